Source: an optimization exercise on an open RTL-to-GDS flow (aim: small area, a short achievable clock period and few clock cycles). Production flows keep margins and buffers that such runs may drop. RTL that was checked went through simulation tests only; none was proved equivalent to the original. Order is by start time. A run may have started before the one above it ended, and the first run may already hold edits. Not every run is shown, and edits may drop behaviour that the tests do not exercise. For runs 2 to 4, 13 and 15 to 17, only the layout was checked, not whether the RTL still works. Power and IR drop assume default switching activity.

==> design/flow/design.v <==
module fixed_point_add (
    a,
    b,
    result
);
parameter INTEGER_PART_WIDTH    = 8;
parameter FRACTIONAL_PART_WIDTH = 8;
localparam NUMBER_WIDTH = INTEGER_PART_WIDTH + FRACTIONAL_PART_WIDTH;
localparam MAX_POSITIVE_NUMBER = 2 ** (NUMBER_WIDTH - 1) - 1;
localparam MIN_NEGATIVE_NUMBER = -MAX_POSITIVE_NUMBER - 1;
input signed [NUMBER_WIDTH - 1:0] a;
input signed [NUMBER_WIDTH - 1:0] b;
output reg signed [NUMBER_WIDTH - 1:0] result;
wire signed [NUMBER_WIDTH - 1:0] result_with_overflow;
assign result_with_overflow = a + b;
always @(*) begin
    if (a >= 0 && b >= 0 && result_with_overflow < 0) begin
        result = MAX_POSITIVE_NUMBER;
    end else if (a < 0 && b < 0 && result_with_overflow >= 0) begin
        result = MIN_NEGATIVE_NUMBER;
    end else begin
        result = result_with_overflow;
    end
end
endmodule
module fixed_point_sub (
    a,
    b,
    result
);
parameter INTEGER_PART_WIDTH    = 8;
parameter FRACTIONAL_PART_WIDTH = 8;
localparam NUMBER_WIDTH = INTEGER_PART_WIDTH + FRACTIONAL_PART_WIDTH;
localparam MAX_POSITIVE_NUMBER = 2 ** (NUMBER_WIDTH - 1) - 1;
localparam MIN_NEGATIVE_NUMBER = -MAX_POSITIVE_NUMBER - 1;
input signed [NUMBER_WIDTH - 1:0] a;
input signed [NUMBER_WIDTH - 1:0] b;
output reg signed [NUMBER_WIDTH - 1:0] result;
wire signed [NUMBER_WIDTH:0] result_with_overflow;
assign result_with_overflow = a - b;
always @(*) begin
    if      (result_with_overflow < MIN_NEGATIVE_NUMBER) result = MIN_NEGATIVE_NUMBER;
    else if (result_with_overflow > MAX_POSITIVE_NUMBER) result = MAX_POSITIVE_NUMBER;
    else                                                 result = result_with_overflow;
end
endmodule
module fixed_point_mul (
    clk,
    rst,
    start,
    done,
    a,
    b,
    result
);
parameter INTEGER_PART_WIDTH    = 8;
parameter FRACTIONAL_PART_WIDTH = 8;
localparam NUMBER_WIDTH = INTEGER_PART_WIDTH + FRACTIONAL_PART_WIDTH;
localparam MAX_POSITIVE_NUMBER = 2 ** (NUMBER_WIDTH - 1) - 1;
localparam MIN_NEGATIVE_NUMBER = -MAX_POSITIVE_NUMBER - 1;
localparam COUNTER_WIDTH = $clog2(NUMBER_WIDTH);
input clk;
input rst;
input      start;
output reg done;
input signed [NUMBER_WIDTH - 1:0] a;
input signed [NUMBER_WIDTH - 1:0] b;
output reg signed [NUMBER_WIDTH - 1:0] result;
reg [NUMBER_WIDTH:0] a_abs_reg;
reg [NUMBER_WIDTH:0] b_abs_reg;
reg                  result_sign;  
reg [2 * NUMBER_WIDTH:0] full_precision_result_abs;
reg [COUNTER_WIDTH - 1:0] counter;
wire [2 * NUMBER_WIDTH - FRACTIONAL_PART_WIDTH:0] full_precision_result_abs_rounded = full_precision_result_abs[2 * NUMBER_WIDTH:FRACTIONAL_PART_WIDTH] + full_precision_result_abs[FRACTIONAL_PART_WIDTH - 1];
always @(*) begin
    if (result_sign) begin
        if (full_precision_result_abs_rounded > -MIN_NEGATIVE_NUMBER) begin
            result = MIN_NEGATIVE_NUMBER;
        end else begin
            result = -full_precision_result_abs_rounded;
        end
    end else begin
        if (full_precision_result_abs_rounded > MAX_POSITIVE_NUMBER) begin
            result = MAX_POSITIVE_NUMBER;
        end else begin
            result = full_precision_result_abs_rounded;
        end
    end
end
always @(posedge clk) begin
    if (rst)                              done <= 1;
    else if (done)                        done <= !start;
    else if (counter == NUMBER_WIDTH - 1) done <= 1;
end
always @(posedge clk) begin
    if (done && start) begin
        a_abs_reg <= (a < 0) ? -a : a;
    end
end
always @(posedge clk) begin
    if (done && start) begin
        b_abs_reg <= (b < 0) ? -b : b;
    end
end
always @(posedge clk) begin
    if (done && start) result_sign <= (a < 0) ^ (b < 0);
end
always @(posedge clk) begin
    if (done) begin
        if (start) begin
            full_precision_result_abs <= {(2 * NUMBER_WIDTH + 1){1'b0}};
        end
    end else if (b_abs_reg[counter]) begin
        full_precision_result_abs <= full_precision_result_abs + (a_abs_reg << counter);
    end
end
always @(posedge clk) begin
    if (rst) counter <= 0;
    else if (!done) begin
        if (counter == NUMBER_WIDTH - 1) counter <= 0;
        else                             counter <= counter + 1;
    end
end
endmodule
module fixed_point_div (
    clk,
    rst,
    start,
    done,
    a,
    b,
    result
);
parameter INTEGER_PART_WIDTH    = 8;
parameter FRACTIONAL_PART_WIDTH = 8;
localparam NUMBER_WIDTH = INTEGER_PART_WIDTH + FRACTIONAL_PART_WIDTH;
localparam MAX_POSITIVE_NUMBER = 2 ** (NUMBER_WIDTH - 1) - 1;
localparam MIN_NEGATIVE_NUMBER = -MAX_POSITIVE_NUMBER - 1;
localparam COUNTER_WIDTH = $clog2(NUMBER_WIDTH + FRACTIONAL_PART_WIDTH + 1);
input clk;
input rst;
input      start;
output reg done;
input signed [NUMBER_WIDTH - 1:0] a;
input signed [NUMBER_WIDTH - 1:0] b;
output reg signed [NUMBER_WIDTH - 1:0] result;
reg [NUMBER_WIDTH + FRACTIONAL_PART_WIDTH:0] a_abs_reg;
reg [NUMBER_WIDTH:0]                         b_abs_reg;
reg                                          result_sign;  
reg [NUMBER_WIDTH + FRACTIONAL_PART_WIDTH:0] quotient, next_quotient;
reg [NUMBER_WIDTH + FRACTIONAL_PART_WIDTH:0] remainder, next_remainder;
reg [COUNTER_WIDTH - 1:0] counter;
always @(*) begin
    if (result_sign) begin
        if (quotient > -MIN_NEGATIVE_NUMBER) result = MIN_NEGATIVE_NUMBER;
        else                                 result = -quotient;
    end else begin
        if (quotient > MAX_POSITIVE_NUMBER) result = MAX_POSITIVE_NUMBER;
        else                                result = quotient;
    end
end
always @(*) begin
    next_quotient  = quotient;
    next_remainder = remainder;
    if (done) begin
        if (start) begin
            next_quotient  = {(NUMBER_WIDTH + FRACTIONAL_PART_WIDTH){1'b0}};
            next_remainder = {(NUMBER_WIDTH + FRACTIONAL_PART_WIDTH){1'b0}};
        end
    end else begin
        next_remainder = {next_remainder, a_abs_reg[counter]};
        if (next_remainder >= b_abs_reg) begin
            next_quotient[counter] = 1;
            next_remainder         = next_remainder - b_abs_reg;
        end
    end
end
always @(posedge clk) begin
    if (rst)               done <= 1;
    else if (done)         done <= !start;
    else if (counter == 0) done <= 1;
end
always @(posedge clk) begin
    if (done && start) begin
        a_abs_reg <= ((a < 0) ? -a : a) << FRACTIONAL_PART_WIDTH;
    end
end
always @(posedge clk) begin
    if (done && start) begin
        b_abs_reg <= (b < 0) ? -b : b;
    end
end
always @(posedge clk) begin
    if (done && start) result_sign <= (a < 0) ^ (b < 0);
end
always @(posedge clk) begin
    quotient <= next_quotient;
end
always @(posedge clk) begin
    remainder <= next_remainder;
end
always @(posedge clk) begin
    if (rst) counter <= NUMBER_WIDTH + FRACTIONAL_PART_WIDTH;
    else if (!done) begin
        if (counter == 0) counter <= NUMBER_WIDTH + FRACTIONAL_PART_WIDTH;
        else              counter <= counter - 1;
    end
end
endmodule
module fixed_point_pow (
    clk,
    rst,
    start,
    done,
    a,
    b,
    result
);
parameter INTEGER_PART_WIDTH    = 8;
parameter FRACTIONAL_PART_WIDTH = 8;
localparam NUMBER_WIDTH = INTEGER_PART_WIDTH + FRACTIONAL_PART_WIDTH;
localparam STATE_READY            = 0;
localparam STATE_CHECK_POWER_ZERO = 1;
localparam STATE_START_MUL        = 2;
localparam STATE_WAIT_MUL         = 3;
input clk;
input rst;
input  start;
output done;
input signed [NUMBER_WIDTH - 1:0] a;
input signed [NUMBER_WIDTH - 1:0] b;
output reg signed [NUMBER_WIDTH - 1:0] result;
reg signed [NUMBER_WIDTH - 1:0]       value;
reg        [INTEGER_PART_WIDTH - 1:0] power;
reg [1:0] state;
wire                             result_mul_start = (state == STATE_START_MUL);
wire                             result_mul_done;
wire signed [NUMBER_WIDTH - 1:0] result_mul_a     = result;
wire signed [NUMBER_WIDTH - 1:0] result_mul_b     = value;
wire signed [NUMBER_WIDTH - 1:0] result_mul_result;
assign done = (state == STATE_READY);
fixed_point_mul #(
    .INTEGER_PART_WIDTH    (INTEGER_PART_WIDTH),
    .FRACTIONAL_PART_WIDTH (FRACTIONAL_PART_WIDTH)
) result_mul (
    .clk    (clk),
    .rst    (rst),
    .start  (result_mul_start),
    .done   (result_mul_done),
    .a      (result_mul_a),
    .b      (result_mul_b),
    .result (result_mul_result)
);
always @(posedge clk) begin
    if (rst) state <= STATE_READY;
    else case (state)
        STATE_READY:            state <= start ? STATE_CHECK_POWER_ZERO : STATE_READY;
        STATE_CHECK_POWER_ZERO: state <= (power == 0) ? STATE_READY : STATE_START_MUL;
        STATE_START_MUL:        state <= STATE_WAIT_MUL;
        STATE_WAIT_MUL:         state <= result_mul_done ? STATE_CHECK_POWER_ZERO : STATE_WAIT_MUL;
    endcase
end
always @(posedge clk) begin
    case (state)
        STATE_READY: begin
            if (start) begin
                value <= a;
            end
        end
    endcase
end
always @(posedge clk) begin
    case (state)
        STATE_READY: begin
            if (start) begin
                power <= b[NUMBER_WIDTH - 1-:INTEGER_PART_WIDTH];
            end
        end
        STATE_START_MUL: begin
            power <= power - 1;
        end
    endcase
end
always @(posedge clk) begin
    case (state)
        STATE_READY: begin
            if (start) begin
                result <= 1 << FRACTIONAL_PART_WIDTH;
            end
        end
        STATE_WAIT_MUL: begin
            if (result_mul_done) begin
                result <= result_mul_result;
            end
        end
    endcase
end
endmodule
module fixed_point_alu (
    clk,
    rst,
    start,
    done,
    op,
    a,
    b,
    result
);
parameter INTEGER_PART_WIDTH    = 11;
parameter FRACTIONAL_PART_WIDTH = 8;
localparam NUMBER_WIDTH = INTEGER_PART_WIDTH + FRACTIONAL_PART_WIDTH;
localparam OP_ADD = 3'b000;
localparam OP_SUB = 3'b001;
localparam OP_MUL = 3'b010;
localparam OP_DIV = 3'b011;
localparam OP_POW = 3'b100;
localparam STATE_READY     = 0;
localparam STATE_ADD       = 1;
localparam STATE_SUB       = 2;
localparam STATE_MUL_START = 3;
localparam STATE_MUL_WAIT  = 4;
localparam STATE_DIV_START = 5;
localparam STATE_DIV_WAIT  = 6;
localparam STATE_POW_START = 7;
localparam STATE_POW_WAIT  = 8;
input clk;
input rst;
input  start;
output done;
input [2:0] op;
input signed [NUMBER_WIDTH - 1:0] a;
input signed [NUMBER_WIDTH - 1:0] b;
output reg signed [NUMBER_WIDTH - 1:0] result;
wire signed [NUMBER_WIDTH - 1:0] fixed_point_add_result;
wire signed [NUMBER_WIDTH - 1:0] fixed_point_sub_result;
wire                             fixed_point_mul_start;
wire                             fixed_point_mul_done;
wire signed [NUMBER_WIDTH - 1:0] fixed_point_mul_result;
wire                             fixed_point_div_start;
wire                             fixed_point_div_done;
wire signed [NUMBER_WIDTH - 1:0] fixed_point_div_result;
wire                             fixed_point_pow_start;
wire                             fixed_point_pow_done;
wire signed [NUMBER_WIDTH - 1:0] fixed_point_pow_result;
reg [3:0] state;
assign done = (state == STATE_READY);
assign fixed_point_mul_start = (state == STATE_MUL_START);
assign fixed_point_div_start = (state == STATE_DIV_START);
assign fixed_point_pow_start = (state == STATE_POW_START);
fixed_point_add #(
    .INTEGER_PART_WIDTH    (INTEGER_PART_WIDTH),
    .FRACTIONAL_PART_WIDTH (FRACTIONAL_PART_WIDTH)
) fixed_point_add (
    .a      (a),
    .b      (b),
    .result (fixed_point_add_result)
);
fixed_point_sub #(
    .INTEGER_PART_WIDTH    (INTEGER_PART_WIDTH),
    .FRACTIONAL_PART_WIDTH (FRACTIONAL_PART_WIDTH)
) fixed_point_sub (
    .a      (a),
    .b      (b),
    .result (fixed_point_sub_result)
);
fixed_point_mul #(
    .INTEGER_PART_WIDTH    (INTEGER_PART_WIDTH),
    .FRACTIONAL_PART_WIDTH (FRACTIONAL_PART_WIDTH)
) fixed_point_mul (
    .clk    (clk),
    .rst    (rst),
    .start  (fixed_point_mul_start),
    .done   (fixed_point_mul_done),
    .a      (a),
    .b      (b),
    .result (fixed_point_mul_result)
);
fixed_point_div #(
    .INTEGER_PART_WIDTH    (INTEGER_PART_WIDTH),
    .FRACTIONAL_PART_WIDTH (FRACTIONAL_PART_WIDTH)
) fixed_point_div (
    .clk    (clk),
    .rst    (rst),
    .start  (fixed_point_div_start),
    .done   (fixed_point_div_done),
    .a      (a),
    .b      (b),
    .result (fixed_point_div_result)
);
fixed_point_pow #(
    .INTEGER_PART_WIDTH    (INTEGER_PART_WIDTH),
    .FRACTIONAL_PART_WIDTH (FRACTIONAL_PART_WIDTH)
) fixed_point_pow (
    .clk    (clk),
    .rst    (rst),
    .start  (fixed_point_pow_start),
    .done   (fixed_point_pow_done),
    .a      (a),
    .b      (b),
    .result (fixed_point_pow_result)
);
always @(posedge clk) begin
    if (rst) state <= STATE_READY;
    else case (state)
        STATE_READY: begin
            if (start) begin
                case (op)
                    OP_ADD: state <= STATE_ADD;
                    OP_SUB: state <= STATE_SUB;
                    OP_MUL: state <= STATE_MUL_START;
                    OP_DIV: state <= STATE_DIV_START;
                    OP_POW: state <= STATE_POW_START;
                endcase
            end
        end
        STATE_ADD, STATE_SUB: state <= STATE_READY;
        STATE_MUL_START: state <= STATE_MUL_WAIT;
        STATE_MUL_WAIT: if (fixed_point_mul_done) state <= STATE_READY;
        STATE_DIV_START: state <= STATE_DIV_WAIT;
        STATE_DIV_WAIT: if (fixed_point_div_done) state <= STATE_READY;
        STATE_POW_START: state <= STATE_POW_WAIT;
        STATE_POW_WAIT: if (fixed_point_pow_done) state <= STATE_READY;
    endcase
end
always @(posedge clk) begin
    if (rst) result <= 0;
    else case (state)
        STATE_ADD:                                result <= fixed_point_add_result;
        STATE_SUB:                                result <= fixed_point_sub_result;
        STATE_MUL_WAIT: if (fixed_point_mul_done) result <= fixed_point_mul_result;
        STATE_DIV_WAIT: if (fixed_point_div_done) result <= fixed_point_div_result;
        STATE_POW_WAIT: if (fixed_point_pow_done) result <= fixed_point_pow_result;
    endcase
end
endmodule
==> design/flow/run.sh <==
#!/bin/bash
# synth_recipe.tcl (not shown) runs the flow's synth.tcl, then flattens the netlist and writes it again
# the make line also repeats each setting of config.mk as NAME=value (left out here)
make -C /OpenROAD-flow-scripts/flow DESIGN_CONFIG=/design/flow/config.mk WORK_HOME=/design/flow/orfs CLKGATE_MAP_FILE= SYNTH_SCRIPT=/design/flow/synth_recipe.tcl finish
==> design/flow/config.mk <==
export PLATFORM = sky130hd
export DESIGN_NAME = fixed_point_alu
export DESIGN_NICKNAME = fixed_point_alu
export VERILOG_FILES = /design/flow/design.v
export SDC_FILE = /design/flow/constraint.sdc
export NUM_CORES = 4
export LEC_CHECK = 0
export CAP_MARGIN = 20
export CORE_MARGIN = 2
export CORE_UTILIZATION = 40
export SLEW_MARGIN = 20
==> design/flow/constraint.sdc <==
create_clock -name core_clock -period 7.0 [get_ports {clk}]
set_input_delay 1.4000 -clock core_clock [delete_from_list [all_inputs] [get_ports {clk}]]
set_output_delay 1.4000 -clock core_clock [all_outputs]
set_load 0.01 [all_outputs]
==> metrics.cfg, run 1 <==
[run_status]
outcome=timing/DRC/antenna clean

[floorplanning]
rows=96
die_area_um2=71800
design.core.area_um2=68800
fp.dieW_um=268
dieHeight_um=268
ios=64
initial_utilization_pct=40.5

[global_route]
grt_start_max_net_pins=71
globalRoute.busiestLayer=met2
grtUsageMet1_pct=31.3
antenna_found_initial=3
grt_pass1_vias=22300
grt_usage_pct=23.5
grt_pass1_wl_um=131000
met2_usage_pct=39.3
grt_util_met3_pct=2.55
grt_overflow_total=0

[worst_setup_path]
crit_fanout=21
cp-start-kind=register
worst-endpoint-required_ps=7320
cp.arrival_ps=5700
critPathKind=reg -> reg
crit_path_end_kind=register

[clock_network]
cts_resized=0
clock_path_buffers=3
cts_setup_buffers=0
cts-hold-fix-buffers=0
root_buffer=clkbuf_16
cts.sinks=348
clk-insertion-delay-late_ps=590
htree_levels=2
numCtsBuffers=43
cts.reportedPaths.clkPinSlew_ps=60
cts_tree=yes

[synth]
synth_top_area_cell=edfxtp_1
synth.ff_latch_count=348
synth.avg_cell_area_um2=8.87
synth_top_area_share_pct=32.8
synth_cells=3143
ys_warn_count=6
synth_edf_count=305
synth.distinct_cells=91
ys.flop_type=edfxtp_1
synth.area.top_cells=edfxtp_1 33%, ha_1 7.0%, xnor2_1 5.2%
async_flop_share_pct=0
mappedNetlistArea_um2=27900
seq_area_frac_synth_pct=35.9

[routing]
drc_errors=0
drt_iter0_markers=1884
routed_wl_um=85400
wl_per_cell_um=20.9
num_vias=23900
drt-pass1-iter-count=5
ant_nets=0
vias_per_cell=5.83

[finish]
nets=3337
drive_gt1_share_pct=6.19
instances_no_fill=4098
area_growth_pct=10.5
antennaDiodeCount=0
reg_top3=fixed_point_mul.full_precision_result_abs (39), fixed_point_pow.result_mul.full_precision_result_abs (39), fixed_point_div.quotient (28)
fin_util_pct=44.8

[placed_design]
place_hpwl_um=65600
io_buffer_count=63
dp_cells=4017
gp_congestion=0.933

[timing]
fin_skew_ps=24.1
fin_tns_setup_ps=0
hold_slack_ps=528
timing.slew.headroom_pct=29.9
max_freq_mhz=186
maxSlewViolCount=0
min_period_ps=5380
final_hold_viol_count=0
worst_pin_slew_ps=1040
rsz0062_at_grt=false
timing.final.crit_share_pct=76.9
setup_violations=0

[power_and_ir_drop]
p_switching_mw=2.09
p_seq_share_pct=39.6
comb_power_share_pct=24.9
intPower_mw=4.47
switching_share_pct=31.8
finalPower_mw=6.56
ir_worst_vdd_mv=0.193
leakage_nw=11.2
clockPowerShare_pct=35.6
cellPowerDensity_nw_per_um2=213

[flow_run]
cap_violations=0

[worst_hold_path]
hold_path.class=reg -> reg

==> worst max-delay path, stage by stage, from the launching register on <==
cell and delay (ps):
dfxtp_1 900, inv_1 450, a21oi_1 320, mux2i_1 140, o22a_1 270, nor2_1 190, ha_1 330, a21oi_1 190
a21oi_1 80, a311o_1 340, o211a_1 290, a31o_2 280, a2111oi_0 600, o311ai_0 260, a31oi_1 240, xor2_1 170
nor2_1 50
==> cell families (layout without fill, tap and decap cells) <==
logic type / Yosys count / after routing / share of synthesized area (%)
AND/OR/NAND/NOR: 1111 / 1111 / 19.4
AO/OA/AOI/OAI: 877 / 877 / 20.3
flip-flops: 348 / 348 / 35.9
buffers and inverters: 287 / 306 / 4.11
XOR/XNOR: 255 / 255 / 8.01
adder cells (fa/ha/maj): 161 / 161 / 7.36
multiplexers: 103 / 103 / 4.94
other: 1 / 6 / 0.0134
==> per-layer routing <==
metal | up-vias | routed length (µm)
met5 | - | 12
met4 | 2 | 3100
met3 | 145 | 4640
met2 | 744 | 40200
met1 | 11300 | 37500
li1 | 11700 | -
==> Yosys cell counts (all sizes together) (8+ instances only) <==
library cell    n
edfxtp        305
o21bai         17
o311ai         10
a31oi          33
clkbuf        106
o211a           9
xor2           88
ha            156
o211ai         27
o31ai          28
o221ai          8
a211oi         48
nand2         277
nor3b          15
or4            13
or3            32
or2            16
dfxtp          43
o21ai         215
o21a           28
o31a            8
a311oi         19
inv           134
nor3          100
xnor2         167
o22ai          28
mux2           16
nor2          336
nor2b          40
a2111oi         8
a21oi         229
a21o           60
and2           29
nand3          65
mux2i          61
o41ai          11
mux4           26
and4           12
nand4          35
nand2b         52
nand3b         10
and3           29
a221oi         24
nor4           30
buf            46
==> worst paths after layout <==
| check | end | start | slack [ps] | cells after the start |
|---|---|---|---|---|
| setup / recovery | fixed_point_mul.full_precision_result_abs[35] | fixed_point_mul.counter[0] | 1620 | 16 |
| hold / removal | result[18] | result[18] | 530 | 2 |
| setup reg to reg | fixed_point_mul.full_precision_result_abs[35] | fixed_point_mul.counter[0] | 1620 | 16 |
| hold reg to reg | result[18] | result[18] | 530 | 2 |
==> per-stage QoR <==
| step | instance area, µm² | setup WS, ps |
|---|---|---|
| 2_1_floorplan | 27900 | 1780 |
| 3_3_place_gp | 29300 | 1510 |
| 3_5_place_dp | 29300 | 1500 |
| 4_1_cts | 30800 | 1640 |
| 5_1_grt | 30800 | 1100 |
| 6_report | 30800 | 1620 |
==> cells in the final DEF, fill, tap and decap left out, types with 48 or more instances in the layout <==
cell type        Yosys  layout
nor2_1             336     334
edfxtp_1           305     305
nand2_1            277     277
a21oi_1            229     228
o21ai_0            210     210
xnor2_1            167     167
ha_1               156     156
inv_1              132     132
nor3_1              98      97
xor2_1              88      88
nand3_1             65      65
clkdlybuf4s50_1      0      63
mux2i_1             61      61
a21o_1              60      60
nand2b_1            52      51
a211oi_1            48      48
==> power groups by stage <==
stage                     Clock, mW  Combinational [mW]  Sequential [mW]
after floorplan                   0                1.11             2.56
after global placement            0                1.61             2.64
after detailed placement          0                1.61             2.64
after CTS                      2.38                1.62             2.59
after global routing           2.46                1.79             2.61
final                          2.33                1.63             2.60
==> layout make-up <==
| cell class | count | area [µm²] |
|---|---|---|
| Fill cell | 6736 | 38000 |
| Timing Repair Buffer | 91 | 861 |
| Inverter | 135 | 507 |
| Sequential cell | 348 | 10000 |
| Multi-Input combinational cell | 2513 | 16800 |
| Clock buffer | 63 | 1240 |
| Clock inverter | 17 | 230 |
| Tap cell | 931 | 1160 |
Testbench counts, summed over its fixed seeds: cycles 258,645.
==> inputs of run 2 (changes only) <==
==> design/flow/design.v (replaced) <==
module fixed_point_add #(
    parameter N = 20
) (
    input  [N - 1:0] x,
    input  [N - 1:0] y,
    input            ci,
    output [N - 1:0] s,
    output           co
);
wire [N - 1:0] p0 = x ^ y;
wire [N - 1:0] g0 = x & y;
reg [N - 1:0] g, p;
integer i, k;
always @(*) begin
    g    = g0;
    p    = p0;
    g[0] = g0[0] | (p0[0] & ci);
    for (k = 1; k < N; k = k * 2)
        for (i = 0; i < N; i = i + 1)
            if ((i / k) % 2 == 1) begin
                g[i] = g[i] | (p[i] & g[(i / k) * k - 1]);
                p[i] = p[i] & p[(i / k) * k - 1];
            end
end
assign s  = p0 ^ {g[N - 2:0], ci};
assign co = g[N - 1];
endmodule
module fixed_point_sub;
endmodule
module fixed_point_mul;
endmodule
module fixed_point_div;
endmodule
module fixed_point_pow;
endmodule
module fixed_point_alu (
    clk,
    rst,
    start,
    done,
    op,
    a,
    b,
    result
);
parameter INTEGER_PART_WIDTH    = 11;
parameter FRACTIONAL_PART_WIDTH = 8;
localparam W = 19;
input clk;
input rst;
input  start;
output done;
input [2:0] op;
input signed [W - 1:0] a;
input signed [W - 1:0] b;
output reg signed [W - 1:0] result;
localparam [W - 1:0] MAXV = 19'h3ffff;
localparam [W - 1:0] MINV = 19'h40000;
localparam M_MUL  = 2'd0;
localparam M_DIV0 = 2'd1;
localparam M_DIV  = 2'd2;
reg        busy;
reg [1:0]  mode;
reg [3:0]  icnt;       
reg [10:0] pcnt;       
reg        neg;        
reg        short;      
reg        prev;       
reg [19:0] sh;         
reg [20:0] acc;        
assign done = !busy;
wire go = start && !busy;
wire [W:0] as_sum;
wire       as_co;
fixed_point_add #(.N(W + 1)) as_add (
    .x  ({a[W - 1], a}),
    .y  ({b[W - 1], b} ^ {(W + 1){op[0]}}),
    .ci (op[0]),
    .s  (as_sum),
    .co (as_co)
);
wire [W - 1:0] as_res = (as_sum[W] != as_sum[W - 1]) ? (as_sum[W] ? MINV : MAXV) : as_sum[W - 1:0];
wire a_small = (a[18:11] == {8{a[18]}});
wire b_small = (b[18:11] == {8{b[18]}});
wire m_swap  = b_small && !a_small;
function [21:0] brow;
    input [2:0]  bits;
    input [18:0] m;
    reg one, two, ng;
    reg [20:0] mm, x;
    begin
        one  = bits[0] ^ bits[1];
        two  = (bits == 3'b011) | (bits == 3'b100);
        ng   = bits[2] & ~(bits[1] & bits[0]);
        mm   = {{2{m[18]}}, m};
        x    = ({21{one}} & mm) | ({21{two}} & {mm[19:0], 1'b0});
        brow = {x[20] ^ ng, x ^ {21{ng}}};
    end
endfunction
wire [2:0]  bd0 = {sh[1:0], prev};
wire [2:0]  bd1 = sh[3:1];
wire        n0  = bd0[2] & ~(bd0[1] & bd0[0]);
wire        n1  = bd1[2] & ~(bd1[1] & bd1[0]);
wire [21:0] pr0 = brow(bd0, result);
wire [21:0] pr1 = brow(bd1, result);
wire [24:0] x0 = {{4{acc[20]}}, acc};
wire [24:0] x1 = {{3{pr0[21]}}, pr0};
wire [24:0] x2 = {pr1[21], pr1, n1, n1};
wire [24:0] cs_s = x0 ^ x1 ^ x2;
wire [24:0] cs_c = {(x0[23:0] & x1[23:0]) | (x0[23:0] & x2[23:0]) | (x1[23:0] & x2[23:0]), n0};
wire [24:0] msum;
wire        m_co;
fixed_point_add #(.N(25)) m_add (
    .x  (cs_s),
    .y  (cs_c),
    .ci (n1),
    .s  (msum),
    .co (m_co)
);
wire [20:0] acc_n = msum[24:4];
wire [19:0] sh_n  = {msum[3:0], sh[19:4]};
wire m_fit_l = (acc_n[20:6]  == {15{acc_n[20]}});
wire m_fit_s = (acc_n[20:14] == {7{acc_n[20]}});
wire [W - 1:0] m_raw = short ? {acc_n[14:0], sh_n[19:16]} : {acc_n[6:0], sh_n[19:8]};
wire           m_fit = short ? m_fit_s : m_fit_l;
wire [W - 1:0] m_res = m_fit ? m_raw : (acc_n[20] ? MINV : MAXV);
function [20:0] rinit;
    input n;
    rinit = {13'd0, ~n, {7{n}}};
endfunction
function [18:0] vabs;
    input [18:0] v;
    reg   [18:0] o;
    integer i;
    begin
        o[0] = 1'b0;
        for (i = 1; i < 19; i = i + 1) o[i] = o[i - 1] | v[i - 1];
        vabs = v[18] ? v ^ o : v;
    end
endfunction
wire [18:0] da = result;
wire [18:0] db = sh[18:0];
reg  [18:0] db_sm;     
integer k;
always @(*) begin
    db_sm[18] = db[18];
    for (k = 17; k >= 0; k = k - 1) db_sm[k] = db_sm[k + 1] | db[k];
end
function le;
    input integer c;
    le = ((c >= 0 ? (da >> c) : (da << -c)) & ~db_sm) == 0;
endfunction
wire d_ovf = (db == 0) || !le(10);   
wire d_z   = le(-9);                 
wire d_l6  = le(-3);                 
wire d_l12 = le(3);                  
wire [26:0] nd = {da, 8'd0};
wire [18:0] t0 = {acc[17:0], result[18]};
wire [18:0] s0;
wire        q1;
fixed_point_add #(.N(19)) d_sub0 (.x(t0), .y(~db), .ci(1'b1), .s(s0), .co(q1));
wire [17:0] r0 = q1 ? s0[17:0] : t0[17:0];
wire [18:0] t1 = {r0, result[17]};
wire [18:0] s1;
wire        q0;
fixed_point_add #(.N(19)) d_sub1 (.x(t1), .y(~db), .ci(1'b1), .s(s1), .co(q0));
wire [17:0] r1 = q0 ? s1[17:0] : t1[17:0];
wire [16:0] qh = result[16:0];
reg  [16:0] qh_or;
always @(*) begin
    qh_or[0] = 1'b0;
    for (k = 1; k < 17; k = k + 1) qh_or[k] = qh_or[k - 1] | qh[k - 1];
end
wire        q_lo_or = q1 | q0;
wire [16:0] qh_neg  = qh ^ (qh_or | {17{q_lo_or}});
wire [W - 1:0] d_res = qh[16] ? (neg ? MINV : MAXV) :
                       neg ? {q_lo_or | (|qh), qh_neg[15:0], q1 ^ q0, q0} : {1'b0, qh[15:0], q1, q0};
always @(posedge clk) begin
    if (rst) begin
        busy   <= 1'b0;
        result <= 0;
    end else if (go) begin
        case (op)
            3'd0, 3'd1: result <= as_res;
            3'd2: begin
                result <= m_swap ? a : b;
                sh     <= m_swap ? {b[W - 1], b} : {a[W - 1], a};
                short  <= a_small | b_small;
                prev   <= 1'b0;
                acc    <= rinit(a[W - 1] ^ b[W - 1]);
                icnt   <= (a_small | b_small) ? 4'd2 : 4'd4;
                pcnt   <= 11'd0;
                mode   <= M_MUL;
                busy   <= 1'b1;
            end
            3'd3: begin
                result <= vabs(a);
                sh     <= {1'b0, vabs(b)};
                neg    <= a[W - 1] ^ b[W - 1];
                mode   <= M_DIV0;
                busy   <= 1'b1;
            end
            default: begin
                result <= (b[18:8] == 0) ? 19'h00100 : a;
                sh     <= {a[W - 1], a};
                short  <= a_small;
                prev   <= 1'b0;
                acc    <= rinit(1'b0);
                icnt   <= a_small ? 4'd2 : 4'd4;
                pcnt   <= b[18:8] - 11'd2;
                mode   <= M_MUL;
                busy   <= (b[18:9] != 0);
            end
        endcase
    end else if (busy) begin
        case (mode)
            M_MUL: begin
                if (icnt == 0) begin
                    result <= m_res;
                    if (pcnt == 0) begin
                        busy <= 1'b0;
                    end else begin
                        pcnt <= pcnt - 1;
                        sh   <= {a[W - 1], a};
                        prev <= 1'b0;
                        acc  <= rinit(a[W - 1] ^ m_res[W - 1]);
                        icnt <= short ? 4'd2 : 4'd4;
                    end
                end else begin
                    acc  <= acc_n;
                    sh   <= sh_n;
                    prev <= sh[3];
                    icnt <= icnt - 1;
                end
            end
            M_DIV0: begin
                mode <= M_DIV;
                if (d_ovf) begin
                    result <= neg ? MINV : MAXV;
                    busy   <= 1'b0;
                end else if (d_z) begin
                    result <= 0;
                    busy   <= 1'b0;
                end else if (d_l6) begin
                    acc    <= nd >> 6;
                    result <= {nd[5:0], 13'd0};
                    icnt   <= 4'd2;
                end else if (d_l12) begin
                    acc    <= nd >> 12;
                    result <= {nd[11:0], 7'd0};
                    icnt   <= 4'd5;
                end else begin
                    acc    <= nd >> 20;
                    result <= nd[19:1];
                    icnt   <= 4'd9;
                end
            end
            default: begin
                acc[17:0] <= r1;
                if (icnt == 0) begin
                    result <= d_res;
                    busy   <= 1'b0;
                end else begin
                    result <= {result[16:0], q1, q0};
                    icnt   <= icnt - 1;
                end
            end
        endcase
    end
end
endmodule
--- a/design/flow/config.mk
+++ b/design/flow/config.mk
@@ -7,2 +7,3 @@
 export LEC_CHECK = 0
+export ABC_AREA = 1
 export CAP_MARGIN = 20
==> run 2 against run 1 <==
Non-clock buffer count rose by 25. Sequential power decreased by 73%. Global-route usage up 8.9 points. Combinational power increased by 110%. Clock skew decreased by 11 ps. Routed wire length fell by 32%. Fmax fell by 17%. Cell area shrank 51%. Sequential cell count down 267. Core utilization up 0.35 points. Worst hold slack better by 140 ps. Critical path type unchanged. Largest cell class unchanged.
==> metrics.cfg, run 2 <==
[worst_setup_path]
crit_fanout=23
rr_startpoint=sh[0]
worst-endpoint-required_ps=7280
cp_slowest_cell=edfxtp_1
reg2regPathDepth=44
cp-start-kind=register
cpPeakStageDelay_ps=460
critPathKind=reg -> reg
cp.arrival_ps=6760
cpMostUsedCell=nand2_1
rr_endpoint=result[14]
crit_path_end_kind=register
reg2reg_slack_ps=510

[floorplanning]
initial_utilization_pct=40.7
design.core.area_um2=33600
dieHeight_um=189
rows=67
ios=64
fp.dieW_um=189
die_area_um2=35700

[global_route]
grt_pass1_vias=14300
grt_usage_pct=32.4
grt_pass1_wl_um=87600
grt_overflow_total=0
grt_start_max_net_pins=46
antenna_found_initial=3

[finish]
drive_gt1_share_pct=7.41
nets=2281
stdcell_area_um2=15200
reg_top3=acc (21), sh (20), result (19)
regMostFlops=acc
mostFrequentLayoutCells=452 x nand2_1, 236 x inv_1, 158 x nand3_1
instances_no_fill=2528
largest_reg_flops=21
area_growth_pct=11.0
layout_commonest_cell=nand2_1

[worst_hold_path]
holdPathEnd=pcnt[0]
hold_path.class=reg -> reg
hold_depth=1
hold_start=pcnt[0]

[clock_network]
cts.sinks=81
clock_path_buffers=2
clk-insertion-delay-late_ps=370
htree_levels=3
numCtsBuffers=9
root_buffer=clkbuf_16
cts-hold-fix-buffers=0
cts_tree=yes
cts.reportedPaths.clkPinSlew_ps=80

[routing]
drc_errors=0
drt_iter0_markers=1605
ant_nets=0
num_vias=15100
drt-pass1-iter-count=6
routed_wl_um=58000
vias_per_cell=5.96
wl_per_cell_um=22.9

[timing]
layout_setup_ws_ps=514
fin_skew_ps=12.7
maxSlewViolCount=0
hold_slack_ps=670
worst_pin_slew_ps=1030
min_period_ps=6490
final_hold_viol_count=0
timing.final.crit_share_pct=92.7
timing.slew.headroom_pct=30.8
setup_violations=0
max_freq_mhz=154

[placed_design]
gp_congestion=0.990
post-place-ws_ps=219
place_hpwl_um=45400
place_area_um2=14900
dp_cells=2509
io_buffer_count=63

[run_status]
outcome=timing/DRC/antenna clean

[synth]
ys_warn_count=4
async_flop_share_pct=0
synth.area.top_cells=edfxtp_1 13%, nand2_1 12%, ha_1 11%
synth_commonest_cells=453 x nand2_1, 236 x inv_1, 158 x nand3_1, 145 x a21oi_1, 134 x o21ai_0
synth.avg_cell_area_um2=6.72
synth.ff_latch_count=81
synth_top_area_share_pct=13.4
ys.flop_type=edfxtp_1
seq_area_frac_synth_pct=16.3
synth_edf_count=61
mappedNetlistArea_um2=13700
synth.distinct_cells=59
synth_cells=2036
synth_top_area_cell=edfxtp_1
post-synth-top-count-cell=nand2_1

[power_and_ir_drop]
leakage_nw=7.12
cellPowerDensity_nw_per_um2=299
finalPower_mw=4.53
ir_worst_vdd_mv=0.205

[flow_run]
cap_violations=0

run 2: power breakdown:
group	switching [mW]	leakage, nW	total (mW)	internal [mW]
logic	2.23	6.24	3.35	1.12
clock network	0.234	0.131	0.479	0.246
registers	0.101	0.741	0.706	0.605
run 2: layout make-up:
type	instances	area, µm²
diodes	1	2.50
clock inverters	6	52.6
fillers	3559	18400
well taps	448	561
repair buffers	116	1030
inverters	267	1000
multi-input cells	1599	10100
flip-flops and latches	81	2230
clock buffers	10	229
run 2: layer usage:
layer  vias up  part of all wire (%)  GRT usage (%)
met2       699                    44           52.0
li1       7006                     -              -
met4         6                   5.7           17.2
met1      7169                    42           41.6
met5         -                 0.071              0
met3       198                   8.3           5.60
run 2: critical path: cells and delay by family (launching register included):
kind            cells  cell delay [ps]
fa+ha+maj           4             1190
simple gates       30             3370
flops               1              460
buf+inv             4              440
compound gates      6              950
run 2: kinds of logic (layout without fill, tap and decap cells):
| group | Yosys count | count (layout) | share of synthesized area [%] |
|---|---|---|---|
| flip-flops | 81 | 81 | 16.3 |
| multiplexers | 2 | 2 | 0.146 |
| XOR/XNOR | 114 | 114 | 7.30 |
| other | 0 | 1 | 0 |
| buffers and inverters | 356 | 399 | 10.3 |
| AND/OR/NAND/NOR | 846 | 846 | 27.8 |
| AO/OA/AOI/OAI | 474 | 474 | 20.9 |
| adder cells (fa/ha/maj) | 163 | 163 | 17.2 |
run 2: worst max-delay path by stage:
stage / startpoint / end / slack [ps] / depth (start not counted)
2_1_floorplan: result[18] / result[14] / 1100 / 47
3_3_place_gp: a[1] / result[17] / 220 / 27
3_5_place_dp: a[1] / result[17] / 220 / 27
4_1_cts: sh[0] / result[14] / 360 / 45
5_1_grt: sh[0] / result[14] / -4 / 44
6_report: sh[0] / result[14] / 510 / 44
run 2: through the flow:
stage                     TNS [ps]  util (%)
after floorplan                  0         -
after global placement           0      44.2
after detailed placement         0      44.2
after CTS                        0      45.0
after global routing         -3.51      45.1
final                            0      45.1
run 2: timing repair:
action / CTS / global route
resized for setup: 0 / 6
buffers inserted: 0 / 2
endpoints found under the setup margin: 0 / 9
==> inputs of run 3 (changes only) <==
--- a/design/flow/config.mk
+++ b/design/flow/config.mk
@@ -11,2 +11,3 @@
 export CORE_UTILIZATION = 40
+export SETUP_SLACK_MARGIN = 3
 export SLEW_MARGIN = 20
==> run 3 against run 2 <==
Clock power grew 2%. Sequential power grew 1%. Synthesized cell count is the same. Fmax grew 12%. Register-to-register slack gained 710 ps. Global-route usage grew 1.7 points. Routed wire length grew 8.0%. Worst setup slack gained 710 ps. Sequential share of layout area shrank 2.1 points. Core utilization grew 7.6 points. Clock-buffer cell count shrank 1.
==> metrics.cfg, run 3 <==
[run_status]
outcome=timing/DRC/antenna clean

[worst_setup_path]
worst-endpoint-required_ps=7210
cpPeakStageDelay_ps=620
critPathKind=reg -> reg
crit_fanout=7
reg2regPathDepth=33
cp_slowest_cell=a221oi_2
critical-path-top-delay-family=buffers and inverters
path_buf_inv=19
cpMostUsedCell=buf_4
reg2reg_slack_ps=1220
cp.arrival_ps=5990
crit_path_end_kind=register
rr_endpoint=acc[7]
rr_startpoint=sh[17]
cp-start-kind=register

[worst_hold_path]
hold_path.class=reg -> reg
hold_start=icnt[0]
holdPathEnd=icnt[0]
hold_depth=3

[power_and_ir_drop]
leakage_nw=7.87
ir_worst_vdd_mv=0.231
cellPowerDensity_nw_per_um2=324

[routing]
drc_errors=0
wl_per_cell_um=23.7
num_vias=15900
ant_nets=0
drt_iter0_markers=1889
routed_wl_um=62600
drt-pass1-iter-count=6
vias_per_cell=6.02

[synth]
synth.avg_cell_area_um2=6.72
synth.ff_latch_count=81
ys_warn_count=4
mappedNetlistArea_um2=13700
async_flop_share_pct=0
synth_cells=2036
seq_area_frac_synth_pct=16.3
synth_top_area_cell=edfxtp_1
synth.distinct_cells=59
synth_top_area_share_pct=13.4
synth.area.top_cells=edfxtp_1 13%, nand2_1 12%, ha_1 11%
post-synth-top-count-cell=nand2_1
ys.flop_type=edfxtp_1
synth_commonest_cells=453 x nand2_1, 236 x inv_1, 158 x nand3_1, 145 x a21oi_1, 134 x o21ai_0
synth_edf_count=61

[floorplanning]
die_area_um2=35700
fp.dieW_um=189
dieHeight_um=189
rows=67
ios=64
design.core.area_um2=33600
initial_utilization_pct=40.7

[timing]
fin_tns_setup_ps=0
worst_pin_slew_ps=994
max_freq_mhz=173
rsz0062_at_grt=true
setup_violations=0
timing.slew.headroom_pct=33.1
fin_skew_ps=11.0
timing.final.crit_share_pct=82.5
final_hold_viol_count=0
min_period_ps=5780
maxSlewViolCount=0
hold_slack_ps=670

[finish]
nets=2399
layout_commonest_cell=nand2_1
area_growth_pct=29.6
antennaDiodeCount=0
regMostFlops=acc
drive_gt1_share_pct=21.9
largest_reg_flops=21
reg_top3=acc (21), sh (20), result (19)
stdcell_area_um2=17700
mostFrequentLayoutCells=427 x nand2_1, 211 x inv_1, 144 x nand3_1

[global_route]
grt_start_max_net_pins=46
grt_overflow_total=0
grt_pass1_wl_um=92000
grt_pass1_vias=15200
antenna_found_initial=1
grt_usage_pct=34.0

[clock_network]
cts-hold-fix-buffers=0
clk-insertion-delay-late_ps=370
clock_path_buffers=2
cts.sinks=81
root_buffer=clkbuf_16
htree_levels=3
cts.reportedPaths.clkPinSlew_ps=70
numCtsBuffers=9
cts_tree=yes

[placed_design]
place_hpwl_um=45700
gp_congestion=1.00
place_area_um2=15400
io_buffer_count=63

[flow_run]
cap_violations=0

==> run 3: cell counts after synthesis <==
No cell type changed its count.
==> run 3: timing repair <==
action | CTS | global route
pin swaps | 68 | 44
gates resized for setup | 147 | 104
setup buffers | 84 | 47
endpoints found under the setup margin | 75 | 61
gates cloned | 3 | 2
==> run 3: kinds of logic after synthesis <==
family          count (synthesis)  share of synthesized area, %
simple gates                  846                          27.8
compound gates                474                          20.9
flops                          81                          16.3
mux                             2                         0.146
fa+ha+maj                     163                          17.2
buf+inv                       356                          10.3
xor+xnor                      114                          7.30
==> run 3: worst max path at each step <==
stage           start    endpoint  cells past startpoint
6_report       sh[17]      acc[7]                     33
2_1_floorplan   sh[0]  result[14]                     47
5_1_grt         sh[0]  result[12]                     45
3_3_place_gp    sh[0]  result[14]                     46
4_1_cts         sh[0]  result[17]                     44
3_5_place_dp    sh[0]  result[14]                     46
==> run 3: layout make-up <==
class                      count  area (µm²)
timing repair buffer         232        2160
sequential                    81        2240
inverter                     267        1090
timing repair inverter         1        7.51
clock inverter                 7        58.8
fill                        3265       15900
tap                          448         561
multi-input combinational   1600       11400
clock buffer                   9         225
==> run 3: metal layers <==
metal  global-route usage, %  vias up  wire, µm
li1                        -     7246         -
met1                    41.5     7515     24000
met2                    55.7      928     28700
met3                    6.12      247      5510
met4                    21.3        0      4500
met5                       0        -         0
==> run 3: worst min-delay path, stage by stage, from the launching register on <==
cell and delay [ps]:
edfxtp_1 320, inv_1 60, nand2_1 60, a21oi_1 60
==> run 3: report_power, final <==
part / switching (mW) / internal (mW)
logic: 2.67 / 1.86
clock network: 0.242 / 0.247
registers: 0.109 / 0.605
total: 3.02 / 2.71
==> run 3: metrics by stage <==
stage,instances,utilization [%],setup WS [ps],total power [mW]
finish,2645,52.7,1220,5.74
global route,2645,52.7,843,6.10
CTS,2596,50.1,1490,5.08
detailed placement,2493,45.8,720,4.09
global placement,2493,45.8,817,4.05
floorplan,2036,-,1530,3.10
==> inputs of run 4 (changes only) <==
--- a/design/flow/design.v
+++ b/design/flow/design.v
@@ -7,2 +7,3 @@
     output [N - 1:0] s,
+    output [N - 1:0] c,
     output           co
@@ -24,3 +25,4 @@
 end
-assign s  = p0 ^ {g[N - 2:0], ci};
+assign c  = {g[N - 2:0], ci};
+assign s  = p0 ^ c;
 assign co = g[N - 1];
@@ -66,2 +68,3 @@
 reg        neg;        
+reg        dsb;        
 reg        short;      
@@ -70,11 +73,15 @@
 reg [20:0] acc;        
+reg [15:1] orr;        
 assign done = !busy;
 wire go = start && !busy;
+wire       as_div = op[1] & op[0];
 wire [W:0] as_sum;
+wire [W:0] as_c;
 wire       as_co;
 fixed_point_add #(.N(W + 1)) as_add (
-    .x  ({a[W - 1], a}),
-    .y  ({b[W - 1], b} ^ {(W + 1){op[0]}}),
-    .ci (op[0]),
+    .x  (as_div ? {(W + 1){1'b0}} : {a[W - 1], a}),
+    .y  (as_div ? {1'b0, a ^ {W{a[W - 1]}}} : ({b[W - 1], b} ^ {(W + 1){op[0]}})),
+    .ci (as_div ? a[W - 1] : op[0]),
     .s  (as_sum),
+    .c  (as_c),
     .co (as_co)
@@ -111,2 +118,3 @@
 wire [24:0] msum;
+wire [24:0] m_c;
 wire        m_co;
@@ -117,2 +125,3 @@
     .s  (msum),
+    .c  (m_c),
     .co (m_co)
@@ -121,4 +130,7 @@
 wire [19:0] sh_n  = {msum[3:0], sh[19:4]};
-wire m_fit_l = (acc_n[20:6]  == {15{acc_n[20]}});
-wire m_fit_s = (acc_n[20:14] == {7{acc_n[20]}});
+wire [24:0] m_p  = cs_s ^ cs_c;
+wire [24:0] m_z  = ~(m_p[24:0] ^ {cs_s[23:0] | cs_c[23:0], 1'b0});
+wire [24:0] m_o  = ~(m_p[24:0] ^ ~{cs_s[23:0] & cs_c[23:0], 1'b1});
+wire m_fit_l = ((&m_z[24:11]) & ~(m_p[10] ^ m_c[10])) | ((&m_o[24:11]) & (m_p[10] ^ m_c[10]));
+wire m_fit_s = ((&m_z[24:19]) & ~(m_p[18] ^ m_c[18])) | ((&m_o[24:19]) & (m_p[18] ^ m_c[18]));
 wire [W - 1:0] m_raw = short ? {acc_n[14:0], sh_n[19:16]} : {acc_n[6:0], sh_n[19:8]};
@@ -130,49 +142,37 @@
 endfunction
-function [18:0] vabs;
-    input [18:0] v;
-    reg   [18:0] o;
-    integer i;
-    begin
-        o[0] = 1'b0;
-        for (i = 1; i < 19; i = i + 1) o[i] = o[i - 1] | v[i - 1];
-        vabs = v[18] ? v ^ o : v;
-    end
-endfunction
 wire [18:0] da = result;
-wire [18:0] db = sh[18:0];
-reg  [18:0] db_sm;     
+wire [18:0] bl = ~sh[18:0];
+reg  [18:0] bl_sm;     
 integer k;
 always @(*) begin
-    db_sm[18] = db[18];
-    for (k = 17; k >= 0; k = k - 1) db_sm[k] = db_sm[k + 1] | db[k];
+    bl_sm[18] = bl[18];
+    for (k = 17; k >= 0; k = k - 1) bl_sm[k] = bl_sm[k + 1] | bl[k];
 end
+wire [18:0] bh_sm = dsb ? {bl_sm[17:0], 1'b1} : bl_sm;
 function le;
     input integer c;
-    le = ((c >= 0 ? (da >> c) : (da << -c)) & ~db_sm) == 0;
+    input [18:0]  sm;
+    le = ((c >= 0 ? (da >> c) : (da << -c)) & ~sm) == 0;
 endfunction
-wire d_ovf = (db == 0) || !le(10);   
-wire d_z   = le(-9);                 
-wire d_l6  = le(-3);                 
-wire d_l12 = le(3);                  
+wire d_ovf = ((bl == 0) && !dsb) || !le(10, bh_sm);   
+wire d_z   = le(-9, bl_sm);                           
+wire d_l6  = le(-3, bl_sm);                           
+wire d_l12 = le(3, bl_sm);                            
 wire [26:0] nd = {da, 8'd0};
 wire [18:0] t0 = {acc[17:0], result[18]};
-wire [18:0] s0;
+wire [18:0] s0, c0;
 wire        q1;
-fixed_point_add #(.N(19)) d_sub0 (.x(t0), .y(~db), .ci(1'b1), .s(s0), .co(q1));
+fixed_point_add #(.N(19)) d_sub0 (.x(t0), .y(sh[18:0]), .ci(~dsb), .s(s0), .c(c0), .co(q1));
 wire [17:0] r0 = q1 ? s0[17:0] : t0[17:0];
 wire [18:0] t1 = {r0, result[17]};
-wire [18:0] s1;
+wire [18:0] s1, c1;
 wire        q0;
-fixed_point_add #(.N(19)) d_sub1 (.x(t1), .y(~db), .ci(1'b1), .s(s1), .co(q0));
+fixed_point_add #(.N(19)) d_sub1 (.x(t1), .y(sh[18:0]), .ci(~dsb), .s(s1), .c(c1), .co(q0));
 wire [17:0] r1 = q0 ? s1[17:0] : t1[17:0];
-wire [16:0] qh = result[16:0];
-reg  [16:0] qh_or;
-always @(*) begin
-    qh_or[0] = 1'b0;
-    for (k = 1; k < 17; k = k + 1) qh_or[k] = qh_or[k - 1] | qh[k - 1];
-end
+wire [15:0] qh      = result[15:0];
 wire        q_lo_or = q1 | q0;
-wire [16:0] qh_neg  = qh ^ (qh_or | {17{q_lo_or}});
-wire [W - 1:0] d_res = qh[16] ? (neg ? MINV : MAXV) :
-                       neg ? {q_lo_or | (|qh), qh_neg[15:0], q1 ^ q0, q0} : {1'b0, qh[15:0], q1, q0};
+wire [15:0] qh_neg  = qh ^ ({orr, 1'b0} | {16{q_lo_or}});
+wire        q_any   = orr[15] | qh[15] | q_lo_or;
+wire [W - 1:0] d_res = (result[17] | result[16]) ? (neg ? MINV : MAXV) :
+                       neg ? {q_any, qh_neg, q1 ^ q0, q0} : {1'b0, qh, q1, q0};
 always @(posedge clk) begin
@@ -196,4 +196,5 @@
             3'd3: begin
-                result <= vabs(a);
-                sh     <= {1'b0, vabs(b)};
+                result <= as_sum[W - 1:0];
+                sh     <= {1'b0, b ^ {W{~b[W - 1]}}};
+                dsb    <= b[W - 1];
                 neg    <= a[W - 1] ^ b[W - 1];
@@ -237,2 +238,3 @@
                 mode <= M_DIV;
+                orr  <= 0;
                 if (d_ovf) begin
@@ -264,2 +266,3 @@
                     result <= {result[16:0], q1, q0};
+                    orr    <= {orr[13:1] | {13{q_lo_or}}, q_lo_or, q0};
                     icnt   <= icnt - 1;
--- a/design/flow/config.mk
+++ b/design/flow/config.mk
@@ -11,3 +11,2 @@
 export CORE_UTILIZATION = 40
-export SETUP_SLACK_MARGIN = 3
 export SLEW_MARGIN = 20
==> run 4 against run 3 <==
Synthesized area rose by 5.3%. Worst setup slack worse by 640 ps. Power fell by 18%. Synthesized cell count grew 3.5%. Critical path type unchanged. Sequential cell count increased by 16. Still clean. Worst hold slack worse by 98 ps.
==> metrics.cfg, run 4 <==
[finish]
antennaDiodeCount=0
largest_reg_flops=21
drive_gt1_share_pct=6.37
regMostFlops=acc
area_growth_pct=10.7
instances_no_fill=2613
reg_top3=acc (21), sh (20), result (19)
nFillCells=3711
nets=2338
mostFrequentLayoutCells=400 x nand2_1, 291 x inv_1, 164 x nor2_1
multiInputGateArea_um2=10100
layout_commonest_cell=nand2_1
regArea_um2=2710

[timing]
setup_violations=0
fin_tns_setup_ps=0
final_hold_viol_count=0
worst_pin_slew_ps=1130
rsz0062_at_grt=false
maxSlewViolCount=0
max_freq_mhz=156
timing.final.crit_share_pct=91.7
fin_skew_ps=21.7
timing.slew.headroom_pct=24.8
min_period_ps=6420

[synth]
synth_top_area_cell=edfxtp_1
synth_cells=2107
synth.avg_cell_area_um2=6.83
async_flop_share_pct=0
synth.area.top_cells=edfxtp_1 16%, nand2_1 10%, ha_1 8.3%
seq_area_frac_synth_pct=18.8
ys.flop_type=edfxtp_1
synth_edf_count=77
ys_warn_count=4
synth.distinct_cells=61
post-synth-top-count-cell=nand2_1
mappedNetlistArea_um2=14400
synth_top_area_share_pct=16.1
synth.ff_latch_count=97
synth_commonest_cells=400 x nand2_1, 291 x inv_1, 168 x nor2_1, 155 x a21oi_1, 149 x o21ai_0

[routing]
routed_wl_um=64400
vias_per_cell=5.99
drt-pass1-iter-count=8
drc_errors=0
drt_iter0_markers=1715
wl_per_cell_um=24.7
num_vias=15700
ant_nets=0

[clock_network]
cts.reportedPaths.clkPinSlew_ps=90
numCtsBuffers=9
htree_levels=3
cts_setup_buffers=0
clock_path_buffers=2
cts.sinks=97
cts_tree=yes
root_buffer=clkbuf_16
clk-insertion-delay-late_ps=390

[global_route]
grt_start_max_net_pins=41
grt_usage_pct=33.6
grt_overflow_total=0
grt_pass1_wl_um=94800
antenna_found_initial=0
grt_pass1_vias=14900

[worst_setup_path]
path_buf_inv=5
cpMostUsedCell=nand2_1
worst-endpoint-required_ps=7250
critical-path-top-delay-family=simple AND/OR/NAND/NOR gates
cp.arrival_ps=6670
cpPeakStageDelay_ps=430
crit_path_end_kind=register
cp_slowest_cell=edfxtp_1
cp-start-kind=register
critPathKind=reg -> reg
crit_fanout=25

[placed_design]
place_hpwl_um=51300
gp_congestion=1.01
io_buffer_count=63
dp_cells=2597

[floorplanning]
dieHeight_um=194
fp.dieW_um=194
design.core.area_um2=35500
ios=64
rows=69
die_area_um2=37500
initial_utilization_pct=40.6

[power_and_ir_drop]
cellPowerDensity_nw_per_um2=296
leakage_nw=7.32
ir_worst_vdd_mv=0.281

[flow_run]
cap_violations=0

[run_status]
outcome=timing/DRC/antenna clean

[worst_hold_path]
hold_path.class=reg -> reg

==> run 4: cell count changes in the layout (fill, tap and decap cells not counted), sizes merged, moves of 16 or more <==
cell / change
a31oi: +18
buf: -117
edfxtp: +16
ha: -25
inv: +53
nand2: -58
nand3: -35
nand4: +21
nor2: +42
==> run 4: path summary, 6_finish.rpt <==
check | start | endpoint | slack [ps] | cells after the start
worst min register to register | orr[4] | orr[6] | 570 | 2
worst max register to register | sh[0] | result[16] | 580 | 42
worst min-delay path | orr[4] | orr[6] | 570 | 2
worst max-delay path | sh[0] | result[16] | 580 | 42
==> run 4: repair_timing <==
item,in CTS,in global routing
hold endpoints to repair,0,0
endpoints found under the setup margin,0,9
resized for setup,0,2
hold buffers,0,0
==> run 4: cell type report <==
type,instances,share of cell area (%)
multi-input cells,1610,63.6
flip-flops and latches,97,17.0
inverters,313,7.41
repair buffers,116,6.45
well taps,461,3.62
clock buffers,9,1.41
clock inverters,7,0.479
==> run 4: tightest hold or removal path, cell delays in order, from the launching register on <==
cell and delay (ps):
edfxtp_1 350, o21ai_0 70, inv_1 50
==> run 4: cells by family (layout without fill, tap and decap cells) <==
family          Yosys count  count (layout)  share of synthesized area, %
flops                    97              97                          18.8
fa+ha+maj               147             147                          15.4
compound gates          517             517                          21.3
buf+inv                 400             445                          10.8
mux                       3               3                         0.209
xor+xnor                134             134                          8.15
simple gates            809             809                          25.3
==> run 4: per-layer routing <==
| layer | track usage [%] | wire length, µm | up-vias |
|---|---|---|---|
| met4 | 20.5 | 4530 | 0 |
| met1 | 41.8 | 25000 | 7262 |
| met2 | 55.3 | 29300 | 963 |
| met5 | 0 | 0 | - |
| li1 | - | - | 7211 |
| met3 | 4.66 | 5590 | 226 |
==> run 4: through the flow <==
stage / cell area, µm² / power (mW) / util, % / setup WS (ps) / hold WS (ps)
detailed placement: 15600 / 4.11 / 44.1 / 635 / 551
finish: 15900 / 4.71 / 44.9 / 579 / 572
global placement: 15600 / 4.08 / 44.1 / 822 / 575
floorplan: 14400 / 3.06 / - / 1050 / 518
CTS: 15900 / 4.65 / 44.9 / 590 / 569
global route: 15900 / 5.09 / 44.9 / 24.4 / 622
==> run 4: where the power goes <==
part / internal, mW / switching (mW)
clock: 0.256 / 0.278
sequential: 0.717 / 0.0911
combinational: 1.15 / 2.22
==> inputs of run 5 (changes only) <==
--- a/design/flow/design.v
+++ b/design/flow/design.v
@@ -73,3 +73,2 @@
 reg [20:0] acc;        
-reg [15:1] orr;        
 assign done = !busy;
@@ -150,12 +149,11 @@
 end
-wire [18:0] bh_sm = dsb ? {bl_sm[17:0], 1'b1} : bl_sm;
+wire [18:0] b_sm = (dsb && (bl == bl_sm)) ? {bl_sm[17:0], 1'b1} : bl_sm;
 function le;
     input integer c;
-    input [18:0]  sm;
-    le = ((c >= 0 ? (da >> c) : (da << -c)) & ~sm) == 0;
+    le = ((c >= 0 ? (da >> c) : (da << -c)) & ~b_sm) == 0;
 endfunction
-wire d_ovf = ((bl == 0) && !dsb) || !le(10, bh_sm);   
-wire d_z   = le(-9, bl_sm);                           
-wire d_l6  = le(-3, bl_sm);                           
-wire d_l12 = le(3, bl_sm);                            
+wire d_ovf = ((bl == 0) && !dsb) || !le(10);   
+wire d_z   = le(-9);                           
+wire d_l7  = le(-2);                           
+wire d_l13 = le(4);                            
 wire [26:0] nd = {da, 8'd0};
@@ -171,8 +169,12 @@
 wire [17:0] r1 = q0 ? s1[17:0] : t1[17:0];
-wire [15:0] qh      = result[15:0];
-wire        q_lo_or = q1 | q0;
-wire [15:0] qh_neg  = qh ^ ({orr, 1'b0} | {16{q_lo_or}});
-wire        q_any   = orr[15] | qh[15] | q_lo_or;
-wire [W - 1:0] d_res = (result[17] | result[16]) ? (neg ? MINV : MAXV) :
-                       neg ? {q_any, qh_neg, q1 ^ q0, q0} : {1'b0, qh, q1, q0};
+wire [16:0] qh = result[16:0];
+reg  [16:0] qh_or;     
+always @(*) begin
+    qh_or[0] = 1'b0;
+    for (k = 1; k < 17; k = k + 1) qh_or[k] = qh_or[k - 1] | qh[k - 1];
+end
+wire [16:0] qh_neg = qh ^ (qh_or | {17{q1}});
+wire        q_any  = qh_or[16] | qh[16] | q1;
+wire [W - 1:0] d_res = result[17] ? (neg ? MINV : MAXV) :
+                       neg ? {q_any, qh_neg, q1} : {1'b0, qh, q1};
 always @(posedge clk) begin
@@ -238,3 +240,2 @@
                 mode <= M_DIV;
-                orr  <= 0;
                 if (d_ovf) begin
@@ -245,13 +246,13 @@
                     busy   <= 1'b0;
-                end else if (d_l6) begin
-                    acc    <= nd >> 6;
-                    result <= {nd[5:0], 13'd0};
-                    icnt   <= 4'd2;
-                end else if (d_l12) begin
-                    acc    <= nd >> 12;
-                    result <= {nd[11:0], 7'd0};
-                    icnt   <= 4'd5;
+                end else if (d_l7) begin
+                    acc    <= nd >> 7;
+                    result <= {nd[6:0], 12'd0};
+                    icnt   <= 4'd3;
+                end else if (d_l13) begin
+                    acc    <= nd >> 13;
+                    result <= {nd[12:0], 6'd0};
+                    icnt   <= 4'd6;
                 end else begin
-                    acc    <= nd >> 20;
-                    result <= nd[19:1];
+                    acc    <= nd >> 19;
+                    result <= nd[18:0];
                     icnt   <= 4'd9;
@@ -266,3 +267,2 @@
                     result <= {result[16:0], q1, q0};
-                    orr    <= {orr[13:1] | {13{q_lo_or}}, q_lo_or, q0};
                     icnt   <= icnt - 1;
==> run 5 against run 4 <==
Still clean on timing, DRC and antenna. Clock skew down 10 ps. Fmax up 2.6%. Sequential share of layout area down 2.2 points. Sequential cell count down 15. Worst hold slack better by 47 ps. Clock power down 8.2%. Critical path depth down 3. Die area down 3.9%. Cell area down 3.9%. Register-to-register slack better by 160 ps. Core utilization down 0.27 points. Clock-buffer cell count unchanged. Critical path type unchanged. Highest routed layer is now met5.
==> metrics.cfg, run 5 <==
[run_status]
outcome=timing/DRC/antenna clean

[power_and_ir_drop]
cellPowerDensity_nw_per_um2=312
leakage_nw=7.09
ir_worst_vdd_mv=0.243

[synth]
seq_area_frac_synth_pct=16.4
synth.avg_cell_area_um2=6.52
synth.ff_latch_count=82
synth_top_area_share_pct=13.7
synth.distinct_cells=55
mappedNetlistArea_um2=13800
synth_commonest_cells=503 x nand2_1, 255 x inv_1, 153 x o21ai_0, 152 x a21oi_1, 134 x nand3_1
ys_warn_count=4
synth.area.top_cells=nand2_1 14%, edfxtp_1 13%, ha_1 8.7%
synth_edf_count=62
post-synth-top-count-cell=nand2_1
synth_cells=2120
ys.flop_type=edfxtp_1
async_flop_share_pct=0
synth_top_area_cell=nand2_1

[finish]
stdcell_area_um2=15300
nFillCells=3624
nets=2331
largest_reg_flops=21
layout_commonest_cell=nand2_1
mostFrequentLayoutCells=503 x nand2_1, 254 x inv_1, 153 x o21ai_0
regMostFlops=acc
drive_gt1_share_pct=5.64
area_growth_pct=10.8
reg_top3=acc (21), sh (20), result (19)

[routing]
ant_nets=0
vias_per_cell=6.00
drt_iter0_markers=1698
drt-pass1-iter-count=6
drc_errors=0
num_vias=15600
wl_per_cell_um=22.8
routed_wl_um=59300

[placed_design]
gp_congestion=1.07
io_buffer_count=63
place_hpwl_um=46700
place_area_um2=15000

[worst_setup_path]
worst-endpoint-required_ps=7120
rr_startpoint=sh[0]
cp-start-kind=register
cp_slowest_cell=fa_1
crit_path_end_kind=register
critPathKind=reg -> reg
crit_fanout=30
cpPeakStageDelay_ps=470
rr_endpoint=acc[8]
cp.arrival_ps=6380
reg2reg_slack_ps=740
cpMostUsedCell=nand2_1
critPathLaunch=sh[0]
reg2regPathDepth=39

[floorplanning]
rows=68
dieHeight_um=190
initial_utilization_pct=40.3
fp.dieW_um=190
die_area_um2=36100
ios=64
design.core.area_um2=34300

[timing]
maxSlewViolCount=0
timing.slew.headroom_pct=28.6
min_period_ps=6260
hold_slack_ps=619
fin_skew_ps=11.3
fin_tns_setup_ps=0
timing.final.crit_share_pct=89.4
worst_pin_slew_ps=1070
rsz0062_at_grt=false
final_hold_viol_count=0
setup_violations=0
max_freq_mhz=160

[clock_network]
cts_tree=yes
cts-hold-fix-buffers=0
cts.reportedPaths.clkPinSlew_ps=70
clock_path_buffers=2
root_buffer=clkbuf_16
clk-insertion-delay-late_ps=360
numCtsBuffers=9
htree_levels=3
cts.sinks=82

[flow_run]
cap_violations=0

[global_route]
grt_overflow_total=0
grt_usage_pct=32.6
grt_pass1_vias=14800
grt_pass1_wl_um=88800
antenna_found_initial=1
grt_start_max_net_pins=38

[worst_hold_path]
hold_start=result[16]
holdPathEnd=result[16]
hold_depth=2
hold_path.class=reg -> reg

==> run 5: cell count changes after synthesis, moves of 13 or more <==
| cell | delta |
|---|---|
| inv_1 | -36 |
| o22ai_1 | -13 |
| clkbuf_1 | +31 |
| nand2_1 | +103 |
| nor2_1 | -37 |
| edfxtp_1 | -15 |
| buf_2 | -16 |
==> run 5: worst max-delay path by stage <==
stage | end | slack, ps | cells past startpoint
finish | acc[8] | 740 | 39
global route | acc[1] | 140 | 42
CTS | acc[0] | 690 | 42
detailed placement | acc[0] | 710 | 42
global placement | acc[13] | 840 | 42
floorplan | acc[0] | 1260 | 42
==> run 5: final cells by class <==
cell class	count	area, µm²	area share [%]
Tap cell	455	569	3.72
Inverter	272	1020	6.66
Clock inverter	7	67.6	0.441
Sequential cell	82	2260	14.8
Clock buffer	9	225	1.47
Timing Repair Buffer	121	1070	6.96
Multi-Input combinational cell	1654	10100	66.0
Antenna cell	1	2.50	0.0163
==> run 5: critical path: cells and delay by family, from the launching register on <==
kind / cells / cell delay, ps
simple gates: 24 / 2140
buf+inv: 6 / 970
flops: 1 / 430
compound gates: 6 / 1160
fa+ha+maj: 3 / 1300
==> run 5: kinds of logic (layout without fill, tap and decap cells) <==
kind of cell / after synthesis / count (layout) / share of synthesized area, %
AO/OA/AOI/OAI: 493 / 493 / 21.0
XOR/XNOR: 132 / 132 / 8.36
adder cells (fa/ha/maj): 147 / 147 / 16.1
buffers and inverters: 384 / 409 / 10.7
flip-flops: 82 / 82 / 16.4
multiplexers: 2 / 2 / 0.145
other: 0 / 1 / 0
AND/OR/NAND/NOR: 880 / 880 / 27.4
==> run 5: timing repair <==
| action | 4_1_cts | 5_1_grt |
|---|---|---|
| endpoints found under the hold margin | 0 | 0 |
| buffers inserted | 0 | 0 |
| endpoints found under the setup margin | 0 | 2 |
| gates resized for setup | 0 | 1 |
==> run 5: stage by stage <==
step	util, %	total power, mW	cells	setup WS, ps
after floorplan	-	3.08	2120	1260
after global placement	43.8	4.16	2584	843
after detailed placement	43.8	4.18	2584	706
after CTS	44.7	4.69	2600	688
after global routing	44.7	5.16	2600	136
final	44.7	4.78	2601	742
==> run 5: report_power, final <==
| group | internal, mW | leakage, nW | switching (mW) | total (mW) |
|---|---|---|---|---|
| logic | 1.25 | 6.20 | 2.32 | 3.57 |
| registers | 0.621 | 0.747 | 0.104 | 0.725 |
| clock network | 0.252 | 0.143 | 0.237 | 0.490 |
==> run 5: metal layers <==
metal	wire [µm]	track usage (%)	vias up
met5	13	0	-
met4	3550	17.7	2
met3	6130	5.59	206
met2	26100	51.9	945
met1	23500	42.1	7243
li1	-	-	7197
Testbench counts for the RTL of run 5, summed over its fixed seeds: cycles 48,035.
==> inputs of run 6 (changes only) <==
==> design/flow/flow/run.sh (new file) <==
#!/bin/bash
# Standard layout, but the port buffers are plain buffers instead of the
# delay cells buffer_ports picks by default.
cp standard.sh standard_sh_copy.txt
export BUFFER_PORTS_ARGS="-buffer_cell sky130_fd_sc_hd__buf_2"
bash standard.sh > standard.log 2>&1
==> design/flow/standard.sh (new file) <==
#!/bin/bash
# synth_recipe.tcl (not shown) runs the flow's synth.tcl, then flattens the netlist and writes it again
# the make line also repeats each setting of config.mk as NAME=value (left out here)
make -C /OpenROAD-flow-scripts/flow DESIGN_CONFIG=/design/flow/config.mk WORK_HOME=/design/flow/orfs CLKGATE_MAP_FILE= SYNTH_SCRIPT=/design/flow/synth_recipe.tcl "${@:-finish}"
removed: design/flow/run.sh
==> run 6 against run 5 <==
Core utilization fell by 0.89 points. Sequential power rose by 1%. Combinational power barely moved. Worst setup slack got worse by 120 ps. First-iteration DRC count rose by 1.8%. Clock power rose by 12%. Critical path depth rose by 1. Sequential cell count did not move. Global-route usage rose by 1.1 points. Power rose by 1.4%. Cell area fell by 2.0%. Largest power group unchanged. Highest routed layer unchanged.
==> metrics.cfg, run 6 <==
[synth]
synth.avg_cell_area_um2=6.52
seq_area_frac_synth_pct=16.4
synth_edf_count=62
async_flop_share_pct=0
ys.flop_type=edfxtp_1
synth.ff_latch_count=82
synth_commonest_cells=503 x nand2_1, 255 x inv_1, 153 x o21ai_0, 152 x a21oi_1, 134 x nand3_1
mappedNetlistArea_um2=13800
synth_cells=2120
post-synth-top-count-cell=nand2_1
synth_top_area_cell=nand2_1
synth.distinct_cells=55
ys_warn_count=4
synth_top_area_share_pct=13.7
synth.area.top_cells=nand2_1 14%, edfxtp_1 13%, ha_1 8.7%

[routing]
num_vias=15400
wl_per_cell_um=23.5
drc_errors=0
vias_per_cell=5.93
drt_iter0_markers=1728
routed_wl_um=61000
drt-pass1-iter-count=8
ant_nets=0

[timing]
hold_slack_ps=636
layout_setup_ws_ps=622
fin_tns_setup_ps=0
max_freq_mhz=157
final_hold_viol_count=0
worst_pin_slew_ps=1020
setup_violations=0
timing.final.crit_share_pct=91.1
maxSlewViolCount=0
timing.slew.headroom_pct=31.9
fin_skew_ps=15.3
min_period_ps=6380
rsz0062_at_grt=false

[clock_network]
cts.sinks=82
cts_setup_buffers=0
cts_resized=0
root_buffer=clkbuf_16
htree_levels=3
cts.reportedPaths.clkPinSlew_ps=70
clock_path_buffers=2
cts_tree=yes
cts-hold-fix-buffers=0
numCtsBuffers=9
clk-insertion-delay-late_ps=370

[power_and_ir_drop]
ir_worst_vdd_mv=0.258
cellPowerDensity_nw_per_um2=323
leakage_nw=7.12

[floorplanning]
ios=64
rows=68
die_area_um2=36100
design.core.area_um2=34300
dieHeight_um=190
initial_utilization_pct=40.3
fp.dieW_um=190

[finish]
drive_gt1_share_pct=8.50
antennaDiodeCount=0
largest_reg_flops=21
layout_commonest_cell=nand2_1
nets=2328
reg_top3=acc (21), sh (20), result (19)
mostFrequentLayoutCells=503 x nand2_1, 254 x inv_1, 152 x a21oi_1, 152 x o21ai_0, 134 x nand3_1
area_growth_pct=8.59
regMostFlops=acc

[worst_setup_path]
critical-path-top-delay-family=simple AND/OR/NAND/NOR gates
path_buf_inv=6
rr_startpoint=sh[0]
crit_fanout=30
reg2reg_slack_ps=620
critPathKind=reg -> reg
cpMostUsedCell=nand2_1
reg2regPathDepth=40
cp_slowest_cell=fa_1
cp.arrival_ps=6500
crit_path_end_kind=register
worst-endpoint-required_ps=7120
cpPeakStageDelay_ps=430
cp-start-kind=register
rr_endpoint=acc[11]

[global_route]
met2_usage_pct=55.7
antenna_found_initial=1
grt_util_met3_pct=4.63
grt_overflow_total=0
grt_start_max_net_pins=36
grtUsageMet1_pct=43.7
grt_usage_pct=33.7
globalRoute.busiestLayer=met2
grt_pass1_vias=14500
grt_pass1_wl_um=90800

[worst_hold_path]
hold_path.class=reg -> reg
hold_start=result[16]
hold_depth=2
holdPathEnd=result[16]

[placed_design]
place_hpwl_um=48400
io_buffer_count=63
gp_congestion=1.05
post-place-ws_ps=445

[run_status]
outcome=timing/DRC/antenna clean

[flow_run]
cap_violations=0

==> run 6: cell counts after synthesis <==
Identical to the previous run, type by type.
==> run 6: layout make-up <==
type,instances,area [µm²]
Sequential cell,82,2260
Tap cell,455,569
Fill cell,3673,19300
Inverter,272,1020
Multi-Input combinational cell,1654,10100
Clock inverter,7,98.8
Timing Repair Buffer,118,728
Clock buffer,9,225
==> run 6: how the worst max path moves through the flow <==
stage / end / from / slack, ps / depth (start not counted)
3_3_place_gp: acc[11] / sh[0] / 560 / 40
6_report: acc[11] / sh[0] / 620 / 40
4_1_cts: acc[11] / sh[0] / 410 / 40
2_1_floorplan: acc[0] / result[18] / 1260 / 42
5_1_grt: acc[11] / sh[0] / 30 / 39
3_5_place_dp: acc[11] / sh[0] / 450 / 40
==> run 6: kinds of logic (layout without fill, tap and decap cells) <==
family          Yosys count  count (layout)  synth area share, %
mux                       2               2                0.145
buf+inv                 384             406                 10.7
fa+ha+maj               147             147                 16.1
xor+xnor                132             132                 8.36
flops                    82              82                 16.4
simple gates            880             880                 27.4
compound gates          493             493                 21.0
==> run 6: worst min-delay path: stages, from the launching register on <==
cell,delay (ps)
dfxtp_1,420
nand2_1,110
a21oi_1,50
==> run 6: stage by stage <==
stage          util, %  std cells  instance area, µm²  total power [mW]
3_3_place_gp      42.8       2581               14700              4.17
6_report          43.8       2597               15000              4.85
4_1_cts           43.8       2597               15000              4.77
5_1_grt           43.8       2597               15000              5.21
2_1_floorplan        -       2120               13800              3.08
3_5_place_dp      42.8       2581               14700              4.20
==> run 6: metal layers <==
layer  wire length, µm  vias up
met2             28100      819
met4              2900        4
met5                40        -
met1             24500     7250
met3              5470      149
li1                  -     7186
==> run 6: power by group <==
group	internal (mW)	switching [mW]
Combinational	1.22	2.34
Clock	0.316	0.234
Sequential	0.621	0.113
==> inputs of run 7 (changes only) <==
==> design/flow/run.sh (new file) <==
#!/bin/bash
# synth_recipe.tcl (not shown) runs the flow's synth.tcl, then flattens the netlist and writes it again
# the make line also repeats each setting of config.mk as NAME=value (left out here)
make -C /OpenROAD-flow-scripts/flow DESIGN_CONFIG=/design/flow/config.mk WORK_HOME=/design/flow/orfs CLKGATE_MAP_FILE= SYNTH_SCRIPT=/design/flow/synth_recipe.tcl finish
--- a/design/flow/config.mk
+++ b/design/flow/config.mk
@@ -11,2 +11,3 @@
 export CORE_UTILIZATION = 40
+export SETUP_SLACK_MARGIN = 2.5
 export SLEW_MARGIN = 20
removed: design/flow/flow/run.sh
removed: design/flow/standard.sh
==> run 7 against run 6 <==
Core utilization is 7.3 points higher. Critical endpoint is now acc[3]. Critical path type unchanged. Fmax increased by 19%. Worst hold slack better by 3.7 ps. Combinational power is 33% higher. Largest power group unchanged. Cell count grew 5.0%. Non-clock buffer count grew 124. Highest routed layer is now met4. Global-route usage up 0.92 points. Worst setup slack better by 1000 ps. Sequential power shrank 2%. Sequential share of layout area down 2.1 points. First-iteration DRC count up 8.0%.
==> metrics.cfg, run 7 <==
[synth]
async_flop_share_pct=0
ys_warn_count=4
synth_top_area_share_pct=13.7
synth.avg_cell_area_um2=6.52
synth.distinct_cells=55
ys.flop_type=edfxtp_1
post-synth-top-count-cell=nand2_1
synth.area.top_cells=nand2_1 14%, edfxtp_1 13%, ha_1 8.7%
mappedNetlistArea_um2=13800
synth_cells=2120
synth_commonest_cells=503 x nand2_1, 255 x inv_1, 153 x o21ai_0, 152 x a21oi_1, 134 x nand3_1
synth_edf_count=62
synth_top_area_cell=nand2_1
seq_area_frac_synth_pct=16.4
synth.ff_latch_count=82

[timing]
maxSlewViolCount=0
worst_pin_slew_ps=1120
max_freq_mhz=186
fin_tns_setup_ps=0
rsz0062_at_grt=true
timing.slew.headroom_pct=25.1
min_period_ps=5370
timing.final.crit_share_pct=76.7
fin_skew_ps=12.2
final_hold_viol_count=0
setup_violations=0

[routing]
num_vias=16400
wl_per_cell_um=23.1
routed_wl_um=62900
ant_nets=0
drt-pass1-iter-count=7
drc_errors=0
drt_iter0_markers=1867
vias_per_cell=6.00

[finish]
antennaDiodeCount=0
nFillCells=3368
drive_gt1_share_pct=18.9
mostFrequentLayoutCells=445 x nand2_1, 240 x inv_1, 149 x buf_4
regArea_um2=2270
largest_reg_flops=21
stdcell_area_um2=17500
instances_no_fill=2726
reg_top3=acc (21), sh (20), result (19)
layout_commonest_cell=nand2_1
nets=2457
regMostFlops=acc
area_growth_pct=26.6
multiInputGateArea_um2=11000

[clock_network]
clock_path_buffers=2
root_buffer=clkbuf_16
numCtsBuffers=9
clk-insertion-delay-late_ps=370
cts_tree=yes
cts.reportedPaths.clkPinSlew_ps=80
htree_levels=3
cts.sinks=82

[placed_design]
io_buffer_count=63
dp_cells=2578
gp_congestion=1.06
place_hpwl_um=46500
place_area_um2=15100

[power_and_ir_drop]
intPower_mw=2.80
p_seq_share_pct=12.0
leakage_nw=7.94
clockPowerShare_pct=8.6
cellPowerDensity_nw_per_um2=342
switching_share_pct=53.3
comb_power_share_pct=79.4
p_switching_mw=3.19
ir_worst_vdd_mv=0.263

[floorplanning]
fp.dieW_um=190
die_area_um2=36100
ios=64
initial_utilization_pct=40.3
rows=68
design.core.area_um2=34300
dieHeight_um=190

[worst_setup_path]
path_buf_inv=17
cp.arrival_ps=5490
crit_path_end_kind=register
cp_slowest_cell=fa_2
reg2reg_slack_ps=1630
cpPeakStageDelay_ps=410
worst-endpoint-required_ps=7120
crit_fanout=11
cp-start-kind=register
cpMostUsedCell=buf_4
critPathKind=reg -> reg
critical-path-top-delay-family=buffers and inverters

[global_route]
grt_usage_pct=34.6
grt_overflow_total=0
grt_pass1_vias=15600
grt_start_max_net_pins=40
grt_pass1_wl_um=94000
antenna_found_initial=1

[flow_run]
cap_violations=0

[worst_hold_path]
hold_path.class=reg -> reg

[run_status]
outcome=timing/DRC/antenna clean

[run 7: area by class of cell]
cell class | count | share of cell area (%)
well taps | 455 | 3.25
flip-flops and latches | 82 | 12.9
multi-input cells | 1657 | 63.1
clock buffers | 10 | 1.31
repair buffers | 242 | 12.8
repair inverters | 2 | 0.107
clock inverters | 6 | 0.372
inverters | 272 | 6.15
[run 7: path summary, 6_finish.rpt]
kind,startpoint,to,depth (start not counted)
worst max-delay path,sh[0],acc[3],40
worst min-delay path,result[16],result[16],2
worst max register to register,sh[0],acc[3],40
worst min register to register,result[16],result[16],2
[run 7: metal layers]
metal  vias up  share of wire (%)  track usage [%]  wire length (µm)
li1       7473                  -                -                 -
met1      7619                 38             42.0             23800
met2       998                 45             54.8             28000
met3       270                 10             7.64              6290
met4         0                7.7             23.5              4820
met5         -                  0                0                 0
[run 7: per-stage QoR]
step | worst slack (ps) | utilization (%) | hold WS [ps] | total power [mW]
after global routing | 1400 | 51.1 | 641 | 6.36
after detailed placement | 778 | 44.0 | 538 | 4.22
after CTS | 1870 | 49.9 | 626 | 5.59
final | 1630 | 51.1 | 640 | 5.99
after floorplan | 1910 | - | 512 | 3.15
after global placement | 840 | 44.0 | 517 | 4.18
[run 7: worst min-delay path: stages, from the launching register on]
cell and delay [ps]:
dfxtp_1 420, nand2_1 110, a21oi_1 60
[run 7: repair_timing]
action | 4_1_cts | 5_1_grt
hold buffers | 0 | 0
buffers inserted | 104 | 21
endpoints found under the setup margin | 56 | 83
pin swaps | 80 | 76
resized for setup | 212 | 57
cloned | 6 | 1
[run 7: power groups by stage]
stage          sequential (mW)  combinational [mW]  clock, mW
2_1_floorplan            0.693                2.46          0
3_3_place_gp             0.733                3.45          0
3_5_place_dp             0.733                3.49          0
4_1_cts                  0.719                4.36      0.514
5_1_grt                  0.724                5.11      0.531
6_report                 0.722                4.76      0.512
[run 7: kinds of logic after synthesis]
logic type               synth area share [%]
flip-flops                               16.4
adder cells (fa/ha/maj)                  16.1
buffers and inverters                    10.7
AO/OA/AOI/OAI                            21.0
XOR/XNOR                                 8.36
AND/OR/NAND/NOR                          27.4
multiplexers                            0.145
==> inputs of run 8 (changes only) <==
--- a/design/flow/config.mk
+++ b/design/flow/config.mk
@@ -11,3 +11,3 @@
 export CORE_UTILIZATION = 40
-export SETUP_SLACK_MARGIN = 2.5
+export SETUP_SLACK_MARGIN = 1.5
 export SLEW_MARGIN = 20
==> run 8 against run 7 <==
Cell area fell by 8.5%. Synthesized cell count did not move. Power fell by 13%. Clock-buffer cell count fell by 1. Combinational power fell by 17%. Worst setup slack improved by 6.3 ps. Largest power group unchanged. Worst hold slack improved by 11 ps. Critical path type unchanged. Clock skew rose by 2.7 ps. Critical endpoint is now acc[6]. Routed wire length fell by 1.4%.
==> metrics.cfg, run 8 <==
[run_status]
outcome=timing/DRC/antenna clean

[worst_setup_path]
worst-endpoint-required_ps=7110
cp.arrival_ps=5470
cpPeakStageDelay_ps=450
crit_path_end_kind=register
path_buf_inv=3
crit_fanout=8
cp_slowest_cell=edfxtp_1
critPathKind=reg -> reg
cp-start-kind=register
critical-path-top-delay-family=simple AND/OR/NAND/NOR gates
cpMostUsedCell=nand2_2

[timing]
min_period_ps=5360
fin_skew_ps=14.9
worst_pin_slew_ps=1040
setup_violations=0
timing.final.crit_share_pct=76.6
max_freq_mhz=186
timing.slew.headroom_pct=30.2
final_hold_viol_count=0
fin_tns_setup_ps=0
rsz0062_at_grt=true
maxSlewViolCount=0

[synth]
synth.ff_latch_count=82
synth_compound_area_share_pct=21.0
synth_xor_area_share_pct=8.36
synth.area.mux_share_pct=0.145
async_flop_share_pct=0
ys_warn_count=4
synth_top_family_by_area=simple AND/OR/NAND/NOR gates
post-synth-top-count-cell=nand2_1
synth.area.top_cells=nand2_1 14%, edfxtp_1 13%, ha_1 8.7%
synth_commonest_cells=503 x nand2_1, 255 x inv_1, 153 x o21ai_0, 152 x a21oi_1, 134 x nand3_1
ys.flop_type=edfxtp_1
synth_top_area_cell=nand2_1
synthSimpleGateAreaFrac_pct=27.4
synth.distinct_cells=55
synth_edf_count=62
seq_area_frac_synth_pct=16.4
synth_cells=2120
synth_top_area_share_pct=13.7
synth.avg_cell_area_um2=6.52
mappedNetlistArea_um2=13800
synthAdderAreaFrac_pct=16.1

[clock_network]
clock_path_buffers=2
cts.sinks=82
cts.reportedPaths.clkPinSlew_ps=80
root_buffer=clkbuf_16
htree_levels=3
numCtsBuffers=9
cts_tree=yes
clk-insertion-delay-late_ps=370

[worst_hold_path]
hold_path.class=reg -> reg

[finish]
stdcell_area_um2=16000
multiInputGateArea_um2=10400
layout_commonest_cell=nand2_1
regArea_um2=2270
drive_gt1_share_pct=10.3
instances_no_fill=2637
nFillCells=3648
area_growth_pct=15.8
regMostFlops=acc
mostFrequentLayoutCells=482 x nand2_1, 246 x inv_1, 149 x a21oi_1
largest_reg_flops=21
antennaDiodeCount=0
reg_top3=acc (21), sh (20), result (19)
nets=2368

[global_route]
grt_pass1_wl_um=90900
grt_usage_pct=33.6
grt_pass1_vias=14800
grt_start_max_net_pins=40
grt_overflow_total=0
antenna_found_initial=1

[flow_run]
cap_violations=0

[power_and_ir_drop]
ir_worst_vdd_mv=0.238
switching_share_pct=55.1
comb_power_share_pct=76.2
clockPowerShare_pct=9.6
intPower_mw=2.34
cellPowerDensity_nw_per_um2=325
leakage_nw=7.36
p_switching_mw=2.86
p_seq_share_pct=14.1
finalPower_mw=5.20

[floorplanning]
rows=68
ios=64
design.core.area_um2=34300
fp.dieW_um=190
dieHeight_um=190
initial_utilization_pct=40.3
die_area_um2=36100

[routing]
wl_per_cell_um=23.5
wl_met2_um=28300
top_layer=met5
ant_nets=0
drt_iter0_markers=1580
num_vias=15800
met3WireLength_um=5950
drc_errors=0
vias_per_cell=6.00
met1Wirelength_um=24200
routed_wl_um=62000
drt-pass1-iter-count=7

[placed_design]
io_buffer_count=63
place_hpwl_um=48100
dp_cells=2579
gp_congestion=1.02
place_area_um2=15000

-- run 8: cells by family (layout without fill, tap and decap cells) --
logic type | count (synthesis) | count (layout)
compound gates | 493 | 493
xor+xnor | 132 | 132
fa+ha+maj | 147 | 147
buf+inv | 384 | 445
flops | 82 | 82
mux | 2 | 2
simple gates | 880 | 881
-- run 8: through the flow --
step           hold WS [ps]  utilization, %  setup slack, ps
3_3_place_gp            521            43.7              829
2_1_floorplan           508               -             1540
4_1_cts                 642            45.2             1520
3_5_place_dp            524            43.7              748
6_report                651            46.7             1640
5_1_grt                 669            46.7             1360
-- run 8: worst paths after layout --
check	from	end	slack, ps	cells past startpoint
worst max-delay path	dsb	acc[6]	1640	39
worst min register to register	result[16]	result[16]	650	2
worst min-delay path	result[16]	result[16]	650	2
worst max register to register	dsb	acc[6]	1640	39
-- run 8: power by group through the flow --
stage | combinational [mW] | clock, mW | sequential [mW]
finish | 3.96 | 0.501 | 0.736
global route | 4.29 | 0.518 | 0.737
CTS | 3.59 | 0.501 | 0.729
detailed placement | 3.49 | 0 | 0.742
global placement | 3.46 | 0 | 0.743
floorplan | 2.39 | 0 | 0.692
-- run 8: layout make-up --
class                           count  area share, %
Inverter                          272           6.50
Timing Repair Buffer              156           8.93
Multi-Input combinational cell   1655           64.9
Clock buffer                        9           1.41
Timing Repair inverter              1         0.0469
Tap cell                          455           3.56
Clock inverter                      7          0.461
Sequential cell                    82           14.2
-- run 8: layer usage --
metal	track usage [%]	up-vias
met5	0	-
met4	18.1	2
met3	5.02	205
met2	54.9	923
met1	42.8	7403
li1	-	7281
-- run 8: tightest hold or removal path: cells and delay by family (launching register included) --
family / cells / cell delay (ps)
simple gates: 1 / 120
compound gates: 1 / 50
flops: 1 / 430
-- run 8: timing repair --
| action | CTS | global route |
|---|---|---|
| gates resized for setup | 42 | 78 |
| pin swaps | 4 | 29 |
| hold buffers | 0 | 0 |
| cloned | 1 | 4 |
| setup buffers | 13 | 24 |
| endpoints found under the setup margin | 36 | 37 |
==> inputs of run 9 (changes only) <==
==> design/flow/flow/run.sh (new file) <==
#!/bin/bash
# Standard layout, but the port buffers are plain buffers instead of the
# delay cells buffer_ports picks by default.
cp standard.sh standard_sh_copy.txt
export BUFFER_PORTS_ARGS="-buffer_cell sky130_fd_sc_hd__buf_1"
bash standard.sh > standard.log 2>&1
==> design/flow/standard.sh (new file) <==
#!/bin/bash
# synth_recipe.tcl (not shown) runs the flow's synth.tcl, then flattens the netlist and writes it again
# the make line also repeats each setting of config.mk as NAME=value (left out here)
make -C /OpenROAD-flow-scripts/flow DESIGN_CONFIG=/design/flow/config.mk WORK_HOME=/design/flow/orfs CLKGATE_MAP_FILE= SYNTH_SCRIPT=/design/flow/synth_recipe.tcl "${@:-finish}"
removed: design/flow/run.sh
==> run 9 against run 8 <==
Clock-buffer cell count grew 1. Worst setup slack got worse by 83 ps. Fmax is 1.5% lower.
==> metrics.cfg, run 9 <==
[placed_design]
place_hpwl_um=47100
io_buffer_count=63
gp_congestion=1.03
place_area_um2=14600

[timing]
timing.final.crit_share_pct=77.8
fin_tns_setup_ps=0
worst_pin_slew_ps=1080
max_freq_mhz=184
fin_skew_ps=9.57
min_period_ps=5440
setup_violations=0
timing.slew.headroom_pct=27.7
final_hold_viol_count=0
maxSlewViolCount=0
rsz0062_at_grt=true

[synth]
ys_warn_count=4
synth.avg_cell_area_um2=6.52
synth.ff_latch_count=82
synth_edf_count=62
mappedNetlistArea_um2=13800
ys.flop_type=edfxtp_1
synth_commonest_cells=503 x nand2_1, 255 x inv_1, 153 x o21ai_0, 152 x a21oi_1, 134 x nand3_1
synth_top_area_share_pct=13.7
synth_top_area_cell=nand2_1
synth_cells=2120
synth.distinct_cells=55
seq_area_frac_synth_pct=16.4
post-synth-top-count-cell=nand2_1
async_flop_share_pct=0
synth.area.top_cells=nand2_1 14%, edfxtp_1 13%, ha_1 8.7%

[worst_hold_path]
hold_path.class=reg -> reg

[routing]
ant_nets=0
drc_errors=0
drt_iter0_markers=1532
wl_per_cell_um=23.0
routed_wl_um=61200
vias_per_cell=5.98
num_vias=15900
drt-pass1-iter-count=6

[floorplanning]
rows=68
initial_utilization_pct=40.3
fp.dieW_um=190
ios=64
dieHeight_um=190
design.core.area_um2=34300
die_area_um2=36100

[finish]
mostFrequentLayoutCells=479 x nand2_1, 244 x inv_1, 148 x a21oi_1
antennaDiodeCount=0
area_growth_pct=14.2
drive_gt1_share_pct=11.4
nets=2392
reg_top3=acc (21), sh (20), result (19)
stdcell_area_um2=15800
nFillCells=3585
regMostFlops=acc
largest_reg_flops=21
layout_commonest_cell=nand2_1

[worst_setup_path]
crit_path_end_kind=register
cp_slowest_cell=edfxtp_1
reg2reg_slack_ps=1560
cpPeakStageDelay_ps=500
critPathLaunch=sh[3]
cp-endpoint=acc[9]
cp.arrival_ps=5570
cpMostUsedCell=buf_4
rr_endpoint=acc[9]
critPathKind=reg -> reg
worst-endpoint-required_ps=7120
reg2regPathDepth=32
cp-start-kind=register
rr_startpoint=sh[3]
crit_fanout=5

[run_status]
outcome=timing/DRC/antenna clean

[power_and_ir_drop]
leakage_nw=7.29
ir_worst_vdd_mv=0.202
cellPowerDensity_nw_per_um2=332

[clock_network]
cts-hold-fix-buffers=0
htree_levels=3
cts.reportedPaths.clkPinSlew_ps=70
clk-insertion-delay-late_ps=360
clock_path_buffers=2
root_buffer=clkbuf_16
cts_tree=yes
numCtsBuffers=9
cts.sinks=82

[global_route]
grt_overflow_total=0
grt_usage_pct=33.5
grt_start_max_net_pins=38
grt_pass1_wl_um=91200
grt_pass1_vias=15000
antenna_found_initial=0

[flow_run]
cap_violations=0

[run 9: what timing repair did]
item / in CTS / in global routing
setup endpoints to repair: 37 / 37
buffers inserted: 32 / 30
gates cloned: 2 / 0
resized for setup: 45 / 64
pin swaps: 11 / 25
[run 9: layer usage]
metal / routed length (µm) / global-route usage (%) / up-vias / part of all wire, %
met1: 24200 / 43.0 / 7531 / 40
met2: 27400 / 53.6 / 845 / 45
met3: 5510 / 4.61 / 215 / 9.0
met5: 0 / 0 / - / 0
met4: 4120 / 19.9 / 0 / 6.7
li1: - / - / 7314 / -
[run 9: logic make-up (layout without fill, tap and decap cells)]
kind of cell / Yosys count / after routing / share of synthesized area, %
AND/OR/NAND/NOR: 880 / 880 / 27.4
AO/OA/AOI/OAI: 493 / 493 / 21.0
buffers and inverters: 384 / 470 / 10.7
adder cells (fa/ha/maj): 147 / 147 / 16.1
XOR/XNOR: 132 / 132 / 8.36
flip-flops: 82 / 82 / 16.4
multiplexers: 2 / 2 / 0.145
[run 9: cell type report]
| class | instances | area, µm² | area share [%] |
|---|---|---|---|
| inverter | 272 | 1050 | 6.63 |
| timing repair buffer | 182 | 1220 | 7.76 |
| sequential | 82 | 2270 | 14.4 |
| clock buffer | 10 | 229 | 1.45 |
| clock inverter | 6 | 90.1 | 0.571 |
| tap | 455 | 569 | 3.61 |
| multi-input combinational | 1654 | 10400 | 65.6 |
[run 9: where the power goes]
| part | switching (mW) | total, mW | internal (mW) |
|---|---|---|---|
| Sequential | 0.110 | 0.732 | 0.621 |
| Combinational | 2.50 | 3.96 | 1.46 |
| Clock | 0.230 | 0.545 | 0.315 |
| Total | 2.84 | 5.24 | 2.40 |
[run 9: worst max-delay path: cells and delay by family (launching register included)]
family	cells	cell delay (ps)
XOR/XNOR	2	450
AND/OR/NAND/NOR	6	480
adder cells (fa/ha/maj)	3	1060
flip-flops	1	500
buffers and inverters	16	1890
AO/OA/AOI/OAI	5	810
[run 9: worst min path at each step]
| stage | from | endpoint | slack, ps | depth (start not counted) |
|---|---|---|---|---|
| 2_1_floorplan | result[18] | result[18] | 510 | 2 |
| 3_3_place_gp | result[18] | result[18] | 510 | 2 |
| 3_5_place_dp | result[18] | result[18] | 530 | 2 |
| 4_1_cts | result[16] | result[16] | 620 | 2 |
| 5_1_grt | result[16] | result[16] | 630 | 2 |
| 6_report | result[16] | result[16] | 630 | 2 |
[run 9: per-stage QoR]
step           utilization, %  hold slack, ps  std cells  setup slack [ps]  total power [mW]
2_1_floorplan               -             508       2120              1540              3.08
3_3_place_gp             42.6             509       2581               617              4.14
3_5_place_dp             42.6             534       2581               474              4.19
4_1_cts                  44.8             619       2631              1500              4.98
5_1_grt                  46.0             635       2661              1300              5.60
6_report                 46.0             630       2661              1560              5.24
==> inputs of run 10 (changes only) <==
==> design/flow/run.sh (new file) <==
#!/bin/bash
# synth_recipe.tcl (not shown) runs the flow's synth.tcl, then flattens the netlist and writes it again
# the make line also repeats each setting of config.mk as NAME=value (left out here)
make -C /OpenROAD-flow-scripts/flow DESIGN_CONFIG=/design/flow/config.mk WORK_HOME=/design/flow/orfs CLKGATE_MAP_FILE= SYNTH_SCRIPT=/design/flow/synth_recipe.tcl finish
--- a/design/flow/config.mk
+++ b/design/flow/config.mk
@@ -11,3 +11,3 @@
 export CORE_UTILIZATION = 40
-export SETUP_SLACK_MARGIN = 1.5
+export SETUP_SLACK_MARGIN = 2.0
 export SLEW_MARGIN = 20
removed: design/flow/flow/run.sh
removed: design/flow/standard.sh
==> run 10 against run 9 <==
Still clean. Sequential cell count unchanged. Clock skew increased by 6.9 ps. Worst setup slack got worse by 52 ps. Combinational power increased by 18%. Core utilization increased by 4.4 points. Synthesized area unchanged. Register-to-register slack got worse by 50 ps. Sequential share of layout area decreased by 1.2 points. Non-clock buffer count increased by 45. Synthesized cell count unchanged. Cell area increased by 9.5%. Clock-buffer cell count decreased by 1. Critical path type unchanged.
==> metrics.cfg, run 10 <==
[placed_design]
io_buffer_count=63
place_hpwl_um=47500
gp_congestion=1.07
place_area_um2=15000
dp_cells=2581

[floorplanning]
ios=64
initial_utilization_pct=40.3
fp.dieW_um=190
design.core.area_um2=34300
rows=68
dieHeight_um=190
die_area_um2=36100

[finish]
regMostFlops=acc
fin_util_pct=50.4
reg_top3=acc (21), sh (20), result (19)
drive_gt1_share_pct=17.8
antennaDiodeCount=0
layout_commonest_cell=nand2_1
stdcell_area_um2=17300
instances_no_fill=2709
nFillCells=3481
mostFrequentLayoutCells=460 x nand2_1, 243 x inv_1, 138 x buf_4
area_growth_pct=25.0
largest_reg_flops=21
nets=2440

[synth]
ys_warn_count=4
synth_compound_area_share_pct=21.0
synth.ff_latch_count=82
synth.distinct_cells=55
async_flop_share_pct=0
synth_cells=2120
synth_top_area_share_pct=13.7
synth.area.top_cells=nand2_1 14%, edfxtp_1 13%, ha_1 8.7%
synth_top_area_cell=nand2_1
synthAdderAreaFrac_pct=16.1
synth_commonest_cells=503 x nand2_1, 255 x inv_1, 153 x o21ai_0, 152 x a21oi_1, 134 x nand3_1
post-synth-top-count-cell=nand2_1
synthSimpleGateAreaFrac_pct=27.4
synth_top_family_by_area=simple AND/OR/NAND/NOR gates
synth.avg_cell_area_um2=6.52
synth.area.mux_share_pct=0.145
synth_xor_area_share_pct=8.36
ys.flop_type=edfxtp_1
synth_edf_count=62
seq_area_frac_synth_pct=16.4
mappedNetlistArea_um2=13800

[timing]
timing.final.crit_share_pct=78.5
hold_slack_ps=671
max_freq_mhz=182
fin_tns_setup_ps=0
timing.slew.headroom_pct=26.6
min_period_ps=5500
maxSlewViolCount=0
final_hold_viol_count=0
setup_violations=0
fin_skew_ps=16.5
worst_pin_slew_ps=1100
rsz0062_at_grt=true

[worst_setup_path]
critical-path-top-delay-family=simple AND/OR/NAND/NOR gates
critPathKind=reg -> reg
crit_fanout=7
worst-endpoint-required_ps=7130
cpPeakStageDelay_ps=420
reg2regPathDepth=40
rr_endpoint=acc[12]
crit_cells=40
reg2reg_slack_ps=1500
cp_slowest_cell=fa_2
cp-start-kind=register
rr_startpoint=sh[0]
crit_path_end_kind=register
path_buf_inv=5
cp.arrival_ps=5630

[global_route]
antenna_found_initial=0
grt_start_max_net_pins=41
grt_pass1_vias=15700
grt_overflow_total=0
grt_pass1_wl_um=94200
grt_usage_pct=34.9

[worst_hold_path]
holdPathEnd=pcnt[10]
hold_start=pcnt[10]
hold_path.class=reg -> reg
hold_depth=4

[clock_network]
cts_tree=yes
clock_path_buffers=2
numCtsBuffers=9
htree_levels=3
cts.reportedPaths.clkPinSlew_ps=80
root_buffer=clkbuf_16
cts.sinks=82
clk-insertion-delay-late_ps=370

[routing]
drt-pass1-iter-count=8
drc_errors=0
ant_nets=0
wl_per_cell_um=23.7
num_vias=16400
drt_iter0_markers=1817
vias_per_cell=6.05
routed_wl_um=64100

[power_and_ir_drop]
clockPowerShare_pct=8.7
p_seq_share_pct=12.5
cellPowerDensity_nw_per_um2=345
switching_share_pct=53.0
leakage_nw=7.89
comb_power_share_pct=78.8
intPower_mw=2.80
ir_worst_vdd_mv=0.218
p_switching_mw=3.16

[run_status]
outcome=timing/DRC/antenna clean

[flow_run]
cap_violations=0

## run 10: worst reg2reg max path, delay by kind of cell, from the launching register on
kind,cells,cell delay [ps]
compound gates,6,1080
fa+ha+maj,3,1050
buf+inv,5,400
flops,1,370
simple gates,26,2340
## run 10: worst max-delay path by stage
stage               startpoint      end  slack [ps]
global route             sh[0]  acc[12]        1260
CTS                        dsb   acc[7]        1680
global placement    result[18]   acc[9]         670
finish                   sh[0]  acc[12]        1500
floorplan                sh[0]  acc[17]        1910
detailed placement       sh[0]   acc[9]         610
## run 10: layer usage
metal	GRT usage (%)	vias up	wire (µm)
li1	-	7434	-
met1	41.5	7667	23400
met2	57.3	975	28500
met3	6.55	326	6790
met4	23.3	0	5410
met5	0	-	0
## run 10: power by group through the flow
stage | combinational (mW) | clock (mW) | sequential, mW
after floorplan | 2.44 | 0 | 0.692
after global placement | 3.42 | 0 | 0.755
after detailed placement | 3.47 | 0 | 0.755
after CTS | 4.18 | 0.516 | 0.739
after global routing | 5.03 | 0.537 | 0.745
final | 4.69 | 0.518 | 0.745
## run 10: cells by family after synthesis
| group | after synthesis |
|---|---|
| and+or+nand+nor | 880 |
| adders and majority gates | 147 |
| DFF | 82 |
| muxes | 2 |
| AOI/OAI and AO/OA | 493 |
| xor gates and xnor gates | 132 |
| buffers and inverters | 384 |
## run 10: final cells by class
cell class,instances,area [µm²],share of cell area (%)
clock buffers,9,225,1.30
clock inverters,7,88.8,0.514
flip-flops and latches,82,2270,13.1
repair buffers,227,2110,12.2
well taps,455,569,3.29
repair inverters,3,21.3,0.123
multi-input cells,1654,10900,63.3
inverters,272,1060,6.15
## run 10: through the flow
| stage | setup slack [ps] | power [mW] |
|---|---|---|
| CTS | 1680 | 5.44 |
| floorplan | 1910 | 3.13 |
| global placement | 672 | 4.17 |
| global route | 1260 | 6.31 |
| detailed placement | 611 | 4.22 |
| finish | 1500 | 5.96 |
## run 10: repair_timing
action,in CTS,in global routing
resized for setup,128,139
pin swaps,49,75
hold buffers,0,0
buffers inserted,76,27
gates cloned,8,1
endpoints found under the setup margin,38,49
endpoints found under the hold margin,0,0
==> inputs of run 11 (changes only) <==
--- a/design/flow/config.mk
+++ b/design/flow/config.mk
@@ -7,3 +7,3 @@
 export LEC_CHECK = 0
-export ABC_AREA = 1
+export ABC_AREA = 0
 export CAP_MARGIN = 20
@@ -11,3 +11,3 @@
 export CORE_UTILIZATION = 40
-export SETUP_SLACK_MARGIN = 2.0
+export SETUP_SLACK_MARGIN = 1.5
 export SLEW_MARGIN = 20
==> run 11 against run 10 <==
Worst setup slack got worse by 29 ps. Die area fell by 2.4%. Largest power group unchanged. Synthesized cell count fell by 18%. Clock power rose by 3%. Power fell by 12%. Register-to-register slack got worse by 30 ps. Fmax fell by 0.52%. Non-clock buffer count fell by 35. Worst hold slack got worse by 28 ps. Clock skew fell by 1.5 ps. Sequential power fell by 0.9%.
==> metrics.cfg, run 11 <==
[run_status]
outcome=timing/DRC/antenna clean

[worst_setup_path]
worst-endpoint-required_ps=7090
crit_fanout=5
cp.arrival_ps=5620
cp-start-kind=register
reg2regPathDepth=24
rr_startpoint=sh[0]
crit_path_end_kind=register
rr_endpoint=acc[17]
reg2reg_slack_ps=1470
critPathKind=reg -> reg

[placed_design]
place_hpwl_um=44000
post-place-ws_ps=772
dp_cells=2180
gp_congestion=0.994
place_area_um2=14700
io_buffer_count=63

[synth]
synth.area.top_cells=edfxtp_1 14%, ha_1 8.9%, fa_1 7.6%
synth.avg_cell_area_um2=7.79
synth_commonest_cells=144 x nor2_1, 126 x nand2_1, 122 x a21oi_1, 116 x o21ai_0, 106 x clkbuf_1
synth_edf_count=62
ys.flop_type=edfxtp_1
synth_top_area_cell=edfxtp_1
synth.ff_latch_count=82
post-synth-top-count-cell=nor2_1
ys_warn_count=4
synth_top_area_share_pct=13.8
async_flop_share_pct=0
synth_cells=1730
seq_area_frac_synth_pct=16.8
synth.distinct_cells=89
mappedNetlistArea_um2=13500

[finish]
instances_no_fill=2253
mostFrequentLayoutCells=140 x nor2_1, 123 x nand2_1, 112 x buf_4
area_growth_pct=20.5
regMostFlops=acc
stdcell_area_um2=16200
antennaDiodeCount=0
nets=1992
fin_util_pct=48.7
nFillCells=3327
drive_gt1_share_pct=16.2
reg_top3=acc (21), sh (20), result (19)
layout_commonest_cell=nor2_1
largest_reg_flops=21

[routing]
num_vias=14800
ant_nets=0
routed_wl_um=59600
wl_per_cell_um=26.5
drt-pass1-iter-count=6
drt_iter0_markers=1967
vias_per_cell=6.58
drc_errors=0

[timing]
timing.slew.headroom_pct=41.2
timing.final.crit_share_pct=78.9
hold_slack_ps=643
fin_skew_ps=15.0
final_hold_viol_count=0
worst_pin_slew_ps=879
fin_tns_setup_ps=0
rsz0062_at_grt=true
maxSlewViolCount=0
max_freq_mhz=181
layout_setup_ws_ps=1470
setup_violations=0
min_period_ps=5530

[clock_network]
clock_path_buffers=2
root_buffer=clkbuf_16
cts.sinks=82
cts_tree=yes
clk-insertion-delay-late_ps=370
numCtsBuffers=9
cts.reportedPaths.clkPinSlew_ps=70
htree_levels=3

[worst_hold_path]
holdPathEnd=sh[15]
hold_start=sh[19]
hold_path.class=reg -> reg
hold_depth=2

[power_and_ir_drop]
clockPowerShare_pct=10.2
intPower_mw=2.56
leakage_nw=6.17
cellPowerDensity_nw_per_um2=323
switching_share_pct=51.2
comb_power_share_pct=75.7
p_switching_mw=2.69
p_seq_share_pct=14.1
ir_worst_vdd_mv=0.221
finalPower_mw=5.25

[floorplanning]
fp.dieW_um=188
rows=67
design.core.area_um2=33400
initial_utilization_pct=40.4
die_area_um2=35200
dieHeight_um=188
ios=64

[flow_run]
cap_violations=0

[global_route]
grt_pass1_wl_um=87900
grt_start_max_net_pins=52
grt_pass1_vias=13900
grt_usage_pct=32.9
grt_overflow_total=0
antenna_found_initial=1

-- run 11: changes by cell type after synthesis, sizes merged, moves of 18 or more --
cell,before,now
a21oi,152,123
a22oi,7,45
and2,0,25
inv,260,96
mux2,0,20
nand2,511,127
nand2b,0,21
nand3,135,37
nor3,20,50
o21ai,160,124
o221ai,36,18
xnor2,43,96
xor2,89,52
-- run 11: how the worst max path moves through the flow --
stage                from         to  slack, ps
floorplan           op[1]  result[8]       1510
global placement    op[1]  result[8]        830
detailed placement  op[1]  result[8]        770
CTS                 sh[0]    acc[17]       1470
global route        sh[0]    acc[17]       1340
finish              sh[0]    acc[17]       1470
-- run 11: layout make-up --
cell class / count / area [µm²] / share of cell area (%)
repair buffers: 192 / 1710 / 10.5
well taps: 448 / 561 / 3.45
clock inverters: 5 / 80.1 / 0.493
inverters: 98 / 368 / 2.26
flip-flops and latches: 82 / 2260 / 13.9
clock buffers: 10 / 229 / 1.41
multi-input cells: 1418 / 11000 / 68.0
-- run 11: critical path, cell delays in order, from the launching register on --
cell       delay [ps]
edfxtp_1          450
inv_2             130
fa_2              250
fa_2              250
nor2b_4            50
o31a_1            330
o221ai_2          260
o21ai_2           140
a2111oi_4         320
buf_6             170
mux2_4            310
fa_2              370
nor2b_1           120
o21a_1            210
o21ai_4            90
a211oi_4          320
o21ai_4           120
o21ai_4           220
nor2_2             60
fa_2              370
xnor2_2           130
mux2i_1           240
nor2_1             90
a221oi_2          190
nor2_1             70
-- run 11: cell families after synthesis --
logic type      count (synthesis)  synth area share (%)
flops                          82                  16.8
simple gates                  511                  18.6
compound gates                575                  28.9
mux                            35                  2.78
fa+ha+maj                     147                  16.5
xor+xnor                      148                  9.61
buf+inv                       232                  6.81
-- run 11: repair_timing --
action,CTS,global route
hold endpoints to repair,0,0
pin swaps,17,42
resized for setup,54,103
setup endpoints to repair,36,36
buffers inserted,25,28
hold buffers,0,0
gates cloned,3,2
-- run 11: metal layers --
metal  track usage [%]  part of all wire [%]
met1              45.5                    41
met2              47.6                    42
met3              6.92                    11
met4              17.7                   6.2
met5                 0                 0.013
-- run 11: power by group through the flow --
| stage | logic, mW | registers, mW | clock network, mW |
|---|---|---|---|
| after floorplan | 2.26 | 0.684 | 0 |
| after global placement | 3.23 | 0.742 | 0 |
| after detailed placement | 3.25 | 0.741 | 0 |
| after CTS | 3.46 | 0.728 | 0.533 |
| after global routing | 4.24 | 0.738 | 0.553 |
| final | 3.97 | 0.738 | 0.536 |
==> inputs of run 12 (changes only) <==
--- a/design/flow/config.mk
+++ b/design/flow/config.mk
@@ -7,3 +7,3 @@
 export LEC_CHECK = 0
-export ABC_AREA = 0
+export ABC_AREA = 1
 export CAP_MARGIN = 20
@@ -11,3 +11,3 @@
 export CORE_UTILIZATION = 40
-export SETUP_SLACK_MARGIN = 1.5
+export SETUP_SLACK_MARGIN = 1.25
 export SLEW_MARGIN = 20
==> run 12 against run 11 <==
Still clean on timing, DRC and antenna. Worst setup slack improved by 58 ps. Sequential power down 1%. Sequential cell count unchanged. Routed wire length increased by 0.36%. First-iteration DRC count shrank 16%. Critical path depth up 18. Power decreased by 4.0%. Clock-buffer cell count shrank 1. Clock power is 8.4% lower. Sequential share of layout area up 0.45 points. Combinational power shrank 4%. Worst hold slack worse by 32 ps.
==> metrics.cfg, run 12 <==
[synth]
synth_commonest_cells=503 x nand2_1, 255 x inv_1, 153 x o21ai_0, 152 x a21oi_1, 134 x nand3_1
post-synth-top-count-cell=nand2_1
synth.distinct_cells=55
ys_warn_count=4
synth_cells=2120
mappedNetlistArea_um2=13800
synth_top_area_cell=nand2_1
synth.area.top_cells=nand2_1 14%, edfxtp_1 13%, ha_1 8.7%
seq_area_frac_synth_pct=16.4
synth.avg_cell_area_um2=6.52
synth_top_area_share_pct=13.7
async_flop_share_pct=0
synth_edf_count=62
ys.flop_type=edfxtp_1
synth.ff_latch_count=82

[clock_network]
htree_levels=3
clock_path_buffers=2
cts.reportedPaths.clkPinSlew_ps=70
numCtsBuffers=9
cts.sinks=82
clk-insertion-delay-late_ps=360
cts_tree=yes
root_buffer=clkbuf_16

[timing]
rsz0062_at_grt=false
max_freq_mhz=183
fin_skew_ps=11.9
worst_pin_slew_ps=1050
fin_tns_setup_ps=0
layout_setup_ws_ps=1530
min_period_ps=5470
maxSlewViolCount=0
timing.slew.headroom_pct=30.1
final_hold_viol_count=0
setup_violations=0
timing.final.crit_share_pct=78.1

[routing]
routed_wl_um=59900
drc_errors=0
vias_per_cell=6.01
drt_iter0_markers=1652
wl_per_cell_um=22.8
drt-pass1-iter-count=7
ant_nets=0
num_vias=15800

[finish]
mostFrequentLayoutCells=485 x nand2_1, 248 x inv_1, 152 x a21oi_1
largest_reg_flops=21
nets=2351
drive_gt1_share_pct=8.45
reg_top3=acc (21), sh (20), result (19)
nFillCells=3606
regArea_um2=2260
area_growth_pct=13.8
multiInputGateArea_um2=10200
stdcell_area_um2=15700
layout_commonest_cell=nand2_1
regMostFlops=acc

[worst_hold_path]
hold_depth=2
hold_path.class=reg -> reg
holdPathEnd=result[16]
hold_start=result[16]

[worst_setup_path]
cp_slowest_cell=fa_2
worst-endpoint-required_ps=7110
cpPeakStageDelay_ps=390
reg2reg_slack_ps=1530
critPathKind=reg -> reg
cpMostUsedCell=nand2_1
crit_fanout=8
cp.arrival_ps=5580
rr_startpoint=sh[0]
rr_endpoint=acc[13]
reg2regPathDepth=42
crit_path_end_kind=register
cp-start-kind=register

[floorplanning]
rows=68
fp.dieW_um=190
ios=64
die_area_um2=36100
initial_utilization_pct=40.3
design.core.area_um2=34300
dieHeight_um=190

[global_route]
grt_pass1_vias=14800
grt_pass1_wl_um=88900
antenna_found_initial=1
grt_overflow_total=0
grt_start_max_net_pins=38
grt_usage_pct=32.6

[placed_design]
place_hpwl_um=46700
place_area_um2=15000
post-place-ws_ps=706
gp_congestion=1.07
io_buffer_count=63

[power_and_ir_drop]
ir_worst_vdd_mv=0.244
finalPower_mw=5.04
leakage_nw=7.24
cellPowerDensity_nw_per_um2=320

[run_status]
outcome=timing/DRC/antenna clean

[flow_run]
cap_violations=0

==> run 12: critical path, delay by kind of cell (launching register included) <==
kind / cells / cell delay, ps
simple gates: 27 / 2480
fa+ha+maj: 3 / 1020
compound gates: 6 / 790
buf+inv: 6 / 550
flops: 1 / 380
==> run 12: logic make-up after synthesis <==
| group | count (synthesis) | synth area share (%) |
|---|---|---|
| and+or+nand+nor | 880 | 27.4 |
| AOI/OAI and AO/OA | 493 | 21.0 |
| buffers and inverters | 384 | 10.7 |
| adders and majority gates | 147 | 16.1 |
| xor gates and xnor gates | 132 | 8.36 |
| DFF | 82 | 16.4 |
| muxes | 2 | 0.145 |
==> run 12: cell type report <==
cell class | count | share of cell area (%)
Clock buffer | 9 | 1.43
Antenna cell | 2 | 0.0318
Tap cell | 455 | 3.62
Multi-Input combinational cell | 1654 | 65.1
Clock inverter | 7 | 0.429
Inverter | 272 | 6.64
Sequential cell | 82 | 14.4
Timing Repair Buffer | 141 | 8.40
==> run 12: metal layers <==
layer	GRT usage, %	share of wire, %	vias to the layer above
met5	0	0.022	-
met4	17.5	5.6	2
met3	5.57	10	197
met2	51.9	44	914
met1	42.1	40	7394
li1	-	-	7251
==> run 12: worst max-delay path by stage <==
| stage | from | end | slack [ps] | cells after the start |
|---|---|---|---|---|
| CTS | sh[1] | result[6] | 1270 | 30 |
| global route | sh[0] | acc[13] | 1190 | 42 |
| global placement | sh[0] | acc[13] | 840 | 42 |
| floorplan | result[18] | acc[0] | 1260 | 42 |
| finish | sh[0] | acc[13] | 1530 | 42 |
| detailed placement | sh[0] | acc[0] | 710 | 42 |
==> run 12: repair_timing <==
action,in CTS,in global routing
endpoints found under the setup margin,35,37
cloned,0,2
buffers inserted,2,16
pin swaps,1,15
hold buffers,0,0
gates resized for setup,15,60
==> run 12: where the power goes <==
part	internal, mW	switching, mW	leakage [nW]
clock	0.252	0.238	0.143
combinational	1.40	2.42	6.35
sequential	0.621	0.106	0.747
total	2.28	2.76	7.24
==> run 12: metrics by stage <==
| step | cells | hold slack, ps | util [%] |
|---|---|---|---|
| 6_report | 2622 | 611 | 45.9 |
| 5_1_grt | 2620 | 642 | 45.9 |
| 4_1_cts | 2602 | 601 | 44.8 |
| 3_5_place_dp | 2584 | 590 | 43.8 |
| 3_3_place_gp | 2584 | 593 | 43.8 |
| 2_1_floorplan | 2120 | 543 | - |
==> inputs of run 13 (changes only) <==
--- a/design/flow/design.v
+++ b/design/flow/design.v
@@ -67,8 +67,5 @@
 reg [10:0] pcnt;       
-reg        neg;        
-reg        dsb;        
-reg        short;      
 reg        prev;       
 reg [19:0] sh;         
-reg [20:0] acc;        
+reg [18:0] acc;        
 assign done = !busy;
@@ -87,3 +84,3 @@
 );
-wire [W - 1:0] as_res = (as_sum[W] != as_sum[W - 1]) ? (as_sum[W] ? MINV : MAXV) : as_sum[W - 1:0];
+wire [W - 1:0] as_res = (as_sum[W] != as_sum[W - 1] && !as_div) ? (as_sum[W] ? MINV : MAXV) : as_sum[W - 1:0];
 wire a_small = (a[18:11] == {8{a[18]}});
@@ -91,3 +88,6 @@
 wire m_swap  = b_small && !a_small;
-function [21:0] brow;
+wire short   = a_small | (b_small & ~op[2]);    
+wire neg     = a[W - 1] ^ b[W - 1];             
+wire dsb     = b[W - 1];                        
+function [20:0] brow;
     input [2:0]  bits;
@@ -102,3 +102,3 @@
         x    = ({21{one}} & mm) | ({21{two}} & {mm[19:0], 1'b0});
-        brow = {x[20] ^ ng, x ^ {21{ng}}};
+        brow = x ^ {21{ng}};
     end
@@ -109,13 +109,13 @@
 wire        n1  = bd1[2] & ~(bd1[1] & bd1[0]);
-wire [21:0] pr0 = brow(bd0, result);
-wire [21:0] pr1 = brow(bd1, result);
-wire [24:0] x0 = {{4{acc[20]}}, acc};
-wire [24:0] x1 = {{3{pr0[21]}}, pr0};
-wire [24:0] x2 = {pr1[21], pr1, n1, n1};
-wire [24:0] cs_s = x0 ^ x1 ^ x2;
-wire [24:0] cs_c = {(x0[23:0] & x1[23:0]) | (x0[23:0] & x2[23:0]) | (x1[23:0] & x2[23:0]), n0};
-wire [24:0] msum;
-wire [24:0] m_c;
+wire [20:0] pr0 = brow(bd0, result);
+wire [20:0] pr1 = brow(bd1, result);
+wire [22:0] x0 = {{4{acc[18]}}, acc};
+wire [22:0] x1 = {{2{pr0[20]}}, pr0};
+wire [22:0] x2 = {pr1, n1, n1};
+wire [22:0] cs_s = x0 ^ x1 ^ x2;
+wire [22:0] cs_c = {(x0[21:0] & x1[21:0]) | (x0[21:0] & x2[21:0]) | (x1[21:0] & x2[21:0]), n0};
+wire [22:0] msum;
+wire [22:0] m_c;
 wire        m_co;
-fixed_point_add #(.N(25)) m_add (
+fixed_point_add #(.N(23)) m_add (
     .x  (cs_s),
@@ -127,15 +127,15 @@
 );
-wire [20:0] acc_n = msum[24:4];
+wire [18:0] acc_n = msum[22:4];
 wire [19:0] sh_n  = {msum[3:0], sh[19:4]};
-wire [24:0] m_p  = cs_s ^ cs_c;
-wire [24:0] m_z  = ~(m_p[24:0] ^ {cs_s[23:0] | cs_c[23:0], 1'b0});
-wire [24:0] m_o  = ~(m_p[24:0] ^ ~{cs_s[23:0] & cs_c[23:0], 1'b1});
-wire m_fit_l = ((&m_z[24:11]) & ~(m_p[10] ^ m_c[10])) | ((&m_o[24:11]) & (m_p[10] ^ m_c[10]));
-wire m_fit_s = ((&m_z[24:19]) & ~(m_p[18] ^ m_c[18])) | ((&m_o[24:19]) & (m_p[18] ^ m_c[18]));
+wire [22:0] m_p  = cs_s ^ cs_c;
+wire [22:0] m_z  = ~(m_p ^ {cs_s[21:0] | cs_c[21:0], 1'b0});
+wire [22:0] m_o  = ~(m_p ^ ~{cs_s[21:0] & cs_c[21:0], 1'b1});
+wire m_fit_l = ((&m_z[22:11]) & ~(m_p[10] ^ m_c[10])) | ((&m_o[22:11]) & (m_p[10] ^ m_c[10]));
+wire m_fit_s = ((&m_z[22:19]) & ~(m_p[18] ^ m_c[18])) | ((&m_o[22:19]) & (m_p[18] ^ m_c[18]));
 wire [W - 1:0] m_raw = short ? {acc_n[14:0], sh_n[19:16]} : {acc_n[6:0], sh_n[19:8]};
 wire           m_fit = short ? m_fit_s : m_fit_l;
-wire [W - 1:0] m_res = m_fit ? m_raw : (acc_n[20] ? MINV : MAXV);
-function [20:0] rinit;
+wire [W - 1:0] m_res = m_fit ? m_raw : (acc_n[18] ? MINV : MAXV);
+function [18:0] rinit;
     input n;
-    rinit = {13'd0, ~n, {7{n}}};
+    rinit = {11'd0, ~n, {7{n}}};
 endfunction
@@ -189,3 +189,2 @@
                 sh     <= m_swap ? {b[W - 1], b} : {a[W - 1], a};
-                short  <= a_small | b_small;
                 prev   <= 1'b0;
@@ -198,6 +197,4 @@
             3'd3: begin
-                result <= as_sum[W - 1:0];
+                result <= as_res;
                 sh     <= {1'b0, b ^ {W{~b[W - 1]}}};
-                dsb    <= b[W - 1];
-                neg    <= a[W - 1] ^ b[W - 1];
                 mode   <= M_DIV0;
@@ -208,3 +205,2 @@
                 sh     <= {a[W - 1], a};
-                short  <= a_small;
                 prev   <= 1'b0;
--- a/design/flow/config.mk
+++ b/design/flow/config.mk
@@ -11,3 +11,3 @@
 export CORE_UTILIZATION = 40
-export SETUP_SLACK_MARGIN = 1.25
+export SETUP_SLACK_MARGIN = 1.5
 export SLEW_MARGIN = 20
==> run 13 against run 12 <==
Still clean on timing, DRC and antenna. Clock power up 5.5%. Synthesized area shrank 0.89%. First-iteration DRC count rose by 26%. Die area fell by 0.87%. Highest routed layer is now met4.
==> metrics.cfg, run 13 <==
[synth]
mappedNetlistArea_um2=13700
async_flop_share_pct=0
synth_top_area_share_pct=12.6
ys.flop_type=edfxtp_1
seq_area_frac_synth_pct=15.4
synth.ff_latch_count=77
synth.avg_cell_area_um2=6.57
synth_cells=2087
post-synth-top-count-cell=nand2_1
synth_commonest_cells=461 x nand2_1, 238 x inv_1, 159 x nand3_1, 149 x nor2_1, 147 x o21ai_0
synth.distinct_cells=55
synth.area.top_cells=nand2_1 13%, edfxtp_1 12%, ha_1 8.5%
ys_warn_count=4
synth_top_area_cell=nand2_1
synth_edf_count=57

[placed_design]
place_hpwl_um=44400
gp_congestion=1.03
post-place-ws_ps=125
io_buffer_count=63

[global_route]
grt_start_max_net_pins=37
grt_pass1_vias=14600
antenna_found_initial=0
grt_overflow_total=0
grt_pass1_wl_um=87800
grt_usage_pct=32.1

[timing]
fin_skew_ps=13.8
max_freq_mhz=176
setup_violations=0
timing.slew.headroom_pct=32.6
fin_tns_setup_ps=0
hold_slack_ps=636
min_period_ps=5670
worst_pin_slew_ps=1010
layout_setup_ws_ps=1330
final_hold_viol_count=0
maxSlewViolCount=0
timing.final.crit_share_pct=81.1
rsz0062_at_grt=true

[routing]
drt-pass1-iter-count=6
routed_wl_um=57800
drc_errors=0
num_vias=15500
vias_per_cell=5.96
ant_nets=0
wl_per_cell_um=22.2
drt_iter0_markers=2088

[clock_network]
cts.reportedPaths.clkPinSlew_ps=80
htree_levels=3
cts_tree=yes
clk-insertion-delay-late_ps=370
root_buffer=clkbuf_16
cts.sinks=77
numCtsBuffers=9
clock_path_buffers=2

[run_status]
outcome=timing/DRC/antenna clean

[flow_run]
cap_violations=0

[finish]
nets=2339
largest_reg_flops=20
fin_util_pct=47.1
drive_gt1_share_pct=10.3
regMostFlops=sh
layout_commonest_cell=nand2_1
mostFrequentLayoutCells=446 x nand2_1, 230 x inv_1, 153 x nand3_1
area_growth_pct=15.5
reg_top3=sh (20), acc (19), result (19)
antennaDiodeCount=0

[power_and_ir_drop]
ir_worst_vdd_mv=0.272
cellPowerDensity_nw_per_um2=329
leakage_nw=7.27

[worst_hold_path]
hold_path.class=reg -> reg
hold_start=sh[19]

[floorplanning]
ios=64
dieHeight_um=189
design.core.area_um2=33600
rows=67
fp.dieW_um=189
initial_utilization_pct=40.8
die_area_um2=35800

[worst_setup_path]
rr_startpoint=result[11]
cp.arrival_ps=5800
crit_fanout=4
cp_slowest_cell=fa_2
cp-start-kind=primary input
worst-endpoint-required_ps=7120
crit_path_end_kind=register
cpPeakStageDelay_ps=380
cpMostUsedCell=nand2_2
critPathLaunch=b[18]
critPathKind=in -> reg

-- run 13: logic make-up after synthesis --
group | count (synthesis) | synth area share [%]
and+or+nand+nor | 880 | 28.5
muxes | 2 | 0.146
xor gates and xnor gates | 145 | 9.27
DFF | 77 | 15.4
adders and majority gates | 144 | 15.9
buffers and inverters | 357 | 9.91
AOI/OAI and AO/OA | 482 | 20.8
-- run 13: what timing repair did --
action,4_1_cts,5_1_grt
setup endpoints to repair,37,37
gates resized for setup,40,52
hold buffers,0,0
setup buffers,17,10
gates cloned,0,2
pin swaps,21,10
-- run 13: area by class of cell --
cell class | instances | area [µm²]
clock buffers | 10 | 239
clock inverters | 6 | 67.6
fillers | 3461 | 17800
inverters | 259 | 990
multi-input cells | 1653 | 10500
flip-flops and latches | 77 | 2110
well taps | 448 | 561
repair buffers | 151 | 1380
-- run 13: final timing paths --
kind                            endpoint  slack [ps]  cells after the start
worst max-delay path             acc[17]        1330                     36
worst max register to register    acc[4]        1630                     22
worst min-delay path              sh[15]         640                      2
worst min register to register    sh[15]         640                      2
-- run 13: where the power goes --
part	total, mW	leakage [nW]	switching (mW)	internal (mW)
Sequential	0.714	0.702	0.128	0.585
Clock	0.518	0.145	0.230	0.289
Combinational	3.97	6.43	2.49	1.48
Total	5.20	7.27	2.85	2.35
-- run 13: per-stage QoR --
step	total power, mW	cells	cell area [µm²]
2_1_floorplan	3.12	2087	13800
3_3_place_gp	4.23	2558	15000
3_5_place_dp	4.25	2559	15000
4_1_cts	4.90	2592	15500
5_1_grt	5.58	2604	15800
6_report	5.20	2604	15800
-- run 13: layer usage --
| metal | vias to the layer above | global-route usage (%) | share of wire [%] |
|---|---|---|---|
| met5 | - | 0 | 0 |
| met4 | 0 | 12.5 | 4.3 |
| met3 | 161 | 6.88 | 11 |
| met2 | 929 | 50.5 | 44 |
| met1 | 7220 | 42.7 | 40 |
| li1 | 7212 | - | - |
-- run 13: critical path, delay by kind of cell --
family          cells  cell delay (ps)
compound gates      7              960
buf+inv             3              200
fa+ha+maj           4             1340
xor+xnor            1              180
simple gates       21             1710
==> inputs of run 14 (changes only) <==
==> design/flow/design.v: back to that of run 5 <==
--- a/design/flow/config.mk
+++ b/design/flow/config.mk
@@ -11,3 +11,3 @@
 export CORE_UTILIZATION = 40
-export SETUP_SLACK_MARGIN = 1.5
+export SETUP_SLACK_MARGIN = 1.75
 export SLEW_MARGIN = 20
==> run 14 against run 13 <==
Still clean. Register-to-register slack got worse by 20 ps. Global-route usage rose by 1.3 points. Cell area rose by 5.6%. Die area rose by 0.88%. Combinational power rose by 12%. Critical path depth rose by 5. Sequential cell count rose by 5. Core utilization rose by 1.6 points. Fmax rose by 5.3%. Worst hold slack improved by 8.0 ps. First-iteration DRC count fell by 6.1%.
==> metrics.cfg, run 14 <==
[routing]
drt_iter0_markers=1960
routed_wl_um=61600
num_vias=16100
vias_per_cell=5.99
drt-pass1-iter-count=7
drc_errors=0
ant_nets=0
wl_per_cell_um=23.0

[placed_design]
gp_congestion=1.06
io_buffer_count=63
place_hpwl_um=46500

[finish]
nets=2410
layout_commonest_cell=nand2_1
drive_gt1_share_pct=14.2
largest_reg_flops=21
regMostFlops=acc
nFillCells=3528
area_growth_pct=20.8
mostFrequentLayoutCells=468 x nand2_1, 241 x inv_1, 141 x a21oi_1
reg_top3=acc (21), sh (20), result (19)

[floorplanning]
fp.dieW_um=190
ios=64
die_area_um2=36100
dieHeight_um=190
initial_utilization_pct=40.3
rows=68
design.core.area_um2=34300

[worst_setup_path]
cp_slowest_cell=edfxtp_1
crit_fanout=8
critPathKind=reg -> reg
cpMostUsedCell=nand2_2
rr_startpoint=dsb
reg2reg_slack_ps=1610
worst-endpoint-required_ps=7220
crit_path_end_kind=register
cp.arrival_ps=5610
rr_endpoint=acc[4]
reg2regPathDepth=41
cp-start-kind=register
critPathLaunch=dsb
cpPeakStageDelay_ps=430

[power_and_ir_drop]
intPower_mw=2.64
cellPowerDensity_nw_per_um2=342
comb_power_share_pct=78.1
p_seq_share_pct=13.0
finalPower_mw=5.71
clockPowerShare_pct=8.8
switching_share_pct=53.8
ir_worst_vdd_mv=0.220
p_switching_mw=3.07
leakage_nw=7.65

[synth]
synth.area.top_cells=nand2_1 14%, edfxtp_1 13%, ha_1 8.7%
synth.ff_latch_count=82
seq_area_frac_synth_pct=16.4
synth_edf_count=62
synth_top_area_share_pct=13.7
mappedNetlistArea_um2=13800
synth_commonest_cells=503 x nand2_1, 255 x inv_1, 153 x o21ai_0, 152 x a21oi_1, 134 x nand3_1
synth_cells=2120
ys.flop_type=edfxtp_1
ys_warn_count=4
synth_top_area_cell=nand2_1
async_flop_share_pct=0
synth.distinct_cells=55
synth.avg_cell_area_um2=6.52
post-synth-top-count-cell=nand2_1

[timing]
max_freq_mhz=186
min_period_ps=5390
fin_tns_setup_ps=0
timing.slew.headroom_pct=25.4
fin_skew_ps=18.0
setup_violations=0
worst_pin_slew_ps=1110
final_hold_viol_count=0
rsz0062_at_grt=true
timing.final.crit_share_pct=77.0
maxSlewViolCount=0

[global_route]
grt_pass1_wl_um=90700
grt_pass1_vias=14900
grt_start_max_net_pins=46
grt_overflow_total=0
antenna_found_initial=0
grt_usage_pct=33.4

[clock_network]
numCtsBuffers=9
clock_path_buffers=2
htree_levels=3
clk-insertion-delay-late_ps=370
cts.sinks=82
cts-hold-fix-buffers=0
cts_tree=yes
root_buffer=clkbuf_16
cts.reportedPaths.clkPinSlew_ps=80

[worst_hold_path]
hold_start=result[12]
hold_depth=2
hold_path.class=reg -> reg
holdPathEnd=result[12]

[flow_run]
cap_violations=0

[run_status]
outcome=timing/DRC/antenna clean

## run 14: cell count changes after synthesis, moves of 7 or more
cell / previous run / this run
xor2_1: 115 / 89
nor2_1: 149 / 131
o211ai_1: 45 / 28
o21ai_1: 14 / 6
a21oi_1: 134 / 152
nand3b_1: 2 / 9
xnor2_1: 30 / 43
buf_1: 6 / 13
o22ai_1: 41 / 51
nand3_1: 159 / 134
inv_1: 238 / 255
nand2_1: 461 / 503
## run 14: power groups by stage
stage / Clock [mW] / Combinational, mW / Sequential [mW]
after global placement: 0 / 3.43 / 0.751
after CTS: 0.502 / 3.95 / 0.737
final: 0.505 / 4.46 / 0.744
after detailed placement: 0 / 3.47 / 0.751
after global routing: 0.523 / 4.78 / 0.744
after floorplan: 0 / 2.39 / 0.692
## run 14: kinds of logic after synthesis
logic type | count (synthesis) | share of synthesized area (%)
simple gates | 880 | 27.4
compound gates | 493 | 21.0
buf+inv | 384 | 10.7
fa+ha+maj | 147 | 16.1
xor+xnor | 132 | 8.36
flops | 82 | 16.4
mux | 2 | 0.145
## run 14: worst max-delay path by stage
stage	end	slack (ps)	cells past startpoint
global placement	result[7]	750	26
global route	acc[6]	1400	36
detailed placement	result[7]	710	26
floorplan	acc[0]	1770	42
finish	acc[4]	1610	41
CTS	acc[12]	1740	41
## run 14: through the flow
step / worst slack [ps] / hold WS, ps / cell area (µm²) / util (%) / instances
global route: 1400 / 650 / 16700 / 48.7 / 2679
finish: 1610 / 644 / 16700 / 48.7 / 2680
detailed placement: 712 / 537 / 15000 / 43.7 / 2577
floorplan: 1770 / 512 / 13900 / - / 2120
global placement: 754 / 530 / 15000 / 43.7 / 2577
CTS: 1740 / 634 / 16000 / 46.7 / 2645
## run 14: worst max-delay path: cells and delay by family (launching register included)
| family | cells | cell delay (ps) |
|---|---|---|
| AOI/OAI and AO/OA | 6 | 830 |
| buffers and inverters | 4 | 390 |
| and+or+nand+nor | 28 | 2490 |
| DFF | 1 | 430 |
| adders and majority gates | 3 | 1060 |
## run 14: area by class of cell
cell class / count / area [µm²] / share of cell area, %
Clock buffer: 9 / 225 / 1.35
Tap cell: 455 / 569 / 3.41
Sequential cell: 82 / 2270 / 13.6
Antenna cell: 1 / 2.50 / 0.0150
Clock inverter: 7 / 68.8 / 0.412
Timing Repair Buffer: 199 / 1870 / 11.2
Multi-Input combinational cell: 1654 / 10600 / 63.7
Inverter: 272 / 1060 / 6.33
Timing Repair inverter: 1 / 7.51 / 0.0449
## run 14: what timing repair did
action	4_1_cts	5_1_grt
buffers inserted	48	33
resized for setup	93	103
cloned	4	1
pin swaps	32	56
setup endpoints to repair	37	37
## run 14: metal layers
metal | up-vias | GRT usage (%) | wire length (µm)
met5 | - | 0 | 0
met4 | 0 | 17.4 | 3790
met3 | 231 | 5.96 | 6060
met2 | 986 | 54.6 | 28000
met1 | 7491 | 42.0 | 23700
li1 | 7352 | - | -
Testbench counts for the RTL of run 14, summed over its fixed seeds: cycles 48,035.
==> inputs of run 15 (changes only) <==
==> design/flow/design.v: back to that of run 13 <==
==> run 15 against run 14 <==
Still clean on timing, DRC and antenna. Clock skew down 9.8 ps. Cell count down 1.2%. Worst hold slack lost 29 ps. Global-route usage is 0.85 points lower. Non-clock buffer count down 3. Core utilization grew 0.84 points. Largest power group unchanged.
==> metrics.cfg, run 15 <==
[run_status]
outcome=timing/DRC/antenna clean

[worst_hold_path]
hold_path.class=reg -> reg

[worst_setup_path]
critPathKind=in -> reg
crit_path_end_kind=register
cp.arrival_ps=5810
crit_fanout=7
cp-start-kind=primary input
worst-endpoint-required_ps=7110
cpMostUsedCell=buf_4
cp_slowest_cell=fa_1
cpPeakStageDelay_ps=410

[synth]
seq_area_frac_synth_pct=15.4
synth.area.top_cells=nand2_1 13%, edfxtp_1 12%, ha_1 8.5%
synth_top_area_share_pct=12.6
synth.distinct_cells=55
ys.flop_type=edfxtp_1
synth_top_area_cell=nand2_1
post-synth-top-count-cell=nand2_1
synth_commonest_cells=461 x nand2_1, 238 x inv_1, 159 x nand3_1, 149 x nor2_1, 147 x o21ai_0
ys_warn_count=4
synth.avg_cell_area_um2=6.57
synth.ff_latch_count=77
mappedNetlistArea_um2=13700
synth_cells=2087
async_flop_share_pct=0
synth_edf_count=57

[power_and_ir_drop]
finalPower_mw=5.79
ir_worst_vdd_mv=0.303
cellPowerDensity_nw_per_um2=347
leakage_nw=7.59

[timing]
timing.slew.headroom_pct=32.0
rsz0062_at_grt=true
timing.final.crit_share_pct=81.4
setup_violations=0
maxSlewViolCount=0
min_period_ps=5700
worst_pin_slew_ps=1020
max_freq_mhz=175
layout_setup_ws_ps=1300
final_hold_viol_count=0
fin_skew_ps=8.17

[clock_network]
clock_path_buffers=2
cts.reportedPaths.clkPinSlew_ps=70
clk-insertion-delay-late_ps=360
cts.sinks=77
numCtsBuffers=9
htree_levels=3
root_buffer=clkbuf_16
cts_tree=yes

[routing]
drt_iter0_markers=1833
drc_errors=0
drt-pass1-iter-count=7
vias_per_cell=5.98
routed_wl_um=59100
wl_per_cell_um=22.3
ant_nets=0
num_vias=15900

[flow_run]
cap_violations=0

[floorplanning]
dieHeight_um=189
initial_utilization_pct=40.8
die_area_um2=35800
ios=64
rows=67
design.core.area_um2=33600
fp.dieW_um=189

[global_route]
grt_start_max_net_pins=45
grt_pass1_vias=14900
grtUsageMet1_pct=43.5
grt_util_met3_pct=6.27
grt_pass1_wl_um=89500
met2_usage_pct=51.9
globalRoute.busiestLayer=met2
antenna_found_initial=2
grt_usage_pct=32.5
grt_overflow_total=0

[placed_design]
place_hpwl_um=44600
place_area_um2=15000
post-place-ws_ps=-9.49
io_buffer_count=63
gp_congestion=1.02

[finish]
nets=2384
layout_commonest_cell=nand2_1
reg_top3=sh (20), acc (19), result (19)
antennaDiodeCount=0
regMostFlops=sh
drive_gt1_share_pct=14.4
mostFrequentLayoutCells=437 x nand2_1, 228 x inv_1, 151 x nand3_1
area_growth_pct=21.6
stdcell_area_um2=16700
largest_reg_flops=20

-- run 15: layout make-up --
cell class	count	area (µm²)
fillers	3388	17000
flip-flops and latches	77	2110
multi-input cells	1653	10800
clock inverters	7	105
clock buffers	9	225
well taps	448	561
inverters	259	1000
repair buffers	196	1860
-- run 15: power by group --
part / total, mW / switching, mW / internal, mW
logic: 4.53 / 2.70 / 1.83
registers: 0.705 / 0.120 / 0.585
clock network: 0.553 / 0.234 / 0.319
-- run 15: final timing paths --
check	cells after the start	startpoint	slack, ps	endpoint
max	32	b[18]	1300	acc[4]
max reg2reg	31	sh[8]	1680	acc[16]
min	2	sh[19]	620	sh[15]
min reg2reg	2	sh[19]	620	sh[15]
-- run 15: critical path: cells and delay by family --
family                     cells  cell delay, ps
buffers and inverters         12            1270
AOI/OAI and AO/OA              4             710
and+or+nand+nor               12            1040
adders and majority gates      4            1370
-- run 15: routing by layer --
layer  routed length (µm)  up-vias
met5                    0        -
met4                 2640        0
met3                 6820      183
met2                26100      966
met1                23500     7405
li1                     -     7298
-- run 15: stage by stage --
| step | hold slack (ps) | cells | setup TNS, ps | utilization, % |
|---|---|---|---|---|
| 2_1_floorplan | 546 | 2087 | 0 | - |
| 3_3_place_gp | 612 | 2562 | 0 | 44.7 |
| 3_5_place_dp | 603 | 2562 | -9.49 | 44.7 |
| 4_1_cts | 621 | 2622 | 0 | 47.6 |
| 5_1_grt | 640 | 2649 | 0 | 49.6 |
| 6_report | 615 | 2649 | 0 | 49.6 |
-- run 15: repair_timing --
item,in CTS,in global routing
hold buffers,0,0
endpoints found under the hold margin,0,0
buffers inserted,42,26
resized for setup,85,82
pin swaps,23,34
endpoints found under the setup margin,55,37
cloned,2,1
-- run 15: logic make-up (layout without fill, tap and decap cells) --
kind of cell,Yosys count,in the layout,share of synthesized area (%)
AOI/OAI and AO/OA,482,482,20.8
buffers and inverters,357,471,9.91
adders and majority gates,144,144,15.9
xor gates and xnor gates,145,145,9.27
and+or+nand+nor,880,880,28.5
DFF,77,77,15.4
muxes,2,2,0.146
==> inputs of run 16 (changes only) <==
--- a/design/flow/design.v
+++ b/design/flow/design.v
@@ -67,2 +67,3 @@
 reg [10:0] pcnt;       
+reg        dsb;        
 reg        prev;       
@@ -90,3 +91,2 @@
 wire neg     = a[W - 1] ^ b[W - 1];             
-wire dsb     = b[W - 1];                        
 function [20:0] brow;
@@ -199,2 +199,3 @@
                 sh     <= {1'b0, b ^ {W{~b[W - 1]}}};
+                dsb    <= b[W - 1];
                 mode   <= M_DIV0;
--- a/design/flow/config.mk
+++ b/design/flow/config.mk
@@ -11,3 +11,3 @@
 export CORE_UTILIZATION = 40
-export SETUP_SLACK_MARGIN = 1.75
+export SETUP_SLACK_MARGIN = 1.5
 export SLEW_MARGIN = 20
==> run 16 against run 15 <==
Still clean. Largest cell class unchanged. Cell area shrank 2.2%. Highest routed layer is now met5. Routed wire length grew 4.1%. Worst hold slack lost 3.8 ps. Non-clock buffer count shrank 6. Synthesized area shrank 0.24%. Global-route usage grew 0.97 points.
==> metrics.cfg, run 16 <==
[floorplanning]
die_area_um2=35700
dieHeight_um=189
design.core.area_um2=33600
ios=64
initial_utilization_pct=40.7
fp.dieW_um=189
rows=67

[worst_hold_path]
hold_depth=1
hold_path.class=reg -> reg

[global_route]
grt_pass1_wl_um=91200
antenna_found_initial=2
grt_usage_pct=33.5
grt_pass1_vias=15100
grt_overflow_total=0
grt_start_max_net_pins=35

[clock_network]
cts.reportedPaths.clkPinSlew_ps=70
clk-insertion-delay-late_ps=370
root_buffer=clkbuf_16
cts_tree=yes
htree_levels=3
cts-hold-fix-buffers=0
clock_path_buffers=2
cts.sinks=78
numCtsBuffers=9

[synth]
synth.distinct_cells=55
synth_edf_count=58
synth_top_area_cell=nand2_1
async_flop_share_pct=0
synth.avg_cell_area_um2=6.57
synth.area.top_cells=nand2_1 13%, edfxtp_1 13%, ha_1 8.5%
synth_cells=2081
seq_area_frac_synth_pct=15.7
mappedNetlistArea_um2=13700
synth_commonest_cells=466 x nand2_1, 242 x inv_1, 160 x o21ai_0, 146 x nor2_1, 141 x nand3_1
ys.flop_type=edfxtp_1
post-synth-top-count-cell=nand2_1
synth.ff_latch_count=78
synth_top_area_share_pct=12.8
ys_warn_count=4

[timing]
rsz0062_at_grt=false
setup_violations=0
timing.final.crit_share_pct=77.2
min_period_ps=5400
worst_pin_slew_ps=1080
timing.slew.headroom_pct=27.7
fin_skew_ps=21.1
hold_slack_ps=611
final_hold_viol_count=0
layout_setup_ws_ps=1600
fin_tns_setup_ps=0
max_freq_mhz=185
maxSlewViolCount=0

[worst_setup_path]
cp_slowest_cell=edfxtp_1
cpPeakStageDelay_ps=430
cp.arrival_ps=5610
reg2regPathDepth=27
cpMostUsedCell=nand2_2
critPathKind=reg -> reg
cp-start-kind=register
reg2reg_slack_ps=1600
worst-endpoint-required_ps=7200
crit_fanout=8
crit_path_end_kind=register

[finish]
regMostFlops=sh
nFillCells=3457
reg_top3=sh (20), acc (19), result (19)
largest_reg_flops=20
drive_gt1_share_pct=11.7
stdcell_area_um2=16300
mostFrequentLayoutCells=455 x nand2_1, 234 x inv_1, 149 x o21ai_0
area_growth_pct=19.3
antennaDiodeCount=0
layout_commonest_cell=nand2_1
nets=2372

[routing]
num_vias=16100
drc_errors=0
routed_wl_um=61500
vias_per_cell=6.10
ant_nets=0
wl_per_cell_um=23.3
drt_iter0_markers=1943
drt-pass1-iter-count=8

[placed_design]
place_area_um2=15000
place_hpwl_um=46300
gp_congestion=1.02
io_buffer_count=63
post-place-ws_ps=712

[run_status]
outcome=timing/DRC/antenna clean

[power_and_ir_drop]
comb_power_share_pct=78.0
intPower_mw=2.52
p_switching_mw=2.98
switching_share_pct=54.2
leakage_nw=7.38
ir_worst_vdd_mv=0.193
clockPowerShare_pct=9.4
p_seq_share_pct=12.6
cellPowerDensity_nw_per_um2=338

[flow_run]
cap_violations=0

## run 16: cell count changes in the layout (fill, tap and decap cells not counted), sizes merged, moves of 7 or more
| cell | before | now |
|---|---|---|
| a31oi | 24 | 14 |
| buf | 134 | 123 |
| inv | 244 | 251 |
| nand3 | 162 | 146 |
| nand4 | 37 | 48 |
| nor3 | 17 | 24 |
| o2111ai | 1 | 14 |
| o211ai | 45 | 36 |
| o21ai | 161 | 180 |
## run 16: cell type report
type | count | area [µm²] | area share [%]
multi-input cells | 1639 | 10500 | 64.2
flip-flops and latches | 78 | 2140 | 13.1
repair buffers | 190 | 1790 | 11.0
inverters | 264 | 1020 | 6.26
well taps | 448 | 561 | 3.44
clock buffers | 9 | 225 | 1.38
clock inverters | 7 | 81.3 | 0.499
repair inverters | 2 | 12.5 | 0.0767
## run 16: kinds of logic (layout without fill, tap and decap cells)
group,Yosys count,in the layout,synth area share [%]
buffers and inverters,364,472,10.1
AOI/OAI and AO/OA,487,487,21.3
xor gates and xnor gates,141,141,9.03
and+or+nand+nor,865,865,27.7
adders and majority gates,144,144,16.0
DFF,78,78,15.7
muxes,2,2,0.146
## run 16: worst paths after layout
check	to	startpoint
max	result[0]	dsb
min	icnt[0]	icnt[0]
max reg2reg	result[0]	dsb
min reg2reg	icnt[0]	icnt[0]
## run 16: power groups by stage
stage                     clock network [mW]  logic (mW)  registers, mW
final                                  0.518        4.29          0.695
after global routing                   0.535        4.64          0.699
after CTS                              0.516        3.75          0.689
after detailed placement                   0        3.59          0.700
after global placement                     0        3.55          0.699
after floorplan                            0        2.47          0.673
## run 16: per-stage QoR
| stage | util [%] | power [mW] | instances |
|---|---|---|---|
| CTS | 46.3 | 4.95 | 2593 |
| global route | 48.5 | 5.88 | 2637 |
| floorplan | - | 3.15 | 2081 |
| detailed placement | 44.6 | 4.29 | 2555 |
| finish | 48.5 | 5.51 | 2637 |
| global placement | 44.6 | 4.25 | 2555 |
## run 16: worst max-delay path: cells and delay by family (launching register included)
family,cells,cell delay (ps)
adder cells (fa/ha/maj),3,1080
buffers and inverters,3,360
AND/OR/NAND/NOR,11,1410
flip-flops,1,430
AO/OA/AOI/OAI,10,1960
## run 16: layer usage
layer,wire (µm),vias to the layer above,GRT usage (%)
li1,-,7280,-
met1,23100,7432,41.5
met2,27600,1090,55.0
met3,6520,275,5.91
met4,4280,4,19.1
met5,26,-,0
## run 16: timing repair
| item | CTS | global route |
|---|---|---|
| cloned | 1 | 6 |
| gates resized for setup | 38 | 76 |
| setup buffers | 21 | 38 |
| pin swaps | 13 | 36 |
| setup endpoints to repair | 37 | 37 |
==> inputs of run 17 (changes only) <==
--- a/design/flow/design.v
+++ b/design/flow/design.v
@@ -67,6 +67,8 @@
 reg [10:0] pcnt;       
+reg        neg;        
 reg        dsb;        
+reg        short;      
 reg        prev;       
 reg [19:0] sh;         
-reg [18:0] acc;        
+reg [20:0] acc;        
 assign done = !busy;
@@ -74,2 +76,3 @@
 wire       as_div = op[1] & op[0];
+wire       as_nb  = busy;
 wire [W:0] as_sum;
@@ -79,4 +82,5 @@
     .x  (as_div ? {(W + 1){1'b0}} : {a[W - 1], a}),
-    .y  (as_div ? {1'b0, a ^ {W{a[W - 1]}}} : ({b[W - 1], b} ^ {(W + 1){op[0]}})),
-    .ci (as_div ? a[W - 1] : op[0]),
+    .y  (as_div ? (as_nb ? {1'b0, b ^ {W{~b[W - 1]}}} : {1'b0, a ^ {W{a[W - 1]}}}) :
+                  ({b[W - 1], b} ^ {(W + 1){op[0]}})),
+    .ci (as_div ? (as_nb ? ~b[W - 1] : a[W - 1]) : op[0]),
     .s  (as_sum),
@@ -85,3 +89,3 @@
 );
-wire [W - 1:0] as_res = (as_sum[W] != as_sum[W - 1] && !as_div) ? (as_sum[W] ? MINV : MAXV) : as_sum[W - 1:0];
+wire [W - 1:0] as_res = (as_sum[W] != as_sum[W - 1]) ? (as_sum[W] ? MINV : MAXV) : as_sum[W - 1:0];
 wire a_small = (a[18:11] == {8{a[18]}});
@@ -89,5 +93,3 @@
 wire m_swap  = b_small && !a_small;
-wire short   = a_small | (b_small & ~op[2]);    
-wire neg     = a[W - 1] ^ b[W - 1];             
-function [20:0] brow;
+function [21:0] brow;
     input [2:0]  bits;
@@ -102,3 +104,3 @@
         x    = ({21{one}} & mm) | ({21{two}} & {mm[19:0], 1'b0});
-        brow = x ^ {21{ng}};
+        brow = {x[20] ^ ng, x ^ {21{ng}}};
     end
@@ -109,13 +111,13 @@
 wire        n1  = bd1[2] & ~(bd1[1] & bd1[0]);
-wire [20:0] pr0 = brow(bd0, result);
-wire [20:0] pr1 = brow(bd1, result);
-wire [22:0] x0 = {{4{acc[18]}}, acc};
-wire [22:0] x1 = {{2{pr0[20]}}, pr0};
-wire [22:0] x2 = {pr1, n1, n1};
-wire [22:0] cs_s = x0 ^ x1 ^ x2;
-wire [22:0] cs_c = {(x0[21:0] & x1[21:0]) | (x0[21:0] & x2[21:0]) | (x1[21:0] & x2[21:0]), n0};
-wire [22:0] msum;
-wire [22:0] m_c;
+wire [21:0] pr0 = brow(bd0, result);
+wire [21:0] pr1 = brow(bd1, result);
+wire [24:0] x0 = {{4{acc[20]}}, acc};
+wire [24:0] x1 = {{3{pr0[21]}}, pr0};
+wire [24:0] x2 = {pr1[21], pr1, n1, n1};
+wire [24:0] cs_s = x0 ^ x1 ^ x2;
+wire [24:0] cs_c = {(x0[23:0] & x1[23:0]) | (x0[23:0] & x2[23:0]) | (x1[23:0] & x2[23:0]), n0};
+wire [24:0] msum;
+wire [24:0] m_c;
 wire        m_co;
-fixed_point_add #(.N(23)) m_add (
+fixed_point_add #(.N(25)) m_add (
     .x  (cs_s),
@@ -127,15 +129,15 @@
 );
-wire [18:0] acc_n = msum[22:4];
+wire [20:0] acc_n = msum[24:4];
 wire [19:0] sh_n  = {msum[3:0], sh[19:4]};
-wire [22:0] m_p  = cs_s ^ cs_c;
-wire [22:0] m_z  = ~(m_p ^ {cs_s[21:0] | cs_c[21:0], 1'b0});
-wire [22:0] m_o  = ~(m_p ^ ~{cs_s[21:0] & cs_c[21:0], 1'b1});
-wire m_fit_l = ((&m_z[22:11]) & ~(m_p[10] ^ m_c[10])) | ((&m_o[22:11]) & (m_p[10] ^ m_c[10]));
-wire m_fit_s = ((&m_z[22:19]) & ~(m_p[18] ^ m_c[18])) | ((&m_o[22:19]) & (m_p[18] ^ m_c[18]));
+wire [24:0] m_p  = cs_s ^ cs_c;
+wire [24:0] m_z  = ~(m_p[24:0] ^ {cs_s[23:0] | cs_c[23:0], 1'b0});
+wire [24:0] m_o  = ~(m_p[24:0] ^ ~{cs_s[23:0] & cs_c[23:0], 1'b1});
+wire m_fit_l = ((&m_z[24:11]) & ~(m_p[10] ^ m_c[10])) | ((&m_o[24:11]) & (m_p[10] ^ m_c[10]));
+wire m_fit_s = ((&m_z[24:19]) & ~(m_p[18] ^ m_c[18])) | ((&m_o[24:19]) & (m_p[18] ^ m_c[18]));
 wire [W - 1:0] m_raw = short ? {acc_n[14:0], sh_n[19:16]} : {acc_n[6:0], sh_n[19:8]};
 wire           m_fit = short ? m_fit_s : m_fit_l;
-wire [W - 1:0] m_res = m_fit ? m_raw : (acc_n[18] ? MINV : MAXV);
-function [18:0] rinit;
+wire [W - 1:0] m_res = m_fit ? m_raw : (acc_n[20] ? MINV : MAXV);
+function [20:0] rinit;
     input n;
-    rinit = {11'd0, ~n, {7{n}}};
+    rinit = {13'd0, ~n, {7{n}}};
 endfunction
@@ -162,3 +164,3 @@
 wire        q1;
-fixed_point_add #(.N(19)) d_sub0 (.x(t0), .y(sh[18:0]), .ci(~dsb), .s(s0), .c(c0), .co(q1));
+fixed_point_add #(.N(19)) d_sub0 (.x(t0), .y(sh[18:0]), .ci(1'b0), .s(s0), .c(c0), .co(q1));
 wire [17:0] r0 = q1 ? s0[17:0] : t0[17:0];
@@ -167,3 +169,3 @@
 wire        q0;
-fixed_point_add #(.N(19)) d_sub1 (.x(t1), .y(sh[18:0]), .ci(~dsb), .s(s1), .c(c1), .co(q0));
+fixed_point_add #(.N(19)) d_sub1 (.x(t1), .y(sh[18:0]), .ci(1'b0), .s(s1), .c(c1), .co(q0));
 wire [17:0] r1 = q0 ? s1[17:0] : t1[17:0];
@@ -189,2 +191,3 @@
                 sh     <= m_swap ? {b[W - 1], b} : {a[W - 1], a};
+                short  <= a_small | b_small;
                 prev   <= 1'b0;
@@ -197,5 +200,6 @@
             3'd3: begin
-                result <= as_res;
+                result <= as_sum[W - 1:0];
                 sh     <= {1'b0, b ^ {W{~b[W - 1]}}};
                 dsb    <= b[W - 1];
+                neg    <= a[W - 1] ^ b[W - 1];
                 mode   <= M_DIV0;
@@ -206,2 +210,3 @@
                 sh     <= {a[W - 1], a};
+                short  <= a_small;
                 prev   <= 1'b0;
@@ -237,2 +242,3 @@
                 mode <= M_DIV;
+                sh   <= {1'b0, as_sum[W - 1:0]};
                 if (d_ovf) begin
==> run 17 against run 16 <==
Still clean. Worst hold slack worse by 11 ps. Sequential power up 6.3%. Worst setup slack better by 1.8 ps. Synthesized cell count up 4.2%. Core utilization down 1.3 points. Clock-buffer cell count unchanged. Register-to-register slack about the same. Synthesized area up 5.9%. Clock power up 11%. Largest cell class unchanged.
==> metrics.cfg, run 17 <==
[placed_design]
dp_cells=2625
post-place-ws_ps=286
gp_congestion=1.01
place_area_um2=15600
io_buffer_count=63
place_hpwl_um=48300

[synth]
synth.avg_cell_area_um2=6.68
synth_cells=2168
ys_warn_count=4
seq_area_frac_synth_pct=15.6
synth.ff_latch_count=82
synth_edf_count=62
synth_commonest_cells=440 x nand2_1, 233 x inv_1, 190 x o21ai_0, 155 x nor2_1, 150 x nand3_1
async_flop_share_pct=0
synth_top_area_cell=edfxtp_1
ys.flop_type=edfxtp_1
post-synth-top-count-cell=nand2_1
synth.distinct_cells=67
synth_top_area_share_pct=12.9
synth.area.top_cells=edfxtp_1 13%, nand2_1 11%, ha_1 8.5%
mappedNetlistArea_um2=14500

[power_and_ir_drop]
p_switching_mw=3.09
finalPower_mw=5.56
leakage_nw=7.43
cellPowerDensity_nw_per_um2=331
p_seq_share_pct=13.3
switching_share_pct=55.5
intPower_mw=2.47
comb_power_share_pct=76.4
ir_worst_vdd_mv=0.283
clockPowerShare_pct=10.3

[finish]
nets=2408
instances_no_fill=2683
antennaDiodeCount=0
largest_reg_flops=21
reg_top3=acc (21), sh (20), result (19)
regMostFlops=acc
fin_util_pct=47.2
area_growth_pct=16.1
stdcell_area_um2=16800
drive_gt1_share_pct=11.7
mostFrequentLayoutCells=413 x nand2_1, 229 x inv_1, 177 x o21ai_0
layout_commonest_cell=nand2_1

[floorplanning]
ios=64
design.core.area_um2=35600
fp.dieW_um=194
dieHeight_um=194
rows=69
die_area_um2=37700
initial_utilization_pct=40.7

[clock_network]
cts_tree=yes
cts.reportedPaths.clkPinSlew_ps=80
htree_levels=3
root_buffer=clkbuf_16
clock_path_buffers=2
numCtsBuffers=9
cts.sinks=82
clk-insertion-delay-late_ps=370

[routing]
routed_wl_um=63100
drt_iter0_markers=2170
vias_per_cell=6.14
drt-pass1-iter-count=9
num_vias=16500
drc_errors=0
ant_nets=0
wl_per_cell_um=23.5

[timing]
max_freq_mhz=185
worst_pin_slew_ps=1060
fin_skew_ps=15.7
rsz0062_at_grt=true
final_hold_viol_count=0
timing.final.crit_share_pct=77.2
timing.slew.headroom_pct=29.5
min_period_ps=5400
layout_setup_ws_ps=1600
maxSlewViolCount=0
setup_violations=0
hold_slack_ps=600
fin_tns_setup_ps=0

[worst_hold_path]
hold_path.class=reg -> reg

[worst_setup_path]
path_buf_inv=4
reg2reg_slack_ps=1600
cp-start-kind=register
cpPeakStageDelay_ps=430
critical-path-top-delay-family=compound AO/OA/AOI/OAI gates
crit_fanout=25
worst-endpoint-required_ps=7070
crit_path_end_kind=register
critPathKind=reg -> reg
cp_slowest_cell=edfxtp_1
cp.arrival_ps=5470
cpMostUsedCell=nand2_2

[global_route]
grt_overflow_total=0
grt_start_max_net_pins=60
grt_usage_pct=32.4
grt_pass1_vias=15300
antenna_found_initial=0
grt_pass1_wl_um=94200

[flow_run]
cap_violations=0

[run_status]
outcome=timing/DRC/antenna clean

[run 17: layout make-up]
cell class	instances	area [µm²]
timing repair buffer	156	1470
clock buffer	9	225
sequential	82	2260
tap	461	577
inverter	250	960
clock inverter	7	108
fill	3671	18800
multi-input combinational	1718	11200
[run 17: path summary, 6_finish.rpt]
path | from | endpoint | cells after the start
worst max-delay path | sh[0] | acc[9] | 29
worst max register to register | sh[0] | acc[9] | 29
worst min register to register | pcnt[0] | pcnt[0] | 1
worst min-delay path | pcnt[0] | pcnt[0] | 1
[run 17: timing repair]
item / in CTS / in global routing
resized for setup: 50 / 83
setup buffers: 17 / 22
endpoints found under the hold margin: 0 / 0
hold buffers: 0 / 0
cloned: 1 / 2
pin swaps: 8 / 41
setup endpoints to repair: 38 / 38
[run 17: cell families (layout without fill, tap and decap cells)]
logic type | count (synthesis) | count (layout) | synth area share, %
AND/OR/NAND/NOR | 883 | 884 | 27.5
adder cells (fa/ha/maj) | 147 | 147 | 15.2
XOR/XNOR | 153 | 153 | 9.26
buffers and inverters | 369 | 422 | 10.2
AO/OA/AOI/OAI | 532 | 532 | 22.0
flip-flops | 82 | 82 | 15.6
multiplexers | 2 | 2 | 0.138
[run 17: metal layers]
metal  part of all wire (%)  wire [µm]  GRT usage [%]
met3                     10       6570           6.17
met5                      0          0              0
met2                     43      26900           49.6
met1                     41      26000           43.9
met4                    5.8       3660           15.2
[run 17: power groups by stage]
stage          sequential (mW)  clock [mW]  combinational, mW
2_1_floorplan            0.700           0               2.52
3_3_place_gp             0.743           0               3.65
3_5_place_dp             0.743           0               3.67
4_1_cts                  0.731       0.577               3.89
5_1_grt                  0.741       0.589               4.61
6_report                 0.739       0.575               4.24
==> inputs of run 18 (changes only) <==
--- a/design/flow/design.v
+++ b/design/flow/design.v
@@ -76,3 +76,2 @@
 wire       as_div = op[1] & op[0];
-wire       as_nb  = busy;
 wire [W:0] as_sum;
@@ -82,5 +81,4 @@
     .x  (as_div ? {(W + 1){1'b0}} : {a[W - 1], a}),
-    .y  (as_div ? (as_nb ? {1'b0, b ^ {W{~b[W - 1]}}} : {1'b0, a ^ {W{a[W - 1]}}}) :
-                  ({b[W - 1], b} ^ {(W + 1){op[0]}})),
-    .ci (as_div ? (as_nb ? ~b[W - 1] : a[W - 1]) : op[0]),
+    .y  (as_div ? {1'b0, a ^ {W{a[W - 1]}}} : ({b[W - 1], b} ^ {(W + 1){op[0]}})),
+    .ci (as_div ? a[W - 1] : op[0]),
     .s  (as_sum),
@@ -164,3 +162,3 @@
 wire        q1;
-fixed_point_add #(.N(19)) d_sub0 (.x(t0), .y(sh[18:0]), .ci(1'b0), .s(s0), .c(c0), .co(q1));
+fixed_point_add #(.N(19)) d_sub0 (.x(t0), .y(sh[18:0]), .ci(~dsb), .s(s0), .c(c0), .co(q1));
 wire [17:0] r0 = q1 ? s0[17:0] : t0[17:0];
@@ -169,3 +167,3 @@
 wire        q0;
-fixed_point_add #(.N(19)) d_sub1 (.x(t1), .y(sh[18:0]), .ci(1'b0), .s(s1), .c(c1), .co(q0));
+fixed_point_add #(.N(19)) d_sub1 (.x(t1), .y(sh[18:0]), .ci(~dsb), .s(s1), .c(c1), .co(q0));
 wire [17:0] r1 = q0 ? s1[17:0] : t1[17:0];
@@ -242,3 +240,2 @@
                 mode <= M_DIV;
-                sh   <= {1'b0, as_sum[W - 1:0]};
                 if (d_ovf) begin
--- a/design/flow/config.mk
+++ b/design/flow/config.mk
@@ -10,3 +10,3 @@
 export CORE_MARGIN = 2
-export CORE_UTILIZATION = 40
+export CORE_UTILIZATION = 50
 export SETUP_SLACK_MARGIN = 1.5
==> run 18 against run 17 <==
Clock power fell by 13%. Core utilization rose by 11 points. Die area fell by 23%. Clock skew rose by 1.3 ps. Via count fell by 3.6%. Fmax rose by 0.50%. Worst setup slack improved by 27 ps. First-iteration DRC count fell by 7.1%. Clock-buffer cell count did not move. Synthesized area fell by 4.5%. Non-clock buffer count fell by 18. Sequential power barely moved. Critical endpoint is now acc[12]. Largest cell class unchanged. Highest routed layer is now met5.
==> metrics.cfg, run 18 <==
[synth]
synth.avg_cell_area_um2=6.52
synth_top_area_cell=nand2_1
synth_commonest_cells=503 x nand2_1, 255 x inv_1, 153 x o21ai_0, 152 x a21oi_1, 134 x nand3_1
synth_cells=2120
synth_top_family_by_area=simple AND/OR/NAND/NOR gates
synth.ff_latch_count=82
synthAdderAreaFrac_pct=16.1
mappedNetlistArea_um2=13800
synth_edf_count=62
post-synth-top-count-cell=nand2_1
ys.flop_type=edfxtp_1
synth_compound_area_share_pct=21.0
synth.distinct_cells=55
synth.area.mux_share_pct=0.145
async_flop_share_pct=0
synth.area.top_cells=nand2_1 14%, edfxtp_1 13%, ha_1 8.7%
synthSimpleGateAreaFrac_pct=27.4
synth_top_area_share_pct=13.7
ys_warn_count=4
seq_area_frac_synth_pct=16.4
synth_xor_area_share_pct=8.36

[floorplanning]
fp.dieW_um=170
ios=64
dieHeight_um=170
die_area_um2=29000
rows=60
initial_utilization_pct=51.2
design.core.area_um2=27000

[timing]
maxSlewViolCount=0
final_hold_viol_count=0
fin_tns_setup_ps=0
timing.slew.headroom_pct=23.3
fin_skew_ps=17.0
setup_violations=0
min_period_ps=5370
rsz0062_at_grt=true
worst_pin_slew_ps=1150
timing.final.crit_share_pct=76.8
layout_setup_ws_ps=1630
max_freq_mhz=186

[worst_setup_path]
rr_endpoint=acc[12]
worst-endpoint-required_ps=7140
cp.arrival_ps=5510
reg2regPathDepth=40
cp-start-kind=register
reg2reg_slack_ps=1630
critPathKind=reg -> reg
cp_slowest_cell=fa_2
crit_path_end_kind=register
cpMostUsedCell=nand2_2
path_buf_inv=5
rr_startpoint=result[18]
cpPeakStageDelay_ps=410
critical-path-top-delay-family=simple AND/OR/NAND/NOR gates
crit_fanout=7

[clock_network]
cts.sinks=82
clock_path_buffers=2
cts.reportedPaths.clkPinSlew_ps=80
cts-hold-fix-buffers=0
cts_tree=yes
numCtsBuffers=9
root_buffer=clkbuf_16
clk-insertion-delay-late_ps=370
htree_levels=3

[routing]
wl_per_cell_um=23.9
ant_nets=0
vias_per_cell=6.34
routed_wl_um=59800
num_vias=15900
drt_iter0_markers=2016
drc_errors=0
drt-pass1-iter-count=6

[placed_design]
place_hpwl_um=46400
dp_cells=2457
post-place-ws_ps=745
gp_congestion=1.08
place_area_um2=14800
io_buffer_count=63

[worst_hold_path]
hold_start=result[16]
hold_path.class=reg -> reg
holdPathEnd=result[16]
hold_depth=2

[power_and_ir_drop]
ir_worst_vdd_mv=0.171
cellPowerDensity_nw_per_um2=327
leakage_nw=7.24

[finish]
reg_top3=acc (21), sh (20), result (19)
nets=2348
regMostFlops=acc
instances_no_fill=2503
drive_gt1_share_pct=9.81
layout_commonest_cell=nand2_1
mostFrequentLayoutCells=477 x nand2_1, 244 x inv_1, 148 x a21oi_1
antennaDiodeCount=0
area_growth_pct=13.5
largest_reg_flops=21
stdcell_area_um2=15700

[global_route]
grt_usage_pct=41.2
grt_pass1_wl_um=89500
grt_start_max_net_pins=47
grt_pass1_vias=14800
antenna_found_initial=1
grt_overflow_total=0

[flow_run]
cap_violations=0

[run_status]
outcome=timing/DRC/antenna clean

run 18: final cells by class:
cell class                      instances  area [µm²]
Inverter                              272        1040
Clock inverter                          7        65.1
Tap cell                              341         427
Timing Repair Buffer                  138        1250
Fill cell                            2715       11300
Clock buffer                            9         225
Multi-Input combinational cell       1654       10400
Sequential cell                        82        2270
run 18: stage by stage:
stage               hold slack [ps]  util (%)  total power [mW]
floorplan                       508         -              3.08
detailed placement              512      54.7              4.17
finish                          616      58.1              5.13
global placement                503      54.7              4.14
global route                    647      58.1              5.47
CTS                             599      56.6              4.78
run 18: worst max-delay path by stage:
stage	start	to	slack (ps)	cells after the start
global placement	result[18]	acc[11]	840	40
floorplan	a[18]	result[17]	1540	25
detailed placement	result[18]	acc[11]	750	40
finish	result[18]	acc[12]	1630	40
CTS	sh[0]	acc[11]	1500	40
global route	result[18]	acc[11]	1370	40
run 18: worst min-delay path, delay by kind of cell (launching register included):
kind	cells	cell delay, ps
AO/OA/AOI/OAI	1	60
flip-flops	1	410
AND/OR/NAND/NOR	1	110
run 18: timing repair:
item                                    4_1_cts  5_1_grt
pin swaps                                     6       29
endpoints found under the setup margin       37       37
endpoints found under the hold margin         0        0
setup buffers                                14       16
resized for setup                            46       86
run 18: routing by layer:
layer	share of wire [%]	vias up	track usage, %	routed length (µm)
li1	-	7238	-	-
met1	39	7411	53.9	23400
met2	43	1016	63.9	25800
met3	11	212	7.49	6810
met4	6.3	2	23.7	3790
met5	0.013	-	0	8
run 18: cell families (layout without fill, tap and decap cells):
family / after synthesis / in the layout
buf+inv: 384 / 426
flops: 82 / 82
xor+xnor: 132 / 132
mux: 2 / 2
compound gates: 493 / 493
simple gates: 880 / 880
fa+ha+maj: 147 / 147
run 18: power by group:
group	switching [mW]	total [mW]	internal [mW]	leakage [nW]
Combinational	2.46	3.89	1.43	6.35
Clock	0.250	0.501	0.252	0.141
Sequential	0.118	0.739	0.621	0.748
Total	2.82	5.13	2.30	7.24
Testbench counts for the RTL of run 18, summed over its fixed seeds: cycles 48,035.
==> inputs of run 19 (changes only) <==
--- a/design/flow/config.mk
+++ b/design/flow/config.mk
@@ -10,4 +10,5 @@
 export CORE_MARGIN = 2
-export CORE_UTILIZATION = 50
+export CORE_UTILIZATION = 40
 export SETUP_SLACK_MARGIN = 1.5
 export SLEW_MARGIN = 20
+export TNS_END_PERCENT = 10
==> run 19 against run 18 <==
Sequential cell count is the same. Highest routed layer unchanged. Via count shrank 0.54%. Still clean. Largest cell class unchanged. Power grew 1.4%.
==> metrics.cfg, run 19 <==
[global_route]
grt_pass1_vias=14800
antenna_found_initial=1
grt_start_max_net_pins=40
grt_usage_pct=33.6
grt_overflow_total=0
grt_pass1_wl_um=90900

[routing]
ant_nets=0
drt_iter0_markers=1522
num_vias=15800
vias_per_cell=6.00
wl_per_cell_um=23.5
drc_errors=0
routed_wl_um=62000
drt-pass1-iter-count=7

[timing]
max_freq_mhz=187
setup_violations=0
timing.slew.headroom_pct=31.8
layout_setup_ws_ps=1660
rsz0062_at_grt=true
maxSlewViolCount=0
timing.final.crit_share_pct=76.3
fin_skew_ps=15.8
fin_tns_setup_ps=0
final_hold_viol_count=0
worst_pin_slew_ps=1020
min_period_ps=5340

[clock_network]
cts.sinks=82
clock_path_buffers=2
cts_tree=yes
numCtsBuffers=9
htree_levels=3
cts.reportedPaths.clkPinSlew_ps=80
cts-hold-fix-buffers=0
root_buffer=clkbuf_16
clk-insertion-delay-late_ps=370

[worst_setup_path]
cp.arrival_ps=5470
cp-endpoint=acc[11]
crit_fanout=21
crit_path_end_kind=register
critPathKind=reg -> reg
reg2reg_slack_ps=1660
rr_startpoint=dsb
cp-start-kind=register
rr_endpoint=acc[11]
cpMostUsedCell=nand2_2
worst-endpoint-required_ps=7130
cp_slowest_cell=edfxtp_1
reg2regPathDepth=38
critPathLaunch=dsb
cpPeakStageDelay_ps=440

[synth]
async_flop_share_pct=0
synth_cells=2120
synth_commonest_cells=503 x nand2_1, 255 x inv_1, 153 x o21ai_0, 152 x a21oi_1, 134 x nand3_1
synth.distinct_cells=55
mappedNetlistArea_um2=13800
seq_area_frac_synth_pct=16.4
synth.area.top_cells=nand2_1 14%, edfxtp_1 13%, ha_1 8.7%
post-synth-top-count-cell=nand2_1
ys.flop_type=edfxtp_1
synth_edf_count=62
ys_warn_count=4
synth.avg_cell_area_um2=6.52
synth.ff_latch_count=82
synth_top_area_cell=nand2_1
synth_top_area_share_pct=13.7

[power_and_ir_drop]
switching_share_pct=55.1
leakage_nw=7.34
p_switching_mw=2.87
clockPowerShare_pct=9.7
ir_worst_vdd_mv=0.243
comb_power_share_pct=76.2
p_seq_share_pct=14.2
cellPowerDensity_nw_per_um2=326
intPower_mw=2.33

[finish]
nFillCells=3656
area_growth_pct=15.5
multiInputGateArea_um2=10400
nets=2365
regMostFlops=acc
reg_top3=acc (21), sh (20), result (19)
regArea_um2=2270
largest_reg_flops=21
mostFrequentLayoutCells=483 x nand2_1, 246 x inv_1, 149 x a21oi_1
antennaDiodeCount=0
fin_util_pct=46.6
stdcell_area_um2=16000
layout_commonest_cell=nand2_1
drive_gt1_share_pct=10.2

[run_status]
outcome=timing/DRC/antenna clean

[floorplanning]
fp.dieW_um=190
design.core.area_um2=34300
dieHeight_um=190
ios=64
rows=68
die_area_um2=36100
initial_utilization_pct=40.3

[flow_run]
cap_violations=0

[worst_hold_path]
hold_start=result[16]
hold_path.class=reg -> reg

[placed_design]
io_buffer_count=63
place_area_um2=15000
post-place-ws_ps=748
gp_congestion=1.02
place_hpwl_um=48100

==> run 19: cell families after synthesis <==
logic type               synth area share [%]
flip-flops                               16.4
buffers and inverters                    10.7
XOR/XNOR                                 8.36
multiplexers                            0.145
adder cells (fa/ha/maj)                  16.1
AO/OA/AOI/OAI                            21.0
AND/OR/NAND/NOR                          27.4
==> run 19: worst min path at each step <==
stage	to	slack, ps	cells after the start
finish	result[16]	650	2
detailed placement	result[18]	520	2
global placement	result[18]	520	2
CTS	result[16]	640	2
global route	result[16]	670	2
floorplan	result[18]	510	2
==> run 19: what timing repair did <==
action / in CTS / in global routing
gates cloned: 0 / 5
resized for setup: 37 / 82
pin swaps: 3 / 33
setup buffers: 11 / 23
endpoints found under the setup margin: 36 / 37
==> run 19: through the flow <==
stage | hold WS, ps | std cells | total power [mW]
2_1_floorplan | 508 | 2120 | 3.08
3_3_place_gp | 521 | 2579 | 4.20
3_5_place_dp | 524 | 2579 | 4.23
4_1_cts | 642 | 2606 | 4.80
5_1_grt | 669 | 2634 | 5.55
6_report | 646 | 2634 | 5.20
==> run 19: worst max-delay path, delay by kind of cell (launching register included) <==
kind,cells,cell delay (ps)
buffers and inverters,4,440
flip-flops,1,440
AND/OR/NAND/NOR,24,2210
AO/OA/AOI/OAI,7,850
adder cells (fa/ha/maj),3,1150
==> run 19: area by class of cell <==
class	count	share of cell area [%]
Multi-Input combinational cell	1655	65.1
Sequential cell	82	14.2
Timing Repair inverter	1	0.0470
Clock inverter	7	0.462
Timing Repair Buffer	153	8.72
Clock buffer	9	1.41
Inverter	272	6.53
Tap cell	455	3.57
==> run 19: per-layer routing <==
layer	vias to the layer above	track usage (%)	share of wire, %
met5	-	0	0.021
met4	2	18.0	5.8
met3	198	4.87	9.5
met2	894	55.0	46
met1	7424	42.8	39
li1	7276	-	-
==> run 19: power by group through the flow <==
| stage | Clock (mW) | Sequential (mW) | Combinational (mW) |
|---|---|---|---|
| global route | 0.518 | 0.737 | 4.29 |
| floorplan | 0 | 0.692 | 2.39 |
| finish | 0.504 | 0.736 | 3.96 |
| detailed placement | 0 | 0.742 | 3.49 |
| CTS | 0.501 | 0.729 | 3.57 |
| global placement | 0 | 0.743 | 3.46 |
==> inputs of run 20 (changes only) <==
--- a/design/flow/config.mk
+++ b/design/flow/config.mk
@@ -10,3 +10,3 @@
 export CORE_MARGIN = 2
-export CORE_UTILIZATION = 40
+export CORE_UTILIZATION = 55
 export SETUP_SLACK_MARGIN = 1.5
==> run 20 against run 19 <==
Still clean on timing, DRC and antenna. Sequential power is 2% higher. Critical path depth increased by 3. Synthesized area is the same. Synthesized cell count unchanged. Critical path type unchanged. Critical endpoint unchanged.
==> metrics.cfg, run 20 <==
[power_and_ir_drop]
intPower_mw=2.35
finalPower_mw=5.15
leakage_nw=7.35
clockPowerShare_pct=10.0
cellPowerDensity_nw_per_um2=325
switching_share_pct=54.3
p_seq_share_pct=14.6
ir_worst_vdd_mv=0.278
p_switching_mw=2.80
comb_power_share_pct=75.3

[worst_setup_path]
critical-path-top-delay-family=simple AND/OR/NAND/NOR gates
crit_fanout=8
crit_path_end_kind=register
path_buf_inv=6
cpPeakStageDelay_ps=390
cp_slowest_cell=fa_2
worst-endpoint-required_ps=7120
cpMostUsedCell=nand2_2
critPathKind=reg -> reg
cp.arrival_ps=5550
cp-start-kind=register

[timing]
setup_violations=0
min_period_ps=5440
fin_skew_ps=13.6
fin_tns_setup_ps=0
final_hold_viol_count=0
max_freq_mhz=184
worst_pin_slew_ps=1050
timing.final.crit_share_pct=77.7
timing.slew.headroom_pct=29.5
maxSlewViolCount=0
layout_setup_ws_ps=1560
rsz0062_at_grt=true

[clock_network]
htree_levels=3
cts.reportedPaths.clkPinSlew_ps=80
root_buffer=clkbuf_16
clk-insertion-delay-late_ps=360
cts.sinks=82
clock_path_buffers=2
cts_tree=yes
numCtsBuffers=9

[floorplanning]
design.core.area_um2=25000
ios=64
fp.dieW_um=163
die_area_um2=26400
dieHeight_um=163
rows=58
initial_utilization_pct=55.4

[global_route]
grt_overflow_total=0
antenna_found_initial=0
grt_util_met3_pct=12.7
grt_start_max_net_pins=46
grt_pass1_vias=15000
grt_pass1_wl_um=88400
globalRoute.busiestLayer=met2
grtUsageMet1_pct=56.2
met2_usage_pct=67.6
grt_usage_pct=44.6

[synth]
seq_area_frac_synth_pct=16.4
synth_compound_area_share_pct=21.0
ys_warn_count=4
synth_xor_area_share_pct=8.36
synth_cells=2120
synth.avg_cell_area_um2=6.52
synth.area.top_cells=nand2_1 14%, edfxtp_1 13%, ha_1 8.7%
mappedNetlistArea_um2=13800
synth.ff_latch_count=82
synth_top_family_by_area=simple AND/OR/NAND/NOR gates
synthSimpleGateAreaFrac_pct=27.4
synth_edf_count=62
synth_top_area_cell=nand2_1
ys.flop_type=edfxtp_1
synth_top_area_share_pct=13.7
async_flop_share_pct=0
synth.area.mux_share_pct=0.145
post-synth-top-count-cell=nand2_1
synth.distinct_cells=55
synthAdderAreaFrac_pct=16.1
synth_commonest_cells=503 x nand2_1, 255 x inv_1, 153 x o21ai_0, 152 x a21oi_1, 134 x nand3_1

[routing]
num_vias=16400
routed_wl_um=60400
drt-pass1-iter-count=7
ant_nets=0
wl_per_cell_um=24.0
drt_iter0_markers=2527
drc_errors=0
vias_per_cell=6.50

[placed_design]
gp_congestion=1.14
post-place-ws_ps=616
io_buffer_count=63
place_hpwl_um=45800
place_area_um2=14800

[flow_run]
cap_violations=0

[worst_hold_path]
hold_path.class=reg -> reg

[run_status]
outcome=timing/DRC/antenna clean

[finish]
nFillCells=2359
fin_util_pct=63.4
layout_commonest_cell=nand2_1
reg_top3=acc (21), sh (20), result (19)
area_growth_pct=14.5
stdcell_area_um2=15800
regMostFlops=acc
largest_reg_flops=21
nets=2372
mostFrequentLayoutCells=477 x nand2_1, 247 x inv_1, 150 x a21oi_1
drive_gt1_share_pct=10.4

[run 20: area by class of cell]
cell class	count	area [µm²]	share of cell area [%]
diodes	1	2.50	0.0158
clock buffers	9	225	1.42
clock inverters	7	82.6	0.521
inverters	272	1040	6.60
multi-input cells	1654	10300	65.2
flip-flops and latches	82	2270	14.3
well taps	330	413	2.61
repair buffers	161	1460	9.24
repair inverters	1	7.51	0.0474
[run 20: metrics by stage]
| stage | hold WS (ps) | instances |
|---|---|---|
| finish | 582 | 2517 |
| global placement | 509 | 2447 |
| floorplan | 508 | 2120 |
| CTS | 551 | 2483 |
| global route | 588 | 2516 |
| detailed placement | 526 | 2447 |
[run 20: cells by family after synthesis]
family	Yosys count
AND/OR/NAND/NOR	880
adder cells (fa/ha/maj)	147
buffers and inverters	384
AO/OA/AOI/OAI	493
flip-flops	82
multiplexers	2
XOR/XNOR	132
[run 20: worst paths after layout]
| check | start | endpoint | slack (ps) | cells after the start |
|---|---|---|---|---|
| min | result[0] | result[0] | 580 | 2 |
| min reg2reg | result[0] | result[0] | 580 | 2 |
| max | result[18] | acc[11] | 1560 | 41 |
| max reg2reg | result[18] | acc[11] | 1560 | 41 |
[run 20: what timing repair did]
item                                    4_1_cts  5_1_grt
hold buffers                                  0        0
pin swaps                                     5       28
endpoints found under the setup margin       36       37
buffers inserted                             19       30
resized for setup                            37       60
cloned                                        1        3
[run 20: power groups by stage]
stage / clock [mW] / combinational (mW) / sequential (mW)
global route: 0.529 / 4.17 / 0.750
floorplan: 0 / 2.39 / 0.692
detailed placement: 0 / 3.38 / 0.750
finish: 0.517 / 3.88 / 0.753
global placement: 0 / 3.32 / 0.749
CTS: 0.512 / 3.48 / 0.738
[run 20: routing by layer]
layer  up-vias  part of all wire [%]
li1       7274                     -
met1      7484                    36
met2      1254                    42
met3       342                    14
met4         0                   7.9
met5         -                     0
[run 20: worst min-delay path, stage by stage, from the launching register on]
cell and delay (ps):
dfxtp_1 390, nand2_1 90, a21oi_1 60
==> inputs of run 21 (changes only) <==
--- a/design/flow/config.mk
+++ b/design/flow/config.mk
@@ -10,3 +10,3 @@
 export CORE_MARGIN = 2
-export CORE_UTILIZATION = 55
+export CORE_UTILIZATION = 50
 export SETUP_SLACK_MARGIN = 1.5
==> run 21 against run 20 <==
Cell count is 0.56% lower. Largest cell class unchanged. Critical path depth decreased by 18. Sequential share of layout area rose by 0.15 points. Critical endpoint is now result[8]. Core utilization fell by 5.5 points. Worst setup slack better by 93 ps. Clock skew increased by 1.3 ps. Combinational power about the same. Synthesized area did not move. Clock power down 3%. Routed wire length fell by 1.1%. Register-to-register slack gained 90 ps. Sequential cell count stayed put.
==> metrics.cfg, run 21 <==
[run_status]
outcome=timing/DRC/antenna clean

[worst_setup_path]
path_buf_inv=4
worst-endpoint-required_ps=7290
critical-path-top-delay-family=simple AND/OR/NAND/NOR gates
reg2reg_slack_ps=1660
reg2regPathDepth=23
cpPeakStageDelay_ps=580
crit_fanout=19
cp_slowest_cell=fa_1
crit_cells=23
crit_chain=inv_1, ha_1, clkinv_1, buf_4, a21oi_2, xor2_1, fa_1, ha_1, fa_1, nand2_1, nor4_2, nand4_1, nand2_1, nand2_1, nand2_1, nand2_4, nand2_2, nand2_4, clkinv_4, o21ai_0, nand3_1, nand2_1, a21oi_1
cpMostUsedCell=nand2_1
cp-start-kind=register
critPathKind=reg -> reg
crit_path_end_kind=register
cp.arrival_ps=5630

[synth]
synth_top_area_share_pct=13.7
synth_compound_area_share_pct=21.0
seq_area_frac_synth_pct=16.4
synth_edf_count=62
mappedNetlistArea_um2=13800
async_flop_share_pct=0
synth_top_area_cell=nand2_1
post-synth-top-count-cell=nand2_1
ys_warn_count=4
synth.area.top_cells=nand2_1 14%, edfxtp_1 13%, ha_1 8.7%
synthAdderAreaFrac_pct=16.1
synth_xor_area_share_pct=8.36
synth.area.mux_share_pct=0.145
synth_cells=2120
synth.avg_cell_area_um2=6.52
synthSimpleGateAreaFrac_pct=27.4
synth.ff_latch_count=82
ys.flop_type=edfxtp_1
synth.distinct_cells=55
synth_top_family_by_area=simple AND/OR/NAND/NOR gates
synth_commonest_cells=503 x nand2_1, 255 x inv_1, 153 x o21ai_0, 152 x a21oi_1, 134 x nand3_1

[timing]
timing.final.crit_share_pct=76.3
min_period_ps=5340
hold_slack_ps=616
rsz0062_at_grt=true
fin_tns_setup_ps=0
final_hold_viol_count=0
maxSlewViolCount=0
setup_violations=0
fin_skew_ps=14.9
worst_pin_slew_ps=1150
timing.slew.headroom_pct=22.8
max_freq_mhz=187

[floorplanning]
rows=60
die_area_um2=29000
ios=64
dieHeight_um=170
initial_utilization_pct=51.2
fp.dieW_um=170
design.core.area_um2=27000

[global_route]
antenna_found_initial=1
grt_pass1_vias=14800
grt_pass1_wl_um=89400
grt_overflow_total=0
grt_usage_pct=41.2
grt_start_max_net_pins=47

[clock_network]
cts.sinks=82
cts.reportedPaths.clkPinSlew_ps=70
htree_levels=3
numCtsBuffers=9
cts_tree=yes
clock_path_buffers=2
clk-insertion-delay-late_ps=370
root_buffer=clkbuf_16

[routing]
top_layer=met5
num_vias=15800
drt_iter0_markers=2024
wl_per_cell_um=23.9
drt-pass1-iter-count=6
wl_met2_um=25700
vias_per_cell=6.31
met1Wirelength_um=23400
ant_nets=0
routed_wl_um=59700
drc_errors=0
met3WireLength_um=6780

[finish]
regMostFlops=acc
layout_commonest_cell=nand2_1
reg_top3=acc (21), sh (20), result (19)
nets=2348
drive_gt1_share_pct=9.39
largest_reg_flops=21
area_growth_pct=13.3
mostFrequentLayoutCells=481 x nand2_1, 245 x inv_1, 148 x a21oi_1
antennaDiodeCount=0
nFillCells=2719

[power_and_ir_drop]
leakage_nw=7.24
ir_worst_vdd_mv=0.157
cellPowerDensity_nw_per_um2=325

[placed_design]
io_buffer_count=63
gp_congestion=1.08
place_hpwl_um=46400

[worst_hold_path]
hold_path.class=reg -> reg
hold_depth=2

[flow_run]
cap_violations=0

-- run 21: changes by cell type in the layout (fill, tap and decap cells not counted), moves of 3 or more --
cell,delta
buf_6,+3
clkbuf_16,-3
buf_4,-23
clkdlybuf4s50_1,-3
nand2_2,-6
nand2_1,+4
-- run 21: metrics by stage --
step / power (mW) / utilization (%) / instances / setup WS, ps / instance area, µm²
3_5_place_dp: 4.17 / 54.7 / 2457 / 745 / 14800
3_3_place_gp: 4.14 / 54.7 / 2457 / 845 / 14800
6_report: 5.09 / 58.0 / 2503 / 1660 / 15700
4_1_cts: 4.78 / 56.6 / 2486 / 1470 / 15300
5_1_grt: 5.44 / 58.0 / 2503 / 1390 / 15700
2_1_floorplan: 3.08 / - / 2120 / 1540 / 13800
-- run 21: final cells by class --
class,instances,area [µm²],share of cell area (%)
Multi-Input combinational cell,1654,10400,66.3
Sequential cell,82,2270,14.5
Timing Repair Buffer,138,1250,7.96
Inverter,272,1040,6.66
Tap cell,341,427,2.72
Clock buffer,9,225,1.44
Clock inverter,7,65.1,0.415
-- run 21: worst paths after layout --
kind,from,endpoint
setup / recovery,prev,result[8]
hold / removal,result[16],result[16]
hold reg to reg,result[16],result[16]
setup reg to reg,prev,result[8]
-- run 21: power breakdown --
group	switching [mW]	internal [mW]	total, mW
Sequential	0.117	0.621	0.739
Combinational	2.44	1.41	3.85
Clock	0.250	0.251	0.502
Total	2.81	2.29	5.09
-- run 21: logic make-up (layout without fill, tap and decap cells) --
kind of cell               count (synthesis)  after routing
and+or+nand+nor                          880            880
AOI/OAI and AO/OA                        493            493
buffers and inverters                    384            426
adders and majority gates                147            147
xor gates and xnor gates                 132            132
DFF                                       82             82
muxes                                      2              2
-- run 21: routing by layer --
metal | GRT usage, % | vias up
li1 | - | 7232
met1 | 53.8 | 7367
met2 | 64.0 | 980
met3 | 7.49 | 220
met4 | 23.7 | 2
met5 | 0 | -
-- run 21: worst reg2reg max path: stages, from the launching register on --
cell and delay, ps:
edfxtp_1 400, inv_1 70, ha_1 340, clkinv_1 70, buf_4 220, a21oi_2 320
xor2_1 370, fa_1 500, ha_1 240, fa_1 580, nand2_1 70, nor4_2 410
nand4_1 220, nand2_1 110, nand2_1 50, nand2_1 130, nand2_4 130, nand2_2 120
nand2_4 100, clkinv_4 160, o21ai_0 150, nand3_1 240, nand2_1 100, a21oi_1 170
-- run 21: repair_timing --
action | CTS | global route
hold buffers | 0 | 0
endpoints found under the setup margin | 37 | 37
pin swaps | 5 | 27
gates resized for setup | 44 | 73
setup buffers | 13 | 17
==> inputs of run 22 (changes only) <==
--- a/design/flow/config.mk
+++ b/design/flow/config.mk
@@ -11,3 +11,3 @@
 export CORE_UTILIZATION = 50
-export SETUP_SLACK_MARGIN = 1.5
+export SETUP_SLACK_MARGIN = 1.6
 export SLEW_MARGIN = 20
==> run 22 against run 21 <==
Still clean on timing, DRC and antenna. Sequential power decreased by 0.8%. Sequential share of layout area down 0.32 points. Cell area is 2.3% higher. Power rose by 5.1%. Worst hold slack got worse by 45 ps. Global-route usage up 0.49 points. Clock-buffer cell count did not move. Routed wire length is 3.6% higher. Synthesized area is the same. First-iteration DRC count is 10% higher.
==> metrics.cfg, run 22 <==
[run_status]
outcome=timing/DRC/antenna clean

[floorplanning]
design.core.area_um2=27000
die_area_um2=29000
dieHeight_um=170
ios=64
fp.dieW_um=170
initial_utilization_pct=51.2
rows=60

[finish]
reg_top3=acc (21), sh (20), result (19)
layout_commonest_cell=nand2_1
drive_gt1_share_pct=11.1
mostFrequentLayoutCells=474 x nand2_1, 244 x inv_1, 149 x a21oi_1
nFillCells=2704
regMostFlops=acc
area_growth_pct=15.8
nets=2375
largest_reg_flops=21

[global_route]
grt_usage_pct=41.7
grt_overflow_total=0
grt_pass1_vias=14900
grt_start_max_net_pins=44
antenna_found_initial=0
grt_pass1_wl_um=90300

[timing]
timing.final.crit_share_pct=76.4
max_freq_mhz=187
maxSlewViolCount=0
min_period_ps=5350
setup_violations=0
worst_pin_slew_ps=1080
hold_slack_ps=571
rsz0062_at_grt=true
fin_skew_ps=19.4
timing.slew.headroom_pct=27.7
final_hold_viol_count=0
fin_tns_setup_ps=0

[routing]
ant_nets=0
drt_iter0_markers=2227
drc_errors=0
routed_wl_um=61800
wl_per_cell_um=24.4
num_vias=16400
drt-pass1-iter-count=6
vias_per_cell=6.46

[synth]
post-synth-top-count-cell=nand2_1
synth.avg_cell_area_um2=6.52
synth.area.top_cells=nand2_1 14%, edfxtp_1 13%, ha_1 8.7%
synth.ff_latch_count=82
ys_warn_count=4
synth_cells=2120
synth_commonest_cells=503 x nand2_1, 255 x inv_1, 153 x o21ai_0, 152 x a21oi_1, 134 x nand3_1
synth_top_area_cell=nand2_1
seq_area_frac_synth_pct=16.4
ys.flop_type=edfxtp_1
synth.distinct_cells=55
synth_top_area_share_pct=13.7
async_flop_share_pct=0
mappedNetlistArea_um2=13800
synth_edf_count=62

[worst_setup_path]
cp_slowest_cell=fa_2
critPathKind=reg -> reg
cpMostUsedCell=nand2_2
critical-path-top-delay-family=simple AND/OR/NAND/NOR gates
worst-endpoint-required_ps=7140
cp.arrival_ps=5490
crit_fanout=8
path_buf_inv=5
crit_path_end_kind=register
cp-start-kind=register
cpPeakStageDelay_ps=400

[power_and_ir_drop]
intPower_mw=2.44
clockPowerShare_pct=10.6
comb_power_share_pct=75.7
cellPowerDensity_nw_per_um2=334
p_seq_share_pct=13.7
p_switching_mw=2.91
leakage_nw=7.42
ir_worst_vdd_mv=0.171
switching_share_pct=54.4

[placed_design]
io_buffer_count=63
place_hpwl_um=47000
gp_congestion=1.08

[worst_hold_path]
hold_path.class=reg -> reg

[clock_network]
cts.reportedPaths.clkPinSlew_ps=80
root_buffer=clkbuf_16
cts.sinks=82
cts_tree=yes
htree_levels=3
numCtsBuffers=9
clock_path_buffers=2
clk-insertion-delay-late_ps=370

[flow_run]
cap_violations=0

-- run 22: cell counts after synthesis --
Identical to the previous run, type by type.
-- run 22: final timing paths --
path,endpoint,cells past startpoint,slack [ps],startpoint
max,acc[13],41,1650,result[18]
min,result[13],2,570,result[13]
max reg2reg,acc[13],41,1650,result[18]
min reg2reg,result[13],2,570,result[13]
-- run 22: what timing repair did --
action	CTS	global route
setup endpoints to repair	37	37
pin swaps	9	32
setup buffers	21	25
endpoints found under the hold margin	0	0
resized for setup	53	79
cloned	1	3
hold buffers	0	0
-- run 22: cell families after synthesis --
group	Yosys count	share of synthesized area, %
simple gates	880	27.4
compound gates	493	21.0
buf+inv	384	10.7
fa+ha+maj	147	16.1
xor+xnor	132	8.36
flops	82	16.4
mux	2	0.145
-- run 22: through the flow --
step	power, mW	worst slack, ps	area, µm²	util (%)	std cells
after floorplan	3.08	1580	13800	-	2120
after global placement	4.18	754	14800	54.9	2464
after detailed placement	4.21	617	14800	54.9	2464
after CTS	4.95	1530	15500	57.3	2502
after global routing	5.66	1330	16000	59.3	2530
final	5.36	1650	16000	59.3	2531
-- run 22: power groups by stage --
stage / registers (mW) / logic [mW] / clock network [mW]
floorplan: 0.692 / 2.39 / 0
global placement: 0.734 / 3.44 / 0
detailed placement: 0.734 / 3.48 / 0
CTS: 0.722 / 3.67 / 0.559
global route: 0.731 / 4.35 / 0.577
finish: 0.733 / 4.06 / 0.566
-- run 22: worst min-delay path: cells and delay by family, from the launching register on --
family / cells / cell delay [ps]
DFF: 1 / 380
and+or+nand+nor: 1 / 90
AOI/OAI and AO/OA: 1 / 60
-- run 22: cell type report --
class                   instances  area [µm²]  area share, %
multi-input cells            1654       10400           64.9
flip-flops and latches         82        2270           14.1
repair buffers                165        1530           9.57
inverters                     272        1060           6.62
well taps                     341         427           2.66
clock buffers                   9         225           1.41
clock inverters                 7         106          0.664
diodes                          1        2.50         0.0156
-- run 22: metal layers --
layer	wire [µm]	global-route usage, %	up-vias
met1	23600	54.7	7643
met2	26700	64.8	1142
met4	4240	23.1	0
met3	7260	7.74	278
met5	0	0	-
li1	-	-	7287

-- static timing again, ports no longer ideal --
How much do the figures lean on ideal ports? The routed layouts below were timed once more, with nothing changed but the port constraints. Step 1, drivers: a clkbuf_16 drives clk and a buf_2 each remaining input, both assumed. Step 2, shift: input delay + t, output delay - t, t = (earliest + latest rising clock arrival at the registers) / 2. This alone moves slack from input paths to output paths. a / b / c = ideal ports / drivers / drivers and shift; a / b = the first two.
run	t, ns	setup slack, ns	worst slew at a driven data input, ns
run 1	0.636	1.619 / 1.619 / 1.345	0.07
run 2	0.418	0.514 / 0.514 / 0.131	0.05
run 3	0.413	1.222 / 1.222 / 1.222	0.06
run 4	0.435	0.579 / 0.579 / 0.579	0.04
run 5	0.410	0.742 / 0.742 / 0.742	0.04
run 6	0.410	0.622 / 0.622 / 0.622	0.04
run 7	0.415	1.632 / 1.632 / 1.632	0.04
run 8	0.411	1.638 / 1.638 / 1.375	0.04
run 9	0.401	1.555 / 1.555 / 1.407	0.04
run 10	0.411	1.504 / 1.504 / 1.504	0.03
run 11	0.415	1.475 / 1.475 / 1.289	0.04
run 12	0.411	1.533 / 1.533 / 1.287	0.04
run 13	0.417	1.326 / 1.343 / 0.926	0.05
run 14	0.412	1.612 / 1.612 / 1.612	0.03
run 15	0.415	1.299 / 1.311 / 0.896	0.06
run 16	0.410	1.597 / 1.597 / 1.282	0.06
run 17	0.418	1.599 / 1.599 / 1.331	0.04
run 18	0.411	1.626 / 1.626 / 1.378	0.03
run 19	0.413	1.662 / 1.662 / 1.312	0.04
run 20	0.404	1.564 / 1.564 / 1.359	0.06
run 21	0.415	1.656 / 1.656 / 1.401	0.03
run 22	0.415	1.652 / 1.652 / 1.442	0.03
After both steps setup and hold are still met in every run listed. The setup slack of run 15, which loses most, moves by +0.012 ns with the drivers and by -0.403 ns with both steps.
